Context: an optimization exercise on an open-source flow, tuned for small area. The choices shown serve that exercise and are no tape-out recipe. At most, simulation tests tie the RTL to the original design; equivalence was not proved. Runs are listed by start time; runs that overlapped did not see each other's results, and the first one shown may already differ from the original design. The series may have gaps, and a smaller design here may also do less where the tests do not look. Only the layout flow was run in runs 9, 10 and 14; the RTL was not checked for function there.

--- run.sh ---
#!/bin/bash
# synth_recipe.tcl (not shown) runs the flow's synth.tcl, then flattens the netlist and writes it again
# the make line also repeats each setting of config.mk as NAME=value (left out here)
make -C /OpenROAD-flow-scripts/flow DESIGN_CONFIG=/design/flow/config.mk WORK_HOME=/design/flow/orfs CLKGATE_MAP_FILE= SYNTH_SCRIPT=/design/flow/synth_recipe.tcl finish
--- config.mk ---
export PLATFORM = sky130hd
export DESIGN_NAME = fc_core
export DESIGN_NICKNAME = fc_core
export VERILOG_FILES = /design/flow/design.v
export SDC_FILE = /design/flow/constraint.sdc
export NUM_CORES = 4
export LEC_CHECK = 0
export CAP_MARGIN = 20
export CORE_MARGIN = 2
export CORE_UTILIZATION = 40
export SLEW_MARGIN = 20
--- constraint.sdc ---
create_clock -name core_clock -period 28.0 [get_ports {clk}]
set_input_delay 5.6000 -clock core_clock [delete_from_list [all_inputs] [get_ports {clk}]]
set_output_delay 5.6000 -clock core_clock [all_outputs]
set_load 0.01 [all_outputs]
--- design.v ---
module pid(
	input logic clk,
	input logic rst,
	input logic data_ready,
	input logic signed[15:0] gyro,
	input logic[11:0] stick,
	output logic signed[12:0] power
);
	parameter signed P = 1;  
	parameter signed D = 0;
	parameter signed I = 0;
	parameter signed FS = 1000;  
	parameter signed MAX = 400;  
	parameter signed MAX_ITERM = 1024 <<< 18;
	localparam signed max_scaled = MAX * 1; 
	wire signed[60:0] scaled_gyro = gyro * FS;  
	wire signed[63:0] scaled_gyro_aligned = {scaled_gyro, {3{1'b0}}};  
	wire signed[11:0] shifted_stick = stick - 500;
	wire signed[63:0] squared_stick = shifted_stick < 0 ? (-shifted_stick * shifted_stick) : (shifted_stick * shifted_stick);
	wire signed[63:0] scaled_stick = squared_stick * max_scaled;  
	wire signed[63:0] diff = scaled_stick - scaled_gyro_aligned;  
	logic signed[63:0] prevValues[0:7];
	logic[2:0] prevValuePtr;
	logic signed[63:0] accumulator;
	wire signed[63:0] nextAcc = accumulator + diff;
	always @(posedge clk) begin
		if (rst) begin
			for (int k = 0; k < 8; k++) prevValues[k] <= 64'sd0;
			prevValuePtr <= 0;
			accumulator <= 64'sd0;
		end else if (data_ready) begin
			prevValues[prevValuePtr] <= diff;
			prevValuePtr <= prevValuePtr + 1;
			accumulator <= nextAcc;
		end
	end
	wire signed[63:0] delta = prevValues[prevValuePtr - 3'd1] - prevValues[prevValuePtr];
	wire signed[63:0] iterm = accumulator * I;
	wire signed[63:0] capped_iterm = iterm > MAX_ITERM ? MAX_ITERM : (iterm < -MAX_ITERM ? -MAX_ITERM : iterm);
	wire signed[48:0] result = (diff * P) - (delta * D) + capped_iterm;  
	assign power = result[48:36];  
endmodule
module fc_core(
	input logic clk,
	input logic rst,                    
	input logic data_ready,             
	input logic signed[15:0] gyro_x,
	input logic signed[15:0] gyro_y,
	input logic[11:0] ch_throttle,      
	input logic[11:0] ch_roll,          
	input logic[11:0] ch_pitch,         
	input logic[11:0] ch_arm,           
	output logic[11:0] motor_br,        
	output logic[11:0] motor_fr,        
	output logic[11:0] motor_fl,        
	output logic[11:0] motor_bl         
);
	localparam signed MOTOR_MIN = 150;
	localparam signed MOTOR_MAX = 600;
	wire[11:0] ly = ch_throttle; 
	wire[11:0] rx = ch_roll; 
	wire[11:0] ry = ch_pitch; 
	wire[11:0] arm = ch_arm;
	logic armed;
	wire  signed[12:0] throttle = ((ly * (MOTOR_MAX - MOTOR_MIN))>>>10) + MOTOR_MIN;
	logic signed[12:0] rollNet;
	logic signed[12:0] pitchNet;
	wire signed[12:0] yawNet = 13'sd0;
	pid #(.P(31'd4 <<< 18), .D(31'd160 <<< 18), .I(32'sd6291), .MAX(10'd300)) roll(.clk(clk),.rst(rst),.data_ready(data_ready),.gyro(gyro_x),.stick(rx), .power(rollNet));
	pid #(.P(31'd4 <<< 18), .D(31'd160 <<< 18), .I(32'sd6291), .MAX(10'd300)) pitch(.clk(clk),.rst(rst),.data_ready(data_ready),.gyro(gyro_y),.stick(ry), .power(pitchNet));
	wire signed[15:0] fl = throttle +rollNet -pitchNet -yawNet;
	wire signed[15:0] fr = throttle -rollNet -pitchNet +yawNet;
	wire signed[15:0] bl = throttle +rollNet +pitchNet +yawNet;
	wire signed[15:0] br = throttle -rollNet +pitchNet -yawNet;
	assign motor_br = !armed ? 1'b0 : (br < MOTOR_MIN ? MOTOR_MIN : (br > MOTOR_MAX ? MOTOR_MAX : br));
	assign motor_fr = !armed ? 1'b0 : (fr < MOTOR_MIN ? MOTOR_MIN : (fr > MOTOR_MAX ? MOTOR_MAX : fr));
	assign motor_fl = !armed ? 1'b0 : (fl < MOTOR_MIN ? MOTOR_MIN : (fl > MOTOR_MAX ? MOTOR_MAX : fl));
	assign motor_bl = !armed ? 1'b0 : (bl < MOTOR_MIN ? MOTOR_MIN : (bl > MOTOR_MAX ? MOTOR_MAX : bl));
	logic[11:0] prev_arm;
	always @(posedge clk) begin
		if (rst) begin
			armed <= 0;
			prev_arm <= 0;
		end else begin
			prev_arm <= arm;
			if (arm > 500 && prev_arm < 500) begin
				if (ly < 50) armed <= 1;
			end
			if (arm < 500) armed <= 0;
		end
	end
endmodule
==> summary.txt, run 1 <==
Syn Inst Count - 16,273
Post-synthesis register bit count - 531
Post-synth ARST share - 0%
Initial antenna violation count - 5
Hold WC Path Type - flip-flop to flip-flop
Vias in the first global route - 113,945
1st-iter DRT viols - 6,842
Max-Cap Viols - 0
Final Wtd Congestion - 0.930
Maximum root-to-sink buffer count - 3
Primary FF master, synth - edfxtp_1
Most used cell, CP - inv_1
Sequential area share after synthesis - 9.88%
Root buf cell - clkbuf_16
Total number of yosys warnings - 2
Initial core utilization - 40.1%
DRC - 0
Hold Vio Cnt, Final - 0
Core Region - 0.365 sq mm
Worst-path fanout max - 7
TritonRoute pass-1 iters - 8
Hold WS - 0.539 ns
Startpoint types - primary input
Via-to-Cell Ratio - 5.22
Die height - 609 microns
GRT Util Overall - 21.3%
HPWL after detailed placement - 325 mm
Clk slew on worst S/H paths - 0.05 ns
Placed insts - 21,164
CTS tree - yes
Die area - 0.371 sq mm
Slew Viols, Final - 0
Final setup margin - 0.645 ns
Arr. time, crit path - 21.75 ns
Pre-CTS setup slack - -0.316 ns
First-pass GRT wire length - 635 mm
Final period utilization - 97.7%
Row cnt - 222
TritonCTS Buffers - 61
Req. time, crit path - 22.40 ns
Largest net degree at the start of global routing - 80
Kind of end point of the critical path - primary output
Syn avg cell area - 9.00 sq um
Outcome - timing/DRC/antenna clean
Final setup vio count - 0
Final min period - 27.35 ns
Critical path class - primary input to primary output
Port-buffer cells - 122
Post-synth EDFFs - 384
H-tree depth - 2
Synth Cell Area - 0.146 sq mm
Antenna Nets Post-Route - 0
Die Wd - 609 microns
Finished Layout Cells - 21,313
RSZ-0062 raised after global routing - yes
Skew-Pair Late Insertion Delay - 0.74 ns
Synthesis-to-finish area growth - 8.13%
Drt wl/cell - 18.5 microns
Netlist cell types - 119
Via count - 111,219
Max Clock Skew - 0.0591 ns
WL final - 395 mm
Slew @ Worst Pin - 1.06 ns
Critical path's slowest cell - clkdlybuf4s50_1
Sink Count - 531
Post-route cell area - 0.158 sq mm
Filler cells - 36,085
I/O pins - 131
Layout cell share with drive strength beyond 1 - 6.92%
Max-slew headroom - 28.4%
Post-DP Area - 0.155 sq mm
Final nets - 20,744
Max frequency - 36.6 MHz
GRT overflow - 0
Crit-path max cell delay - 0.57 ns
[what timing repair did]
| item | 4_1_cts | 5_1_grt |
|---|---|---|
| gates resized for setup | 9 | 217 |
| endpoints found under the setup margin | 36 | 40 |
| hold buffers | 0 | 0 |
| pin swaps | 1 | 39 |
| setup buffers | 1 | 31 |
[worst max-delay path, delay by kind of cell]
family | cells | cell delay [ns]
adder cells (fa/ha/maj) | 18 | 6.48
XOR/XNOR | 6 | 0.96
AO/OA/AOI/OAI | 16 | 3.03
AND/OR/NAND/NOR | 17 | 2.97
buffers and inverters | 17 | 2.65
[worst paths after layout]
check	slack, ns	end	startpoint	cells after the start
max	0.65	motor_fl[0]	ch_roll[3]	74
min	0.54	roll.accumulator[63]$_SDFFE_PP0P_	roll.accumulator[63]$_SDFFE_PP0P_	2
max reg2reg	21.79	roll.accumulator[63]$_SDFFE_PP0P_	roll.accumulator[9]$_SDFFE_PP0P_	19
min reg2reg	0.54	roll.accumulator[63]$_SDFFE_PP0P_	roll.accumulator[63]$_SDFFE_PP0P_	2
[final cells by class]
type | count | area [sq um] | area share, %
antenna | 2 | 5.00 | 0.00316
inverter | 3404 | 12800 | 8.08
multi-input combinational | 11887 | 118000 | 74.8
sequential | 531 | 14500 | 9.15
clock buffer | 77 | 1620 | 1.02
tap | 4816 | 6030 | 3.81
timing repair buffer | 558 | 4570 | 2.89
clock inverter | 38 | 347 | 0.219
[metal layers]
layer  global-route usage [%]  routed length, microns  up-vias
met5                        0                       8        -
met4                     4.78                    9590        2
met3                     2.19                   21900      454
met2                     35.7                  184000     2749
met1                     29.7                  180000    54794
li1                         -                       -    53220
[placed cells by master, fill, tap and decap left out, drive strengths merged, types with 149 or more instances in the layout]
master     n
nand2    963
mux4     192
nand2b   304
nor2    1226
ha      2130
xor2     265
edfxtp   384
fa      2088
a21oi    854
mux2i    149
o21ai    461
nor2b    181
nand3    207
buf      442
nor3     168
and2     235
xnor2    634
a21o     503
inv     3393
o21bai   181
[state kept, by name, summed over array words and instances, names as in the netlist, named ones only]
| signal | cells |
|---|---|
| pitch.prevValuePtr | 3 |
| armed | 1 |
| roll.accumulator | 62 |
| roll.prevValues | 192 |
| prev_arm | 10 |
| pitch.prevValues | 192 |
| pitch.accumulator | 62 |
| roll.prevValuePtr | 3 |
[through the flow]
step | utilization [%] | TNS (ns)
CTS | 43.1 | 0
global route | 43.4 | -2.30
detailed placement | 42.5 | -5.50
floorplan | - | 0
global placement | 42.5 | -0.454
finish | 43.4 | 0
[cell families after synthesis]
| group | after synthesis | synth area share, % |
|---|---|---|
| flops | 531 | 9.88 |
| buf+inv | 3862 | 9.97 |
| compound gates | 2628 | 11.6 |
| mux | 391 | 4.36 |
| other cells | 1 | 0.00256 |
| xor+xnor | 902 | 5.43 |
| simple gates | 3740 | 12.1 |
| fa+ha+maj | 4218 | 46.7 |
[Yosys cell counts, types with 19 or more instances]
library cell / number / share of area [%]
or3_1: 46 / 0.20
o21a_1: 118 / 0.60
xor2_1: 264 / 1.6
o211ai_1: 33 / 0.17
inv_1: 3389 / 8.7
nand3_1: 207 / 0.71
edfxtp_1: 384 / 7.9
a211oi_1: 66 / 0.34
mux4_2: 192 / 3.0
nor2b_1: 181 / 0.77
nor3b_1: 21 / 0.11
mux2_2: 50 / 0.38
nor3_1: 168 / 0.57
a21o_1: 501 / 2.6
ha_1: 2130 / 18
o21ai_0: 455 / 1.6
and2_1: 231 / 0.99
nand2b_1: 304 / 1.3
dfxtp_1: 147 / 2.0
o21bai_1: 181 / 0.93
o31ai_1: 28 / 0.14
nand2_1: 962 / 2.5
or2_2: 72 / 0.31
clkbuf_1: 353 / 0.90
a21boi_0: 26 / 0.13
and3_1: 92 / 0.39
a221oi_1: 20 / 0.12
a31oi_1: 80 / 0.34
a211o_1: 19 / 0.11
nor4_1: 27 / 0.12
fa_1: 2088 / 29
nand4_1: 125 / 0.53
xnor2_1: 634 / 3.8
o2111ai_1: 21 / 0.13
nor2_1: 1225 / 3.1
mux2i_1: 149 / 1.0
buf_1: 81 / 0.21
a31o_2: 27 / 0.16
a21oi_1: 851 / 2.9
Power of run 1 is left out: the tool's default activity adds up to more than one toggle a clock period on the data nets, which glitch-free logic cannot reach.
==> run 2: changes to the inputs <==
==> design.v (replaced) <==
module pid(
	input logic clk,
	input logic rst,
	input logic data_ready,
	input logic h0_valid,               
	input logic h7_valid,               
	input logic signed[15:0] gyro,
	input logic[11:0] stick,
	output logic signed[12:0] power
);
	wire signed[9:0] s = stick[9:0] - 10'd500;
	wire neg = s[9];
	wire[8:0] mag = neg ? -s : s;
	wire[17:0] sq = mag * mag;
	wire[24:0] p75 = sq * 7'd75;
	wire signed[27:0] p75s = {3'b0, p75};
	wire signed[27:0] sp = neg ? -p75s : p75s;
	wire signed[27:0] d = sp - gyro * 28'sd2000;
	logic[23:0] h[0:7];
	logic signed[47:0] acc;
	always @(posedge clk) begin
		if (data_ready && !rst) begin
			h[0] <= d[23:0];
			for (int k = 1; k < 8; k++) h[k] <= h[k-1];
		end
	end
	always @(posedge clk) begin
		if (rst) acc <= 48'sd0;
		else if (data_ready) acc <= acc + d;
	end
	wire[23:0] h0 = h0_valid ? h[0] : 24'd0;
	wire[23:0] h7 = h7_valid ? h[7] : 24'd0;
	wire[23:0] dl = h0 - h7;
	wire[26:0] dl40 = {dl, 3'b0} + {dl[24-3:0], 5'b0};
	wire hi = !acc[47] && (acc > 48'sd10667);
	wire lo = acc[47] && (acc < -48'sd10666);
	wire signed[14:0] a15 = acc[14:0];
	wire signed[27:0] prod = a15 * 28'sd6291;
	wire signed[7:0] t = hi ? 8'sd64 : (lo ? -8'sd64 : prod[27:20]);
	wire[26:0] a = d[26:0] - dl40 + {{19{t[7]}}, t};
	assign power = a[26:14];
endmodule
module fc_core(
	input logic clk,
	input logic rst,                    
	input logic data_ready,             
	input logic signed[15:0] gyro_x,
	input logic signed[15:0] gyro_y,
	input logic[11:0] ch_throttle,      
	input logic[11:0] ch_roll,          
	input logic[11:0] ch_pitch,         
	input logic[11:0] ch_arm,           
	output logic[11:0] motor_br,        
	output logic[11:0] motor_fr,        
	output logic[11:0] motor_fl,        
	output logic[11:0] motor_bl         
);
	wire[9:0] ly = ch_throttle[9:0];
	wire[9:0] arm = ch_arm[9:0];
	logic[3:0] cnt;
	always @(posedge clk) begin
		if (rst) cnt <= 4'd0;
		else if (data_ready && !cnt[3]) cnt <= cnt + 4'd1;
	end
	wire h0_valid = cnt != 4'd0;
	wire h7_valid = cnt[3];
	logic signed[12:0] rollNet, pitchNet;
	pid roll(.clk(clk), .rst(rst), .data_ready(data_ready), .h0_valid(h0_valid), .h7_valid(h7_valid),
	         .gyro(gyro_x), .stick(ch_roll), .power(rollNet));
	pid pitch(.clk(clk), .rst(rst), .data_ready(data_ready), .h0_valid(h0_valid), .h7_valid(h7_valid),
	          .gyro(gyro_y), .stick(ch_pitch), .power(pitchNet));
	wire[18:0] ly450 = ly * 9'd450;
	wire signed[14:0] thr0 = {6'b0, ly450[18:10]};
	wire signed[14:0] throttle = thr0 + 15'sd150;
	wire signed[14:0] fl = throttle + rollNet - pitchNet;
	wire signed[14:0] fr = throttle - rollNet - pitchNet;
	wire signed[14:0] bl = throttle + rollNet + pitchNet;
	wire signed[14:0] br = throttle - rollNet + pitchNet;
	function automatic [11:0] clampm(input logic signed[14:0] v, input logic en);
		clampm = !en ? 12'd0 : (v < 15'sd150 ? 12'd150 : (v > 15'sd600 ? 12'd600 : v[11:0]));
	endfunction
	logic armed;
	assign motor_br = clampm(br, armed);
	assign motor_fr = clampm(fr, armed);
	assign motor_fl = clampm(fl, armed);
	assign motor_bl = clampm(bl, armed);
	logic prev_lt;
	always @(posedge clk) begin
		if (rst) begin
			armed <= 1'b0;
			prev_lt <= 1'b1;
		end else begin
			prev_lt <= arm < 10'd500;
			if (arm > 10'd500 && prev_lt && ly < 10'd50) armed <= 1'b1;
			if (arm < 10'd500) armed <= 1'b0;
		end
	end
endmodule
==> run 2 against run 1 <==
  * Non-clock buffer count is 97 lower
  * Register-to-register slack improved by 1.7 ns
  * Highest routed layer unchanged
  * First-iteration DRC count is 70% lower
  * Maximum frequency grew 0.79%
  * Critical endpoint is now motor_br[0]
  * Sequential share of layout area is 12 points higher
  * Final cell count fell by 61%
  * Via count is 62% lower
  * Still clean on timing, DRC and antenna
  * Routed wire length is 68% lower
  * Synthesized cell count is 64% lower
  * Synthesized area down 61%
==> summary.txt, run 2 <==
R2r startpoint - roll.acc[1]$_SDFFE_PP0P_
Slew Viols, Final - 0 (unchanged)
Synth Cell Area - 0.0570 sq mm (-61%)
Worst reg2reg setup slack - 23.52 ns (+1.73 ns)
Most common cell after layout, fill and taps aside - inv_1
Synth area leader - ha_1
TritonRoute pass-1 iters - 5 (-3)
Worst Hold Path EP - roll.h[5][4]$_DFFE_PP_
Synth top area share - 20.3% (-8.3 points)
Outcome - timing/DRC/antenna clean
Sequential area share after synthesis - 23.8% (+14 points)
TritonCTS Buffers - 53 (-13%)
Filler cells - 13,320 (-63%)
Largest net degree at the start of global routing - 186 (+130%)
Max frequency - 36.8 MHz (+0.79%)
Post-synth EDFFs - 384 (unchanged)
Fin util - 46.3% (+2.9 points)
Root buf cell - clkbuf_16
Hold_buf cts - 0 (unchanged)
Post-synthesis register bit count - 486 (-8.5%)
Sink Count - 486 (-8.5%)
Critical path's slowest cell - or4b_2
Netlist cell types - 102 (-14%)
Worst reg2reg endpoint - roll.acc[46]$_SDFFE_PP0P_
Die area - 0.145 sq mm (-61%)
Hold depth - 0 (-2)
Vias in the first global route - 41,889 (-63%)
Syn avg cell area - 9.62 sq um (+7.0%)
Initial antenna violation count - 3 (-2)
Top cells by area, synth - ha_1 20%, edfxtp_1 20%, fa_1 16%, inv_1 6.3%, xnor2_1 4.6%
Top cells by count, synth - 957 x inv_1, 922 x ha_1, 460 x fa_1
Via count - 42,125 (-62%)
Drt wl/cell - 15.2 microns (-18%)
Die Wd - 381 microns (-37%)
Final setup vio count - 0 (unchanged)
1st-iter DRT viols - 2,076 (-70%)
Max Clock Skew - 0.0226 ns (-0.0364 ns)
Reg2reg path depth - 16 (-3)
Kind of end point of the critical path - primary output
HPWL after detailed placement - 103 mm (-68%)
Final nets - 7,829 (-62%)
Startpoint types - primary input
Antenna Nets Post-Route - 0 (unchanged)
Crit-path leading delay family - adder cells
Largest regs - pitch.h (192), roll.h (192)
Initial core utilization - 40.3% (+0.16 points)
H-tree depth - 2 (unchanged)
Primary FF master, synth - edfxtp_1
Worst-path fanout max - 4 (-3)
Slew @ Worst Pin - 1.03 ns (-0.0345 ns)
Syn Inst Count - 5,918 (-64%)
Clk slew on worst S/H paths - 0.06 ns (about the same)
Hold Vio Cnt, Final - 0 (unchanged)
Via-to-Cell Ratio - 5.08 (-2.7%)
Layout cell share with drive strength beyond 1 - 9.96% (+3.0 points)
Min-delay src - roll.h[4][4]$_DFFE_PP_
First-pass GRT wire length - 210 mm (-67%)
Top-count cell post-synth - inv_1
Hold WC Path Type - flip-flop to flip-flop
Row cnt - 138 (-38%)
Crit-path max cell delay - 0.61 ns (+0.04 ns)
GRT overflow - 0 (unchanged)
Die height - 381 microns (-37%)
Hold WS - 0.399 ns (-0.140 ns)
Post-synth ARST share - 0% (unchanged)
Synthesis-to-finish area growth - 14.8%
Final period utilization - 96.9% (-0.77 points)
Diodes inserted - 0 (-2)
Core Region - 0.141 sq mm (-61%)
Final min period - 27.14 ns (-0.215 ns)
Critical path class - primary input to primary output
Arr. time, crit path - 21.54 ns (-0.21 ns)
RSZ-0062 raised after global routing - yes
Most frequent cells in the layout - 954 x inv_1, 915 x ha_1, 459 x fa_1
Maximum root-to-sink buffer count - 3 (unchanged)
Final Wtd Congestion - 0.885 (-4.8%)
Port-buffer cells - 114 (-6.6%)
Most used cell, CP - inv_1
GRT Util Overall - 17.3% (-4.1 points)
CTS tree - yes
Max-slew headroom - 31.6% (+3.2 points)
Max-Cap Viols - 0 (unchanged)
Skew-Pair Late Insertion Delay - 0.61 ns (-0.13 ns)
Req. time, crit path - 22.40 ns (about the same)
I/O pins - 131 (unchanged)
WL final - 126 mm (-68%)
Total number of yosys warnings - 3 (+1)
DRC - 0 (unchanged)
Buf/Inv on CP - 13 (-4)
run 2: cell types whose count changed after synthesis, sizes merged, moves of 162 or more:
| cell | delta |
|---|---|
| a21o | -382 |
| a21oi | -505 |
| and2 | -162 |
| clkbuf | -298 |
| fa | -1628 |
| ha | -1208 |
| inv | -2434 |
| mux4 | -192 |
| nand2 | -669 |
| nand2b | -243 |
| nor2 | -795 |
| o21ai | -236 |
| xnor2 | -337 |
run 2: worst reg2reg max path, cell delays in order, from the launching register on:
cell and delay, ns:
dfxtp_1 0.59, inv_1 0.12, fa_1 0.45, nor2b_1 0.16
o21a_1 0.15, o21ai_1 0.12, a211oi_1 0.37, o41ai_1 0.15
buf_4 0.18, o311ai_1 0.60, a41oi_1 0.25, o31ai_1 0.44
a21boi_1 0.21, o21ai_0 0.23, xor2_1 0.17, mux2i_1 0.09
nor2_1 0.12
run 2: area by class of cell:
class	count	area (sq um)	area share (%)
flip-flops and latches	486	13600	20.8
well taps	1890	2360	3.62
clock buffers	61	1410	2.15
inverters	962	3620	5.53
multi-input cells	4400	40200	61.5
repair buffers	461	3770	5.77
clock inverters	37	450	0.689
run 2: worst max-delay path by stage:
| stage | endpoint | slack, ns | from | depth (start not counted) |
|---|---|---|---|---|
| 6_report | motor_br[0] | 0.86 | ch_pitch[2] | 72 |
| 4_1_cts | motor_br[0] | 0.007 | ch_roll[2] | 76 |
| 3_3_place_gp | motor_br[0] | -0.33 | ch_roll[2] | 78 |
| 3_5_place_dp | motor_br[1] | -0.46 | ch_roll[0] | 75 |
| 2_1_floorplan | motor_br[0] | 1.45 | ch_roll[0] | 72 |
| 5_1_grt | motor_br[0] | -0.13 | ch_roll[3] | 79 |
run 2: timing repair:
item | 4_1_cts | 5_1_grt
endpoints found under the setup margin | 19 | 40
buffers inserted | 2 | 16
resized for setup | 21 | 150
pin swaps | 6 | 54
hold endpoints to repair | 0 | 0
run 2: per-layer routing:
layer	part of all wire [%]	wire [microns]	track usage, %	vias to the layer above
met5	0.018	23	0	-
met4	1.4	1810	2.88	4
met3	3.7	4650	1.62	106
met2	45	56800	28.0	612
met1	50	63100	25.3	20294
li1	-	-	-	21109
run 2: cells by family after synthesis:
kind of cell	after synthesis	synth area share, %
flip-flops	486	23.8
AND/OR/NAND/NOR	1340	11.4
multiplexers	73	1.30
other	1	0.00658
AO/OA/AOI/OAI	1130	12.9
adder cells (fa/ha/maj)	1382	36.4
XOR/XNOR	467	7.24
buffers and inverters	1039	6.90
run 2: per-stage QoR:
stage | area (sq um) | worst slack (ns) | setup TNS [ns] | std cells
after global routing | 65400 | -0.131 | -1.38 | 8297
after detailed placement | 62700 | -0.462 | -4.11 | 8181
after global placement | 62700 | -0.327 | -2.15 | 8181
after CTS | 64700 | 0.00697 | 0 | 8281
final | 65400 | 0.860 | 0 | 8297
after floorplan | 57000 | 1.45 | 0 | 5925
Power of run 2 is left out for the same reason.
--- run 3: outline of the changes from run 2 ---
design.v: 98 -> 3229 lines; modules unchanged: 0
  pid_fa: new, 4 lines
  pid_ha: new, 4 lines
  fc_core: edited, 56 -> 3221 lines, shown in part
  removed: pid
==> module pid_fa as of run 3 <==
module pid_fa(input logic a, input logic b, input logic c, output logic s, output logic co);
	assign s = a ^ b ^ c;
	assign co = (a & b) | (a & c) | (b & c);
endmodule
==> module pid_ha as of run 3 <==
module pid_ha(input logic a, input logic b, output logic s, output logic co);
	assign s = a ^ b;
	assign co = a & b;
endmodule
==> module fc_core, changes in run 3, first 49 of 3213 lines <==
@@ -24,23 +24,27 @@
 	wire h7_valid = cnt[3];
-	logic signed[12:0] rollNet, pitchNet;
-	pid roll(.clk(clk), .rst(rst), .data_ready(data_ready), .h0_valid(h0_valid), .h7_valid(h7_valid),
-	         .gyro(gyro_x), .stick(ch_roll), .power(rollNet));
-	pid pitch(.clk(clk), .rst(rst), .data_ready(data_ready), .h0_valid(h0_valid), .h7_valid(h7_valid),
-	          .gyro(gyro_y), .stick(ch_pitch), .power(pitchNet));
-	wire[18:0] ly450 = ly * 9'd450;
-	wire signed[14:0] thr0 = {6'b0, ly450[18:10]};
-	wire signed[14:0] throttle = thr0 + 15'sd150;
-	wire signed[14:0] fl = throttle + rollNet - pitchNet;
-	wire signed[14:0] fr = throttle - rollNet - pitchNet;
-	wire signed[14:0] bl = throttle + rollNet + pitchNet;
-	wire signed[14:0] br = throttle - rollNet + pitchNet;
-	function automatic [11:0] clampm(input logic signed[14:0] v, input logic en);
-		clampm = !en ? 12'd0 : (v < 15'sd150 ? 12'd150 : (v > 15'sd600 ? 12'd600 : v[11:0]));
-	endfunction
-	logic armed;
-	assign motor_br = clampm(br, armed);
-	assign motor_fr = clampm(fr, armed);
-	assign motor_fl = clampm(fl, armed);
-	assign motor_bl = clampm(bl, armed);
-	logic prev_lt;
+	logic[23:0] roll_h[0:7], pitch_h[0:7];
+	logic[47:0] roll_acc, pitch_acc;
+	wire[27:0] roll_d, pitch_d;
+	wire[47:0] roll_acc_next, pitch_acc_next;
+	wire[12:0] r, p;
+	always @(posedge clk) begin
+		if (data_ready) begin
+			roll_h[0] <= roll_d[23:0];
+			pitch_h[0] <= pitch_d[23:0];
+			for (int k = 1; k < 8; k++) begin
+				roll_h[k] <= roll_h[k-1];
+				pitch_h[k] <= pitch_h[k-1];
+			end
+		end
+	end
+	always @(posedge clk) begin
+		if (rst) begin
+			roll_acc <= 48'd0;
+			pitch_acc <= 48'd0;
+		end else begin
+			roll_acc <= roll_acc_next;
+			pitch_acc <= pitch_acc_next;
+		end
+	end
+	logic armed, prev_lt;
 	always @(posedge clk) begin
--- a/config.mk
+++ b/config.mk
@@ -11 +11,2 @@
 export SLEW_MARGIN = 20
+export SYNTH_HIERARCHICAL = 1
==> run 3 against run 2 <==
  * The layout now fails its checks (negative setup slack)
  * Count of clock-buffer cells in the layout up 5
  * Largest cell class unchanged
  * Synthesized cell count is 60% lower
  * Via count is 55% lower
  * First-iteration DRC count fell by 54%
  * Clock skew increased by 0.019 ns
==> summary.txt, run 3 <==
Outcome - finished with violations
Layout Check Failures - negative setup slack
I/O pins - 131 (unchanged)
Diodes inserted - 0 (unchanged)
Syn avg cell area - 15.1 sq um (+57%)
Top-count cell post-synth - fa_1
Maximum root-to-sink buffer count - 3 (unchanged)
Register area - 0.0136 sq mm (about the same)
Skew-Pair Late Insertion Delay - 0.61 ns (about the same)
Largest net degree at the start of global routing - 197 (+5.9%)
Via count - 18,870 (-55%)
Clk slew on worst S/H paths - 0.06 ns (about the same)
Final period utilization - 106% (+9.0 points)
Synth area leader - fa_1
Port-buffer cells - 114 (unchanged)
Vias in the first global route - 21,632 (-48%)
Largest regs - pitch_h (192), roll_h (192)
Synthesis-to-finish area growth - 22.4%
Initial core utilization - 40.5% (+0.22 points)
Arr. time, crit path - 24.06 ns (+2.52 ns)
CTS tree - yes
Sequential area share after synthesis - 37.8% (+14 points)
GRT overflow - 0 (unchanged)
Post-synth EDFFs - 384 (unchanged)
1st-iter DRT viols - 955 (-54%)
Max-slew headroom - 30.6% (-0.99 points)
Hold WC Path Type - flip-flop to flip-flop
Hold Vio Cnt, Final - 0 (unchanged)
First-pass GRT wire length - 117 mm (-44%)
Final setup margin - -1.66 ns (-2.52 ns)
Kind of end point of the critical path - primary output
Antenna Nets Post-Route - 0 (unchanged)
Post-synth ARST share - 0% (unchanged)
Worst-path fanout max - 4 (unchanged)
Critical path class - primary input to primary output
Most used cell, CP - fa_2
Final nets - 3,843 (-51%)
DRC - 0 (unchanged)
Drt wl/cell - 17.7 microns (+16%)
Via-to-Cell Ratio - 4.69 (-7.7%)
Total number of yosys warnings - 11 (+8)
Final min period - 29.66 ns (+2.52 ns)
RSZ-0062 raised after global routing - yes
Most frequent cells in the layout - 428 x fa_1, 384 x edfxtp_1, 285 x buf_4
Max frequency - 33.7 MHz (-8.5%)
Sink Count - 486 (unchanged)
Area of the multi-input gates - 0.0227 sq mm (-44%)
Startpoint types - primary input
Core Region - 0.0886 sq mm (-37%)
Root buf cell - clkbuf_16
Max Clock Skew - 0.0418 ns (+0.0191 ns)
Primary FF master, synth - edfxtp_1
Req. time, crit path - 22.40 ns (about the same)
Row cnt - 109 (-21%)
Critical path's slowest cell - fa_2
Die height - 304 microns (-20%)
Synth top area share - 38.8% (+19 points)
Final setup vio count - 41 (+41)
TritonCTS Buffers - 50 (-5.7%)
HPWL after detailed placement - 57.2 mm (-45%)
TritonRoute pass-1 iters - 4 (-1)
Post-synthesis register bit count - 486 (unchanged)
Crit-path max cell delay - 0.63 ns (+0.02 ns)
Die Wd - 304 microns (-20%)
Top cells by count, synth - 696 x fa_1, 384 x edfxtp_1, 257 x inv_1
Synth Cell Area - 0.0359 sq mm (-37%)
Hold WS - 0.380 ns (-0.0188 ns)
Netlist cell types - 50 (-51%)
Final Wtd Congestion - 0.842 (-4.9%)
Hold_buf cts - 0 (unchanged)
Layout cell share with drive strength beyond 1 - 30.7% (+21 points)
WL final - 71.4 mm (-43%)
Slew @ Worst Pin - 1.04 ns (+0.0149 ns)
Die area - 0.0922 sq mm (-37%)
Top cells by area, synth - fa_1 39%, edfxtp_1 32%, ha_1 8.5%, dfxtp_1 5.7%, inv_1 2.7%
Most common cell after layout, fill and taps aside - fa_1
Max-Cap Viols - 0 (unchanged)
Initial antenna violation count - 1 (-2)
H-tree depth - 2 (unchanged)
GRT Util Overall - 16.3% (-0.99 points)
Syn Inst Count - 2,382 (-60%)
Filler cells - 7,512 (-44%)
Slew Viols, Final - 0 (unchanged)
## run 3: metrics by stage
| step | util [%] | setup WS (ns) | area, sq um | std cells | TNS [ns] |
|---|---|---|---|---|---|
| after floorplan | - | -1.05 | 36900 | 2391 | -29.06 |
| after global placement | 46.7 | -2.37 | 41400 | 3905 | -91.11 |
| after detailed placement | 46.7 | -2.53 | 41400 | 3905 | -101.25 |
| after CTS | 49.2 | -1.87 | 43600 | 4019 | -65.99 |
| after global routing | 49.6 | -2.20 | 43900 | 4026 | -79.43 |
| final | 49.6 | -1.66 | 43900 | 4026 | -56.45 |
## run 3: critical path, delay by kind of cell
| family | cells | cell delay, ns |
|---|---|---|
| buf+inv | 13 | 0.79 |
| fa+ha+maj | 41 | 15.84 |
| simple gates | 5 | 1.16 |
| xor+xnor | 2 | 0.23 |
| compound gates | 2 | 0.43 |
## run 3: logic make-up (layout without fill, tap and decap cells)
logic type,after synthesis,in the layout,synth area share (%)
buf+inv,316,786,3.42
compound gates,89,89,1.72
fa+ha+maj,941,941,47.3
xor+xnor,80,80,1.95
other cells,1,10,0.0104
simple gates,468,468,7.72
flops,486,486,37.8
mux,1,1,0.0279
## run 3: final timing paths
kind / from / to / slack [ns] / cells after the start
min: roll_h[1][11]$_DFFE_PP_ / roll_h[2][11]$_DFFE_PP_ / 0.38 / 0
max reg2reg: roll_acc[0]$_SDFF_PP0_ / roll_acc[47]$_SDFF_PP0_ / 9.45 / 51
min reg2reg: roll_h[1][11]$_DFFE_PP_ / roll_h[2][11]$_DFFE_PP_ / 0.38 / 0
max: ch_roll[6] / motor_fr[3] / -1.66 / 63
## run 3: layer usage
layer	global-route usage (%)	wire, microns	vias up
li1	-	-	8608
met1	23.2	32700	9930
met2	27.0	34900	264
met3	2.01	2500	68
met4	3.51	1250	0
met5	0	0	-
## run 3: cell type report
class,count,share of cell area (%)
clock buffer,66,3.22
clock inverter,28,0.769
inverter,269,2.31
multi-input combinational,1589,51.7
sequential,486,30.9
tap,1165,3.32
timing repair buffer,423,7.82
## run 3: per-module statistics from Yosys (local to each module, per instance)
module,flip-flops and latches,cells
pid_ha,0,1
pid_fa,0,1
fc_core,486,1544
## run 3: repair_timing
item	in CTS	in global routing
gates resized for setup	300	126
buffers inserted	20	7
pin swaps	160	118
setup endpoints to repair	45	45
Power of run 3 is left out for the same reason.
## Run 4: large edit since run 3, in outline
design.v: 3229 -> 3325 lines; modules unchanged: 2
  fc_core: edited, 3221 -> 3317 lines, shown in part
==> module fc_core as of run 4, first 67 of 3317 lines <==
module fc_core(
	input logic clk,
	input logic rst,                    
	input logic data_ready,             
	input logic signed[15:0] gyro_x,
	input logic signed[15:0] gyro_y,
	input logic[11:0] ch_throttle,      
	input logic[11:0] ch_roll,          
	input logic[11:0] ch_pitch,         
	input logic[11:0] ch_arm,           
	output logic[11:0] motor_br,        
	output logic[11:0] motor_fr,        
	output logic[11:0] motor_fl,        
	output logic[11:0] motor_bl         
);
	wire[9:0] ly = ch_throttle[9:0];
	wire[9:0] arm = ch_arm[9:0];
	logic[3:0] cnt;
	always @(posedge clk) begin
		if (rst) cnt <= 4'd0;
		else if (data_ready && !cnt[3]) cnt <= cnt + 4'd1;
	end
	wire h0_valid = cnt != 4'd0;
	wire h7_valid = cnt[3];
	logic[23:0] roll_h[0:7], pitch_h[0:7];
	logic[47:0] roll_acc, pitch_acc;
	wire[27:0] roll_d, pitch_d;        
	wire[47:0] roll_acc_next, pitch_acc_next;
	wire[12:0] r, p;
	always @(posedge clk) begin
		if (data_ready) begin
			roll_h[0] <= roll_d[23:0];
			pitch_h[0] <= pitch_d[23:0];
			for (int k = 1; k < 8; k++) begin
				roll_h[k] <= roll_h[k-1];
				pitch_h[k] <= pitch_h[k-1];
			end
		end
	end
	always @(posedge clk) begin
		if (rst) begin
			roll_acc <= 48'd0;
			pitch_acc <= 48'd0;
		end else begin
			roll_acc <= roll_acc_next;
			pitch_acc <= pitch_acc_next;
		end
	end
	logic armed, prev_lt;
	always @(posedge clk) begin
		if (rst) begin
			armed <= 1'b0;
			prev_lt <= 1'b1;
		end else begin
			prev_lt <= arm < 10'd500;
			if (arm > 10'd500 && prev_lt && ly < 10'd50) armed <= 1'b1;
			if (arm < 10'd500) armed <= 1'b0;
		end
	end
	wire n29 = ~ch_roll[2];
	wire n30 = ~(ch_roll[3] ^ ch_roll[2]);
	wire n31 = ch_roll[3] | ch_roll[2];
	wire n32;
	wire n33;
	pid_ha u33(.a(ch_roll[4]), .b(n31), .s(n32), .co(n33));
	wire n34;
	wire n35;
==> run 4 against run 3 <==
  * The run now finishes clean
  * Synthesized area up 2.9%
  * Count of clock-buffer cells in the layout unchanged
  * Maximum frequency up 7.7%
  * Non-clock buffer count down 115
  * Largest cell class unchanged
==> summary.txt, run 4 <==
Mux share of post-synthesis cell area - 0.217% (+0.19 points)
Antenna Nets Post-Route - 0 (unchanged)
Final min period - 27.55 ns (-2.12 ns)
Filler cells - 7,998 (+6.5%)
Worst reg2reg setup slack - 14.59 ns (+5.14 ns)
Critical path's slowest cell - fa_1
R2r startpoint - roll_acc[0]$_SDFF_PP0_
Hold_buf cts - 0 (unchanged)
Most common cell after layout, fill and taps aside - fa_1
Synth top area share - 37.5% (-1.4 points)
Post-DP Area - 0.0407 sq mm (-1.7%)
Sequential area share after synthesis - 36.7% (-1.1 points)
Total number of yosys warnings - 11 (unchanged)
Slew @ Worst Pin - 1.01 ns (-0.0322 ns)
GRT overflow - 0 (unchanged)
Area of the multi-input gates - 0.0229 sq mm (+0.82%)
Reg2reg path depth - 38 (-25%)
Max-Cap Viols - 0 (unchanged)
Root buf cell - clkbuf_16
Die height - 308 microns (+1.4%)
Drt wl/cell - 18.6 microns (+4.8%)
1st-iter DRT viols - 1,229 (+29%)
I/O pins - 131 (unchanged)
Core Region - 0.0915 sq mm (+3.2%)
Vias in the first global route - 23,994 (+11%)
Maximum root-to-sink buffer count - 3 (unchanged)
Post-synthesis compound-gate area fraction - 3.34% (+1.6 points)
H-tree depth - 2 (unchanged)
Slew Viols, Final - 0 (unchanged)
Crit-path leading delay family - adder cells
Largest net degree at the start of global routing - 85 (-57%)
Register area - 0.0136 sq mm (about the same)
Startpoint types - primary input
Post-synth ARST share - 0% (unchanged)
Worst-path fanout max - 5 (+1)
Crit-path max cell delay - 0.58 ns (-0.05 ns)
Req. time, crit path - 22.40 ns (about the same)
Post-route cell area - 0.0431 sq mm (-2.0%)
Max frequency - 36.3 MHz (+7.7%)
Netlist cell types - 75 (+50%)
Max-slew headroom - 32.8% (+2.1 points)
Final period utilization - 98.4% (-7.6 points)
Top cells by area, synth - fa_1 37%, edfxtp_1 31%, ha_1 5.9%, dfxtp_1 5.5%, and2_1 2.7%
Skew-Pair Late Insertion Delay - 0.61 ns (about the same)
XOR/XNOR Fraction of Synth Area - 3.58% (+1.6 points)
Die Wd - 308 microns (+1.4%)
Final setup vio count - 0 (-100%)
Initial core utilization - 40.4% (-0.14 points)
Primary FF master, synth - edfxtp_1
Most frequent cells in the layout - 621 x fa_1, 384 x edfxtp_1, 208 x inv_1
WL final - 78.1 mm (+9.3%)
CTS tree - yes
Top-count cell post-synth - fa_1
Hold WC Path Type - flip-flop to flip-flop
Post-synthesis register bit count - 486 (unchanged)
Largest regs - pitch_h (192), roll_h (192)
Syn Inst Count - 2,651 (+11%)
HPWL after detailed placement - 63.5 mm (+11%)
Kind of end point of the critical path - primary output
Final nets - 3,915 (+1.9%)
Initial antenna violation count - 0 (-1)
TritonRoute pass-1 iters - 5 (+1)
Via-to-Cell Ratio - 5.00 (+6.6%)
DRC - 0 (unchanged)
Min-delay src - roll_h[4][8]$_DFFE_PP_
Final Wtd Congestion - 0.908 (+7.9%)
Via count - 20,969 (+11%)
Most used cell, CP - fa_2
Synth area leader - fa_1
Syn avg cell area - 13.9 sq um (-7.6%)
Synth Cell Area - 0.0369 sq mm (+2.9%)
Post-Synth Simple-Gate Area - 9.78% (+2.1 points)
Row cnt - 111 (+1.8%)
Worst Hold Path EP - roll_h[5][8]$_DFFE_PP_
Final setup margin - 0.455 ns (+2.12 ns)
Largest family of logic cells by synthesized area - adder cells
First-pass GRT wire length - 129 mm (+9.5%)
Post-synth EDFFs - 384 (unchanged)
Synth Area in Adders - 43.5% (-3.8 points)
GRT Util Overall - 17.3% (+0.98 points)
Port-buffer cells - 114 (unchanged)
Pre-CTS setup slack - -0.964 ns (+1.57 ns)
Hold Vio Cnt, Final - 0 (unchanged)
Layout cell share with drive strength beyond 1 - 14.7% (-16 points)
Top cells by count, synth - 691 x fa_1, 384 x edfxtp_1, 210 x inv_1
Die area - 0.0948 sq mm (+2.8%)
Sink Count - 486 (unchanged)
TritonCTS Buffers - 52 (+4.0%)
Buf/Inv on CP - 10 (-3)
Synthesis-to-finish area growth - 16.6%
Hold depth - 0 (unchanged)
Clk slew on worst S/H paths - 0.06 ns (about the same)
Max Clock Skew - 0.0346 ns (-0.00714 ns)
Critical path class - primary input to primary output
Arr. time, crit path - 21.95 ns (-2.11 ns)
Worst reg2reg endpoint - roll_acc[45]$_SDFF_PP0_
Outcome - timing/DRC/antenna clean
run 4: modules after synthesis (local to each module, per instance):
module | cells inside | flip-flops and latches | area [sq um]
fc_core | 1871 | 486 | 22000
pid_fa | 1 | 0 | 20.0
pid_ha | 1 | 0 | 12.5
run 4: cell families after synthesis:
family	count (synthesis)
AOI/OAI and AO/OA	187
xor gates and xnor gates	148
adders and majority gates	871
buffers and inverters	268
DFF	486
muxes	8
other	1
and+or+nand+nor	682
run 4: per-layer routing:
layer	wire [microns]	global-route usage (%)
met3	3050	2.22
met2	39200	29.3
met1	34300	23.7
met4	1510	3.87
met5	0	0
run 4: worst max-delay path by stage:
| stage | startpoint | end | slack, ns | depth (start not counted) |
|---|---|---|---|---|
| 2_1_floorplan | ch_roll[2] | motor_fl[0] | 0.57 | 50 |
| 3_3_place_gp | ch_roll[2] | motor_fl[8] | -0.71 | 51 |
| 3_5_place_dp | ch_roll[2] | motor_bl[5] | -0.96 | 53 |
| 4_1_cts | ch_pitch[2] | motor_bl[5] | 0.002 | 52 |
| 5_1_grt | ch_pitch[2] | motor_fl[5] | -0.01 | 54 |
| 6_report | ch_roll[2] | motor_fl[8] | 0.45 | 55 |
run 4: worst register-to-register path: cells and delay by family, from the launching register on:
| family | cells | cell delay [ns] |
|---|---|---|
| AO/OA/AOI/OAI | 1 | 0.12 |
| flip-flops | 1 | 0.35 |
| XOR/XNOR | 1 | 0.15 |
| AND/OR/NAND/NOR | 6 | 1.40 |
| buffers and inverters | 1 | 0.08 |
| adder cells (fa/ha/maj) | 29 | 11.22 |
run 4: stage by stage:
stage | util [%] | hold WS [ns] | instances | setup TNS, ns
floorplan | - | 0.400 | 2658 | 0
global placement | 44.5 | 0.401 | 4082 | -22.88
detailed placement | 44.5 | 0.405 | 4082 | -32.17
CTS | 46.7 | 0.378 | 4187 | 0
global route | 47.1 | 0.381 | 4195 | -0.0164
finish | 47.1 | 0.389 | 4196 | 0
run 4: final cells by class:
class | count | share of cell area [%]
timing repair buffer | 308 | 5.91
antenna | 1 | 0.00581
sequential | 486 | 31.5
multi-input combinational | 1904 | 53.2
tap | 1186 | 3.45
clock buffer | 66 | 3.34
inverter | 214 | 1.87
clock inverter | 31 | 0.761
run 4: what timing repair did:
action	in CTS	in global routing
resized for setup	106	84
pin swaps	25	55
setup endpoints to repair	40	40
buffers inserted	8	8
cloned	0	0
Power of run 4 is left out for the same reason.
==> run 5: changes to the inputs <==
--- a/design.v
+++ b/design.v
@@ -32,3 +32,3 @@
 	wire h7_valid = cnt[3];
-	logic[23:0] roll_h[0:7], pitch_h[0:7];
+	logic[22:0] roll_h[0:7], pitch_h[0:7];
 	logic[47:0] roll_acc, pitch_acc;
@@ -39,4 +39,4 @@
 		if (data_ready) begin
-			roll_h[0] <= roll_d[23:0];
-			pitch_h[0] <= pitch_d[23:0];
+			roll_h[0] <= {roll_d[23:2], roll_d[0]};
+			pitch_h[0] <= {pitch_d[23:2], pitch_d[0]};
 			for (int k = 1; k < 8; k++) begin
@@ -869,121 +869,121 @@
 	assign roll_acc_next = {n1478, n1474, n1470, n1466, n1462, n1458, n1454, n1450, n1446, n1442, n1438, n1434, n1430, n1426, n1422, n1418, n1414, n1410, n1406, n1404, n1401, n1399, n1397, n1395, n1393, n1391, n1389, n1387, n1385, n1383, n1381, n1379, n1377, n1375, n1373, n1371, n1369, n1367, n1365, n1363, n1361, n1359, n1357, n1355, n1353, n1351, n1349, n1347};
-	wire n1479 = roll_h[0][0] & h0_valid;
-	wire n1480 = roll_h[0][1] & h0_valid;
-	wire n1481 = roll_h[0][2] & h0_valid;
-	wire n1482 = roll_h[0][3] & h0_valid;
-	wire n1483 = roll_h[0][4] & h0_valid;
-	wire n1484 = roll_h[0][5] & h0_valid;
-	wire n1485 = roll_h[0][6] & h0_valid;
-	wire n1486 = roll_h[0][7] & h0_valid;
-	wire n1487 = roll_h[0][8] & h0_valid;
-	wire n1488 = roll_h[0][9] & h0_valid;
-	wire n1489 = roll_h[0][10] & h0_valid;
-	wire n1490 = roll_h[0][11] & h0_valid;
-	wire n1491 = roll_h[0][12] & h0_valid;
-	wire n1492 = roll_h[0][13] & h0_valid;
-	wire n1493 = roll_h[0][14] & h0_valid;
-	wire n1494 = roll_h[0][15] & h0_valid;
-	wire n1495 = roll_h[0][16] & h0_valid;
-	wire n1496 = roll_h[0][17] & h0_valid;
-	wire n1497 = roll_h[0][18] & h0_valid;
-	wire n1498 = roll_h[0][19] & h0_valid;
-	wire n1499 = roll_h[0][20] & h0_valid;
-	wire n1500 = roll_h[0][21] & h0_valid;
-	wire n1501 = roll_h[0][22] & h0_valid;
-	wire n1502 = roll_h[0][23] & h0_valid;
+	wire n1479 = ~(roll_h[0][0] & h0_valid);
+	wire n1480 = ~(roll_h[0][0] & ~roll_h[0][1] & h0_valid);
+	wire n1481 = ~(roll_h[0][1] & h0_valid);
+	wire n1482 = ~(roll_h[0][2] & h0_valid);
+	wire n1483 = ~(roll_h[0][3] & h0_valid);
+	wire n1484 = ~(roll_h[0][4] & h0_valid);
+	wire n1485 = ~(roll_h[0][5] & h0_valid);
+	wire n1486 = ~(roll_h[0][6] & h0_valid);
+	wire n1487 = ~(roll_h[0][7] & h0_valid);
+	wire n1488 = ~(roll_h[0][8] & h0_valid);
+	wire n1489 = ~(roll_h[0][9] & h0_valid);
+	wire n1490 = ~(roll_h[0][10] & h0_valid);
+	wire n1491 = ~(roll_h[0][11] & h0_valid);
+	wire n1492 = ~(roll_h[0][12] & h0_valid);
+	wire n1493 = ~(roll_h[0][13] & h0_valid);
+	wire n1494 = ~(roll_h[0][14] & h0_valid);
+	wire n1495 = ~(roll_h[0][15] & h0_valid);
+	wire n1496 = ~(roll_h[0][16] & h0_valid);
+	wire n1497 = ~(roll_h[0][17] & h0_valid);
+	wire n1498 = ~(roll_h[0][18] & h0_valid);
+	wire n1499 = ~(roll_h[0][19] & h0_valid);
+	wire n1500 = ~(roll_h[0][20] & h0_valid);
+	wire n1501 = ~(roll_h[0][21] & h0_valid);
+	wire n1502 = ~(roll_h[0][22] & h0_valid);
 	wire n1503 = roll_h[7][0] & h7_valid;
-	wire n1504 = roll_h[7][1] & h7_valid;
-	wire n1505 = roll_h[7][2] & h7_valid;
-	wire n1506 = roll_h[7][3] & h7_valid;
-	wire n1507 = roll_h[7][4] & h7_valid;
-	wire n1508 = roll_h[7][5] & h7_valid;
-	wire n1509 = roll_h[7][6] & h7_valid;
-	wire n1510 = roll_h[7][7] & h7_valid;
-	wire n1511 = roll_h[7][8] & h7_valid;
-	wire n1512 = roll_h[7][9] & h7_valid;
-	wire n1513 = roll_h[7][10] & h7_valid;
-	wire n1514 = roll_h[7][11] & h7_valid;
-	wire n1515 = roll_h[7][12] & h7_valid;
-	wire n1516 = roll_h[7][13] & h7_valid;
-	wire n1517 = roll_h[7][14] & h7_valid;
-	wire n1518 = roll_h[7][15] & h7_valid;
-	wire n1519 = roll_h[7][16] & h7_valid;
-	wire n1520 = roll_h[7][17] & h7_valid;
-	wire n1521 = roll_h[7][18] & h7_valid;
-	wire n1522 = roll_h[7][19] & h7_valid;
-	wire n1523 = roll_h[7][20] & h7_valid;
-	wire n1524 = roll_h[7][21] & h7_valid;
-	wire n1525 = roll_h[7][22] & h7_valid;
-	wire n1526 = roll_h[7][23] & h7_valid;
-	wire n1669 = ~(n1503 ^ ~n1479);
-	wire n1670 = n1503 | ~n1479;
+	wire n1504 = roll_h[7][0] & ~roll_h[7][1] & h7_valid;
+	wire n1505 = roll_h[7][1] & h7_valid;
+	wire n1506 = roll_h[7][2] & h7_valid;
+	wire n1507 = roll_h[7][3] & h7_valid;
+	wire n1508 = roll_h[7][4] & h7_valid;
+	wire n1509 = roll_h[7][5] & h7_valid;
+	wire n1510 = roll_h[7][6] & h7_valid;
+	wire n1511 = roll_h[7][7] & h7_valid;
+	wire n1512 = roll_h[7][8] & h7_valid;
+	wire n1513 = roll_h[7][9] & h7_valid;
+	wire n1514 = roll_h[7][10] & h7_valid;
+	wire n1515 = roll_h[7][11] & h7_valid;
+	wire n1516 = roll_h[7][12] & h7_valid;
+	wire n1517 = roll_h[7][13] & h7_valid;
+	wire n1518 = roll_h[7][14] & h7_valid;
+	wire n1519 = roll_h[7][15] & h7_valid;
+	wire n1520 = roll_h[7][16] & h7_valid;
+	wire n1521 = roll_h[7][17] & h7_valid;
+	wire n1522 = roll_h[7][18] & h7_valid;
+	wire n1523 = roll_h[7][19] & h7_valid;
+	wire n1524 = roll_h[7][20] & h7_valid;
+	wire n1525 = roll_h[7][21] & h7_valid;
+	wire n1526 = roll_h[7][22] & h7_valid;
+	wire n1669 = ~(n1503 ^ n1479);
+	wire n1670 = n1503 | n1479;
 	wire n1671;
 	wire n1672;
-	pid_fa u1672(.a(n1670), .b(n1504), .c(~n1480), .s(n1671), .co(n1672));
+	pid_fa u1672(.a(n1670), .b(n1504), .c(n1480), .s(n1671), .co(n1672));
 	wire n1673;
 	wire n1674;
-	pid_fa u1674(.a(n1672), .b(n1505), .c(~n1481), .s(n1673), .co(n1674));
+	pid_fa u1674(.a(n1672), .b(n1505), .c(n1481), .s(n1673), .co(n1674));
 	wire n1675;
 	wire n1676;
-	pid_fa u1676(.a(n1674), .b(n1506), .c(~n1482), .s(n1675), .co(n1676));
+	pid_fa u1676(.a(n1674), .b(n1506), .c(n1482), .s(n1675), .co(n1676));
 	wire n1677;
 	wire n1678;
-	pid_fa u1678(.a(n1676), .b(n1507), .c(~n1483), .s(n1677), .co(n1678));
+	pid_fa u1678(.a(n1676), .b(n1507), .c(n1483), .s(n1677), .co(n1678));
 	wire n1679;
 	wire n1680;
-	pid_fa u1680(.a(n1678), .b(n1508), .c(~n1484), .s(n1679), .co(n1680));
+	pid_fa u1680(.a(n1678), .b(n1508), .c(n1484), .s(n1679), .co(n1680));
 	wire n1681;
 	wire n1682;
-	pid_fa u1682(.a(n1680), .b(n1509), .c(~n1485), .s(n1681), .co(n1682));
+	pid_fa u1682(.a(n1680), .b(n1509), .c(n1485), .s(n1681), .co(n1682));
 	wire n1683;
 	wire n1684;
-	pid_fa u1684(.a(n1682), .b(n1510), .c(~n1486), .s(n1683), .co(n1684));
+	pid_fa u1684(.a(n1682), .b(n1510), .c(n1486), .s(n1683), .co(n1684));
 	wire n1685;
 	wire n1686;
-	pid_fa u1686(.a(n1684), .b(n1511), .c(~n1487), .s(n1685), .co(n1686));
+	pid_fa u1686(.a(n1684), .b(n1511), .c(n1487), .s(n1685), .co(n1686));
 	wire n1687;
 	wire n1688;
-	pid_fa u1688(.a(n1686), .b(n1512), .c(~n1488), .s(n1687), .co(n1688));
+	pid_fa u1688(.a(n1686), .b(n1512), .c(n1488), .s(n1687), .co(n1688));
 	wire n1689;
 	wire n1690;
-	pid_fa u1690(.a(n1688), .b(n1513), .c(~n1489), .s(n1689), .co(n1690));
+	pid_fa u1690(.a(n1688), .b(n1513), .c(n1489), .s(n1689), .co(n1690));
 	wire n1691;
 	wire n1692;
-	pid_fa u1692(.a(n1690), .b(n1514), .c(~n1490), .s(n1691), .co(n1692));
+	pid_fa u1692(.a(n1690), .b(n1514), .c(n1490), .s(n1691), .co(n1692));
 	wire n1693;
 	wire n1694;
-	pid_fa u1694(.a(n1692), .b(n1515), .c(~n1491), .s(n1693), .co(n1694));
+	pid_fa u1694(.a(n1692), .b(n1515), .c(n1491), .s(n1693), .co(n1694));
 	wire n1695;
 	wire n1696;
-	pid_fa u1696(.a(n1694), .b(n1516), .c(~n1492), .s(n1695), .co(n1696));
+	pid_fa u1696(.a(n1694), .b(n1516), .c(n1492), .s(n1695), .co(n1696));
 	wire n1697;
 	wire n1698;
-	pid_fa u1698(.a(n1696), .b(n1517), .c(~n1493), .s(n1697), .co(n1698));
+	pid_fa u1698(.a(n1696), .b(n1517), .c(n1493), .s(n1697), .co(n1698));
 	wire n1699;
 	wire n1700;
-	pid_fa u1700(.a(n1698), .b(n1518), .c(~n1494), .s(n1699), .co(n1700));
+	pid_fa u1700(.a(n1698), .b(n1518), .c(n1494), .s(n1699), .co(n1700));
 	wire n1701;
 	wire n1702;
-	pid_fa u1702(.a(n1700), .b(n1519), .c(~n1495), .s(n1701), .co(n1702));
+	pid_fa u1702(.a(n1700), .b(n1519), .c(n1495), .s(n1701), .co(n1702));
 	wire n1703;
 	wire n1704;
-	pid_fa u1704(.a(n1702), .b(n1520), .c(~n1496), .s(n1703), .co(n1704));
+	pid_fa u1704(.a(n1702), .b(n1520), .c(n1496), .s(n1703), .co(n1704));
 	wire n1705;
 	wire n1706;
-	pid_fa u1706(.a(n1704), .b(n1521), .c(~n1497), .s(n1705), .co(n1706));
+	pid_fa u1706(.a(n1704), .b(n1521), .c(n1497), .s(n1705), .co(n1706));
 	wire n1707;
 	wire n1708;
-	pid_fa u1708(.a(n1706), .b(n1522), .c(~n1498), .s(n1707), .co(n1708));
+	pid_fa u1708(.a(n1706), .b(n1522), .c(n1498), .s(n1707), .co(n1708));
 	wire n1709;
 	wire n1710;
-	pid_fa u1710(.a(n1708), .b(n1523), .c(~n1499), .s(n1709), .co(n1710));
+	pid_fa u1710(.a(n1708), .b(n1523), .c(n1499), .s(n1709), .co(n1710));
 	wire n1711;
 	wire n1712;
-	pid_fa u1712(.a(n1710), .b(n1524), .c(~n1500), .s(n1711), .co(n1712));
+	pid_fa u1712(.a(n1710), .b(n1524), .c(n1500), .s(n1711), .co(n1712));
 	wire n1713;
 	wire n1714;
-	pid_fa u1714(.a(n1712), .b(n1525), .c(~n1501), .s(n1713), .co(n1714));
+	pid_fa u1714(.a(n1712), .b(n1525), .c(n1501), .s(n1713), .co(n1714));
 	wire n1715;
 	wire n1716;
-	pid_fa u1716(.a(n1714), .b(n1526), .c(~n1502), .s(n1715), .co(n1716));
+	pid_fa u1716(.a(n1714), .b(n1526), .c(n1502), .s(n1715), .co(n1716));
 	wire n1803;
@@ -2305,121 +2305,121 @@
 	assign pitch_acc_next = {n4299, n4295, n4291, n4287, n4283, n4279, n4275, n4271, n4267, n4263, n4259, n4255, n4251, n4247, n4243, n4239, n4235, n4231, n4227, n4225, n4222, n4220, n4218, n4216, n4214, n4212, n4210, n4208, n4206, n4204, n4202, n4200, n4198, n4196, n4194, n4192, n4190, n4188, n4186, n4184, n4182, n4180, n4178, n4176, n4174, n4172, n4170, n4168};
-	wire n4300 = pitch_h[0][0] & h0_valid;
-	wire n4301 = pitch_h[0][1] & h0_valid;
-	wire n4302 = pitch_h[0][2] & h0_valid;
-	wire n4303 = pitch_h[0][3] & h0_valid;
-	wire n4304 = pitch_h[0][4] & h0_valid;
-	wire n4305 = pitch_h[0][5] & h0_valid;
-	wire n4306 = pitch_h[0][6] & h0_valid;
-	wire n4307 = pitch_h[0][7] & h0_valid;
-	wire n4308 = pitch_h[0][8] & h0_valid;
-	wire n4309 = pitch_h[0][9] & h0_valid;
-	wire n4310 = pitch_h[0][10] & h0_valid;
-	wire n4311 = pitch_h[0][11] & h0_valid;
-	wire n4312 = pitch_h[0][12] & h0_valid;
-	wire n4313 = pitch_h[0][13] & h0_valid;
-	wire n4314 = pitch_h[0][14] & h0_valid;
-	wire n4315 = pitch_h[0][15] & h0_valid;
-	wire n4316 = pitch_h[0][16] & h0_valid;
-	wire n4317 = pitch_h[0][17] & h0_valid;
-	wire n4318 = pitch_h[0][18] & h0_valid;
-	wire n4319 = pitch_h[0][19] & h0_valid;
-	wire n4320 = pitch_h[0][20] & h0_valid;
-	wire n4321 = pitch_h[0][21] & h0_valid;
-	wire n4322 = pitch_h[0][22] & h0_valid;
-	wire n4323 = pitch_h[0][23] & h0_valid;
+	wire n4300 = ~(pitch_h[0][0] & h0_valid);
+	wire n4301 = ~(pitch_h[0][0] & ~pitch_h[0][1] & h0_valid);
+	wire n4302 = ~(pitch_h[0][1] & h0_valid);
+	wire n4303 = ~(pitch_h[0][2] & h0_valid);
+	wire n4304 = ~(pitch_h[0][3] & h0_valid);
+	wire n4305 = ~(pitch_h[0][4] & h0_valid);
+	wire n4306 = ~(pitch_h[0][5] & h0_valid);
+	wire n4307 = ~(pitch_h[0][6] & h0_valid);
+	wire n4308 = ~(pitch_h[0][7] & h0_valid);
+	wire n4309 = ~(pitch_h[0][8] & h0_valid);
+	wire n4310 = ~(pitch_h[0][9] & h0_valid);
+	wire n4311 = ~(pitch_h[0][10] & h0_valid);
+	wire n4312 = ~(pitch_h[0][11] & h0_valid);
+	wire n4313 = ~(pitch_h[0][12] & h0_valid);
+	wire n4314 = ~(pitch_h[0][13] & h0_valid);
+	wire n4315 = ~(pitch_h[0][14] & h0_valid);
+	wire n4316 = ~(pitch_h[0][15] & h0_valid);
+	wire n4317 = ~(pitch_h[0][16] & h0_valid);
+	wire n4318 = ~(pitch_h[0][17] & h0_valid);
+	wire n4319 = ~(pitch_h[0][18] & h0_valid);
+	wire n4320 = ~(pitch_h[0][19] & h0_valid);
+	wire n4321 = ~(pitch_h[0][20] & h0_valid);
+	wire n4322 = ~(pitch_h[0][21] & h0_valid);
+	wire n4323 = ~(pitch_h[0][22] & h0_valid);
 	wire n4324 = pitch_h[7][0] & h7_valid;
-	wire n4325 = pitch_h[7][1] & h7_valid;
-	wire n4326 = pitch_h[7][2] & h7_valid;
-	wire n4327 = pitch_h[7][3] & h7_valid;
-	wire n4328 = pitch_h[7][4] & h7_valid;
-	wire n4329 = pitch_h[7][5] & h7_valid;
-	wire n4330 = pitch_h[7][6] & h7_valid;
-	wire n4331 = pitch_h[7][7] & h7_valid;
-	wire n4332 = pitch_h[7][8] & h7_valid;
-	wire n4333 = pitch_h[7][9] & h7_valid;
-	wire n4334 = pitch_h[7][10] & h7_valid;
-	wire n4335 = pitch_h[7][11] & h7_valid;
-	wire n4336 = pitch_h[7][12] & h7_valid;
-	wire n4337 = pitch_h[7][13] & h7_valid;
-	wire n4338 = pitch_h[7][14] & h7_valid;
-	wire n4339 = pitch_h[7][15] & h7_valid;
-	wire n4340 = pitch_h[7][16] & h7_valid;
-	wire n4341 = pitch_h[7][17] & h7_valid;
-	wire n4342 = pitch_h[7][18] & h7_valid;
-	wire n4343 = pitch_h[7][19] & h7_valid;
-	wire n4344 = pitch_h[7][20] & h7_valid;
-	wire n4345 = pitch_h[7][21] & h7_valid;
-	wire n4346 = pitch_h[7][22] & h7_valid;
-	wire n4347 = pitch_h[7][23] & h7_valid;
-	wire n4490 = ~(n4324 ^ ~n4300);
-	wire n4491 = n4324 | ~n4300;
+	wire n4325 = pitch_h[7][0] & ~pitch_h[7][1] & h7_valid;
+	wire n4326 = pitch_h[7][1] & h7_valid;
+	wire n4327 = pitch_h[7][2] & h7_valid;
+	wire n4328 = pitch_h[7][3] & h7_valid;
+	wire n4329 = pitch_h[7][4] & h7_valid;
+	wire n4330 = pitch_h[7][5] & h7_valid;
+	wire n4331 = pitch_h[7][6] & h7_valid;
+	wire n4332 = pitch_h[7][7] & h7_valid;
+	wire n4333 = pitch_h[7][8] & h7_valid;
+	wire n4334 = pitch_h[7][9] & h7_valid;
+	wire n4335 = pitch_h[7][10] & h7_valid;
+	wire n4336 = pitch_h[7][11] & h7_valid;
+	wire n4337 = pitch_h[7][12] & h7_valid;
+	wire n4338 = pitch_h[7][13] & h7_valid;
+	wire n4339 = pitch_h[7][14] & h7_valid;
+	wire n4340 = pitch_h[7][15] & h7_valid;
+	wire n4341 = pitch_h[7][16] & h7_valid;
+	wire n4342 = pitch_h[7][17] & h7_valid;
+	wire n4343 = pitch_h[7][18] & h7_valid;
+	wire n4344 = pitch_h[7][19] & h7_valid;
+	wire n4345 = pitch_h[7][20] & h7_valid;
+	wire n4346 = pitch_h[7][21] & h7_valid;
+	wire n4347 = pitch_h[7][22] & h7_valid;
+	wire n4490 = ~(n4324 ^ n4300);
+	wire n4491 = n4324 | n4300;
 	wire n4492;
 	wire n4493;
-	pid_fa u4493(.a(n4491), .b(n4325), .c(~n4301), .s(n4492), .co(n4493));
+	pid_fa u4493(.a(n4491), .b(n4325), .c(n4301), .s(n4492), .co(n4493));
 	wire n4494;
 	wire n4495;
-	pid_fa u4495(.a(n4493), .b(n4326), .c(~n4302), .s(n4494), .co(n4495));
+	pid_fa u4495(.a(n4493), .b(n4326), .c(n4302), .s(n4494), .co(n4495));
 	wire n4496;
 	wire n4497;
-	pid_fa u4497(.a(n4495), .b(n4327), .c(~n4303), .s(n4496), .co(n4497));
+	pid_fa u4497(.a(n4495), .b(n4327), .c(n4303), .s(n4496), .co(n4497));
 	wire n4498;
 	wire n4499;
-	pid_fa u4499(.a(n4497), .b(n4328), .c(~n4304), .s(n4498), .co(n4499));
+	pid_fa u4499(.a(n4497), .b(n4328), .c(n4304), .s(n4498), .co(n4499));
 	wire n4500;
 	wire n4501;
-	pid_fa u4501(.a(n4499), .b(n4329), .c(~n4305), .s(n4500), .co(n4501));
+	pid_fa u4501(.a(n4499), .b(n4329), .c(n4305), .s(n4500), .co(n4501));
 	wire n4502;
 	wire n4503;
-	pid_fa u4503(.a(n4501), .b(n4330), .c(~n4306), .s(n4502), .co(n4503));
+	pid_fa u4503(.a(n4501), .b(n4330), .c(n4306), .s(n4502), .co(n4503));
 	wire n4504;
 	wire n4505;
-	pid_fa u4505(.a(n4503), .b(n4331), .c(~n4307), .s(n4504), .co(n4505));
+	pid_fa u4505(.a(n4503), .b(n4331), .c(n4307), .s(n4504), .co(n4505));
 	wire n4506;
 	wire n4507;
-	pid_fa u4507(.a(n4505), .b(n4332), .c(~n4308), .s(n4506), .co(n4507));
+	pid_fa u4507(.a(n4505), .b(n4332), .c(n4308), .s(n4506), .co(n4507));
 	wire n4508;
 	wire n4509;
-	pid_fa u4509(.a(n4507), .b(n4333), .c(~n4309), .s(n4508), .co(n4509));
+	pid_fa u4509(.a(n4507), .b(n4333), .c(n4309), .s(n4508), .co(n4509));
 	wire n4510;
 	wire n4511;
-	pid_fa u4511(.a(n4509), .b(n4334), .c(~n4310), .s(n4510), .co(n4511));
+	pid_fa u4511(.a(n4509), .b(n4334), .c(n4310), .s(n4510), .co(n4511));
 	wire n4512;
 	wire n4513;
-	pid_fa u4513(.a(n4511), .b(n4335), .c(~n4311), .s(n4512), .co(n4513));
+	pid_fa u4513(.a(n4511), .b(n4335), .c(n4311), .s(n4512), .co(n4513));
 	wire n4514;
 	wire n4515;
-	pid_fa u4515(.a(n4513), .b(n4336), .c(~n4312), .s(n4514), .co(n4515));
+	pid_fa u4515(.a(n4513), .b(n4336), .c(n4312), .s(n4514), .co(n4515));
 	wire n4516;
 	wire n4517;
-	pid_fa u4517(.a(n4515), .b(n4337), .c(~n4313), .s(n4516), .co(n4517));
+	pid_fa u4517(.a(n4515), .b(n4337), .c(n4313), .s(n4516), .co(n4517));
 	wire n4518;
 	wire n4519;
-	pid_fa u4519(.a(n4517), .b(n4338), .c(~n4314), .s(n4518), .co(n4519));
+	pid_fa u4519(.a(n4517), .b(n4338), .c(n4314), .s(n4518), .co(n4519));
 	wire n4520;
 	wire n4521;
-	pid_fa u4521(.a(n4519), .b(n4339), .c(~n4315), .s(n4520), .co(n4521));
+	pid_fa u4521(.a(n4519), .b(n4339), .c(n4315), .s(n4520), .co(n4521));
 	wire n4522;
 	wire n4523;
-	pid_fa u4523(.a(n4521), .b(n4340), .c(~n4316), .s(n4522), .co(n4523));
+	pid_fa u4523(.a(n4521), .b(n4340), .c(n4316), .s(n4522), .co(n4523));
 	wire n4524;
 	wire n4525;
-	pid_fa u4525(.a(n4523), .b(n4341), .c(~n4317), .s(n4524), .co(n4525));
+	pid_fa u4525(.a(n4523), .b(n4341), .c(n4317), .s(n4524), .co(n4525));
 	wire n4526;
 	wire n4527;
-	pid_fa u4527(.a(n4525), .b(n4342), .c(~n4318), .s(n4526), .co(n4527));
+	pid_fa u4527(.a(n4525), .b(n4342), .c(n4318), .s(n4526), .co(n4527));
 	wire n4528;
 	wire n4529;
-	pid_fa u4529(.a(n4527), .b(n4343), .c(~n4319), .s(n4528), .co(n4529));
+	pid_fa u4529(.a(n4527), .b(n4343), .c(n4319), .s(n4528), .co(n4529));
 	wire n4530;
 	wire n4531;
-	pid_fa u4531(.a(n4529), .b(n4344), .c(~n4320), .s(n4530), .co(n4531));
+	pid_fa u4531(.a(n4529), .b(n4344), .c(n4320), .s(n4530), .co(n4531));
 	wire n4532;
 	wire n4533;
-	pid_fa u4533(.a(n4531), .b(n4345), .c(~n4321), .s(n4532), .co(n4533));
+	pid_fa u4533(.a(n4531), .b(n4345), .c(n4321), .s(n4532), .co(n4533));
 	wire n4534;
 	wire n4535;
-	pid_fa u4535(.a(n4533), .b(n4346), .c(~n4322), .s(n4534), .co(n4535));
+	pid_fa u4535(.a(n4533), .b(n4346), .c(n4322), .s(n4534), .co(n4535));
 	wire n4536;
 	wire n4537;
-	pid_fa u4537(.a(n4535), .b(n4347), .c(~n4323), .s(n4536), .co(n4537));
+	pid_fa u4537(.a(n4535), .b(n4347), .c(n4323), .s(n4536), .co(n4537));
 	wire n4624;
@@ -2939,101 +2939,108 @@
 	assign p = {n5642, n5640, n5638, n5636, n5634, n5632, n5630, n5628, n5626, n5624, n5622, n5620, n5618};
-	wire n5730 = ~(~ly[0] ^ ly[5]);
-	wire n5731 = ~ly[0] | ly[5];
-	wire n5732;
-	wire n5733;
-	pid_fa u5733(.a(ly[0]), .b(~ly[3]), .c(ly[8]), .s(n5732), .co(n5733));
-	wire n5734;
-	wire n5735;
-	pid_fa u5735(.a(ly[1]), .b(~ly[4]), .c(ly[9]), .s(n5734), .co(n5735));
-	wire n5736 = ~(ly[2] ^ ~ly[5]);
-	wire n5737 = ly[2] | ~ly[5];
-	wire n5738 = ~(ly[3] ^ ~ly[6]);
-	wire n5739 = ly[3] | ~ly[6];
-	wire n5740 = ~(ly[5] ^ ~ly[8]);
-	wire n5741 = ly[5] | ~ly[8];
+	wire n5725 = ~(~ly[0] ^ ly[5]);
+	wire n5726 = ~ly[0] | ly[5];
+	wire n5727;
+	wire n5728;
+	pid_fa u5728(.a(ly[0]), .b(~ly[3]), .c(ly[8]), .s(n5727), .co(n5728));
+	wire n5729;
+	wire n5730;
+	pid_fa u5730(.a(ly[1]), .b(~ly[4]), .c(ly[9]), .s(n5729), .co(n5730));
+	wire n5731 = ~(ly[2] ^ ~ly[5]);
+	wire n5732 = ly[2] | ~ly[5];
+	wire n5733 = ~(ly[3] ^ ~ly[6]);
+	wire n5734 = ly[3] | ~ly[6];
+	wire n5735 = ~(ly[5] ^ ~ly[8]);
+	wire n5736 = ly[5] | ~ly[8];
+	wire n5737;
+	wire n5738;
+	pid_fa u5738(.a(n5726), .b(~ly[1]), .c(ly[6]), .s(n5737), .co(n5738));
+	wire n5739;
+	wire n5740;
+	pid_fa u5740(.a(n5734), .b(ly[4]), .c(~ly[7]), .s(n5739), .co(n5740));
+	wire n5741;
 	wire n5742;
+	pid_fa u5742(.a(n5736), .b(ly[6]), .c(~ly[9]), .s(n5741), .co(n5742));
 	wire n5743;
-	pid_fa u5743(.a(n5731), .b(~ly[1]), .c(ly[6]), .s(n5742), .co(n5743));
 	wire n5744;
-	wire n5745;
-	pid_fa u5745(.a(n5739), .b(ly[4]), .c(~ly[7]), .s(n5744), .co(n5745));
-	wire n5746;
-	wire n5747;
-	pid_fa u5747(.a(n5741), .b(ly[6]), .c(~ly[9]), .s(n5746), .co(n5747));
+	pid_fa u5744(.a(n5738), .b(~ly[2]), .c(ly[7]), .s(n5743), .co(n5744));
+	wire n5745 = ~(n5742 ^ ly[7]);
+	wire n5746 = n5742 | ly[7];
+	wire n5747 = n5744 & n5727;
 	wire n5748;
 	wire n5749;
-	pid_fa u5749(.a(n5743), .b(~ly[2]), .c(ly[7]), .s(n5748), .co(n5749));
-	wire n5750 = ~(n5747 ^ ly[7]);
-	wire n5751 = n5747 | ly[7];
+	pid_fa u5749(.a(n5728), .b(n5729), .c(n5747), .s(n5748), .co(n5749));
+	wire n5750;
+	wire n5751;
+	pid_fa u5751(.a(n5730), .b(n5731), .c(n5749), .s(n5750), .co(n5751));
 	wire n5752;
 	wire n5753;
-	pid_ha u5753(.a(n5749), .b(n5732), .s(n5752), .co(n5753));
+	pid_fa u5753(.a(n5732), .b(n5733), .c(n5751), .s(n5752), .co(n5753));
 	wire n5754;
 	wire n5755;
-	pid_fa u5755(.a(n5733), .b(n5734), .c(n5753), .s(n5754), .co(n5755));
+	pid_ha u5755(.a(n5739), .b(n5753), .s(n5754), .co(n5755));
 	wire n5756;
 	wire n5757;
-	pid_fa u5757(.a(n5735), .b(n5736), .c(n5755), .s(n5756), .co(n5757));
+	pid_fa u5757(.a(n5740), .b(n5735), .c(n5755), .s(n5756), .co(n5757));
 	wire n5758;
 	wire n5759;
-	pid_fa u5759(.a(n5737), .b(n5738), .c(n5757), .s(n5758), .co(n5759));
+	pid_ha u5759(.a(n5741), .b(n5757), .s(n5758), .co(n5759));
 	wire n5760;
 	wire n5761;
-	pid_ha u5761(.a(n5744), .b(n5759), .s(n5760), .co(n5761));
+	pid_ha u5761(.a(n5745), .b(n5759), .s(n5760), .co(n5761));
 	wire n5762;
 	wire n5763;
-	pid_fa u5763(.a(n5745), .b(n5740), .c(n5761), .s(n5762), .co(n5763));
+	pid_fa u5763(.a(n5746), .b(ly[8]), .c(n5761), .s(n5762), .co(n5763));
 	wire n5764;
 	wire n5765;
-	pid_ha u5765(.a(n5746), .b(n5763), .s(n5764), .co(n5765));
-	wire n5766;
-	wire n5767;
-	pid_ha u5767(.a(n5750), .b(n5765), .s(n5766), .co(n5767));
-	wire n5768;
-	wire n5769;
-	pid_fa u5769(.a(n5751), .b(ly[8]), .c(n5767), .s(n5768), .co(n5769));
-	wire n5770;
-	wire n5771;
-	pid_ha u5771(.a(ly[9]), .b(n5769), .s(n5770), .co(n5771));
-	wire[9:0] thr = {n5771, n5770, n5768, n5766, n5764, n5762, n5760, n5758, n5756, n5754};
-	wire n5901 = ~(thr[0] ^ p[0]);
-	wire n5902 = thr[0] | p[0];
+	pid_ha u5765(.a(ly[9]), .b(n5763), .s(n5764), .co(n5765));
+	wire[9:0] thr = {n5765, n5764, n5762, n5760, n5758, n5756, n5754, n5752, n5750, n5748};
+	wire n5895 = ~(thr[0] ^ p[0]);
+	wire n5896 = thr[0] | p[0];
+	wire n5897;
+	wire n5898;
+	pid_fa u5898(.a(thr[1]), .b(~r[1]), .c(p[1]), .s(n5897), .co(n5898));
+	wire n5899;
+	wire n5900;
+	pid_fa u5900(.a(thr[2]), .b(~r[2]), .c(p[2]), .s(n5899), .co(n5900));
+	wire n5901;
+	wire n5902;
+	pid_fa u5902(.a(thr[3]), .b(~r[3]), .c(p[3]), .s(n5901), .co(n5902));
 	wire n5903;
 	wire n5904;
-	pid_fa u5904(.a(thr[1]), .b(~r[1]), .c(p[1]), .s(n5903), .co(n5904));
+	pid_fa u5904(.a(thr[4]), .b(~r[4]), .c(p[4]), .s(n5903), .co(n5904));
 	wire n5905;
 	wire n5906;
-	pid_fa u5906(.a(thr[2]), .b(~r[2]), .c(p[2]), .s(n5905), .co(n5906));
+	pid_fa u5906(.a(thr[5]), .b(~r[5]), .c(p[5]), .s(n5905), .co(n5906));
 	wire n5907;
 	wire n5908;
-	pid_fa u5908(.a(thr[3]), .b(~r[3]), .c(p[3]), .s(n5907), .co(n5908));
+	pid_fa u5908(.a(thr[6]), .b(~r[6]), .c(p[6]), .s(n5907), .co(n5908));
 	wire n5909;
 	wire n5910;
-	pid_fa u5910(.a(thr[4]), .b(~r[4]), .c(p[4]), .s(n5909), .co(n5910));
+	pid_fa u5910(.a(thr[7]), .b(~r[7]), .c(p[7]), .s(n5909), .co(n5910));
 	wire n5911;
 	wire n5912;
-	pid_fa u5912(.a(thr[5]), .b(~r[5]), .c(p[5]), .s(n5911), .co(n5912));
+	pid_fa u5912(.a(thr[8]), .b(~r[8]), .c(p[8]), .s(n5911), .co(n5912));
 	wire n5913;
 	wire n5914;
-	pid_fa u5914(.a(thr[6]), .b(~r[6]), .c(p[6]), .s(n5913), .co(n5914));
+	pid_fa u5914(.a(thr[9]), .b(~r[9]), .c(p[9]), .s(n5913), .co(n5914));
 	wire n5915;
 	wire n5916;
-	pid_fa u5916(.a(thr[7]), .b(~r[7]), .c(p[7]), .s(n5915), .co(n5916));
+	pid_fa u5916(.a(n5914), .b(~r[10]), .c(p[10]), .s(n5915), .co(n5916));
 	wire n5917;
 	wire n5918;
-	pid_fa u5918(.a(thr[8]), .b(~r[8]), .c(p[8]), .s(n5917), .co(n5918));
+	pid_fa u5918(.a(n5916), .b(~r[11]), .c(p[11]), .s(n5917), .co(n5918));
 	wire n5919;
 	wire n5920;
-	pid_fa u5920(.a(thr[9]), .b(~r[9]), .c(p[9]), .s(n5919), .co(n5920));
-	wire n5921;
-	wire n5922;
-	pid_fa u5922(.a(n5920), .b(~r[10]), .c(p[10]), .s(n5921), .co(n5922));
+	pid_fa u5920(.a(n5918), .b(r[12]), .c(~p[12]), .s(n5919), .co(n5920));
+	wire n5921 = n5895 ^ r[0];
+	wire n5922 = n5895 & ~r[0];
 	wire n5923;
 	wire n5924;
-	pid_fa u5924(.a(n5922), .b(~r[11]), .c(p[11]), .s(n5923), .co(n5924));
+	pid_fa u5924(.a(n5896), .b(n5897), .c(n5922), .s(n5923), .co(n5924));
 	wire n5925;
 	wire n5926;
-	pid_fa u5926(.a(n5924), .b(r[12]), .c(~p[12]), .s(n5925), .co(n5926));
-	wire n5927 = n5901 ^ r[0];
-	wire n5928 = n5901 & ~r[0];
+	pid_fa u5926(.a(n5898), .b(n5899), .c(n5924), .s(n5925), .co(n5926));
+	wire n5927;
+	wire n5928;
+	pid_fa u5928(.a(n5900), .b(n5901), .c(n5926), .s(n5927), .co(n5928));
 	wire n5929;
@@ -3058,22 +3065,13 @@
 	wire n5942;
-	pid_fa u5942(.a(n5914), .b(n5915), .c(n5940), .s(n5941), .co(n5942));
+	pid_ha u5942(.a(n5915), .b(n5940), .s(n5941), .co(n5942));
 	wire n5943;
 	wire n5944;
-	pid_fa u5944(.a(n5916), .b(n5917), .c(n5942), .s(n5943), .co(n5944));
+	pid_ha u5944(.a(n5917), .b(n5942), .s(n5943), .co(n5944));
 	wire n5945;
 	wire n5946;
-	pid_fa u5946(.a(n5918), .b(n5919), .c(n5944), .s(n5945), .co(n5946));
-	wire n5947;
-	wire n5948;
-	pid_ha u5948(.a(n5921), .b(n5946), .s(n5947), .co(n5948));
-	wire n5949;
-	wire n5950;
-	pid_ha u5950(.a(n5923), .b(n5948), .s(n5949), .co(n5950));
-	wire n5951;
-	wire n5952;
-	pid_ha u5952(.a(n5925), .b(n5950), .s(n5951), .co(n5952));
-	wire n5953 = ~(n5926 ^ n5952);
-	wire n5954 = n5926 | n5952;
-	wire n5955 = 1'b1 ^ n5954;
-	wire[14:0] br = {n5955, n5953, n5951, n5949, n5947, n5945, n5943, n5941, n5939, n5937, n5935, n5933, n5931, n5929, ~n5927};
+	pid_ha u5946(.a(n5919), .b(n5944), .s(n5945), .co(n5946));
+	wire n5947 = ~(n5920 ^ n5946);
+	wire n5948 = n5920 | n5946;
+	wire n5949 = 1'b1 ^ n5948;
+	wire[14:0] br = {n5949, n5947, n5945, n5943, n5941, n5939, n5937, n5935, n5933, n5931, n5929, n5927, n5925, n5923, ~n5921};
 	wire br_lt = br[14] | ~(br[13] | (br[12] | (br[11] | (br[10] | (br[9] | (br[8] | (br[7] & (br[6] | (br[5] | (br[4] & (br[3] | (br[2] & br[1]))))))))))));
@@ -3081,52 +3079,61 @@
 	assign motor_br = !armed ? 12'd0 : (br_lt ? 12'd150 : (br_gt ? 12'd600 : {2'b0, br[9:0]}));
+	wire n6075;
+	wire n6076;
+	pid_fa u6076(.a(~thr[0]), .b(r[0]), .c(p[0]), .s(n6075), .co(n6076));
+	wire n6077 = ~(~r[1] ^ ~p[1]);
+	wire n6078 = ~r[1] | ~p[1];
+	wire n6079;
+	wire n6080;
+	pid_fa u6080(.a(~thr[2]), .b(r[2]), .c(p[2]), .s(n6079), .co(n6080));
 	wire n6081;
 	wire n6082;
-	pid_fa u6082(.a(~thr[0]), .b(r[0]), .c(p[0]), .s(n6081), .co(n6082));
-	wire n6083 = ~(~r[1] ^ ~p[1]);
-	wire n6084 = ~r[1] | ~p[1];
+	pid_fa u6082(.a(~thr[3]), .b(r[3]), .c(p[3]), .s(n6081), .co(n6082));
+	wire n6083;
+	wire n6084;
+	pid_fa u6084(.a(~thr[4]), .b(r[4]), .c(p[4]), .s(n6083), .co(n6084));
 	wire n6085;
 	wire n6086;
-	pid_fa u6086(.a(~thr[2]), .b(r[2]), .c(p[2]), .s(n6085), .co(n6086));
+	pid_fa u6086(.a(~thr[5]), .b(r[5]), .c(p[5]), .s(n6085), .co(n6086));
 	wire n6087;
 	wire n6088;
-	pid_fa u6088(.a(~thr[3]), .b(r[3]), .c(p[3]), .s(n6087), .co(n6088));
+	pid_fa u6088(.a(~thr[6]), .b(r[6]), .c(p[6]), .s(n6087), .co(n6088));
 	wire n6089;
 	wire n6090;
-	pid_fa u6090(.a(~thr[4]), .b(r[4]), .c(p[4]), .s(n6089), .co(n6090));
+	pid_fa u6090(.a(~thr[7]), .b(r[7]), .c(p[7]), .s(n6089), .co(n6090));
 	wire n6091;
 	wire n6092;
-	pid_fa u6092(.a(~thr[5]), .b(r[5]), .c(p[5]), .s(n6091), .co(n6092));
+	pid_fa u6092(.a(~thr[8]), .b(r[8]), .c(p[8]), .s(n6091), .co(n6092));
 	wire n6093;
 	wire n6094;
-	pid_fa u6094(.a(~thr[6]), .b(r[6]), .c(p[6]), .s(n6093), .co(n6094));
+	pid_fa u6094(.a(~thr[9]), .b(r[9]), .c(p[9]), .s(n6093), .co(n6094));
 	wire n6095;
 	wire n6096;
-	pid_fa u6096(.a(~thr[7]), .b(r[7]), .c(p[7]), .s(n6095), .co(n6096));
+	pid_fa u6096(.a(~n6076), .b(n6077), .c(thr[1]), .s(n6095), .co(n6096));
 	wire n6097;
 	wire n6098;
-	pid_fa u6098(.a(~thr[8]), .b(r[8]), .c(p[8]), .s(n6097), .co(n6098));
+	pid_fa u6098(.a(n6094), .b(r[10]), .c(p[10]), .s(n6097), .co(n6098));
 	wire n6099;
 	wire n6100;
-	pid_fa u6100(.a(~thr[9]), .b(r[9]), .c(p[9]), .s(n6099), .co(n6100));
+	pid_fa u6100(.a(n6096), .b(n6078), .c(~n6079), .s(n6099), .co(n6100));
 	wire n6101;
 	wire n6102;
-	pid_fa u6102(.a(~n6082), .b(n6083), .c(thr[1]), .s(n6101), .co(n6102));
+	pid_fa u6102(.a(n6098), .b(r[11]), .c(p[11]), .s(n6101), .co(n6102));
 	wire n6103;
 	wire n6104;
-	pid_fa u6104(.a(n6100), .b(r[10]), .c(p[10]), .s(n6103), .co(n6104));
+	pid_fa u6104(.a(~n6100), .b(n6080), .c(n6081), .s(n6103), .co(n6104));
 	wire n6105;
 	wire n6106;
-	pid_fa u6106(.a(n6102), .b(n6084), .c(~n6085), .s(n6105), .co(n6106));
+	pid_fa u6106(.a(~n6102), .b(r[12]), .c(p[12]), .s(n6105), .co(n6106));
 	wire n6107;
 	wire n6108;
-	pid_fa u6108(.a(n6104), .b(r[11]), .c(p[11]), .s(n6107), .co(n6108));
+	pid_fa u6108(.a(n6104), .b(n6082), .c(n6083), .s(n6107), .co(n6108));
 	wire n6109;
 	wire n6110;
-	pid_fa u6110(.a(~n6106), .b(n6086), .c(n6087), .s(n6109), .co(n6110));
+	pid_fa u6110(.a(n6108), .b(n6084), .c(n6085), .s(n6109), .co(n6110));
 	wire n6111;
 	wire n6112;
-	pid_fa u6112(.a(~n6108), .b(r[12]), .c(p[12]), .s(n6111), .co(n6112));
+	pid_fa u6112(.a(n6110), .b(n6086), .c(n6087), .s(n6111), .co(n6112));
 	wire n6113;
 	wire n6114;
-	pid_fa u6114(.a(n6110), .b(n6088), .c(n6089), .s(n6113), .co(n6114));
+	pid_fa u6114(.a(n6112), .b(n6088), .c(n6089), .s(n6113), .co(n6114));
 	wire n6115;
@@ -3137,22 +3144,13 @@
 	pid_fa u6118(.a(n6116), .b(n6092), .c(n6093), .s(n6117), .co(n6118));
-	wire n6119;
-	wire n6120;
-	pid_fa u6120(.a(n6118), .b(n6094), .c(n6095), .s(n6119), .co(n6120));
-	wire n6121;
-	wire n6122;
-	pid_fa u6122(.a(n6120), .b(n6096), .c(n6097), .s(n6121), .co(n6122));
+	wire n6119 = n6118 ^ n6097;
+	wire n6120 = ~n6118 & ~n6097;
+	wire n6121 = n6101 ^ n6120;
+	wire n6122 = ~n6101 & n6120;
 	wire n6123;
 	wire n6124;
-	pid_fa u6124(.a(n6122), .b(n6098), .c(n6099), .s(n6123), .co(n6124));
-	wire n6125 = n6124 ^ n6103;
-	wire n6126 = ~n6124 & ~n6103;
-	wire n6127 = n6107 ^ n6126;
-	wire n6128 = ~n6107 & n6126;
-	wire n6129;
-	wire n6130;
-	pid_ha u6130(.a(n6111), .b(n6128), .s(n6129), .co(n6130));
-	wire n6131 = ~(n6112 ^ n6130);
-	wire n6132 = n6112 | n6130;
-	wire n6133 = 1'b1 ^ n6132;
-	wire[14:0] fr = {n6133, n6131, n6129, ~n6127, n6125, ~n6123, ~n6121, ~n6119, ~n6117, ~n6115, ~n6113, ~n6109, n6105, n6101, ~n6081};
+	pid_ha u6124(.a(n6105), .b(n6122), .s(n6123), .co(n6124));
+	wire n6125 = ~(n6106 ^ n6124);
+	wire n6126 = n6106 | n6124;
+	wire n6127 = 1'b1 ^ n6126;
+	wire[14:0] fr = {n6127, n6125, n6123, ~n6121, n6119, ~n6117, ~n6115, ~n6113, ~n6111, ~n6109, ~n6107, ~n6103, n6099, n6095, ~n6075};
 	wire fr_lt = fr[14] | ~(fr[13] | (fr[12] | (fr[11] | (fr[10] | (fr[9] | (fr[8] | (fr[7] & (fr[6] | (fr[5] | (fr[4] & (fr[3] | (fr[2] & fr[1]))))))))))));
@@ -3160,42 +3158,51 @@
 	assign motor_fr = !armed ? 12'd0 : (fr_lt ? 12'd150 : (fr_gt ? 12'd600 : {2'b0, fr[9:0]}));
-	wire n6263 = ~(thr[0] ^ r[0]);
-	wire n6264 = thr[0] | r[0];
+	wire n6257 = ~(thr[0] ^ r[0]);
+	wire n6258 = thr[0] | r[0];
+	wire n6259;
+	wire n6260;
+	pid_fa u6260(.a(thr[1]), .b(r[1]), .c(~p[1]), .s(n6259), .co(n6260));
+	wire n6261;
+	wire n6262;
+	pid_fa u6262(.a(thr[2]), .b(r[2]), .c(~p[2]), .s(n6261), .co(n6262));
+	wire n6263;
+	wire n6264;
+	pid_fa u6264(.a(thr[3]), .b(r[3]), .c(~p[3]), .s(n6263), .co(n6264));
 	wire n6265;
 	wire n6266;
-	pid_fa u6266(.a(thr[1]), .b(r[1]), .c(~p[1]), .s(n6265), .co(n6266));
+	pid_fa u6266(.a(thr[4]), .b(r[4]), .c(~p[4]), .s(n6265), .co(n6266));
 	wire n6267;
 	wire n6268;
-	pid_fa u6268(.a(thr[2]), .b(r[2]), .c(~p[2]), .s(n6267), .co(n6268));
+	pid_fa u6268(.a(thr[5]), .b(r[5]), .c(~p[5]), .s(n6267), .co(n6268));
 	wire n6269;
 	wire n6270;
-	pid_fa u6270(.a(thr[3]), .b(r[3]), .c(~p[3]), .s(n6269), .co(n6270));
+	pid_fa u6270(.a(thr[6]), .b(r[6]), .c(~p[6]), .s(n6269), .co(n6270));
 	wire n6271;
 	wire n6272;
-	pid_fa u6272(.a(thr[4]), .b(r[4]), .c(~p[4]), .s(n6271), .co(n6272));
+	pid_fa u6272(.a(thr[7]), .b(r[7]), .c(~p[7]), .s(n6271), .co(n6272));
 	wire n6273;
 	wire n6274;
-	pid_fa u6274(.a(thr[5]), .b(r[5]), .c(~p[5]), .s(n6273), .co(n6274));
+	pid_fa u6274(.a(thr[8]), .b(r[8]), .c(~p[8]), .s(n6273), .co(n6274));
 	wire n6275;
 	wire n6276;
-	pid_fa u6276(.a(thr[6]), .b(r[6]), .c(~p[6]), .s(n6275), .co(n6276));
+	pid_fa u6276(.a(thr[9]), .b(r[9]), .c(~p[9]), .s(n6275), .co(n6276));
 	wire n6277;
 	wire n6278;
-	pid_fa u6278(.a(thr[7]), .b(r[7]), .c(~p[7]), .s(n6277), .co(n6278));
+	pid_fa u6278(.a(n6276), .b(r[10]), .c(~p[10]), .s(n6277), .co(n6278));
 	wire n6279;
 	wire n6280;
-	pid_fa u6280(.a(thr[8]), .b(r[8]), .c(~p[8]), .s(n6279), .co(n6280));
+	pid_fa u6280(.a(n6278), .b(r[11]), .c(~p[11]), .s(n6279), .co(n6280));
 	wire n6281;
 	wire n6282;
-	pid_fa u6282(.a(thr[9]), .b(r[9]), .c(~p[9]), .s(n6281), .co(n6282));
-	wire n6283;
-	wire n6284;
-	pid_fa u6284(.a(n6282), .b(r[10]), .c(~p[10]), .s(n6283), .co(n6284));
+	pid_fa u6282(.a(n6280), .b(~r[12]), .c(p[12]), .s(n6281), .co(n6282));
+	wire n6283 = n6257 ^ p[0];
+	wire n6284 = n6257 & ~p[0];
 	wire n6285;
 	wire n6286;
-	pid_fa u6286(.a(n6284), .b(r[11]), .c(~p[11]), .s(n6285), .co(n6286));
+	pid_fa u6286(.a(n6258), .b(n6259), .c(n6284), .s(n6285), .co(n6286));
 	wire n6287;
 	wire n6288;
-	pid_fa u6288(.a(n6286), .b(~r[12]), .c(p[12]), .s(n6287), .co(n6288));
-	wire n6289 = n6263 ^ p[0];
-	wire n6290 = n6263 & ~p[0];
+	pid_fa u6288(.a(n6260), .b(n6261), .c(n6286), .s(n6287), .co(n6288));
+	wire n6289;
+	wire n6290;
+	pid_fa u6290(.a(n6262), .b(n6263), .c(n6288), .s(n6289), .co(n6290));
 	wire n6291;
@@ -3220,22 +3227,13 @@
 	wire n6304;
-	pid_fa u6304(.a(n6276), .b(n6277), .c(n6302), .s(n6303), .co(n6304));
+	pid_ha u6304(.a(n6277), .b(n6302), .s(n6303), .co(n6304));
 	wire n6305;
 	wire n6306;
-	pid_fa u6306(.a(n6278), .b(n6279), .c(n6304), .s(n6305), .co(n6306));
+	pid_ha u6306(.a(n6279), .b(n6304), .s(n6305), .co(n6306));
 	wire n6307;
 	wire n6308;
-	pid_fa u6308(.a(n6280), .b(n6281), .c(n6306), .s(n6307), .co(n6308));
-	wire n6309;
-	wire n6310;
-	pid_ha u6310(.a(n6283), .b(n6308), .s(n6309), .co(n6310));
-	wire n6311;
-	wire n6312;
-	pid_ha u6312(.a(n6285), .b(n6310), .s(n6311), .co(n6312));
-	wire n6313;
-	wire n6314;
-	pid_ha u6314(.a(n6287), .b(n6312), .s(n6313), .co(n6314));
-	wire n6315 = ~(n6288 ^ n6314);
-	wire n6316 = n6288 | n6314;
-	wire n6317 = 1'b1 ^ n6316;
-	wire[14:0] fl = {n6317, n6315, n6313, n6311, n6309, n6307, n6305, n6303, n6301, n6299, n6297, n6295, n6293, n6291, ~n6289};
+	pid_ha u6308(.a(n6281), .b(n6306), .s(n6307), .co(n6308));
+	wire n6309 = ~(n6282 ^ n6308);
+	wire n6310 = n6282 | n6308;
+	wire n6311 = 1'b1 ^ n6310;
+	wire[14:0] fl = {n6311, n6309, n6307, n6305, n6303, n6301, n6299, n6297, n6295, n6293, n6291, n6289, n6287, n6285, ~n6283};
 	wire fl_lt = fl[14] | ~(fl[13] | (fl[12] | (fl[11] | (fl[10] | (fl[9] | (fl[8] | (fl[7] & (fl[6] | (fl[5] | (fl[4] & (fl[3] | (fl[2] & fl[1]))))))))))));
@@ -3243,44 +3241,53 @@
 	assign motor_fl = !armed ? 12'd0 : (fl_lt ? 12'd150 : (fl_gt ? 12'd600 : {2'b0, fl[9:0]}));
+	wire n6420;
+	wire n6421;
+	pid_fa u6421(.a(thr[0]), .b(r[0]), .c(p[0]), .s(n6420), .co(n6421));
+	wire n6422;
+	wire n6423;
+	pid_fa u6423(.a(thr[1]), .b(r[1]), .c(p[1]), .s(n6422), .co(n6423));
+	wire n6424;
+	wire n6425;
+	pid_fa u6425(.a(thr[2]), .b(r[2]), .c(p[2]), .s(n6424), .co(n6425));
 	wire n6426;
 	wire n6427;
-	pid_fa u6427(.a(thr[0]), .b(r[0]), .c(p[0]), .s(n6426), .co(n6427));
+	pid_fa u6427(.a(thr[3]), .b(r[3]), .c(p[3]), .s(n6426), .co(n6427));
 	wire n6428;
 	wire n6429;
-	pid_fa u6429(.a(thr[1]), .b(r[1]), .c(p[1]), .s(n6428), .co(n6429));
+	pid_fa u6429(.a(thr[4]), .b(r[4]), .c(p[4]), .s(n6428), .co(n6429));
 	wire n6430;
 	wire n6431;
-	pid_fa u6431(.a(thr[2]), .b(r[2]), .c(p[2]), .s(n6430), .co(n6431));
+	pid_fa u6431(.a(thr[5]), .b(r[5]), .c(p[5]), .s(n6430), .co(n6431));
 	wire n6432;
 	wire n6433;
-	pid_fa u6433(.a(thr[3]), .b(r[3]), .c(p[3]), .s(n6432), .co(n6433));
+	pid_fa u6433(.a(thr[6]), .b(r[6]), .c(p[6]), .s(n6432), .co(n6433));
 	wire n6434;
 	wire n6435;
-	pid_fa u6435(.a(thr[4]), .b(r[4]), .c(p[4]), .s(n6434), .co(n6435));
+	pid_fa u6435(.a(thr[7]), .b(r[7]), .c(p[7]), .s(n6434), .co(n6435));
 	wire n6436;
 	wire n6437;
-	pid_fa u6437(.a(thr[5]), .b(r[5]), .c(p[5]), .s(n6436), .co(n6437));
+	pid_fa u6437(.a(thr[8]), .b(r[8]), .c(p[8]), .s(n6436), .co(n6437));
 	wire n6438;
 	wire n6439;
-	pid_fa u6439(.a(thr[6]), .b(r[6]), .c(p[6]), .s(n6438), .co(n6439));
+	pid_fa u6439(.a(thr[9]), .b(r[9]), .c(p[9]), .s(n6438), .co(n6439));
 	wire n6440;
 	wire n6441;
-	pid_fa u6441(.a(thr[7]), .b(r[7]), .c(p[7]), .s(n6440), .co(n6441));
+	pid_fa u6441(.a(n6439), .b(r[10]), .c(p[10]), .s(n6440), .co(n6441));
 	wire n6442;
 	wire n6443;
-	pid_fa u6443(.a(thr[8]), .b(r[8]), .c(p[8]), .s(n6442), .co(n6443));
+	pid_fa u6443(.a(n6441), .b(r[11]), .c(p[11]), .s(n6442), .co(n6443));
 	wire n6444;
 	wire n6445;
-	pid_fa u6445(.a(thr[9]), .b(r[9]), .c(p[9]), .s(n6444), .co(n6445));
+	pid_fa u6445(.a(~n6443), .b(r[12]), .c(p[12]), .s(n6444), .co(n6445));
 	wire n6446;
 	wire n6447;
-	pid_fa u6447(.a(n6445), .b(r[10]), .c(p[10]), .s(n6446), .co(n6447));
+	pid_ha u6447(.a(n6421), .b(n6422), .s(n6446), .co(n6447));
 	wire n6448;
 	wire n6449;
-	pid_fa u6449(.a(n6447), .b(r[11]), .c(p[11]), .s(n6448), .co(n6449));
+	pid_fa u6449(.a(n6423), .b(n6424), .c(n6447), .s(n6448), .co(n6449));
 	wire n6450;
 	wire n6451;
-	pid_fa u6451(.a(~n6449), .b(r[12]), .c(p[12]), .s(n6450), .co(n6451));
+	pid_fa u6451(.a(n6425), .b(n6426), .c(n6449), .s(n6450), .co(n6451));
 	wire n6452;
 	wire n6453;
-	pid_ha u6453(.a(n6427), .b(n6428), .s(n6452), .co(n6453));
+	pid_fa u6453(.a(n6427), .b(n6428), .c(n6451), .s(n6452), .co(n6453));
 	wire n6454;
@@ -3302,21 +3309,12 @@
 	wire n6465;
-	pid_fa u6465(.a(n6439), .b(n6440), .c(n6463), .s(n6464), .co(n6465));
+	pid_ha u6465(.a(n6440), .b(n6463), .s(n6464), .co(n6465));
 	wire n6466;
 	wire n6467;
-	pid_fa u6467(.a(n6441), .b(n6442), .c(n6465), .s(n6466), .co(n6467));
-	wire n6468;
-	wire n6469;
-	pid_fa u6469(.a(n6443), .b(n6444), .c(n6467), .s(n6468), .co(n6469));
-	wire n6470;
-	wire n6471;
-	pid_ha u6471(.a(n6446), .b(n6469), .s(n6470), .co(n6471));
-	wire n6472;
-	wire n6473;
-	pid_ha u6473(.a(n6448), .b(n6471), .s(n6472), .co(n6473));
-	wire n6474 = n6450 ^ n6473;
-	wire n6475 = ~n6450 & n6473;
-	wire n6476 = ~(~n6451 ^ n6475);
-	wire n6477 = ~n6451 | n6475;
-	wire n6478 = 1'b1 ^ n6477;
-	wire[14:0] bl = {n6478, n6476, ~n6474, n6472, n6470, n6468, n6466, n6464, n6462, n6460, n6458, n6456, n6454, n6452, n6426};
+	pid_ha u6467(.a(n6442), .b(n6465), .s(n6466), .co(n6467));
+	wire n6468 = n6444 ^ n6467;
+	wire n6469 = ~n6444 & n6467;
+	wire n6470 = ~(~n6445 ^ n6469);
+	wire n6471 = ~n6445 | n6469;
+	wire n6472 = 1'b1 ^ n6471;
+	wire[14:0] bl = {n6472, n6470, ~n6468, n6466, n6464, n6462, n6460, n6458, n6456, n6454, n6452, n6450, n6448, n6446, n6420};
 	wire bl_lt = bl[14] | ~(bl[13] | (bl[12] | (bl[11] | (bl[10] | (bl[9] | (bl[8] | (bl[7] & (bl[6] | (bl[5] | (bl[4] & (bl[3] | (bl[2] & bl[1]))))))))))));
--- a/config.mk
+++ b/config.mk
@@ -10,2 +10,5 @@
 export CORE_UTILIZATION = 40
+export CTS_BUF_LIST = sky130_fd_sc_hd__clkbuf_4 sky130_fd_sc_hd__clkbuf_8
+export CTS_CLUSTER_DIAMETER = 50
+export CTS_CLUSTER_SIZE = 16
 export SLEW_MARGIN = 20
==> run 5 against run 4 <==
  * Still clean on timing, DRC and antenna
  * Final area decreased by 2.3%
  * Critical endpoint is now motor_br[5]
  * Via count decreased by 0.83%
  * Synthesized area decreased by 1.3%
  * Critical path depth decreased by 1
==> summary.txt, run 5 <==
Clk slew on worst S/H paths - 0.11 ns (+0.05 ns)
Root buf cell - clkbuf_8
Kind of end point of the critical path - primary output
Antenna Nets Post-Route - 0 (unchanged)
Drt wl/cell - 18.9 microns (+1.3%)
Hold Vio Cnt, Final - 0 (unchanged)
Vias in the first global route - 23,403 (-2.5%)
Via-to-Cell Ratio - 4.96 (-0.69%)
Most used cell, CP - fa_2
WL final - 79.0 mm (+1.2%)
Post-synth ARST share - 0% (unchanged)
Hold_buf cts - 0 (unchanged)
DRC - 0 (unchanged)
Slew Viols, Final - 0 (unchanged)
Die area - 0.0936 sq mm (-1.3%)
Initial core utilization - 40.4% (+0.085 points)
Req. time, crit path - 22.40 ns (about the same)
Skew-Pair Late Insertion Delay - 0.67 ns (+0.06 ns)
Arr. time, crit path - 21.88 ns (-0.07 ns)
Crit path from - ch_roll[3]
Syn Inst Count - 2,652 (+0.038%)
Met2 WL - 37.0 mm (-5.6%)
Reg2reg path depth - 37 (-2.6%)
Top cells by count, synth - 691 x fa_1, 368 x edfxtp_1, 215 x inv_1
Final min period - 27.48 ns (-0.0619 ns)
First-pass GRT wire length - 130 mm (+1.0%)
Row cnt - 110 (-0.90%)
Worst reg2reg endpoint - roll_acc[46]$_SDFF_PP0_
Die height - 306 microns (-0.64%)
Worst-path fanout max - 3 (-2)
Worst reg2reg setup slack - 14.23 ns (-0.36 ns)
Maximum root-to-sink buffer count - 3 (unchanged)
Final period utilization - 98.2% (-0.22 points)
Critical path class - primary input to primary output
TritonRoute pass-1 iters - 7 (+2)
Post-synthesis register bit count - 470 (-3.3%)
Initial antenna violation count - 8 (+8)
Final setup vio count - 0 (unchanged)
1st-iter DRT viols - 1,422 (+16%)
Pre-CTS setup slack - -1.18 ns (-0.212 ns)
Final setup margin - 0.516 ns (+0.0619 ns)
Core Region - 0.0901 sq mm (-1.5%)
HPWL after detailed placement - 64.3 mm (+1.2%)
Crit-path max cell delay - 0.57 ns (about the same)
Most frequent cells in the layout - 634 x fa_1, 368 x edfxtp_1, 210 x inv_1
WL met1 - 37.2 mm (+8.3%)
Port-buffer cells - 114 (unchanged)
Max-slew headroom - 28.9% (-3.9 points)
Sequential area share after synthesis - 35.9% (-0.84 points)
Largest net degree at the start of global routing - 154 (+81%)
GRT overflow - 0 (unchanged)
Outcome - timing/DRC/antenna clean
Max frequency - 36.4 MHz (+0.23%)
Total number of yosys warnings - 11 (unchanged)
Critical path's slowest cell - fa_1
CTS tree - yes
Startpoint types - primary input
Netlist cell types - 73 (-2.7%)
Met3 routed WL - 3.61 mm (+19%)
H-tree depth - 2 (unchanged)
I/O pins - 131 (unchanged)
Via count - 20,795 (-0.83%)
Final Wtd Congestion - 0.907 (-0.13%)
Slew @ Worst Pin - 1.06 ns (+0.0565 ns)
R2r startpoint - roll_acc[0]$_SDFF_PP0_
Layout cell share with drive strength beyond 1 - 14.5% (-0.21 points)
Top cells by area, synth - fa_1 38%, edfxtp_1 30%, ha_1 6.0%, dfxtp_1 5.6%, and2_1 2.7%
Post-synth EDFFs - 368 (-4.2%)
Max Clock Skew - 0.0310 ns (-0.00359 ns)
Uppermost layer routed - met5
RSZ-0062 raised after global routing - no
Hold depth - 0 (unchanged)
Max-Cap Viols - 0 (unchanged)
Syn avg cell area - 13.7 sq um (-1.3%)
TritonCTS Buffers - 51 (-1.9%)
Largest regs - pitch_h (184), roll_h (184)
Synth top area share - 37.9% (+0.49 points)
Primary FF master, synth - edfxtp_1
Final nets - 3,918 (+0.077%)
Critical path endpoint - motor_br[5]
GRT Util Overall - 17.7% (+0.40 points)
Most common cell after layout, fill and taps aside - fa_1
Hold WC Path Type - flip-flop to flip-flop
Top-count cell post-synth - fa_1
Synth Cell Area - 0.0365 sq mm (-1.3%)
Die Wd - 306 microns (-0.64%)
Synth area leader - fa_1
Synthesis-to-finish area growth - 15.4%
Sink Count - 470 (-3.3%)
run 5: how the worst min path moves through the flow:
| stage | from | endpoint | slack [ns] |
|---|---|---|---|
| 2_1_floorplan | pitch_h[1][0]$_DFFE_PP_ | pitch_h[2][0]$_DFFE_PP_ | 0.40 |
| 3_3_place_gp | roll_h[1][5]$_DFFE_PP_ | roll_h[2][5]$_DFFE_PP_ | 0.40 |
| 3_5_place_dp | pitch_h[1][20]$_DFFE_PP_ | pitch_h[2][20]$_DFFE_PP_ | 0.40 |
| 4_1_cts | pitch_h[1][13]$_DFFE_PP_ | pitch_h[2][13]$_DFFE_PP_ | 0.41 |
| 5_1_grt | pitch_h[1][19]$_DFFE_PP_ | pitch_h[2][19]$_DFFE_PP_ | 0.41 |
| 6_report | pitch_h[2][6]$_DFFE_PP_ | pitch_h[3][6]$_DFFE_PP_ | 0.41 |
run 5: area by class of cell:
cell class                      count  area (sq um)
Fill cell                        7825         48100
Inverter                          218           818
Timing Repair Buffer              316          2660
Antenna cell                        2          5.00
Multi-Input combinational cell   1913         22800
Tap cell                         1176          1470
Clock inverter                     38           473
Clock buffer                       57           753
Sequential cell                   470         13100
run 5: modules after synthesis (local to each module, per instance):
| module | area [sq um] | cells inside | times used | flip-flops and latches |
|---|---|---|---|---|
| fc_core | 21500 | 1873 | 1 | 470 |
| pid_fa | 20.0 | 1 | 691 | 0 |
| pid_ha | 12.5 | 1 | 88 | 0 |
run 5: kinds of logic after synthesis:
| family | share of synthesized area, % |
|---|---|
| multiplexers | 0.110 |
| AND/OR/NAND/NOR | 10.0 |
| AO/OA/AOI/OAI | 3.36 |
| buffers and inverters | 2.95 |
| adder cells (fa/ha/maj) | 44.0 |
| flip-flops | 35.9 |
| XOR/XNOR | 3.60 |
| other | 0.0103 |
run 5: per-stage QoR:
| step | util, % | instances | hold WS, ns | TNS, ns | area, sq um |
|---|---|---|---|---|---|
| floorplan | - | 2659 | 0.400 | 0 | 36500 |
| global placement | 44.8 | 4088 | 0.401 | -35.44 | 40400 |
| global route | 46.7 | 4189 | 0.414 | 0 | 42100 |
| finish | 46.7 | 4190 | 0.412 | 0 | 42100 |
| CTS | 46.4 | 4185 | 0.412 | 0 | 41800 |
| detailed placement | 44.8 | 4088 | 0.405 | -39.21 | 40400 |
run 5: routing by layer:
| metal | vias up | track usage [%] |
|---|---|---|
| met4 | 6 | 3.35 |
| met5 | - | 0 |
| li1 | 9438 | - |
| met3 | 87 | 2.87 |
| met2 | 356 | 28.2 |
| met1 | 10908 | 25.7 |
run 5: repair_timing:
action                     in CTS  in global routing
setup endpoints to repair      40                 40
pin swaps                      12                 23
resized for setup              94                 79
buffers inserted                2                  3
run 5: worst max-delay path, delay by kind of cell:
family | cells | cell delay [ns]
simple gates | 8 | 1.77
fa+ha+maj | 36 | 13.13
buf+inv | 8 | 1.03
compound gates | 1 | 0.23
xor+xnor | 1 | 0.13
Power of run 5 is left out for the same reason.
==> run 6: changes to the inputs <==
--- a/config.mk
+++ b/config.mk
@@ -9,6 +9,6 @@
 export CORE_MARGIN = 2
-export CORE_UTILIZATION = 40
+export CORE_UTILIZATION = 55
 export CTS_BUF_LIST = sky130_fd_sc_hd__clkbuf_4 sky130_fd_sc_hd__clkbuf_8
 export CTS_CLUSTER_DIAMETER = 50
-export CTS_CLUSTER_SIZE = 16
+export CTS_CLUSTER_SIZE = 20
 export SLEW_MARGIN = 20
==> run 6 against run 5 <==
  * First-iteration DRC count grew 1.1%
  * Die area down 27%
  * Non-clock buffer count is 5 lower
  * Clock skew grew 0.042 ns
  * Critical path depth increased by 1
  * Routed wire length down 2.7%
  * Worst hold slack worse by 0.036 ns
  * Critical path type unchanged
  * Sequential share of layout area rose by 0.29 points
  * Still clean on timing, DRC and antenna
  * Register-to-register slack worse by 0.14 ns
  * Sequential cell count did not move
  * Synthesized area unchanged
==> summary.txt, run 6 <==
Hold WC Path Type - flip-flop to flip-flop
Maximum root-to-sink buffer count - 3 (unchanged)
Max Clock Skew - 0.0726 ns (+0.0416 ns)
Arr. time, crit path - 21.89 ns (about the same)
Worst-path fanout max - 3 (unchanged)
Die Wd - 261 microns (-15%)
Most used cell, CP - fa_2
1st-iter DRT viols - 1,437 (+1.1%)
Post-synth ARST share - 0% (unchanged)
Kind of end point of the critical path - primary output
Syn avg cell area - 13.7 sq um (unchanged)
Vias in the first global route - 22,707 (-3.0%)
DRC - 0 (unchanged)
Max frequency - 36.4 MHz (about the same)
Synth Cell Area - 0.0365 sq mm (unchanged)
Final period utilization - 98.2% (about the same)
Layout cell share with drive strength beyond 1 - 15.2% (+0.71 points)
Sink Count - 470 (unchanged)
GRT Util Overall - 23.9% (+6.3 points)
Initial antenna violation count - 2 (-6)
Netlist cell types - 73 (unchanged)
TritonRoute pass-1 iters - 8 (+1)
Max-slew headroom - 34.8% (+5.8 points)
GR Util met1 - 37.0% (+11 points)
First-pass GRT wire length - 125 mm (-3.4%)
Top cells by area, synth - fa_1 38%, edfxtp_1 30%, ha_1 6.0%, dfxtp_1 5.6%, and2_1 2.7%
Total number of yosys warnings - 11 (unchanged)
Most common cell after layout, fill and taps aside - fa_1
Critical path's slowest cell - fa_2
Antenna Nets Post-Route - 0 (unchanged)
Critical path class - primary input to primary output
Synth top area share - 37.9% (unchanged)
Fin util - 63.4% (+17 points)
Met2 Usage GRT - 37.1% (+8.9 points)
Routing usage on met3 - 3.43% (+0.56 points)
I/O pins - 131 (unchanged)
Crit-path leading delay family - adder cells
Synth area leader - fa_1
Top cells by count, synth - 691 x fa_1, 368 x edfxtp_1, 215 x inv_1
Post-synthesis register bit count - 470 (unchanged)
Req. time, crit path - 22.40 ns (about the same)
Final min period - 27.49 ns (+0.00451 ns)
Skew-Pair Late Insertion Delay - 0.67 ns (about the same)
Sequential area share after synthesis - 35.9% (unchanged)
Core Region - 0.0657 sq mm (-27%)
Top-count cell post-synth - fa_1
Row cnt - 94 (-15%)
Primary FF master, synth - edfxtp_1
Slew Viols, Final - 0 (unchanged)
Crit-path max cell delay - 0.60 ns (+0.03 ns)
Clk slew on worst S/H paths - 0.10 ns (about the same)
Largest regs - pitch_h (184), roll_h (184)
HPWL after detailed placement - 61.8 mm (-3.9%)
Die area - 0.0684 sq mm (-27%)
Startpoint types - primary input
Largest net degree at the start of global routing - 174 (+13%)
Hold_buf cts - 0 (unchanged)
Root buf cell - clkbuf_8
Outcome - timing/DRC/antenna clean
Post-synth EDFFs - 368 (unchanged)
Initial core utilization - 55.5% (+15 points)
Die height - 261 microns (-15%)
RSZ-0062 raised after global routing - no
Via count - 20,777 (-0.087%)
Via-to-Cell Ratio - 5.36 (+8.0%)
Slew @ Worst Pin - 0.979 ns (-0.0862 ns)
Busiest metal layer after global routing - met2
GRT overflow - 0 (unchanged)
Most frequent cells in the layout - 631 x fa_1, 368 x edfxtp_1, 208 x inv_1
CTS tree - yes
Drt wl/cell - 19.8 microns (+5.2%)
Final nets - 3,914 (-0.10%)
Synthesis-to-finish area growth - 14.3%
TritonCTS Buffers - 52 (+2.0%)
Buf/Inv on CP - 13 (+5)
Syn Inst Count - 2,652 (unchanged)
Hold WS - 0.375 ns (-0.0365 ns)
H-tree depth - 2 (unchanged)
Final setup vio count - 0 (unchanged)
Port-buffer cells - 114 (unchanged)
Max-Cap Viols - 0 (unchanged)
WL final - 76.9 mm (-2.7%)
Hold Vio Cnt, Final - 0 (unchanged)
Final Wtd Congestion - 0.903 (-0.46%)
## run 6: changes by cell type in the layout (fill, tap and decap cells not counted), sizes merged, moves of 3 or more
| cell | before | now |
|---|---|---|
| inv | 225 | 238 |
| dlygate4sd2 | 26 | 20 |
| clkbuf | 64 | 69 |
| bufinv | 4 | 1 |
| clkdlybuf4s15 | 3 | 0 |
| clkinv | 20 | 17 |
## run 6: cell type report
cell class,instances,area (sq um)
flip-flops and latches,470,13100
inverters,218,818
fillers,5041,24100
well taps,864,1080
diodes,2,5.00
clock inverters,43,518
repair buffers,311,2540
multi-input cells,1913,22900
clock buffers,54,731
## run 6: cells by family (layout without fill, tap and decap cells)
logic type / count (synthesis) / count (layout) / synth area share, %
other: 1 / 10 / 0.0103
and+or+nand+nor: 694 / 694 / 10.0
DFF: 470 / 470 / 35.9
buffers and inverters: 276 / 626 / 2.95
adders and majority gates: 870 / 870 / 44.0
muxes: 4 / 4 / 0.110
AOI/OAI and AO/OA: 189 / 189 / 3.36
xor gates and xnor gates: 148 / 148 / 3.60
## run 6: modules after synthesis (local to each module, per instance)
| module | cells inside | flops+latches | cell area (sq um) |
|---|---|---|---|
| pid_ha | 1 | 0 | 12.5 |
| fc_core | 1873 | 470 | 21500 |
| pid_fa | 1 | 0 | 20.0 |
## run 6: repair_timing
action                                  CTS  global route
endpoints found under the setup margin   40            40
resized for setup                       111           108
pin swaps                                16            51
setup buffers                             2             4
## run 6: layer usage
| metal | share of wire (%) | vias up |
|---|---|---|
| met5 | 0 | - |
| met4 | 1.4 | 0 |
| met2 | 46 | 439 |
| met1 | 47 | 10836 |
| met3 | 4.9 | 71 |
| li1 | - | 9431 |
## run 6: metrics by stage
step | area [sq um] | cells | setup TNS (ns) | setup WS (ns)
after floorplan | 36500 | 2659 | 0 | 0.324
after global placement | 39900 | 3770 | -36.83 | -1.10
after detailed placement | 39900 | 3770 | -44.58 | -1.30
after CTS | 41500 | 3869 | 0 | 0.0138
after global routing | 41700 | 3874 | 0 | 0.00345
final | 41700 | 3875 | 0 | 0.512
## run 6: path summary, 6_finish.rpt
| kind | from | to | slack, ns | cells past startpoint |
|---|---|---|---|---|
| worst max-delay path | ch_roll[2] | motor_fr[9] | 0.51 | 55 |
| worst min-delay path | roll_h[5][10]$_DFFE_PP_ | roll_h[6][10]$_DFFE_PP_ | 0.38 | 0 |
| worst max register to register | roll_acc[0]$_SDFF_PP0_ | roll_acc[46]$_SDFF_PP0_ | 14.09 | 37 |
| worst min register to register | roll_h[5][10]$_DFFE_PP_ | roll_h[6][10]$_DFFE_PP_ | 0.38 | 0 |
Power of run 6 is left out for the same reason.
==> run 7: changes to the inputs <==
--- a/config.mk
+++ b/config.mk
@@ -9,6 +9,6 @@
 export CORE_MARGIN = 2
-export CORE_UTILIZATION = 55
-export CTS_BUF_LIST = sky130_fd_sc_hd__clkbuf_4 sky130_fd_sc_hd__clkbuf_8
+export CORE_UTILIZATION = 40
+export CTS_BUF_LIST = sky130_fd_sc_hd__clkbuf_8
 export CTS_CLUSTER_DIAMETER = 50
-export CTS_CLUSTER_SIZE = 20
+export CTS_CLUSTER_SIZE = 18
 export SLEW_MARGIN = 20
==> run 7 against run 6 <==
  * Non-clock buffer count rose by 5
  * Worst setup slack got worse by 0.0029 ns
  * Core utilization fell by 17 points
  * Maximum frequency barely moved
  * Synthesized area did not move
  * Sequential share of layout area fell by 0.32 points
  * Clock skew fell by 0.034 ns
  * Via count rose by 0.23%
  * Final cell count rose by 8.2%
  * Synthesized cell count did not move
  * Routed wire length rose by 2.7%
  * Global-route usage fell by 6.3 points
==> summary.txt, run 7 <==
Placed insts - 4,088 (+8.4%)
Post-synth EDFFs - 368 (unchanged)
Critical path's slowest cell - fa_2
Startpoint types - primary input
Sequential area share after synthesis - 35.9% (unchanged)
Finished Layout Cells - 4,192 (+8.2%)
Vias in the first global route - 23,372 (+2.9%)
Via-to-Cell Ratio - 4.97 (-7.3%)
Initial antenna violation count - 7 (+5)
H-tree depth - 2 (unchanged)
Final setup vio count - 0 (unchanged)
Register area - 0.0131 sq mm (unchanged)
Row cnt - 110 (+17%)
Pre-CTS setup slack - -1.18 ns (+0.126 ns)
Die area - 0.0936 sq mm (+37%)
Synth Cell Area - 0.0365 sq mm (unchanged)
TritonRoute pass-1 iters - 5 (-3)
Post-synth ARST share - 0% (unchanged)
Max-Cap Viols - 0 (unchanged)
TritonCTS Buffers - 51 (-1.9%)
Port-buffer cells - 114 (unchanged)
Kind of end point of the critical path - primary output
1st-iter DRT viols - 1,333 (-7.2%)
Top cells by area, synth - fa_1 38%, edfxtp_1 30%, ha_1 6.0%, dfxtp_1 5.6%, and2_1 2.7%
Drt wl/cell - 18.8 microns (-5.0%)
Req. time, crit path - 22.40 ns (about the same)
Slew Viols, Final - 0 (unchanged)
Outcome - timing/DRC/antenna clean
Largest net degree at the start of global routing - 154 (-11%)
Synth area leader - fa_1
Core Region - 0.0901 sq mm (+37%)
Critical path endpoint - motor_br[5]
Via count - 20,825 (+0.23%)
Final period utilization - 98.2% (about the same)
WL final - 79.0 mm (+2.7%)
Critical path class - primary input to primary output
Reg2reg path depth - 37 (unchanged)
Arr. time, crit path - 21.89 ns (about the same)
Max frequency - 36.4 MHz (about the same)
Worst reg2reg endpoint - roll_acc[46]$_SDFF_PP0_
Hold WC Path Type - flip-flop to flip-flop
Fin util - 46.7% (-17 points)
Crit-path max cell delay - 0.57 ns (-0.03 ns)
Sink Count - 470 (unchanged)
Final min period - 27.49 ns (+0.00288 ns)
DRC - 0 (unchanged)
Total number of yosys warnings - 11 (unchanged)
Min-delay src - pitch_h[2][18]$_DFFE_PP_
Most common cell after layout, fill and taps aside - fa_1
Maximum root-to-sink buffer count - 3 (unchanged)
GRT Util Overall - 17.7% (-6.3 points)
Syn Inst Count - 2,652 (unchanged)
Root buf cell - clkbuf_8
Crit path from - ch_roll[3]
Die height - 306 microns (+17%)
Area of the multi-input gates - 0.0228 sq mm (-0.45%)
Syn avg cell area - 13.7 sq um (unchanged)
Die Wd - 306 microns (+17%)
Setup TNS - 0 ns (unchanged)
Final Wtd Congestion - 0.907 (+0.47%)
Most frequent cells in the layout - 634 x fa_1, 368 x edfxtp_1, 214 x inv_1
Skew-Pair Late Insertion Delay - 0.68 ns (about the same)
Final nets - 3,918 (+0.10%)
Worst reg2reg setup slack - 14.23 ns (+0.14 ns)
Antenna Nets Post-Route - 0 (unchanged)
First-pass GRT wire length - 130 mm (+3.6%)
Filler cells - 7,842 (+56%)
Primary FF master, synth - edfxtp_1
Most used cell, CP - fa_2
I/O pins - 131 (unchanged)
Initial core utilization - 40.4% (-15 points)
HPWL after detailed placement - 64.3 mm (+4.0%)
Max Clock Skew - 0.0391 ns (-0.0335 ns)
Slew @ Worst Pin - 1.06 ns (+0.0805 ns)
R2r startpoint - roll_acc[0]$_SDFF_PP0_
Synthesis-to-finish area growth - 15.5%
Clk slew on worst S/H paths - 0.11 ns (about the same)
Final setup margin - 0.509 ns (-0.00288 ns)
Worst-path fanout max - 3 (unchanged)
CTS tree - yes
Hold depth - 0 (unchanged)
Post-synthesis register bit count - 470 (unchanged)
Top cells by count, synth - 691 x fa_1, 368 x edfxtp_1, 215 x inv_1
Largest regs - pitch_h (184), roll_h (184)
Hold Vio Cnt, Final - 0 (unchanged)
Layout cell share with drive strength beyond 1 - 14.4% (-0.78 points)
Netlist cell types - 73 (unchanged)
Synth top area share - 37.9% (unchanged)
GRT overflow - 0 (unchanged)
Top-count cell post-synth - fa_1
Max-slew headroom - 29.3% (-5.5 points)
## run 7: cell counts after synthesis
No cell type changed its count.
## run 7: timing repair
| item | CTS | global route |
|---|---|---|
| setup buffers | 2 | 3 |
| pin swaps | 12 | 23 |
| endpoints found under the setup margin | 40 | 40 |
| resized for setup | 94 | 79 |
| hold buffers | 0 | 0 |
## run 7: per-layer routing
metal / wire length (microns) / vias to the layer above / GRT usage [%]
met5: 25 / - / 0
met4: 1130 / 4 / 3.28
met3: 3450 / 81 / 2.74
met2: 36900 / 360 / 28.2
met1: 37500 / 10923 / 25.9
li1: - / 9457 / -
## run 7: cell type report
class	count	area share (%)
multi-input combinational	1913	54.1
clock buffer	52	1.70
sequential	470	31.1
clock inverter	44	1.30
tap	1176	3.49
timing repair buffer	316	6.31
inverter	218	1.94
antenna	3	0.0178
## run 7: worst min path at each step
stage,end,slack [ns]
final,pitch_h[3][18]$_DFFE_PP_,0.41
after global routing,pitch_h[2][19]$_DFFE_PP_,0.41
after CTS,pitch_h[3][18]$_DFFE_PP_,0.41
after detailed placement,pitch_h[2][20]$_DFFE_PP_,0.40
after global placement,roll_h[2][5]$_DFFE_PP_,0.40
after floorplan,pitch_h[2][0]$_DFFE_PP_,0.40
## run 7: logic make-up after synthesis
family / count (synthesis) / synth area share (%)
xor gates and xnor gates: 148 / 3.60
AOI/OAI and AO/OA: 189 / 3.36
other: 1 / 0.0103
adders and majority gates: 870 / 44.0
and+or+nand+nor: 694 / 10.0
DFF: 470 / 35.9
buffers and inverters: 276 / 2.95
muxes: 4 / 0.110
## run 7: per-module statistics from Yosys (local to each module, per instance)
| module | flip-flops and latches | times used |
|---|---|---|
| fc_core | 470 | 1 |
| pid_fa | 0 | 691 |
| pid_ha | 0 | 88 |
## run 7: critical path: cells and delay by family
kind	cells	cell delay [ns]
AOI/OAI and AO/OA	1	0.23
xor gates and xnor gates	1	0.13
and+or+nand+nor	8	1.77
adders and majority gates	35	13.12
buffers and inverters	8	1.03
## run 7: through the flow
| stage | hold WS [ns] | area [sq um] |
|---|---|---|
| 2_1_floorplan | 0.400 | 36500 |
| 3_3_place_gp | 0.401 | 40400 |
| 3_5_place_dp | 0.405 | 40400 |
| 4_1_cts | 0.412 | 41900 |
| 5_1_grt | 0.411 | 42100 |
| 6_report | 0.412 | 42100 |
Power of run 7 is left out for the same reason.
==> run 8: changes to the inputs <==
--- a/config.mk
+++ b/config.mk
@@ -10,5 +10,6 @@
 export CORE_UTILIZATION = 40
-export CTS_BUF_LIST = sky130_fd_sc_hd__clkbuf_8
+export CTS_BUF_LIST = sky130_fd_sc_hd__clkbuf_4 sky130_fd_sc_hd__clkbuf_8
 export CTS_CLUSTER_DIAMETER = 50
-export CTS_CLUSTER_SIZE = 18
+export CTS_CLUSTER_SIZE = 16
+export GPL_TIMING_DRIVEN = 0
 export SLEW_MARGIN = 20
==> run 8 against run 7 <==
  * Still clean on timing, DRC and antenna
  * Register-to-register slack got worse by 0.04 ns
  * Clock skew decreased by 0.0055 ns
  * Core utilization decreased by 0.20 points
  * Routed wire length increased by 0.99%
  * Global-route usage increased by 0.075 points
  * Worst setup slack got worse by 0.048 ns
  * Final area decreased by 0.44%
  * Synthesized area unchanged
==> summary.txt, run 8 <==
Most frequent cells in the layout - 624 x fa_1, 368 x edfxtp_1, 206 x inv_1
Synth Cell Area - 0.0365 sq mm (unchanged)
Max-Cap Viols - 0 (unchanged)
Vias in the first global route - 23,101 (-1.2%)
Reg2reg path depth - 38 (+2.7%)
Post-synth ARST share - 0% (unchanged)
Hold Vio Cnt, Final - 0 (unchanged)
Critical path's slowest cell - fa_2
Die Wd - 306 microns (unchanged)
Netlist cell types - 73 (unchanged)
Port-buffer cells - 113 (-0.88%)
Arr. time, crit path - 21.94 ns (+0.05 ns)
Hold WC Path Type - flip-flop to flip-flop
Most common cell after layout, fill and taps aside - fa_1
Top cells by count, synth - 691 x fa_1, 368 x edfxtp_1, 215 x inv_1
Row cnt - 110 (unchanged)
Final Wtd Congestion - 0.905 (-0.21%)
Clk slew on worst S/H paths - 0.10 ns (about the same)
Post-synth EDFFs - 368 (unchanged)
GRT overflow - 0 (unchanged)
Layout cell share with drive strength beyond 1 - 12.5% (-1.9 points)
Final setup vio count - 0 (unchanged)
CTS tree - yes
Via count - 20,703 (-0.59%)
Critical path class - primary input to primary output
Final nets - 3,816 (-2.6%)
Outcome - timing/DRC/antenna clean
Total number of yosys warnings - 11 (unchanged)
TritonCTS Buffers - 54 (+5.9%)
Post-synthesis register bit count - 470 (unchanged)
HPWL after detailed placement - 64.5 mm (+0.41%)
Final period utilization - 98.4% (+0.17 points)
Synth area leader - fa_1
Primary FF master, synth - edfxtp_1
Core Region - 0.0901 sq mm (unchanged)
DRC - 0 (unchanged)
Initial antenna violation count - 7 (unchanged)
Max-slew headroom - 28.2% (-1.1 points)
Kind of end point of the critical path - primary output
TritonRoute pass-1 iters - 5 (unchanged)
Drt wl/cell - 19.5 microns (+3.5%)
Req. time, crit path - 22.40 ns (about the same)
First-pass GRT wire length - 130 mm (+0.32%)
Root buf cell - clkbuf_8
Hold depth - 0 (unchanged)
H-tree depth - 2 (unchanged)
Die height - 306 microns (unchanged)
Slew Viols, Final - 0 (unchanged)
Final min period - 27.54 ns (+0.0481 ns)
Placed insts - 3,953 (-3.3%)
Maximum root-to-sink buffer count - 3 (unchanged)
Max Clock Skew - 0.0336 ns (-0.00554 ns)
Top-count cell post-synth - fa_1
Top cells by area, synth - fa_1 38%, edfxtp_1 30%, ha_1 6.0%, dfxtp_1 5.6%, and2_1 2.7%
Worst-path fanout max - 10 (+7)
Antenna Nets Post-Route - 0 (unchanged)
Largest regs - pitch_h (184), roll_h (184)
Sink Count - 470 (unchanged)
Most used cell, CP - fa_2
Syn Inst Count - 2,652 (unchanged)
Sequential area share after synthesis - 35.9% (unchanged)
Crit-path max cell delay - 0.62 ns (+0.05 ns)
WL final - 79.8 mm (+0.99%)
Startpoint types - primary input
1st-iter DRT viols - 1,450 (+8.8%)
Initial core utilization - 40.4% (unchanged)
Hold_buf cts - 0 (unchanged)
Max frequency - 36.3 MHz (-0.17%)
Synth top area share - 37.9% (unchanged)
GRT Util Overall - 17.7% (+0.075 points)
Finished Layout Cells - 4,092 (-2.4%)
Largest net degree at the start of global routing - 107 (-31%)
Skew-Pair Late Insertion Delay - 0.66 ns (-0.02 ns)
Die area - 0.0936 sq mm (unchanged)
Via-to-Cell Ratio - 5.06 (+1.8%)
Syn avg cell area - 13.7 sq um (unchanged)
Slew @ Worst Pin - 1.08 ns (+0.0174 ns)
I/O pins - 131 (unchanged)
Synthesis-to-finish area growth - 15.0%
[run 8: stage by stage]
step / hold slack (ns) / setup WS (ns) / area, sq um / setup TNS [ns] / util (%)
floorplan: 0.400 / 0.324 / 36500 / 0 / -
global route: 0.407 / -0.0616 / 41900 / -0.528 / 46.5
detailed placement: 0.405 / -2.33 / 39200 / -85.54 / 43.5
CTS: 0.391 / 0.000401 / 41200 / 0 / 45.7
global placement: 0.400 / -2.54 / 39100 / -161.83 / 43.4
finish: 0.410 / 0.461 / 41900 / 0 / 46.5
[run 8: Yosys stat by module, one instance, submodules excluded]
module | cells | area (sq um) | flops+latches | times used
pid_fa | 1 | 20.0 | 0 | 691
fc_core | 1873 | 21500 | 470 | 1
pid_ha | 1 | 12.5 | 0 | 88
[run 8: worst max-delay path: cells and delay by family]
kind,cells,cell delay [ns]
fa+ha+maj,36,12.96
compound gates,1,0.31
simple gates,8,1.81
xor+xnor,1,0.15
buf+inv,8,1.13
[run 8: area by class of cell]
class                      count  area [sq um]
buffer                        56           263
antenna                        2          5.00
fill                        7860         48200
multi-input combinational   1913         23400
clock inverter                42           549
sequential                   470         13100
tap                         1176          1470
timing repair buffer         155          1530
inverter                     218           821
clock buffer                  60           795
[run 8: timing repair]
| item | 4_1_cts | 5_1_grt |
|---|---|---|
| endpoints found under the setup margin | 40 | 40 |
| pin swaps | 12 | 52 |
| gates resized for setup | 156 | 122 |
| buffers inserted | 14 | 23 |
[run 8: path summary, 6_finish.rpt]
| path | start | end | slack (ns) |
|---|---|---|---|
| max | ch_roll[3] | motor_br[5] | 0.46 |
| min | pitch_h[4][18]$_DFFE_PP_ | pitch_h[5][18]$_DFFE_PP_ | 0.41 |
| max reg2reg | roll_acc[0]$_SDFF_PP0_ | roll_acc[46]$_SDFF_PP0_ | 14.19 |
| min reg2reg | pitch_h[4][18]$_DFFE_PP_ | pitch_h[5][18]$_DFFE_PP_ | 0.41 |
[run 8: per-layer routing]
metal | wire, microns | part of all wire (%) | up-vias | GRT usage, %
li1 | - | - | 9261 | -
met1 | 36800 | 46 | 10834 | 25.9
met3 | 4090 | 5.1 | 108 | 2.83
met2 | 37300 | 47 | 490 | 28.2
met5 | 68 | 0.085 | - | 0
met4 | 1500 | 1.9 | 10 | 3.70
[run 8: cells by family (layout without fill, tap and decap cells)]
| group | after synthesis | count (layout) | synth area share, % |
|---|---|---|---|
| fa+ha+maj | 870 | 870 | 44.0 |
| buf+inv | 276 | 531 | 2.95 |
| xor+xnor | 148 | 148 | 3.60 |
| compound gates | 189 | 189 | 3.36 |
| mux | 4 | 4 | 0.110 |
| simple gates | 694 | 694 | 10.0 |
| flops | 470 | 470 | 35.9 |
| other cells | 1 | 10 | 0.0103 |
Power of run 8 is left out for the same reason.
--- run 9: outline of the changes from run 8 ---
design.v: 3323 -> 3273 lines; modules unchanged: 2
  fc_core: edited, 3315 -> 3265 lines, shown in part
==> module fc_core as of run 9, first 65 of 3265 lines <==
module fc_core(
	input logic clk,
	input logic rst,                    
	input logic data_ready,             
	input logic signed[15:0] gyro_x,
	input logic signed[15:0] gyro_y,
	input logic[11:0] ch_throttle,      
	input logic[11:0] ch_roll,          
	input logic[11:0] ch_pitch,         
	input logic[11:0] ch_arm,           
	output logic[11:0] motor_br,        
	output logic[11:0] motor_fr,        
	output logic[11:0] motor_fl,        
	output logic[11:0] motor_bl         
);
	wire[9:0] ly = ch_throttle[9:0];
	wire[9:0] arm = ch_arm[9:0];
	logic[3:0] cnt;
	always @(posedge clk) begin
		if (rst) cnt <= 4'd0;
		else if (data_ready && !cnt[3]) cnt <= cnt + 4'd1;
	end
	wire h0_valid = cnt != 4'd0;
	wire h7_valid = cnt[3];
	logic[22:0] roll_h[0:7], pitch_h[0:7];
	logic[47:0] roll_acc, pitch_acc;
	wire[27:0] roll_d, pitch_d;        
	wire[47:0] roll_acc_next, pitch_acc_next;
	wire[12:0] r, p;
	always @(posedge clk) begin
		if (data_ready) begin
			roll_h[0] <= {roll_d[23:2], roll_d[0]};
			pitch_h[0] <= {pitch_d[23:2], pitch_d[0]};
			for (int k = 1; k < 8; k++) begin
				roll_h[k] <= roll_h[k-1];
				pitch_h[k] <= pitch_h[k-1];
			end
		end
	end
	always @(posedge clk) begin
		if (rst) begin
			roll_acc <= 48'd0;
			pitch_acc <= 48'd0;
		end else begin
			roll_acc <= roll_acc_next;
			pitch_acc <= pitch_acc_next;
		end
	end
	logic armed, prev_lt;
	always @(posedge clk) begin
		if (rst) begin
			armed <= 1'b0;
			prev_lt <= 1'b1;
		end else begin
			prev_lt <= arm < 10'd500;
			if (arm > 10'd500 && prev_lt && ly < 10'd50) armed <= 1'b1;
			if (arm < 10'd500) armed <= 1'b0;
		end
	end
	wire n29 = ~ch_roll[2];
	wire n30 = ~(ch_roll[3] ^ ch_roll[2]);
	wire n31 = ch_roll[3] | ch_roll[2];
	wire n32;
	wire n33;
	pid_ha u33(.a(ch_roll[4]), .b(n31), .s(n32), .co(n33));
==> run 9 against run 8 <==
  * Still clean
  * Synthesized area shrank 1.2%
  * Core utilization grew 0.33 points
  * Sequential cell count is the same
  * Count of clock-buffer cells in the layout shrank 2
  * Register-to-register slack gained 0.62 ns
  * Sequential share of layout area is essentially flat
  * Die area shrank 1.2%
  * Synthesized cell count grew 0.15%
==> summary.txt, run 9 <==
Die height - 304 microns (-0.58%)
First-pass GRT wire length - 124 mm (-5.2%)
Top cells by count, synth - 637 x fa_1, 368 x edfxtp_1, 227 x inv_1
Critical path's slowest cell - fa_2
Antenna Nets Post-Route - 0 (unchanged)
GRT Util Overall - 16.7% (-1.0 points)
Slew Viols, Final - 0 (unchanged)
Synth top area share - 35.4% (-2.5 points)
Final setup vio count - 0 (unchanged)
Row cnt - 110 (unchanged)
Synthesis-to-finish area growth - 16.5%
GRT overflow - 0 (unchanged)
Layout cell share with drive strength beyond 1 - 15.2% (+2.8 points)
DRC - 0 (unchanged)
Post-synthesis register bit count - 470 (unchanged)
Primary FF master, synth - edfxtp_1
Kind of end point of the critical path - primary output
Post-Synth Simple-Gate Area - 10.0% (+0.022 points)
TritonCTS Buffers - 53 (-1.9%)
Buf/Inv on CP - 8 (unchanged)
Vias in the first global route - 23,006 (-0.41%)
Syn avg cell area - 13.6 sq um (-1.3%)
Root buf cell - clkbuf_8
Top-count cell post-synth - fa_1
Largest regs - pitch_h (184), roll_h (184)
Max Clock Skew - 0.0356 ns (+0.00202 ns)
Via-to-Cell Ratio - 5.04 (-0.28%)
Initial antenna violation count - 2 (-5)
HPWL after detailed placement - 59.8 mm (-7.4%)
Hold_buf cts - 0 (unchanged)
Crit-path max cell delay - 0.67 ns (+0.05 ns)
Max-slew headroom - 30.8% (+2.6 points)
Post-synth ARST share - 0% (unchanged)
Hold WS - 0.410 ns (-0.000223 ns)
Top cells by area, synth - fa_1 35%, edfxtp_1 31%, ha_1 6.3%, dfxtp_1 5.7%, xnor2_1 2.7%
Final nets - 3,820 (+0.10%)
Sink Count - 470 (unchanged)
Hold WC Path Type - flip-flop to flip-flop
Initial core utilization - 40.2% (-0.23 points)
Crit-path leading delay family - adder cells
Synth Cell Area - 0.0360 sq mm (-1.2%)
Crit path from - ch_roll[3]
Synth Area in Adders - 41.8% (-2.2 points)
Largest net degree at the start of global routing - 112 (+4.7%)
Largest family of logic cells by synthesized area - adder cells
Post-route cell area - 0.0420 sq mm (about the same)
Outcome - timing/DRC/antenna clean
Max-Cap Viols - 0 (unchanged)
Min-delay src - pitch_h[3][4]$_DFFE_PP_
1st-iter DRT viols - 1,068 (-26%)
Post-synth EDFFs - 368 (unchanged)
Req. time, crit path - 22.40 ns (about the same)
XOR/XNOR Fraction of Synth Area - 4.06% (+0.46 points)
R2r startpoint - pitch_acc[0]$_SDFF_PP0_
Port-buffer cells - 113 (unchanged)
Placed insts - 3,955 (+0.051%)
CTS tree - yes
Final Wtd Congestion - 0.884 (-2.4%)
WL final - 75.9 mm (-4.8%)
Critical path class - primary input to primary output
Die Wd - 304 microns (-0.58%)
Post-synthesis compound-gate area fraction - 4.29% (+0.92 points)
Clk slew on worst S/H paths - 0.10 ns (about the same)
Maximum root-to-sink buffer count - 3 (unchanged)
I/O pins - 131 (unchanged)
Drt wl/cell - 18.4 microns (-5.8%)
Startpoint types - primary input
Hold Vio Cnt, Final - 0 (unchanged)
Sequential area share after synthesis - 36.3% (+0.43 points)
H-tree depth - 2 (unchanged)
Max frequency - 36.3 MHz (about the same)
Skew-Pair Late Insertion Delay - 0.70 ns (+0.04 ns)
Core Region - 0.0896 sq mm (-0.61%)
Most frequent cells in the layout - 538 x fa_1, 368 x edfxtp_1, 220 x inv_1
Final min period - 27.54 ns (-0.00374 ns)
Via count - 20,861 (+0.76%)
Synth area leader - fa_1
Finished Layout Cells - 4,135 (+1.1%)
Netlist cell types - 82 (+12%)
TritonRoute pass-1 iters - 5 (unchanged)
Syn Inst Count - 2,656 (+0.15%)
Post-DP Area - 0.0387 sq mm (-1.3%)
Arr. time, crit path - 21.94 ns (about the same)
Die area - 0.0925 sq mm (-1.2%)
Mux share of post-synthesis cell area - 0.194% (+0.085 points)
Most common cell after layout, fill and taps aside - fa_1
Total number of yosys warnings - 11 (unchanged)
Worst-path fanout max - 8 (-2)
Final period utilization - 98.3% (about the same)
Slew @ Worst Pin - 1.04 ns (-0.0390 ns)
-- run 9: worst reg2reg max path, delay by kind of cell (launching register included) --
family                   cells  cell delay (ns)
buffers and inverters        1             0.07
flip-flops                   1             0.39
AO/OA/AOI/OAI                1             0.22
AND/OR/NAND/NOR              3             0.98
XOR/XNOR                     1             0.14
adder cells (fa/ha/maj)     29            11.30
-- run 9: final timing paths --
check	cells past startpoint	to	slack [ns]
setup / recovery	51	motor_fl[5]	0.46
hold / removal	0	pitch_h[4][4]$_DFFE_PP_	0.41
setup reg to reg	35	pitch_acc[47]$_SDFF_PP0_	14.81
hold reg to reg	0	pitch_h[4][4]$_DFFE_PP_	0.41
-- run 9: layer usage --
metal	track usage [%]	vias to the layer above	routed length [microns]
met1	23.7	10915	34900
li1	-	9432	-
met5	0	-	0
met4	4.54	0	1590
met3	2.19	103	3080
met2	27.1	411	36400
-- run 9: layout make-up --
class / instances / area, sq um
repair buffers: 205 / 1870
diodes: 1 / 2.50
flip-flops and latches: 470 / 13100
clock buffers: 58 / 779
fillers: 7751 / 47600
inverters: 229 / 865
multi-input cells: 1899 / 23100
plain buffers: 60 / 359
clock inverters: 37 / 414
well taps: 1176 / 1470
-- run 9: cells by family after synthesis --
family / Yosys count
AOI/OAI and AO/OA: 230
buffers and inverters: 294
adders and majority gates: 823
muxes: 7
other: 1
DFF: 470
and+or+nand+nor: 664
xor gates and xnor gates: 167
-- run 9: per-module statistics from Yosys (local to each module, per instance) --
module / cells inside / flops+latches
fc_core: 1907 / 470
pid_fa: 1 / 0
pid_ha: 1 / 0
-- run 9: per-stage QoR --
step | setup WS, ns | setup TNS [ns] | util (%)
finish | 0.465 | 0 | 46.8
floorplan | 0.00826 | 0 | -
detailed placement | -2.86 | -103.65 | 43.2
global placement | -2.79 | -157.51 | 43.1
CTS | 0.00842 | 0 | 45.9
global route | -0.0324 | -0.158 | 46.8
-- run 9: what timing repair did --
item                                    in CTS  in global routing
resized for setup                          212                121
buffers inserted                            43                 46
pin swaps                                   26                 64
cloned                                       0                  0
endpoints found under the setup margin      40                 40
Power of run 9 is left out for the same reason.
==> run 10: changes to the inputs <==
==> flow/run.sh (new file) <==
#!/bin/bash
# Standard layout, with the tools' output kept in this folder.
set -e
cp standard.sh standard_copy.sh.txt 2>/dev/null || true
cp synth_recipe.tcl synth_recipe_copy.tcl.txt 2>/dev/null || true
bash standard.sh finish > standard.log 2>&1
==> standard.sh (new file) <==
#!/bin/bash
# synth_recipe.tcl (not shown) runs the flow's synth.tcl, then flattens the netlist and writes it again
# the make line also repeats each setting of config.mk as NAME=value (left out here)
make -C /OpenROAD-flow-scripts/flow DESIGN_CONFIG=/design/flow/config.mk WORK_HOME=/design/flow/orfs CLKGATE_MAP_FILE= SYNTH_SCRIPT=/design/flow/synth_recipe.tcl "${@:-finish}"
removed: run.sh
==> run 10 against run 9 <==
  * Core utilization is the same
  * Synthesized cell count is the same
  * Register-to-register slack is essentially flat
  * Sequential cell count is the same
  * Final area is the same
  * Final cell count is the same
  * Worst setup slack is the same
  * Sequential share of layout area is the same
  * Global-route usage is the same
  * Non-clock buffer count is the same
  * Highest routed layer unchanged
==> summary.txt, run 10 <==
Fin util - 46.8% (unchanged)
Post-synth EDFFs - 368 (unchanged)
Core Region - 0.0896 sq mm (unchanged)
Post-synth ARST share - 0% (unchanged)
Final nets - 3,820 (unchanged)
GRT overflow - 0 (unchanged)
Top cells by count, synth - 637 x fa_1, 368 x edfxtp_1, 227 x inv_1
Clk slew on worst S/H paths - 0.10 ns (about the same)
Antenna Nets Post-Route - 0 (unchanged)
Critical path's slowest cell - fa_2
Skew-Pair Late Insertion Delay - 0.70 ns (about the same)
Final setup vio count - 0 (unchanged)
Root buf cell - clkbuf_8
I/O pins - 131 (unchanged)
DRC - 0 (unchanged)
Req. time, crit path - 22.40 ns (about the same)
Via count - 20,861 (unchanged)
Worst Hold Path EP - pitch_h[4][4]$_DFFE_PP_
Hold depth - 0 (unchanged)
Synth area leader - fa_1
Top cells by area, synth - fa_1 35%, edfxtp_1 31%, ha_1 6.3%, dfxtp_1 5.7%, xnor2_1 2.7%
Critical path class - primary input to primary output
Most frequent cells in the layout - 538 x fa_1, 368 x edfxtp_1, 220 x inv_1
Crit-path max cell delay - 0.67 ns (about the same)
First-pass GRT wire length - 124 mm (unchanged)
Initial core utilization - 40.2% (unchanged)
Worst reg2reg setup slack - 14.81 ns (about the same)
Layout cell share with drive strength beyond 1 - 15.2% (unchanged)
Post-synthesis register bit count - 470 (unchanged)
Synthesis-to-finish area growth - 16.5% (unchanged)
Hold WC Path Type - flip-flop to flip-flop
Netlist cell types - 82 (unchanged)
Maximum root-to-sink buffer count - 3 (unchanged)
Top-count cell post-synth - fa_1
Final Wtd Congestion - 0.884 (unchanged)
H-tree depth - 2 (unchanged)
R2r startpoint - pitch_acc[0]$_SDFF_PP0_
1st-iter DRT viols - 1,068 (unchanged)
Port-buffer cells - 113 (unchanged)
Arr. time, crit path - 21.94 ns (about the same)
Hold Vio Cnt, Final - 0 (unchanged)
Die height - 304 microns (unchanged)
Die Wd - 304 microns (unchanged)
Die area - 0.0925 sq mm (unchanged)
Max Clock Skew - 0.0356 ns (unchanged)
Final min period - 27.54 ns (unchanged)
Worst-path fanout max - 8 (unchanged)
Vias in the first global route - 23,006 (unchanged)
Most common cell after layout, fill and taps aside - fa_1
Kind of end point of the critical path - primary output
Synth Cell Area - 0.0360 sq mm (unchanged)
Primary FF master, synth - edfxtp_1
Slew @ Worst Pin - 1.04 ns (unchanged)
Max-Cap Viols - 0 (unchanged)
Row cnt - 110 (unchanged)
TritonRoute pass-1 iters - 5 (unchanged)
GRT Util Overall - 16.7% (unchanged)
Hold_buf cts - 0 (unchanged)
TritonCTS Buffers - 53 (unchanged)
Final period utilization - 98.3% (unchanged)
HPWL after detailed placement - 59.8 mm (unchanged)
Reg2reg path depth - 35 (unchanged)
Largest regs - pitch_h (184), roll_h (184)
Syn Inst Count - 2,656 (unchanged)
Syn avg cell area - 13.6 sq um (unchanged)
Max-slew headroom - 30.8% (unchanged)
Outcome - timing/DRC/antenna clean
Drt wl/cell - 18.4 microns (unchanged)
Via-to-Cell Ratio - 5.04 (unchanged)
Synth top area share - 35.4% (unchanged)
Sink Count - 470 (unchanged)
Initial antenna violation count - 2 (unchanged)
Largest net degree at the start of global routing - 112 (unchanged)
Min-delay src - pitch_h[3][4]$_DFFE_PP_
Total number of yosys warnings - 11 (unchanged)
Max frequency - 36.3 MHz (unchanged)
WL final - 75.9 mm (unchanged)
Worst reg2reg endpoint - pitch_acc[47]$_SDFF_PP0_
CTS tree - yes
Startpoint types - primary input
Slew Viols, Final - 0 (unchanged)
Sequential area share after synthesis - 36.3% (unchanged)
-- run 10: cell counts in the layout (fill, tap and decap cells not counted) --
Identical to the previous run, type by type.
-- run 10: kinds of logic (layout without fill, tap and decap cells) --
kind of cell	count (synthesis)	in the layout	share of synthesized area, %
adder cells (fa/ha/maj)	823	823	41.8
AND/OR/NAND/NOR	664	664	10.0
flip-flops	470	470	36.3
buffers and inverters	294	589	3.25
AO/OA/AOI/OAI	230	230	4.29
XOR/XNOR	167	167	4.06
multiplexers	7	7	0.194
other	1	9	0.0104
-- run 10: layout make-up --
type / instances / area [sq um]
plain buffers: 60 / 359
clock inverters: 37 / 414
flip-flops and latches: 470 / 13100
diodes: 1 / 2.50
well taps: 1176 / 1470
repair buffers: 205 / 1870
fillers: 7751 / 47600
clock buffers: 58 / 779
inverters: 229 / 865
multi-input cells: 1899 / 23100
-- run 10: what timing repair did --
| item | CTS | global route |
|---|---|---|
| buffers inserted | 43 | 46 |
| gates resized for setup | 212 | 121 |
| pin swaps | 26 | 64 |
| endpoints found under the setup margin | 40 | 40 |
-- run 10: critical path, delay by kind of cell --
kind / cells / cell delay (ns)
adder cells (fa/ha/maj): 35 / 13.34
XOR/XNOR: 2 / 0.50
AND/OR/NAND/NOR: 4 / 1.09
buffers and inverters: 8 / 1.12
AO/OA/AOI/OAI: 2 / 0.26
-- run 10: worst max-delay path by stage --
stage / from / to / slack [ns] / depth (start not counted)
6_report: ch_roll[3] / motor_fl[5] / 0.46 / 51
5_1_grt: ch_roll[3] / motor_fl[0] / -0.03 / 52
4_1_cts: ch_pitch[3] / motor_br[0] / 0.008 / 59
3_5_place_dp: ch_pitch[2] / motor_fr[4] / -2.86 / 58
3_3_place_gp: ch_roll[2] / motor_br[8] / -2.79 / 58
2_1_floorplan: ch_roll[2] / motor_bl[8] / 0.008 / 53
-- run 10: layer usage --
metal | up-vias | GRT usage, % | routed length, microns
met1 | 10915 | 23.7 | 34900
li1 | 9432 | - | -
met5 | - | 0 | 0
met3 | 103 | 2.19 | 3080
met4 | 0 | 4.54 | 1590
met2 | 411 | 27.1 | 36400
-- run 10: per-module statistics from Yosys (local to each module, per instance) --
| module | cells | flip-flops and latches | times used |
|---|---|---|---|
| fc_core | 1907 | 470 | 1 |
| pid_fa | 1 | 0 | 637 |
| pid_ha | 1 | 0 | 112 |
-- run 10: metrics by stage --
step | hold WS (ns) | setup TNS, ns | instances | cell area, sq um | setup slack (ns)
after CTS | 0.410 | 0 | 4089 | 41100 | 0.00842
after global placement | 0.400 | -157.51 | 3952 | 38700 | -2.79
after detailed placement | 0.405 | -103.65 | 3955 | 38700 | -2.86
final | 0.410 | 0 | 4135 | 42000 | 0.465
after global routing | 0.412 | -0.158 | 4135 | 42000 | -0.0324
after floorplan | 0.400 | 0 | 2663 | 36100 | 0.00826
Power of run 10 is left out for the same reason.
==> run 11: too many edits to list; what changed since run 10 <==
design.v: 3273 -> 3235 lines; modules unchanged: 2
  fc_core: edited, 3265 -> 3227 lines, shown in part
==> module fc_core as of run 11, first 64 of 3227 lines <==
module fc_core(
	input logic clk,
	input logic rst,                    
	input logic data_ready,             
	input logic signed[15:0] gyro_x,
	input logic signed[15:0] gyro_y,
	input logic[11:0] ch_throttle,      
	input logic[11:0] ch_roll,          
	input logic[11:0] ch_pitch,         
	input logic[11:0] ch_arm,           
	output logic[11:0] motor_br,        
	output logic[11:0] motor_fr,        
	output logic[11:0] motor_fl,        
	output logic[11:0] motor_bl         
);
	wire[9:0] ly = ch_throttle[9:0];
	wire[9:0] arm = ch_arm[9:0];
	logic[3:0] cnt;
	always @(posedge clk) begin
		if (rst) cnt <= 4'd0;
		else if (data_ready && !cnt[3]) cnt <= cnt + 4'd1;
	end
	wire h0_valid = cnt != 4'd0;
	wire h7_valid = cnt[3];
	logic[22:0] roll_h[0:7], pitch_h[0:7];
	logic[47:0] roll_acc, pitch_acc;
	wire[27:0] roll_d, pitch_d;        
	wire[47:0] roll_acc_next, pitch_acc_next;
	wire[12:0] r, p;
	always @(posedge clk) begin
		if (data_ready) begin
			roll_h[0] <= {roll_d[23:2], roll_d[0]};
			pitch_h[0] <= {pitch_d[23:2], pitch_d[0]};
			for (int k = 1; k < 8; k++) begin
				roll_h[k] <= roll_h[k-1];
				pitch_h[k] <= pitch_h[k-1];
			end
		end
	end
	always @(posedge clk) begin
		if (rst) begin
			roll_acc <= 48'd0;
			pitch_acc <= 48'd0;
		end else begin
			roll_acc <= roll_acc_next;
			pitch_acc <= pitch_acc_next;
		end
	end
	logic armed, prev_lt;
	always @(posedge clk) begin
		if (rst) begin
			armed <= 1'b0;
			prev_lt <= 1'b1;
		end else begin
			prev_lt <= arm < 10'd500;
			if (arm > 10'd500 && prev_lt && ly < 10'd50) armed <= 1'b1;
			if (arm < 10'd500) armed <= 1'b0;
		end
	end
	wire[9:0] roll_s = ch_roll[9:0] + 10'd524;
	wire roll_neg = roll_s[9];
	wire n1 = roll_s[0] & roll_s[1];
	wire n2 = roll_s[0] & roll_s[2];
	wire n3 = roll_s[0] & roll_s[3];
removed: flow/run.sh
removed: standard.sh
==> run.sh (new file) <==
#!/bin/bash
# synth_recipe.tcl (not shown) runs the flow's synth.tcl, then flattens the netlist and writes it again
# the make line also repeats each setting of config.mk as NAME=value (left out here)
make -C /OpenROAD-flow-scripts/flow DESIGN_CONFIG=/design/flow/config.mk WORK_HOME=/design/flow/orfs CLKGATE_MAP_FILE= SYNTH_SCRIPT=/design/flow/synth_recipe.tcl finish
==> run 11 against run 10 <==
  * Final cell count is 0.39% lower
  * Critical path depth is 1 lower
  * Worst hold slack hardly changed
  * Sequential cell count stayed put
  * Routed wire length is 0.67% higher
  * Non-clock buffer count is 34 lower
  * Maximum frequency down 0.17%
  * Synthesized area is 0.34% lower
  * Core utilization decreased by 0.069 points
  * Critical endpoint is now motor_br[3]
==> summary.txt, run 11 <==
Clk slew on worst S/H paths - 0.10 ns (about the same)
Filler cells - 7,765 (+0.18%)
Synth top area share - 35.5% (+0.12 points)
Final nets - 3,799 (-0.55%)
GR Util met1 - 23.6% (-0.12 points)
GRT overflow - 0 (unchanged)
Largest net degree at the start of global routing - 108 (-3.6%)
Slew Viols, Final - 0 (unchanged)
Max Clock Skew - 0.0238 ns (-0.0118 ns)
TritonCTS Buffers - 50 (-5.7%)
Initial antenna violation count - 1 (-1)
Hold Vio Cnt, Final - 0 (unchanged)
H-tree depth - 2 (unchanged)
Critical path class - primary input to primary output
Core Region - 0.0886 sq mm (-1.1%)
Post-synth ARST share - 0% (unchanged)
GRT Util Overall - 17.0% (+0.30 points)
Row cnt - 109 (-0.91%)
Register area - 0.0131 sq mm (unchanged)
I/O pins - 131 (unchanged)
Met2 Usage GRT - 28.9% (+1.8 points)
RSZ-0062 raised after global routing - yes
1st-iter DRT viols - 1,239 (+16%)
Drt wl/cell - 18.6 microns (+1.1%)
Top cells by count, synth - 637 x fa_1, 368 x edfxtp_1, 231 x inv_1
Critical path's slowest cell - fa_2
Synth Cell Area - 0.0359 sq mm (-0.34%)
Largest regs - pitch_h (184), roll_h (184)
Sink Count - 470 (unchanged)
Most frequent cells in the layout - 569 x fa_1, 368 x edfxtp_1, 227 x inv_1
Layout cell share with drive strength beyond 1 - 12.6% (-2.6 points)
Via-to-Cell Ratio - 5.08 (+0.73%)
Slew @ Worst Pin - 1.10 ns (+0.0626 ns)
Fin util - 46.8% (-0.069 points)
Initial core utilization - 40.5% (+0.29 points)
Port-buffer cells - 111 (-1.8%)
CTS tree - yes
First-pass GRT wire length - 125 mm (+1.6%)
Root buf cell - clkbuf_8
Most used cell, CP - fa_2
Sequential area share after synthesis - 36.5% (+0.12 points)
Syn avg cell area - 13.4 sq um (-1.3%)
Kind of end point of the critical path - primary output
TritonRoute pass-1 iters - 5 (unchanged)
Top cells by area, synth - fa_1 36%, edfxtp_1 31%, ha_1 5.9%, dfxtp_1 5.7%, inv_1 2.4%
Arr. time, crit path - 21.98 ns (+0.04 ns)
Final min period - 27.58 ns (+0.0465 ns)
Area of the multi-input gates - 0.0229 sq mm (-1.0%)
Antenna Nets Post-Route - 0 (unchanged)
Req. time, crit path - 22.40 ns (about the same)
Synth area leader - fa_1
Hold WC Path Type - flip-flop to flip-flop
Via count - 20,931 (+0.34%)
Max-slew headroom - 26.7% (-4.2 points)
Worst reg2reg setup slack - 15.08 ns (+0.27 ns)
Most common cell after layout, fill and taps aside - fa_1
Primary FF master, synth - edfxtp_1
Vias in the first global route - 23,243 (+1.0%)
Post-synth EDFFs - 368 (unchanged)
Outcome - timing/DRC/antenna clean
Maximum root-to-sink buffer count - 3 (unchanged)
Post-synthesis register bit count - 470 (unchanged)
DRC - 0 (unchanged)
Startpoint types - primary input
Max frequency - 36.3 MHz (-0.17%)
Top-count cell post-synth - fa_1
Reg2reg path depth - 36 (+2.9%)
Max-Cap Viols - 0 (unchanged)
Hold depth - 0 (unchanged)
Worst-path fanout max - 6 (-2)
Final period utilization - 98.5% (+0.17 points)
Crit-path max cell delay - 0.67 ns (about the same)
Synthesis-to-finish area growth - 15.4%
Busiest metal layer after global routing - met2
HPWL after detailed placement - 61.0 mm (+2.1%)
Die area - 0.0922 sq mm (-0.34%)
Final setup vio count - 0 (unchanged)
Total number of yosys warnings - 11 (unchanged)
Routing usage on met3 - 2.13% (-0.068 points)
Die Wd - 304 microns (-0.17%)
Die height - 304 microns (-0.17%)
Netlist cell types - 69 (-16%)
Skew-Pair Late Insertion Delay - 0.66 ns (-0.04 ns)
Syn Inst Count - 2,683 (+1.0%)
Final Wtd Congestion - 0.869 (-1.7%)
WL final - 76.5 mm (+0.67%)
run 11: cell types whose count changed after synthesis, moves of 7 or more:
cell / before / now
and2_1: 151 / 118
clkbuf_1: 46 / 53
ha_1: 182 / 170
nor2_1: 111 / 170
nor2b_1: 88 / 81
o21a_1: 17 / 10
or3_1: 5 / 15
xnor2_1: 110 / 94
xor2_1: 57 / 88
run 11: routing by layer:
metal	routed length (microns)	share of wire, %
met1	34300	45
met2	38000	50
met3	3070	4.0
met4	1150	1.5
met5	0	0
run 11: cell families after synthesis:
family,after synthesis,synth area share (%)
adders and majority gates,811,41.5
and+or+nand+nor,693,9.98
muxes,10,0.279
xor gates and xnor gates,182,4.44
AOI/OAI and AO/OA,220,4.10
buffers and inverters,296,3.19
other,1,0.0104
DFF,470,36.5
run 11: cell type report:
class                      count  area share (%)
clock inverter                31            1.04
multi-input combinational   1924            55.2
antenna                        3          0.0181
tap                         1165            3.52
timing repair buffer         170            3.89
clock buffer                  63            1.94
sequential                   470            31.6
buffer                        61           0.721
inverter                     232            2.11
run 11: stage by stage:
step / instance area (sq um) / TNS (ns) / hold WS [ns] / setup slack (ns) / std cells
after floorplan: 35900 / 0 / 0.400 / 0.0460 / 2690
after global placement: 38500 / -126.76 / 0.400 / -2.43 / 3966
after detailed placement: 38600 / -94.34 / 0.405 / -2.62 / 3970
after CTS: 41000 / 0 / 0.410 / 0.00926 / 4100
after global routing: 41400 / -0.575 / 0.409 / -0.0616 / 4117
final: 41500 / 0 / 0.411 / 0.418 / 4119
run 11: critical path, delay by kind of cell:
kind | cells | cell delay [ns]
xor+xnor | 2 | 0.23
compound gates | 2 | 0.30
simple gates | 3 | 0.67
fa+ha+maj | 34 | 13.69
buf+inv | 9 | 1.46
run 11: repair_timing:
| action | in CTS | in global routing |
|---|---|---|
| hold buffers | 0 | 0 |
| setup endpoints to repair | 40 | 40 |
| gates resized for setup | 193 | 99 |
| setup buffers | 39 | 16 |
| cloned | 0 | 0 |
| pin swaps | 37 | 31 |
run 11: path summary, 6_finish.rpt:
check                                from                        to
setup / recovery               ch_roll[3]               motor_br[3]
hold / removal    roll_h[3][16]$_DFFE_PP_   roll_h[4][16]$_DFFE_PP_
setup reg to reg  pitch_acc[0]$_SDFF_PP0_  pitch_acc[39]$_SDFF_PP0_
hold reg to reg   roll_h[3][16]$_DFFE_PP_   roll_h[4][16]$_DFFE_PP_
run 11: per-module statistics from Yosys (local to each module, per instance):
module   flops+latches  cells  times used
pid_ha               0      1         102
pid_fa               0      1         637
fc_core            470   1944           1
Power of run 11 is left out for the same reason.
==> run 12: changes to the inputs <==
==> flow/run.sh (new file) <==
#!/bin/bash
# The standard layout (standard.sh: the standard synthesis and ORFS steps,
# unchanged), with two layout options passed to ORFS:
#  - port buffers are sky130_fd_sc_hd__buf_1 cells (every port still gets one);
#  - CTS inserts no dummy loads.
# Each ORFS step writes its full log under orfs/logs/; make's output goes to
# standard.log.
set -euo pipefail
bash standard.sh \
  "BUFFER_PORTS_ARGS=-buffer_cell sky130_fd_sc_hd__buf_1" \
  "CTS_ARGS=-sink_clustering_enable -repair_clock_nets -dont_use_dummy_load -sink_clustering_size 16 -sink_clustering_max_diameter 50 -buf_list {sky130_fd_sc_hd__clkbuf_4 sky130_fd_sc_hd__clkbuf_8}" \
  finish > standard.log 2>&1
==> standard.sh (new file) <==
#!/bin/bash
# synth_recipe.tcl (not shown) runs the flow's synth.tcl, then flattens the netlist and writes it again
# the make line also repeats each setting of config.mk as NAME=value (left out here)
make -C /OpenROAD-flow-scripts/flow DESIGN_CONFIG=/design/flow/config.mk WORK_HOME=/design/flow/orfs CLKGATE_MAP_FILE= SYNTH_SCRIPT=/design/flow/synth_recipe.tcl "${@:-finish}"
removed: run.sh
==> run 12 against run 11 <==
  * Sequential share of layout area is 1.0 points higher
  * Largest cell class unchanged
  * Register-to-register slack got worse by 0.09 ns
  * Still clean
  * Non-clock buffer count increased by 1
==> summary.txt, run 12 <==
Outcome - timing/DRC/antenna clean
R2r startpoint - pitch_acc[0]$_SDFF_PP0_
Netlist cell types - 69 (unchanged)
Total number of yosys warnings - 11 (unchanged)
Largest regs - pitch_h (184), roll_h (184)
I/O pins - 131 (unchanged)
Root buf cell - clkbuf_8
Critical path class - primary input to primary output
Req. time, crit path - 22.40 ns (about the same)
Final setup vio count - 0 (unchanged)
Clk slew on worst S/H paths - 0.10 ns (about the same)
Most common cell after layout, fill and taps aside - fa_1
XOR/XNOR Fraction of Synth Area - 4.44% (unchanged)
Hold Vio Cnt, Final - 0 (unchanged)
Max-Cap Viols - 0 (unchanged)
Busiest metal layer after global routing - met2
Critical path's slowest cell - fa_2
Register area - 0.0131 sq mm (unchanged)
Hold WC Path Type - flip-flop to flip-flop
Final min period - 27.55 ns (-0.0277 ns)
Max Clock Skew - 0.0754 ns (+0.0516 ns)
Top-count cell post-synth - fa_1
Finished Layout Cells - 4,073 (-1.1%)
Initial core utilization - 40.5% (unchanged)
Sink Count - 470 (unchanged)
Final Wtd Congestion - 0.888 (+2.2%)
Crit path from - ch_pitch[2]
Via count - 20,814 (-0.56%)
Filler cells - 7,944 (+2.3%)
Syn Inst Count - 2,683 (unchanged)
Post-synthesis compound-gate area fraction - 4.10% (unchanged)
Post-synth EDFFs - 368 (unchanged)
WL final - 76.4 mm (about the same)
Hold_buf cts - 0 (unchanged)
Worst reg2reg setup slack - 14.99 ns (-0.09 ns)
Layout cell share with drive strength beyond 1 - 10.3% (-2.3 points)
Maximum root-to-sink buffer count - 3 (unchanged)
Slew Viols, Final - 0 (unchanged)
Final nets - 3,797 (-0.053%)
Initial antenna violation count - 4 (+3)
Synth area leader - fa_1
Via-to-Cell Ratio - 5.11 (+0.56%)
Die Wd - 304 microns (unchanged)
Synth top area share - 35.5% (unchanged)
Routing usage on met3 - 2.42% (+0.29 points)
1st-iter DRT viols - 1,164 (-6.1%)
Startpoint types - primary input
Core Region - 0.0886 sq mm (unchanged)
Vias in the first global route - 23,089 (-0.66%)
Slew @ Worst Pin - 1.08 ns (-0.0225 ns)
Worst-path fanout max - 9 (+3)
Synth Area in Adders - 41.5% (unchanged)
Fin util - 45.3% (-1.5 points)
Drt wl/cell - 18.8 microns (+1.1%)
Mux share of post-synthesis cell area - 0.279% (unchanged)
Reg2reg path depth - 36 (unchanged)
Most frequent cells in the layout - 586 x fa_1, 368 x edfxtp_1, 226 x inv_1
Post-Synth Simple-Gate Area - 9.98% (unchanged)
Most used cell, CP - fa_1
Met2 Usage GRT - 28.3% (-0.59 points)
Final period utilization - 98.4% (-0.099 points)
GR Util met1 - 23.6% (-0.025 points)
CTS tree - yes
HPWL after detailed placement - 61.6 mm (+0.88%)
Synth Cell Area - 0.0359 sq mm (unchanged)
Min-delay src - pitch_h[4][4]$_DFFE_PP_
Sequential area share after synthesis - 36.5% (unchanged)
Syn avg cell area - 13.4 sq um (unchanged)
Arr. time, crit path - 21.95 ns (-0.03 ns)
TritonRoute pass-1 iters - 5 (unchanged)
First-pass GRT wire length - 125 mm (-0.14%)
Post-synthesis register bit count - 470 (unchanged)
H-tree depth - 2 (unchanged)
GRT overflow - 0 (unchanged)
Max frequency - 36.3 MHz (+0.10%)
Area of the multi-input gates - 0.0227 sq mm (-0.61%)
GRT Util Overall - 17.0% (+0.034 points)
Crit-path max cell delay - 0.61 ns (-0.06 ns)
Max-slew headroom - 27.6% (+0.98 points)
Port-buffer cells - 111 (unchanged)
Top cells by count, synth - 637 x fa_1, 368 x edfxtp_1, 231 x inv_1
Largest family of logic cells by synthesized area - adder cells
Top cells by area, synth - fa_1 36%, edfxtp_1 31%, ha_1 5.9%, dfxtp_1 5.7%, inv_1 2.4%
Worst reg2reg endpoint - pitch_acc[39]$_SDFF_PP0_
DRC - 0 (unchanged)
Skew-Pair Late Insertion Delay - 0.65 ns (about the same)
Row cnt - 109 (unchanged)
TritonCTS Buffers - 47 (-6.0%)
Antenna Nets Post-Route - 0 (unchanged)
Kind of end point of the critical path - primary output
Die height - 304 microns (unchanged)
Largest net degree at the start of global routing - 38 (-65%)
Post-synth ARST share - 0% (unchanged)
Placed insts - 3,978 (+0.20%)
Primary FF master, synth - edfxtp_1
Critical path endpoint - motor_fl[8]
Hold WS - 0.371 ns (-0.0393 ns)
Die area - 0.0922 sq mm (unchanged)
Synthesis-to-finish area growth - 11.8%
## run 12: cell counts after synthesis
No cell type changed its count.
## run 12: worst min path at each step
stage	to	slack, ns	cells past startpoint
final	pitch_h[5][4]$_DFFE_PP_	0.37	0
after global placement	pitch_h[3][15]$_DFFE_PP_	0.40	0
after detailed placement	pitch_h[2][1]$_DFFE_PP_	0.40	0
after CTS	pitch_h[4][5]$_DFFE_PP_	0.36	0
after floorplan	pitch_h[2][0]$_DFFE_PP_	0.40	0
after global routing	pitch_h[5][4]$_DFFE_PP_	0.37	0
## run 12: per-module statistics from Yosys, one instance, submodules excluded
module	times used	area (sq um)	flip-flops and latches	cells
pid_fa	637	20.0	0	1
pid_ha	102	12.5	0	1
fc_core	1	21900	470	1944
## run 12: timing repair
action / in CTS / in global routing
setup endpoints to repair: 40 / 40
pin swaps: 22 / 39
gates resized for setup: 97 / 111
hold endpoints to repair: 0 / 0
setup buffers: 17 / 31
## run 12: kinds of logic after synthesis
| logic type | after synthesis |
|---|---|
| buf+inv | 296 |
| xor+xnor | 182 |
| simple gates | 693 |
| fa+ha+maj | 811 |
| flops | 470 |
| other cells | 1 |
| mux | 10 |
| compound gates | 220 |
## run 12: layout make-up
type                       instances  area share (%)
tap                             1165            3.63
inverter                         232            2.17
timing repair buffer             171            2.62
buffer                            61           0.720
antenna                            3          0.0187
clock buffer                      47            1.61
multi-input combinational       1924            56.6
sequential                       470            32.6
## run 12: routing by layer
metal | wire length [microns] | up-vias
met5 | 36 | -
met4 | 1750 | 6
met3 | 3470 | 116
met2 | 37400 | 475
met1 | 33800 | 10849
li1 | - | 9368
## run 12: worst max-delay path: cells and delay by family
kind                       cells  cell delay (ns)
AOI/OAI and AO/OA              4             1.02
buffers and inverters          7             0.76
and+or+nand+nor                8             1.87
xor gates and xnor gates       2             0.32
adders and majority gates     32            12.37
## run 12: per-stage QoR
step	TNS [ns]	worst slack [ns]	cell area, sq um
floorplan	0	0.0460	35900
global placement	-68.46	-1.97	37800
detailed placement	-73.84	-2.10	38100
CTS	0	0.00149	39400
global route	-0.0411	-0.0173	40100
finish	0	0.446	40200
Power of run 12 is left out for the same reason.
==> run 13: changes to the inputs <==
--- a/flow/run.sh
+++ b/flow/run.sh
@@ -3,3 +3,3 @@
 # unchanged), with two layout options passed to ORFS:
-#  - port buffers are sky130_fd_sc_hd__buf_1 cells (every port still gets one);
+#  - port buffers are sky130_fd_sc_hd__buf_2 cells (every port still gets one);
 #  - CTS inserts no dummy loads.
@@ -9,3 +9,3 @@
 bash standard.sh \
-  "BUFFER_PORTS_ARGS=-buffer_cell sky130_fd_sc_hd__buf_1" \
+  "BUFFER_PORTS_ARGS=-buffer_cell sky130_fd_sc_hd__buf_2" \
   "CTS_ARGS=-sink_clustering_enable -repair_clock_nets -dont_use_dummy_load -sink_clustering_size 16 -sink_clustering_max_diameter 50 -buf_list {sky130_fd_sc_hd__clkbuf_4 sky130_fd_sc_hd__clkbuf_8}" \
==> run 13 against run 12 <==
  * Register-to-register slack improved by 0.09 ns
  * Clock skew decreased by 0.017 ns
  * Final area decreased by 0.24%
  * Maximum frequency increased by 0.15%
  * Via count decreased by 0.96%
  * Critical endpoint is now motor_br[5]
==> summary.txt, run 13 <==
Outcome - timing/DRC/antenna clean
Pre-CTS setup slack - -2.10 ns (-0.00320 ns)
Via-to-Cell Ratio - 5.07 (-0.72%)
Worst reg2reg endpoint - pitch_acc[39]$_SDFF_PP0_
HPWL after detailed placement - 60.5 mm (-1.7%)
Root buf cell - clkbuf_8
Max-Cap Viols - 0 (unchanged)
Register area - 0.0131 sq mm (unchanged)
Post-synth EDFFs - 368 (unchanged)
Max-slew headroom - 32.0% (+4.3 points)
TritonRoute pass-1 iters - 5 (unchanged)
Most frequent cells in the layout - 595 x fa_1, 368 x edfxtp_1, 226 x inv_1
Row cnt - 109 (unchanged)
Die Wd - 304 microns (unchanged)
Critical path class - primary input to primary output
CTS tree - yes
WL final - 75.4 mm (-1.4%)
Max frequency - 36.3 MHz (+0.15%)
I/O pins - 131 (unchanged)
Clk slew on worst S/H paths - 0.10 ns (about the same)
Hold WC Path Type - flip-flop to flip-flop
Max Clock Skew - 0.0579 ns (-0.0175 ns)
First-pass GRT wire length - 123 mm (-1.4%)
R2r startpoint - pitch_acc[0]$_SDFF_PP0_
Critical path's slowest cell - fa_2
Via count - 20,614 (-0.96%)
Initial core utilization - 40.5% (unchanged)
Core Region - 0.0886 sq mm (unchanged)
Req. time, crit path - 22.40 ns (about the same)
Top cells by area, synth - fa_1 36%, edfxtp_1 31%, ha_1 5.9%, dfxtp_1 5.7%, inv_1 2.4%
Syn Inst Count - 2,683 (unchanged)
Hold depth - 0 (unchanged)
Synth top area share - 35.5% (unchanged)
Most common cell after layout, fill and taps aside - fa_1
Worst Hold Path EP - pitch_h[3][5]$_DFFE_PP_
Kind of end point of the critical path - primary output
Filler cells - 7,969 (+0.31%)
Die height - 304 microns (unchanged)
Min-delay src - pitch_h[2][5]$_DFFE_PP_
Primary FF master, synth - edfxtp_1
Hold Vio Cnt, Final - 0 (unchanged)
H-tree depth - 2 (unchanged)
Die area - 0.0922 sq mm (unchanged)
Synth area leader - fa_1
Sink Count - 470 (unchanged)
Layout cell share with drive strength beyond 1 - 12.9% (+2.6 points)
Fin util - 45.2% (-0.11 points)
Worst-path fanout max - 9 (unchanged)
Final period utilization - 98.3% (-0.15 points)
GRT Util Overall - 16.8% (-0.27 points)
Slew @ Worst Pin - 1.01 ns (-0.0645 ns)
Arr. time, crit path - 21.91 ns (-0.04 ns)
Skew-Pair Late Insertion Delay - 0.64 ns (about the same)
Sequential area share after synthesis - 36.5% (unchanged)
Startpoint types - primary input
Drt wl/cell - 18.5 microns (-1.2%)
TritonCTS Buffers - 46 (-2.1%)
Most used cell, CP - fa_1
Final setup margin - 0.487 ns (+0.0414 ns)
Maximum root-to-sink buffer count - 3 (unchanged)
Reg2reg path depth - 36 (unchanged)
Top cells by count, synth - 637 x fa_1, 368 x edfxtp_1, 231 x inv_1
Crit-path max cell delay - 0.61 ns (about the same)
Area of the multi-input gates - 0.0226 sq mm (-0.40%)
Post-synth ARST share - 0% (unchanged)
1st-iter DRT viols - 1,137 (-2.3%)
Final min period - 27.51 ns (-0.0414 ns)
Syn avg cell area - 13.4 sq um (unchanged)
Largest regs - pitch_h (184), roll_h (184)
Final Wtd Congestion - 0.874 (-1.7%)
Total number of yosys warnings - 11 (unchanged)
Largest net degree at the start of global routing - 105 (+180%)
Final nets - 3,788 (-0.24%)
Slew Viols, Final - 0 (unchanged)
Synthesis-to-finish area growth - 11.6%
Post-synthesis register bit count - 470 (unchanged)
Final setup vio count - 0 (unchanged)
DRC - 0 (unchanged)
Top-count cell post-synth - fa_1
Antenna Nets Post-Route - 0 (unchanged)
Initial antenna violation count - 6 (+2)
Synth Cell Area - 0.0359 sq mm (unchanged)
Vias in the first global route - 22,917 (-0.74%)
Worst reg2reg setup slack - 15.08 ns (+0.09 ns)
Netlist cell types - 69 (unchanged)
Port-buffer cells - 111 (unchanged)
GRT overflow - 0 (unchanged)
## run 13: cell counts after synthesis
Identical to the previous run, type by type.
## run 13: worst max-delay path by stage
stage | start | to | slack [ns] | cells past startpoint
4_1_cts | ch_pitch[2] | motor_fl[0] | 0.0007 | 54
2_1_floorplan | ch_pitch[2] | motor_br[8] | 0.05 | 48
3_5_place_dp | ch_pitch[2] | motor_fl[8] | -2.10 | 52
6_report | ch_pitch[2] | motor_br[5] | 0.49 | 53
5_1_grt | ch_pitch[2] | motor_bl[0] | -0.05 | 53
3_3_place_gp | ch_pitch[2] | motor_fr[8] | -1.93 | 54
## run 13: kinds of logic after synthesis
kind of cell               synth area share (%)
AOI/OAI and AO/OA                          4.10
xor gates and xnor gates                   4.44
adders and majority gates                  41.5
buffers and inverters                      3.19
DFF                                        36.5
muxes                                     0.279
other                                    0.0104
and+or+nand+nor                            9.98
## run 13: metrics by stage
stage	TNS [ns]	cells	cell area (sq um)	hold slack, ns
floorplan	0	2690	35900	0.400
global route	-0.326	4062	40100	0.386
finish	0	4063	40100	0.384
CTS	0	4031	39400	0.383
global placement	-67.16	3966	37900	0.400
detailed placement	-74.26	3970	38100	0.405
## run 13: what timing repair did
| item | 4_1_cts | 5_1_grt |
|---|---|---|
| hold buffers | 0 | 0 |
| gates resized for setup | 97 | 81 |
| setup buffers | 18 | 30 |
| endpoints found under the setup margin | 40 | 40 |
| pin swaps | 17 | 32 |
## run 13: per-layer routing
metal | global-route usage (%) | vias to the layer above | part of all wire, %
li1 | - | 9350 | -
met1 | 23.2 | 10812 | 45
met4 | 3.37 | 6 | 1.5
met5 | 0 | - | 0.048
met3 | 2.49 | 88 | 3.8
met2 | 28.3 | 358 | 49
## run 13: final cells by class
type / instances / area share (%)
buffer: 61 / 0.706
sequential: 470 / 32.7
inverter: 232 / 2.18
timing repair buffer: 163 / 2.66
tap: 1165 / 3.64
clock buffer: 46 / 1.58
antenna: 2 / 0.0125
multi-input combinational: 1924 / 56.5
## run 13: per-module statistics from Yosys (local to each module, per instance)
module	times used	area [sq um]	flip-flops and latches
pid_fa	637	20.0	0
pid_ha	102	12.5	0
fc_core	1	21900	470
## run 13: worst max-delay path, delay by kind of cell
family | cells | cell delay, ns
AND/OR/NAND/NOR | 9 | 1.93
XOR/XNOR | 2 | 0.32
adder cells (fa/ha/maj) | 32 | 12.30
buffers and inverters | 6 | 0.66
AO/OA/AOI/OAI | 4 | 1.08
Power of run 13 is left out for the same reason.
==> run 14: too many edits to list; what changed since run 13 <==
design.v: 3235 -> 3261 lines; modules unchanged: 2
  fc_core: edited, 3227 -> 3253 lines, shown in part
==> module fc_core, changes in run 14, first 54 of 3754 lines <==
@@ -568,44 +568,44 @@
 	pid_fa u999(.a(n345), .b(gyro_x[13]), .c(~n344), .s(n998), .co(n999));
-	wire n1110;
-	wire n1111;
-	pid_ha u1111(.a(n327), .b(roll_neg), .s(n1110), .co(n1111));
-	wire n1112;
-	wire n1113;
-	pid_fa u1113(.a(roll_neg), .b(n952), .c(n1111), .s(n1112), .co(n1113));
-	wire n1114;
-	wire n1115;
-	pid_fa u1115(.a(n953), .b(n954), .c(n1113), .s(n1114), .co(n1115));
-	wire n1116;
-	wire n1117;
-	pid_fa u1117(.a(n955), .b(n956), .c(n1115), .s(n1116), .co(n1117));
-	wire n1118;
-	wire n1119;
-	pid_fa u1119(.a(n957), .b(n958), .c(n1117), .s(n1118), .co(n1119));
-	wire n1120;
-	wire n1121;
-	pid_fa u1121(.a(n959), .b(n960), .c(n1119), .s(n1120), .co(n1121));
-	wire n1122;
-	wire n1123;
-	pid_fa u1123(.a(n961), .b(n962), .c(n1121), .s(n1122), .co(n1123));
-	wire n1124;
-	wire n1125;
-	pid_fa u1125(.a(n963), .b(n964), .c(n1123), .s(n1124), .co(n1125));
-	wire n1126;
-	wire n1127;
-	pid_fa u1127(.a(n965), .b(n966), .c(n1125), .s(n1126), .co(n1127));
-	wire n1128;
-	wire n1129;
-	pid_fa u1129(.a(~roll_neg), .b(n968), .c(n1127), .s(n1128), .co(n1129));
-	wire n1130;
-	wire n1131;
-	pid_fa u1131(.a(~roll_neg), .b(n970), .c(n1129), .s(n1130), .co(n1131));
-	wire n1132;
-	wire n1133;
-	pid_fa u1133(.a(~n798), .b(n972), .c(n1131), .s(n1132), .co(n1133));
-	wire n1134;
-	wire n1135;
-	pid_fa u1135(.a(n973), .b(n974), .c(n1133), .s(n1134), .co(n1135));
-	wire n1136;
-	wire n1137;
-	pid_fa u1137(.a(~gyro_x[2]), .b(n976), .c(n1135), .s(n1136), .co(n1137));
+	wire n1056;
+	wire n1057;
+	pid_ha u1057(.a(n327), .b(roll_neg), .s(n1056), .co(n1057));
+	wire n1058;
+	wire n1059;
+	pid_fa u1059(.a(roll_neg), .b(n952), .c(n1057), .s(n1058), .co(n1059));
+	wire n1060;
+	wire n1061;
+	pid_fa u1061(.a(n953), .b(n954), .c(n1059), .s(n1060), .co(n1061));
+	wire n1062;
==> run 14 against run 13 <==
  * Still clean on timing, DRC and antenna
  * Register-to-register slack worse by 0.10 ns
  * Final area up 0.46%
  * Core utilization down 0.34 points
  * Maximum frequency up 0.22%
  * Clock skew up 0.052 ns
  * Synthesized area up 0.64%
  * Non-clock buffer count down 10
  * Synthesized cell count up 0.71%
  * Critical path type unchanged
  * Highest routed layer unchanged
==> summary.txt, run 14 <==
Die Wd - 305 microns (+0.32%)
Primary FF master, synth - edfxtp_1
Row cnt - 110 (+0.92%)
Worst reg2reg endpoint - pitch_acc[41]$_SDFF_PP0_
Slew @ Worst Pin - 1.08 ns (+0.0621 ns)
Final min period - 27.45 ns (-0.0596 ns)
Synthesis-to-finish area growth - 11.3%
Syn avg cell area - 13.4 sq um (about the same)
Via-to-Cell Ratio - 5.00 (-1.5%)
WL final - 73.8 mm (-2.0%)
Skew-Pair Late Insertion Delay - 0.69 ns (+0.05 ns)
Min-delay src - pitch_h[1][6]$_DFFE_PP_
Largest regs - pitch_h (184), roll_h (184)
Core Region - 0.0897 sq mm (+1.2%)
Hold WC Path Type - flip-flop to flip-flop
Startpoint types - primary input
First-pass GRT wire length - 121 mm (-2.1%)
Syn Inst Count - 2,702 (+0.71%)
Synth area leader - fa_1
I/O pins - 131 (unchanged)
Total number of yosys warnings - 11 (unchanged)
Req. time, crit path - 22.40 ns (about the same)
Largest net degree at the start of global routing - 102 (-2.9%)
HPWL after detailed placement - 59.5 mm (-1.7%)
Kind of end point of the critical path - primary output
Worst reg2reg setup slack - 14.98 ns (-0.10 ns)
Most common cell after layout, fill and taps aside - fa_1
Final setup vio count - 0 (unchanged)
Max-Cap Viols - 0 (unchanged)
Post-synth EDFFs - 368 (unchanged)
Filler cells - 8,145 (+2.2%)
Outcome - timing/DRC/antenna clean
Sink Count - 470 (unchanged)
GRT overflow - 0 (unchanged)
Top-count cell post-synth - fa_1
Reg2reg path depth - 35 (-2.8%)
CTS tree - yes
Worst-path fanout max - 10 (+1)
Max-slew headroom - 27.7% (-4.3 points)
Setup TNS - 0 ns (unchanged)
Layout cell share with drive strength beyond 1 - 12.5% (-0.38 points)
TritonCTS Buffers - 54 (+17%)
Netlist cell types - 65 (-5.8%)
Vias in the first global route - 21,902 (-4.4%)
Antenna Nets Post-Route - 0 (unchanged)
Slew Viols, Final - 0 (unchanged)
Worst Hold Path EP - pitch_h[2][6]$_DFFE_PP_
Drt wl/cell - 18.1 microns (-2.7%)
Root buf cell - clkbuf_8
Post-synth ARST share - 0% (unchanged)
Top cells by count, synth - 663 x fa_1, 368 x edfxtp_1, 237 x inv_1
Most frequent cells in the layout - 622 x fa_1, 368 x edfxtp_1, 231 x inv_1
Final nets - 3,805 (+0.45%)
1st-iter DRT viols - 1,205 (+6.0%)
Hold WS - 0.356 ns (-0.0275 ns)
Initial core utilization - 40.3% (-0.23 points)
GRT Util Overall - 16.5% (-0.29 points)
Final period utilization - 98.0% (-0.21 points)
Post-synthesis register bit count - 470 (unchanged)
Max frequency - 36.4 MHz (+0.22%)
Via count - 20,437 (-0.86%)
Maximum root-to-sink buffer count - 3 (unchanged)
Most used cell, CP - fa_1
Top cells by area, synth - fa_1 37%, edfxtp_1 31%, dfxtp_1 5.7%, ha_1 5.0%, xnor2_1 3.1%
Crit-path max cell delay - 0.64 ns (+0.03 ns)
R2r startpoint - pitch_acc[0]$_SDFF_PP0_
Clk slew on worst S/H paths - 0.08 ns (-0.02 ns)
Hold Vio Cnt, Final - 0 (unchanged)
Crit path from - ch_pitch[2]
Arr. time, crit path - 21.85 ns (-0.06 ns)
TritonRoute pass-1 iters - 7 (+2)
Die height - 305 microns (+0.32%)
Die area - 0.0928 sq mm (+0.63%)
DRC - 0 (unchanged)
Sequential area share after synthesis - 36.2% (-0.23 points)
Final Wtd Congestion - 0.856 (-2.0%)
Critical path class - primary input to primary output
H-tree depth - 2 (unchanged)
Synth top area share - 36.7% (+1.2 points)
Max Clock Skew - 0.110 ns (+0.0522 ns)
Hold depth - 0 (unchanged)
Port-buffer cells - 111 (unchanged)
Critical path's slowest cell - fa_2
Synth Cell Area - 0.0361 sq mm (+0.64%)
Initial antenna violation count - 6 (unchanged)
-- run 14: stage by stage --
stage	util [%]	std cells	cell area, sq um	worst slack (ns)
5_1_grt	44.8	4090	40200	-0.0259
2_1_floorplan	-	2709	36200	0.272
6_report	44.8	4090	40200	0.547
4_1_cts	44.3	4066	39700	0.0547
3_3_place_gp	42.6	3996	38200	-2.36
3_5_place_dp	42.8	4002	38400	-2.45
-- run 14: worst max-delay path by stage --
stage | endpoint | slack [ns]
2_1_floorplan | motor_br[8] | 0.27
3_3_place_gp | motor_fr[4] | -2.36
3_5_place_dp | motor_fr[0] | -2.45
4_1_cts | motor_bl[8] | 0.05
5_1_grt | motor_fl[5] | -0.03
6_report | motor_fl[5] | 0.55
-- run 14: layout make-up --
| type | instances | area (sq um) | area share [%] |
|---|---|---|---|
| clock buffers | 54 | 743 | 1.85 |
| inverters | 239 | 897 | 2.23 |
| flip-flops and latches | 470 | 13100 | 32.5 |
| diodes | 1 | 2.50 | 0.00622 |
| well taps | 1176 | 1470 | 3.66 |
| repair buffers | 154 | 1030 | 2.56 |
| plain buffers | 60 | 283 | 0.703 |
| multi-input cells | 1936 | 22700 | 56.5 |
-- run 14: critical path, delay by kind of cell --
family / cells / cell delay, ns
adders and majority gates: 31 / 12.46
xor gates and xnor gates: 3 / 0.60
AOI/OAI and AO/OA: 7 / 1.23
and+or+nand+nor: 6 / 1.25
buffers and inverters: 6 / 0.68
-- run 14: per-module statistics from Yosys, one instance, submodules excluded --
module / flip-flops and latches / cells inside
fc_core: 470 / 1961
pid_fa: 0 / 1
pid_ha: 0 / 1
-- run 14: logic make-up (layout without fill, tap and decap cells) --
| group | after synthesis | after routing | share of synthesized area [%] |
|---|---|---|---|
| mux | 10 | 10 | 0.277 |
| flops | 470 | 470 | 36.2 |
| buf+inv | 303 | 507 | 3.27 |
| fa+ha+maj | 811 | 811 | 41.8 |
| other cells | 1 | 9 | 0.0104 |
| simple gates | 686 | 686 | 9.65 |
| compound gates | 243 | 243 | 4.42 |
| xor+xnor | 178 | 178 | 4.31 |
-- run 14: timing repair --
item / 4_1_cts / 5_1_grt
hold buffers: 0 / 0
resized for setup: 91 / 69
pin swaps: 22 / 41
endpoints found under the setup margin: 40 / 40
setup buffers: 12 / 24
-- run 14: routing by layer --
metal | wire length [microns] | track usage (%)
met1 | 35800 | 25.3
met2 | 32900 | 24.6
met5 | 46 | 0
met3 | 3750 | 2.64
met4 | 1350 | 3.67
Power of run 14 is left out for the same reason.
==> run 15: changes to the inputs <==
==> design.v: back to that of run 11 <==
--- a/flow/run.sh
+++ b/flow/run.sh
@@ -10,3 +10,3 @@
   "BUFFER_PORTS_ARGS=-buffer_cell sky130_fd_sc_hd__buf_2" \
-  "CTS_ARGS=-sink_clustering_enable -repair_clock_nets -dont_use_dummy_load -sink_clustering_size 16 -sink_clustering_max_diameter 50 -buf_list {sky130_fd_sc_hd__clkbuf_4 sky130_fd_sc_hd__clkbuf_8}" \
+  "CTS_ARGS=-sink_clustering_enable -repair_clock_nets -dont_use_dummy_load -sink_clustering_size 20 -sink_clustering_max_diameter 60 -buf_list {sky130_fd_sc_hd__clkbuf_8}" \
   finish > standard.log 2>&1
==> run 15 against run 14 <==
  * Still clean on timing, DRC and antenna
  * Final area fell by 0.70%
  * Critical path depth did not move
  * Final cell count fell by 0.83%
  * Clock skew fell by 0.031 ns
  * Synthesized area fell by 0.64%
  * Worst setup slack got worse by 0.056 ns
  * Non-clock buffer count rose by 10
  * Routed wire length rose by 1.6%
  * Synthesized cell count fell by 0.70%
  * Critical path type unchanged
  * Critical endpoint is now motor_br[5]
==> summary.txt, run 15 <==
Hold Vio Cnt, Final - 0 (unchanged)
Post-synth EDFFs - 368 (unchanged)
Max-Cap Viols - 0 (unchanged)
Reg2reg path depth - 36 (+2.9%)
Kind of end point of the critical path - primary output
Most common cell after layout, fill and taps aside - fa_1
Antenna Nets Post-Route - 0 (unchanged)
GRT overflow - 0 (unchanged)
Post-route cell area - 0.0400 sq mm (-0.70%)
Worst-path fanout max - 9 (-1)
Port-buffer cells - 111 (unchanged)
Die height - 304 microns (-0.32%)
Critical path endpoint - motor_br[5]
Final nets - 3,781 (-0.63%)
TritonRoute pass-1 iters - 5 (-2)
Top cells by count, synth - 637 x fa_1, 368 x edfxtp_1, 231 x inv_1
Final setup vio count - 0 (unchanged)
TritonCTS Buffers - 39 (-28%)
Slew Viols, Final - 0 (unchanged)
Netlist cell types - 69 (+6.2%)
Top-count cell post-synth - fa_1
Via-to-Cell Ratio - 5.08 (+1.7%)
Synthesis-to-finish area growth - 11.3% (about the same)
Layout cell share with drive strength beyond 1 - 12.6% (+0.14 points)
Clk slew on worst S/H paths - 0.10 ns (+0.02 ns)
Max Clock Skew - 0.0796 ns (-0.0305 ns)
Filler cells - 7,983 (-2.0%)
Post-synth ARST share - 0% (unchanged)
Worst reg2reg setup slack - 15.08 ns (+0.10 ns)
GRT Util Overall - 16.7% (+0.24 points)
Die area - 0.0922 sq mm (-0.63%)
1st-iter DRT viols - 1,142 (-5.2%)
Synth area leader - fa_1
Final period utilization - 98.2% (+0.20 points)
Crit path from - ch_pitch[2]
Hold depth - 0 (unchanged)
Skew-Pair Late Insertion Delay - 0.64 ns (-0.05 ns)
Register area - 0.0131 sq mm (unchanged)
Vias in the first global route - 22,844 (+4.3%)
Crit-path max cell delay - 0.61 ns (-0.03 ns)
First-pass GRT wire length - 123 mm (+2.0%)
Root buf cell - clkbuf_8
H-tree depth - 2 (unchanged)
Final Wtd Congestion - 0.874 (+2.0%)
Primary FF master, synth - edfxtp_1
Initial core utilization - 40.5% (+0.23 points)
Critical path's slowest cell - fa_2
Total number of yosys warnings - 11 (unchanged)
Hold_buf cts - 0 (unchanged)
WL final - 75.0 mm (+1.6%)
Pre-CTS setup slack - -2.10 ns (+0.352 ns)
Sequential area share after synthesis - 36.5% (+0.23 points)
Post-DP Area - 0.0381 sq mm (-0.78%)
Drt wl/cell - 18.5 microns (+2.5%)
Top cells by area, synth - fa_1 36%, edfxtp_1 31%, ha_1 5.9%, dfxtp_1 5.7%, inv_1 2.4%
Slew @ Worst Pin - 1.03 ns (-0.0482 ns)
Final min period - 27.51 ns (+0.0559 ns)
Worst reg2reg endpoint - pitch_acc[39]$_SDFF_PP0_
Sink Count - 470 (unchanged)
Final setup margin - 0.491 ns (-0.0559 ns)
Die Wd - 304 microns (-0.32%)
Startpoint types - primary input
Initial antenna violation count - 6 (unchanged)
Maximum root-to-sink buffer count - 3 (unchanged)
Area of the multi-input gates - 0.0226 sq mm (-0.34%)
Largest regs - pitch_h (184), roll_h (184)
I/O pins - 131 (unchanged)
Synth Cell Area - 0.0359 sq mm (-0.64%)
Synth top area share - 35.5% (-1.2 points)
Most used cell, CP - fa_1
CTS tree - yes
Largest net degree at the start of global routing - 105 (+2.9%)
DRC - 0 (unchanged)
Core Region - 0.0886 sq mm (-1.2%)
R2r startpoint - pitch_acc[0]$_SDFF_PP0_
Most frequent cells in the layout - 596 x fa_1, 368 x edfxtp_1, 226 x inv_1
Row cnt - 109 (-0.91%)
Max frequency - 36.4 MHz (-0.20%)
Syn Inst Count - 2,683 (-0.70%)
HPWL after detailed placement - 60.5 mm (+1.7%)
Post-synthesis register bit count - 470 (unchanged)
Req. time, crit path - 22.40 ns (about the same)
Arr. time, crit path - 21.91 ns (+0.06 ns)
Hold WC Path Type - flip-flop to flip-flop
Critical path class - primary input to primary output
Max-slew headroom - 31.0% (+3.4 points)
Outcome - timing/DRC/antenna clean
Syn avg cell area - 13.4 sq um (about the same)
Via count - 20,618 (+0.89%)
-- run 15: cell count changes after synthesis, sizes merged, moves of 11 or more --
cell	change
fa	-26
ha	+26
a2111oi	-11
xnor2	-34
xor2	+38
-- run 15: how the worst min path moves through the flow --
| stage | endpoint | start | slack [ns] |
|---|---|---|---|
| final | roll_h[5][12]$_DFFE_PP_ | roll_h[4][12]$_DFFE_PP_ | 0.38 |
| after global routing | roll_h[5][12]$_DFFE_PP_ | roll_h[4][12]$_DFFE_PP_ | 0.38 |
| after CTS | roll_h[5][12]$_DFFE_PP_ | roll_h[4][12]$_DFFE_PP_ | 0.37 |
| after detailed placement | pitch_h[2][15]$_DFFE_PP_ | pitch_h[1][15]$_DFFE_PP_ | 0.40 |
| after global placement | roll_h[2][10]$_DFFE_PP_ | roll_h[1][10]$_DFFE_PP_ | 0.40 |
| after floorplan | pitch_h[2][0]$_DFFE_PP_ | pitch_h[1][0]$_DFFE_PP_ | 0.40 |
-- run 15: layer usage --
layer | vias up | GRT usage (%) | wire length, microns
met5 | - | 0 | 36
met4 | 6 | 3.38 | 1160
met3 | 81 | 2.04 | 2600
met2 | 349 | 28.2 | 37100
met1 | 10833 | 23.4 | 34100
li1 | 9349 | - | -
-- run 15: modules after synthesis (local to each module, per instance) --
module / area [sq um] / flip-flops and latches
fc_core: 21900 / 470
pid_fa: 20.0 / 0
pid_ha: 12.5 / 0
-- run 15: repair_timing --
action	in CTS	in global routing
resized for setup	97	80
setup buffers	18	30
pin swaps	17	32
endpoints found under the setup margin	40	40
-- run 15: logic make-up after synthesis --
kind of cell	Yosys count	share of synthesized area, %
AOI/OAI and AO/OA	220	4.10
DFF	470	36.5
adders and majority gates	811	41.5
other	1	0.0104
and+or+nand+nor	693	9.98
muxes	10	0.279
xor gates and xnor gates	182	4.44
buffers and inverters	296	3.19
-- run 15: worst max-delay path: cells and delay by family --
kind,cells,cell delay (ns)
xor gates and xnor gates,2,0.32
AOI/OAI and AO/OA,4,1.07
adders and majority gates,32,12.30
and+or+nand+nor,9,1.91
buffers and inverters,6,0.66
-- run 15: through the flow --
| stage | hold WS, ns | TNS [ns] | cells | util (%) |
|---|---|---|---|---|
| 2_1_floorplan | 0.400 | 0 | 2690 | - |
| 3_3_place_gp | 0.400 | -67.16 | 3966 | 42.8 |
| 3_5_place_dp | 0.405 | -74.26 | 3970 | 42.9 |
| 4_1_cts | 0.370 | 0 | 4024 | 44.3 |
| 5_1_grt | 0.379 | -0.357 | 4055 | 45.1 |
| 6_report | 0.383 | 0 | 4056 | 45.1 |
-- run 15: layout make-up --
cell class	count	share of cell area (%)
diodes	2	0.0125
plain buffers	61	0.708
clock buffers	39	1.34
inverters	232	2.19
multi-input cells	1924	56.7
flip-flops and latches	470	32.8
well taps	1165	3.65
repair buffers	163	2.66
Power of run 15 is left out for the same reason.
==> run 16: changes to the inputs <==
--- a/flow/run.sh
+++ b/flow/run.sh
@@ -10,3 +10,3 @@
   "BUFFER_PORTS_ARGS=-buffer_cell sky130_fd_sc_hd__buf_2" \
-  "CTS_ARGS=-sink_clustering_enable -repair_clock_nets -dont_use_dummy_load -sink_clustering_size 20 -sink_clustering_max_diameter 60 -buf_list {sky130_fd_sc_hd__clkbuf_8}" \
+  "CTS_ARGS=-sink_clustering_enable -repair_clock_nets -dont_use_dummy_load -sink_clustering_size 16 -sink_clustering_max_diameter 50 -buf_list {sky130_fd_sc_hd__clkbuf_4 sky130_fd_sc_hd__clkbuf_8}" \
   finish > standard.log 2>&1
--- a/config.mk
+++ b/config.mk
@@ -9,3 +9,3 @@
 export CORE_MARGIN = 2
-export CORE_UTILIZATION = 40
+export CORE_UTILIZATION = 50
 export CTS_BUF_LIST = sky130_fd_sc_hd__clkbuf_4 sky130_fd_sc_hd__clkbuf_8
@@ -14,2 +14,3 @@
 export GPL_TIMING_DRIVEN = 0
+export PLACE_DENSITY = 0.7
 export SLEW_MARGIN = 20
==> run 16 against run 15 <==
  * Synthesized cell count is the same
  * Sequential cell count did not move
  * Still clean
  * Core utilization increased by 11 points
  * First-iteration DRC count grew 25%
  * Final cell count fell by 5.1%
  * Non-clock buffer count up 1
  * Highest routed layer is now met4
  * Clock skew decreased by 0.015 ns
  * Synthesized area is the same
==> summary.txt, run 16 <==
Outcome - timing/DRC/antenna clean
Post-synth ARST share - 0% (unchanged)
Initial core utilization - 50.4% (+9.9 points)
Initial antenna violation count - 2 (-4)
Largest net degree at the start of global routing - 114 (+8.6%)
Skew-Pair Late Insertion Delay - 0.64 ns (about the same)
1st-iter DRT viols - 1,427 (+25%)
DRC - 0 (unchanged)
Via-to-Cell Ratio - 5.45 (+7.1%)
Via count - 20,969 (+1.7%)
Post-synthesis compound-gate area fraction - 4.10% (unchanged)
Top-count cell post-synth - fa_1
Worst reg2reg setup slack - 15.08 ns (about the same)
Root buf cell - clkbuf_8
Slew @ Worst Pin - 1.00 ns (-0.0252 ns)
Sequential area share after synthesis - 36.5% (unchanged)
Worst reg2reg endpoint - roll_acc[45]$_SDFF_PP0_
Total number of yosys warnings - 11 (unchanged)
Layout cell share with drive strength beyond 1 - 13.1% (+0.48 points)
Largest family of logic cells by synthesized area - adder cells
Clk slew on worst S/H paths - 0.10 ns (about the same)
Post-synth EDFFs - 368 (unchanged)
Critical path endpoint - motor_br[5]
CTS tree - yes
Primary FF master, synth - edfxtp_1
GRT overflow - 0 (unchanged)
Sink Count - 470 (unchanged)
Kind of end point of the critical path - primary output
Netlist cell types - 69 (unchanged)
HPWL after detailed placement - 58.7 mm (-2.9%)
Uppermost layer routed - met4
XOR/XNOR Fraction of Synth Area - 4.44% (unchanged)
Max-Cap Viols - 0 (unchanged)
Max-slew headroom - 32.6% (+1.6 points)
Top cells by area, synth - fa_1 36%, edfxtp_1 31%, ha_1 5.9%, dfxtp_1 5.7%, inv_1 2.4%
TritonCTS Buffers - 47 (+21%)
Post-Synth Simple-Gate Area - 9.98% (unchanged)
Met3 routed WL - 3.85 mm (+48%)
Hold WC Path Type - flip-flop to flip-flop
Hold_buf cts - 0 (unchanged)
Critical path class - primary input to primary output
WL met1 - 31.7 mm (-7.1%)
Req. time, crit path - 22.40 ns (about the same)
Crit-path max cell delay - 0.62 ns (about the same)
Filler cells - 5,720 (-28%)
Reg2reg path depth - 35 (-2.8%)
TritonRoute pass-1 iters - 5 (unchanged)
Synth area leader - fa_1
Die area - 0.0740 sq mm (-20%)
Synth Cell Area - 0.0359 sq mm (unchanged)
Synthesis-to-finish area growth - 10.8%
Placed insts - 3,754 (-5.4%)
Max Clock Skew - 0.0647 ns (-0.0149 ns)
Most common cell after layout, fill and taps aside - fa_1
Die Wd - 272 microns (-10%)
Most used cell, CP - fa_1
Final nets - 3,790 (+0.24%)
Die height - 272 microns (-10%)
Port-buffer cells - 111 (unchanged)
Crit path from - ch_pitch[2]
Mux share of post-synthesis cell area - 0.279% (unchanged)
R2r startpoint - roll_acc[0]$_SDFF_PP0_
Final Wtd Congestion - 0.918 (+5.1%)
Most frequent cells in the layout - 596 x fa_1, 368 x edfxtp_1, 225 x inv_1
Maximum root-to-sink buffer count - 3 (unchanged)
Syn avg cell area - 13.4 sq um (unchanged)
Met2 WL - 36.8 mm (-0.99%)
Vias in the first global route - 22,751 (-0.41%)
Post-synthesis register bit count - 470 (unchanged)
Finished Layout Cells - 3,850 (-5.1%)
Final setup vio count - 0 (unchanged)
Final period utilization - 98.3% (about the same)
Top cells by count, synth - 637 x fa_1, 368 x edfxtp_1, 231 x inv_1
Row cnt - 98 (-10%)
Worst-path fanout max - 9 (unchanged)
Synth Area in Adders - 41.5% (unchanged)
First-pass GRT wire length - 120 mm (-2.8%)
Startpoint types - primary input
Hold Vio Cnt, Final - 0 (unchanged)
Core Region - 0.0712 sq mm (-20%)
Max frequency - 36.3 MHz (about the same)
Antenna Nets Post-Route - 0 (unchanged)
Largest regs - pitch_h (184), roll_h (184)
Slew Viols, Final - 0 (unchanged)
H-tree depth - 2 (unchanged)
Setup TNS - 0 ns (unchanged)
Syn Inst Count - 2,683 (unchanged)
Arr. time, crit path - 21.93 ns (+0.02 ns)
Final min period - 27.53 ns (+0.0249 ns)
Synth top area share - 35.5% (unchanged)
Critical path's slowest cell - fa_2
GRT Util Overall - 20.5% (+3.8 points)
I/O pins - 131 (unchanged)
WL final - 74.0 mm (-1.3%)
Drt wl/cell - 19.2 microns (+3.9%)
## run 16: per-layer routing
metal,vias up,track usage [%]
met4,0,5.36
met1,10933,28.2
li1,9382,-
met5,-,0
met2,538,34.2
met3,116,3.21
## run 16: layout make-up
| class | count | area [sq um] | share of cell area (%) |
|---|---|---|---|
| clock buffers | 47 | 647 | 1.63 |
| diodes | 2 | 5.00 | 0.0126 |
| multi-input cells | 1924 | 22700 | 57.0 |
| well taps | 950 | 1190 | 2.99 |
| plain buffers | 61 | 283 | 0.711 |
| inverters | 232 | 873 | 2.20 |
| flip-flops and latches | 470 | 13100 | 32.9 |
| repair buffers | 164 | 1020 | 2.57 |
## run 16: how the worst min path moves through the flow
stage / to / cells past startpoint / from
2_1_floorplan: pitch_h[2][0]$_DFFE_PP_ / 0 / pitch_h[1][0]$_DFFE_PP_
3_3_place_gp: roll_h[3][14]$_DFFE_PP_ / 0 / roll_h[2][14]$_DFFE_PP_
3_5_place_dp: pitch_h[2][7]$_DFFE_PP_ / 0 / pitch_h[1][7]$_DFFE_PP_
4_1_cts: pitch_h[6][22]$_DFFE_PP_ / 0 / pitch_h[5][22]$_DFFE_PP_
5_1_grt: pitch_h[6][22]$_DFFE_PP_ / 0 / pitch_h[5][22]$_DFFE_PP_
6_report: pitch_h[6][22]$_DFFE_PP_ / 0 / pitch_h[5][22]$_DFFE_PP_
## run 16: per-module statistics from Yosys, one instance, submodules excluded
module   cells inside  cell area, sq um
fc_core          1944             21900
pid_fa              1              20.0
pid_ha              1              12.5
## run 16: timing repair
item	in CTS	in global routing
endpoints found under the setup margin	40	40
gates resized for setup	95	87
buffers inserted	15	35
pin swaps	16	32
## run 16: critical path, delay by kind of cell
kind	cells	cell delay [ns]
simple gates	6	1.65
compound gates	2	0.43
xor+xnor	3	0.47
fa+ha+maj	32	13.05
buf+inv	8	0.73
## run 16: cells by family (layout without fill, tap and decap cells)
logic type      count (synthesis)  after routing
fa+ha+maj                     811            811
xor+xnor                      182            182
compound gates                220            220
other cells                     1             10
simple gates                  693            693
flops                         470            470
mux                            10             10
buf+inv                       296            504
## run 16: stage by stage
stage                     setup slack (ns)  utilization (%)  hold WS, ns  cell area, sq um
after detailed placement             -2.09             53.0        0.405             37800
after CTS                          0.00872             54.8        0.365             39000
after global routing               -0.0806             55.8        0.361             39800
after floorplan                     0.0460                -        0.400             35900
after global placement               -1.66             52.9        0.400             37700
final                                0.466             55.8        0.359             39800
Power of run 16 is left out for the same reason.
==> run 17: changes to the inputs <==
--- a/config.mk
+++ b/config.mk
@@ -9,3 +9,3 @@
 export CORE_MARGIN = 2
-export CORE_UTILIZATION = 50
+export CORE_UTILIZATION = 60
 export CTS_BUF_LIST = sky130_fd_sc_hd__clkbuf_4 sky130_fd_sc_hd__clkbuf_8
@@ -14,3 +14,3 @@
 export GPL_TIMING_DRIVEN = 0
-export PLACE_DENSITY = 0.7
+export PLACE_DENSITY = 0.75
 export SLEW_MARGIN = 20
==> run 17 against run 16 <==
  * Maximum frequency is essentially flat
  * Routed wire length shrank 5.4%
  * Worst hold slack gained 0.017 ns
  * Die area shrank 16%
  * Clock skew grew 0.0063 ns
  * Sequential share of layout area grew 0.42 points
  * First-iteration DRC count grew 0.28%
  * Synthesized cell count is the same
  * Sequential cell count is the same
  * Critical endpoint unchanged
==> summary.txt, run 17 <==
Worst reg2reg setup slack - 15.16 ns (+0.08 ns)
Largest family of logic cells by synthesized area - adder cells
Top cells by count, synth - 637 x fa_1, 368 x edfxtp_1, 231 x inv_1
Max frequency - 36.3 MHz (about the same)
Synthesis-to-finish area growth - 9.39%
Netlist cell types - 69 (unchanged)
GRT overflow - 0 (unchanged)
Total number of yosys warnings - 11 (unchanged)
I/O pins - 131 (unchanged)
Post-Synth Simple-Gate Area - 9.98% (unchanged)
Final setup vio count - 0 (unchanged)
Die Wd - 249 microns (-8.6%)
DRC - 0 (unchanged)
Largest regs - pitch_h (184), roll_h (184)
Initial core utilization - 60.7% (+10 points)
Post-synthesis register bit count - 470 (unchanged)
Min-delay src - roll_h[5][11]$_DFFE_PP_
Primary FF master, synth - edfxtp_1
Sequential area share after synthesis - 36.5% (unchanged)
Critical path class - primary input to primary output
Kind of end point of the critical path - primary output
Via-to-Cell Ratio - 5.68 (+4.3%)
Max-slew headroom - 31.0% (-1.6 points)
Port-buffer cells - 111 (unchanged)
Hold_buf cts - 0 (unchanged)
Register area - 0.0131 sq mm (unchanged)
Area of the multi-input gates - 0.0225 sq mm (-0.71%)
Top cells by area, synth - fa_1 36%, edfxtp_1 31%, ha_1 5.9%, dfxtp_1 5.7%, inv_1 2.4%
HPWL after detailed placement - 56.2 mm (-4.3%)
Critical path endpoint - motor_br[5]
Die area - 0.0618 sq mm (-16%)
Skew-Pair Late Insertion Delay - 0.67 ns (+0.03 ns)
Startpoint types - primary input
XOR/XNOR Fraction of Synth Area - 4.44% (unchanged)
Largest net degree at the start of global routing - 116 (+1.8%)
GRT Util Overall - 23.6% (+3.1 points)
Via count - 20,748 (-1.1%)
WL final - 70.0 mm (-5.4%)
Post-synthesis compound-gate area fraction - 4.10% (unchanged)
TritonCTS Buffers - 50 (+6.4%)
Max Clock Skew - 0.0710 ns (+0.00634 ns)
Synth top area share - 35.5% (unchanged)
Top-count cell post-synth - fa_1
Final period utilization - 98.3% (about the same)
Crit-path max cell delay - 0.62 ns (about the same)
Clk slew on worst S/H paths - 0.09 ns (about the same)
Worst-path fanout max - 9 (unchanged)
Finished Layout Cells - 3,654 (-5.1%)
Req. time, crit path - 22.40 ns (about the same)
Maximum root-to-sink buffer count - 3 (unchanged)
1st-iter DRT viols - 1,431 (+0.28%)
Max-Cap Viols - 0 (unchanged)
Root buf cell - clkbuf_8
Layout cell share with drive strength beyond 1 - 11.8% (-1.3 points)
Placed insts - 3,577 (-4.7%)
Final min period - 27.53 ns (-0.00196 ns)
H-tree depth - 2 (unchanged)
Synth Cell Area - 0.0359 sq mm (unchanged)
Crit path from - ch_pitch[2]
Slew @ Worst Pin - 1.03 ns (+0.0329 ns)
Hold WC Path Type - flip-flop to flip-flop
Most common cell after layout, fill and taps aside - fa_1
Antenna Nets Post-Route - 0 (unchanged)
Hold Vio Cnt, Final - 0 (unchanged)
Critical path's slowest cell - fa_2
Post-synth ARST share - 0% (unchanged)
Initial antenna violation count - 3 (+1)
Final Wtd Congestion - 0.927 (+0.88%)
Synth area leader - fa_1
Synth Area in Adders - 41.5% (unchanged)
CTS tree - yes
Worst reg2reg endpoint - pitch_acc[47]$_SDFF_PP0_
Final nets - 3,771 (-0.50%)
Slew Viols, Final - 0 (unchanged)
Reg2reg path depth - 35 (unchanged)
Post-synth EDFFs - 368 (unchanged)
Row cnt - 89 (-9.2%)
Most frequent cells in the layout - 597 x fa_1, 368 x edfxtp_1, 227 x inv_1
Core Region - 0.0591 sq mm (-17%)
Drt wl/cell - 19.2 microns (-0.37%)
Vias in the first global route - 22,376 (-1.6%)
Mux share of post-synthesis cell area - 0.279% (unchanged)
R2r startpoint - pitch_acc[0]$_SDFF_PP0_
Sink Count - 470 (unchanged)
Syn Inst Count - 2,683 (unchanged)
Syn avg cell area - 13.4 sq um (unchanged)
Filler cells - 4,194 (-27%)
TritonRoute pass-1 iters - 25 (+20)
Die height - 249 microns (-8.6%)
Most used cell, CP - fa_1
Outcome - timing/DRC/antenna clean
Arr. time, crit path - 21.93 ns (about the same)
First-pass GRT wire length - 115 mm (-3.6%)
run 17: how the worst min path moves through the flow:
stage                                          end  cells past startpoint
after floorplan            pitch_h[2][0]$_DFFE_PP_                      0
after global placement      roll_h[2][1]$_DFFE_PP_                      0
after detailed placement  pitch_h[2][11]$_DFFE_PP_                      0
after CTS                  roll_h[6][11]$_DFFE_PP_                      0
after global routing      pitch_h[6][13]$_DFFE_PP_                      0
final                      roll_h[6][11]$_DFFE_PP_                      0
run 17: modules after synthesis, one instance, submodules excluded:
module,area [sq um],cells inside,flip-flops and latches,times used
pid_ha,12.5,1,0,102
pid_fa,20.0,1,0,637
fc_core,21900,1944,470,1
run 17: cells by family (layout without fill, tap and decap cells):
group | after synthesis | count (layout)
adders and majority gates | 811 | 811
muxes | 10 | 10
other | 1 | 10
xor gates and xnor gates | 182 | 182
DFF | 470 | 470
buffers and inverters | 296 | 485
AOI/OAI and AO/OA | 220 | 220
and+or+nand+nor | 693 | 693
run 17: timing repair:
action	in CTS	in global routing
setup endpoints to repair	40	40
gates resized for setup	86	67
pin swaps	12	28
buffers inserted	9	19
run 17: critical path, delay by kind of cell:
kind	cells	cell delay, ns
adder cells (fa/ha/maj)	33	13.42
AND/OR/NAND/NOR	6	1.48
buffers and inverters	7	0.63
AO/OA/AOI/OAI	2	0.47
XOR/XNOR	2	0.28
run 17: cell type report:
cell class | instances | share of cell area [%]
multi-input cells | 1924 | 57.3
well taps | 773 | 2.46
diodes | 2 | 0.0127
flip-flops and latches | 470 | 33.3
clock buffers | 50 | 1.75
inverters | 232 | 2.22
repair buffers | 142 | 2.19
plain buffers | 61 | 0.717
run 17: stage by stage:
| stage | hold slack [ns] | setup TNS, ns | util [%] | instance area [sq um] | worst slack (ns) |
|---|---|---|---|---|---|
| 3_5_place_dp | 0.405 | -54.86 | 63.5 | 37600 | -1.60 |
| 2_1_floorplan | 0.400 | 0 | - | 35900 | 0.0460 |
| 5_1_grt | 0.373 | -0.353 | 66.4 | 39300 | -0.0431 |
| 6_report | 0.376 | 0 | 66.4 | 39300 | 0.468 |
| 3_3_place_gp | 0.400 | -45.25 | 63.3 | 37500 | -1.33 |
| 4_1_cts | 0.376 | 0 | 65.6 | 38800 | 0.0146 |
run 17: layer usage:
layer  wire length, microns  vias to the layer above  track usage [%]
li1                       -                     9327                -
met1                  31800                    10792             35.0
met2                  33300                      531             37.6
met3                   3580                       96             3.32
met4                   1370                        2             5.45
met5                     13                        -                0
Power of run 17 is left out for the same reason.
==> run 18: changes to the inputs <==
==> flow/run.sh (replaced) <==
#!/bin/bash
# The standard layout (standard.sh: the standard synthesis and ORFS steps,
# unchanged), with two layout options passed to ORFS:
#  - port buffers are sky130_fd_sc_hd__buf_1 cells (every port still gets one);
#  - CTS inserts no dummy loads.
# Each ORFS step writes its full log under orfs/logs/; make's output goes to
# standard.log.
set -euo pipefail
bash standard.sh \
  "BUFFER_PORTS_ARGS=-buffer_cell sky130_fd_sc_hd__buf_1" \
  "CTS_ARGS=-sink_clustering_enable -repair_clock_nets -dont_use_dummy_load -sink_clustering_size 18 -sink_clustering_max_diameter 50 -buf_list {sky130_fd_sc_hd__clkbuf_4 sky130_fd_sc_hd__clkbuf_8}" \
  finish > standard.log 2>&1
==> run 18 against run 17 <==
  * Still clean
  * Clock skew shrank 0.014 ns
  * Count of clock-buffer cells in the layout shrank 3
  * Sequential share of layout area is essentially flat
  * Maximum frequency grew 0.12%
==> summary.txt, run 18 <==
HPWL after detailed placement - 57.8 mm (+2.9%)
Total number of yosys warnings - 11 (unchanged)
Sink Count - 470 (unchanged)
Largest net degree at the start of global routing - 37 (-68%)
Die area - 0.0618 sq mm (unchanged)
Hold_buf cts - 0 (unchanged)
Synth Cell Area - 0.0359 sq mm (unchanged)
Most frequent cells in the layout - 600 x fa_1, 368 x edfxtp_1, 226 x inv_1
Arr. time, crit path - 21.90 ns (-0.03 ns)
Slew @ Worst Pin - 0.962 ns (-0.0725 ns)
Finished Layout Cells - 3,662 (+0.22%)
Primary FF master, synth - edfxtp_1
Crit-path max cell delay - 0.68 ns (+0.06 ns)
Final min period - 27.50 ns (-0.0336 ns)
Row cnt - 89 (unchanged)
Layout cell share with drive strength beyond 1 - 8.55% (-3.2 points)
Most common cell after layout, fill and taps aside - fa_1
Mux share of post-synthesis cell area - 0.279% (unchanged)
Max-slew headroom - 35.3% (+4.2 points)
Placed insts - 3,586 (+0.25%)
Final setup vio count - 0 (unchanged)
Hold WS - 0.367 ns (-0.00904 ns)
Initial core utilization - 60.7% (unchanged)
Post-synthesis compound-gate area fraction - 4.10% (unchanged)
XOR/XNOR Fraction of Synth Area - 4.44% (unchanged)
Top cells by area, synth - fa_1 36%, edfxtp_1 31%, ha_1 5.9%, dfxtp_1 5.7%, inv_1 2.4%
Hold WC Path Type - flip-flop to flip-flop
Vias in the first global route - 22,724 (+1.6%)
TritonCTS Buffers - 47 (-6.0%)
Root buf cell - clkbuf_8
Final nets - 3,780 (+0.24%)
I/O pins - 131 (unchanged)
Top cells by count, synth - 637 x fa_1, 368 x edfxtp_1, 231 x inv_1
CTS tree - yes
Syn avg cell area - 13.4 sq um (unchanged)
Post-Synth Simple-Gate Area - 9.98% (unchanged)
Worst-path fanout max - 9 (unchanged)
H-tree depth - 2 (unchanged)
Synthesis-to-finish area growth - 9.48% (about the same)
Netlist cell types - 69 (unchanged)
Initial antenna violation count - 3 (unchanged)
Fin util - 66.5% (about the same)
Antenna Nets Post-Route - 0 (unchanged)
Final Wtd Congestion - 0.921 (-0.60%)
GRT Util Overall - 24.0% (+0.45 points)
DRC - 0 (unchanged)
Req. time, crit path - 22.40 ns (about the same)
Synth area leader - fa_1
Slew Viols, Final - 0 (unchanged)
Final period utilization - 98.2% (-0.12 points)
Die Wd - 249 microns (unchanged)
Buf/Inv on CP - 5 (-2)
First-pass GRT wire length - 117 mm (+1.3%)
Largest family of logic cells by synthesized area - adder cells
Critical path class - primary input to primary output
Hold Vio Cnt, Final - 0 (unchanged)
Post-synth EDFFs - 368 (unchanged)
TritonRoute pass-1 iters - 28 (+12%)
Max frequency - 36.4 MHz (+0.12%)
Via count - 20,787 (+0.19%)
Critical path's slowest cell - fa_2
Largest regs - pitch_h (184), roll_h (184)
Syn Inst Count - 2,683 (unchanged)
Maximum root-to-sink buffer count - 3 (unchanged)
Outcome - timing/DRC/antenna clean
Drt wl/cell - 19.5 microns (+1.8%)
Via-to-Cell Ratio - 5.68 (about the same)
Post-synth ARST share - 0% (unchanged)
WL final - 71.4 mm (+2.0%)
Kind of end point of the critical path - primary output
Startpoint types - primary input
Top-count cell post-synth - fa_1
Post-synthesis register bit count - 470 (unchanged)
GRT overflow - 0 (unchanged)
Core Region - 0.0591 sq mm (unchanged)
Sequential area share after synthesis - 36.5% (unchanged)
1st-iter DRT viols - 1,357 (-5.2%)
Max Clock Skew - 0.0574 ns (-0.0136 ns)
Crit-path leading delay family - adder cells
Skew-Pair Late Insertion Delay - 0.66 ns (about the same)
Synth top area share - 35.5% (unchanged)
Clk slew on worst S/H paths - 0.09 ns (about the same)
Max-Cap Viols - 0 (unchanged)
Synth Area in Adders - 41.5% (unchanged)
Most used cell, CP - fa_1
Port-buffer cells - 111 (unchanged)
Die height - 249 microns (unchanged)
run 18: cell types whose count changed in the layout (fill, tap and decap cells not counted), moves of 5 or more:
| cell | delta |
|---|---|
| buf_4 | +5 |
| buf_1 | +109 |
| buf_2 | -109 |
| xnor2_2 | +5 |
| buf_12 | +9 |
run 18: layout make-up:
| class | instances | area (sq um) |
|---|---|---|
| diodes | 1 | 2.50 |
| clock buffers | 47 | 647 |
| inverters | 232 | 871 |
| well taps | 773 | 967 |
| multi-input cells | 1924 | 22500 |
| fillers | 4205 | 19800 |
| flip-flops and latches | 470 | 13100 |
| plain buffers | 61 | 287 |
| repair buffers | 154 | 915 |
run 18: through the flow:
step                worst slack [ns]  instance area (sq um)  setup TNS (ns)
floorplan                     0.0460                  35900               0
global placement               -1.36                  37300          -45.85
detailed placement             -1.63                  37600          -56.46
CTS                          0.00862                  38800               0
global route                 -0.0495                  39300          -0.272
finish                         0.502                  39300               0
run 18: worst reg2reg max path, delay by kind of cell, from the launching register on:
| family | cells | cell delay (ns) |
|---|---|---|
| simple gates | 3 | 0.57 |
| buf+inv | 1 | 0.07 |
| compound gates | 1 | 0.29 |
| xor+xnor | 1 | 0.17 |
| fa+ha+maj | 29 | 11.20 |
| flops | 1 | 0.38 |
run 18: routing by layer:
metal / wire [microns] / share of wire (%) / up-vias / global-route usage, %
met3: 4190 / 5.9 / 117 / 4.23
met2: 34100 / 48 / 530 / 38.8
met4: 1650 / 2.3 / 0 / 5.94
met5: 0 / 0 / - / 0
met1: 31500 / 44 / 10785 / 34.5
li1: - / - / 9355 / -
run 18: Yosys stat by module, one instance, submodules excluded:
module,times used,flip-flops and latches,cells inside,area (sq um)
pid_fa,637,0,1,20.0
fc_core,1,470,1944,21900
pid_ha,102,0,1,12.5
run 18: logic make-up (layout without fill, tap and decap cells):
logic type,count (synthesis),after routing
AO/OA/AOI/OAI,220,220
flip-flops,470,470
XOR/XNOR,182,182
adder cells (fa/ha/maj),811,811
buffers and inverters,296,494
multiplexers,10,10
AND/OR/NAND/NOR,693,693
other,1,9
run 18: worst paths after layout:
check                                start  slack [ns]  depth (start not counted)                  endpoint
setup reg to reg   pitch_acc[0]$_SDFF_PP0_       15.22                         35  pitch_acc[47]$_SDFF_PP0_
hold reg to reg   pitch_h[3][21]$_DFFE_PP_        0.37                          0  pitch_h[4][21]$_DFFE_PP_
hold / removal    pitch_h[3][21]$_DFFE_PP_        0.37                          0  pitch_h[4][21]$_DFFE_PP_
setup / recovery                ch_roll[2]        0.50                         47               motor_fl[4]
run 18: timing repair:
action	CTS	global route
buffers inserted	10	21
endpoints found under the setup margin	40	40
hold endpoints to repair	0	0
pin swaps	11	26
resized for setup	90	72
Power of run 18 is left out for the same reason.

## re-timing with driven ports
The flow's constraints put no driver on any port. The routed layouts listed below were extracted and timed again, unchanged, in two steps. Step 1, drivers: a clkbuf_16 drives clk and a buf_2 each remaining input, both assumed. Step 2 moves the port delays by t, midway between the first and last clock arrival at a register: inputs arrive t later, outputs are due t later. That takes back most of the time a late clock gives input paths. a / b / c = no drivers / after step 1 / after step 2; a / b = the first two.
| run | t, ns | slack for setup (ns) | clock arrival spread, ns | slew at the worst register clock pin (ns) | pins driven straight from the clock port |
|---|---|---|---|---|---|
| run 1 | 0.778 | 0.645 / 0.488 / 0.488 | 0.059 / 0.059 | 0.07 / 0.07 | 1 |
| run 2 | 0.667 | 0.860 / 0.835 / 0.835 | 0.024 / 0.025 | 0.07 / 0.07 | 1 |
| run 3 | 0.653 | -1.661 / -1.707 / -1.707 | 0.056 / 0.056 | 0.07 / 0.07 | 1 |
| run 4 | 0.661 | 0.455 / 0.432 / 0.432 | 0.036 / 0.037 | 0.07 / 0.07 | 1 |
| run 5 | 0.710 | 0.516 / 0.492 / 0.492 | 0.047 / 0.047 | 0.11 / 0.11 | 1 |
| run 6 | 0.703 | 0.512 / 0.467 / 0.467 | 0.072 / 0.072 | 0.11 / 0.11 | 1 |
| run 7 | 0.719 | 0.509 / 0.485 / 0.485 | 0.051 / 0.052 | 0.11 / 0.11 | 1 |
| run 8 | 0.707 | 0.461 / 0.434 / 0.434 | 0.043 / 0.043 | 0.10 / 0.10 | 1 |
| run 9 | 0.736 | 0.465 / 0.440 / 0.440 | 0.047 / 0.048 | 0.10 / 0.10 | 1 |
| run 10 | 0.736 | 0.465 / 0.440 / 0.440 | 0.047 / 0.048 | 0.10 / 0.10 | 1 |
| run 11 | 0.709 | 0.418 / 0.381 / 0.381 | 0.032 / 0.032 | 0.10 / 0.10 | 1 |
| run 12 | 0.661 | 0.446 / 0.424 / 0.424 | 0.101 / 0.101 | 0.10 / 0.10 | 1 |
| run 13 | 0.673 | 0.487 / 0.461 / 0.461 | 0.064 / 0.064 | 0.10 / 0.10 | 1 |
| run 14 | 0.693 | 0.547 / 0.525 / 0.525 | 0.153 / 0.152 | 0.10 / 0.10 | 1 |
| run 15 | 0.655 | 0.491 / 0.465 / 0.465 | 0.080 / 0.080 | 0.12 / 0.12 | 1 |
| run 16 | 0.663 | 0.466 / 0.439 / 0.439 | 0.082 / 0.082 | 0.10 / 0.10 | 1 |
| run 17 | 0.682 | 0.468 / 0.446 / 0.446 | 0.093 / 0.093 | 0.10 / 0.10 | 1 |
| run 18 | 0.676 | 0.502 / 0.479 / 0.479 | 0.097 / 0.097 | 0.10 / 0.10 | 1 |
For run 1, which loses most, drivers alone change the setup slack by -0.157 ns; drivers and shift together by -0.157 ns.
